This design comes from an exercise in tuning for small area and a short achievable clock period on the open sky130 flow, not from production work. Only simulation tests tie the RTL to the original design; equivalence was not proved. The runs stand in the order in which they began. Some may have run side by side, so a run need not build on the results above it, and the first need not be the original design. Not every run is shown, and edits may drop behaviour that the tests do not exercise. Power and IR drop assume default switching activity.

[design/flow/design.v]
typedef enum bit [4:0] {
    ARITHMETIC,
    MEMORY,
    BRANCH,
    JUMP
} OP_TYPES;
typedef enum bit [5:0] {
    ADD,
    SUB,
    XOR,
    OR,
    AND,
    SLL,
    SRL,
    SRA,
    SLT,
    SLTU,
    EQ,
    LUI,
    AUIPC,
    MUL,
    MULH,
    MULSU,
    MULU,
    DIV,
    DIVU,
    REM,
    REMU
} ARITHMETIC_TYPES;
typedef enum bit [5:0] {
    LB,
    LH,
    LW,
    LBU,
    LHU,
    SB,
    SH,
    SW
} MEMORY_TYPES;
typedef enum bit [5:0] {
    BEQ,
    BNE,
    BLT,
    BGE,
    BLTU,
    BGEU
} BRANCH_TYPES;
typedef enum bit [5:0] {
    JAL,
    JALR
} JUMP_TYPES;
typedef struct packed {
    logic [31:0] instr_addr;  
    logic [4:0] op_type;  
    logic [6:0] op_spec;  
    logic [4:0] rd_ind;  
    logic [31:0] rs1_dat;  
    logic [31:0] rs2_dat;  
    logic [31:0] imm_val;  
} d_e_WI;
typedef struct packed {
    logic [4:0] op_type;   
    logic [6:0] op_spec;  
    logic [4:0] rd_ind;  
    logic [31:0] reg_dat;  
    logic [31:0] jmp_addr;  
    logic jmp_tk;  
} e_w_WI;
module d_ff #(
    parameter logic rst_val = 0
) (
    input logic clk,
    input logic rst_n,
    input logic en,
    input logic flush,
    input logic din,
    output logic dout
);
    logic din_t, dout_t;
    assign din_t = (~flush & din);
    assign dout = (~flush & dout_t);
    always_ff @(posedge clk) begin
        if (~rst_n) begin
            dout_t <= rst_val;
        end else if (en) begin
            dout_t <= din_t;
        end
    end
endmodule
module d_register #(  
    parameter integer _W = 32,
    parameter logic [_W - 1:0] rst_vect = '0
) (
    input logic clk,
    input logic rst_n,
    input logic en,
    input logic flush,
    input logic [_W - 1:0] din,
    output logic [_W - 1:0] dout
);
    logic [_W - 1:0] din_t, dout_t;
    assign din_t = flush ? '0 : din;
    assign dout = flush ? '0 : dout_t;
    always_ff @(posedge clk) begin
        if (~rst_n) begin
            dout_t <= rst_vect;
        end  else if (en) begin
            dout_t <= din_t;
        end
    end
endmodule
module _add_impl (  
    input logic [31:0] a,
    input logic [31:0] b,
    output logic [31:0] aer
);
    logic [31:0] G, P;
    logic [32:0] C;
    assign C[0] = 0;
    for (genvar i = 0; i < 32; ++i) begin : g_carry
        assign G[i] = a[i] & b[i];
        assign P[i] = a[i] | b[i];
        assign C[i + 1] = G[i] | (P[i] & C[i]);
    end
    for (genvar i = 0; i < 32; ++i) begin : g_sum
        assign aer[i] = a[i] ^ b[i] ^ C[i];
    end
endmodule
module _inv_impl (
    input logic [31:0] a,
    output logic [31:0] aer
);
    for (genvar i = 0; i < 32; ++i) begin : g_inv
        assign aer[i] = ~(a[i]);
    end
endmodule
module _sub_impl (
    input logic [31:0] a,
    input logic [31:0] b,
    output logic [31:0] aer
);
    logic [31:0] b_inv;
    _inv_impl inv(
        .a(b),
        .aer(b_inv)
    );
    logic [31:0] G, P;
    logic [32:0] C;
    assign C[0] = 1;
    for (genvar i = 0; i < 32; ++i) begin : g_carry
        assign G[i] = a[i] & b_inv[i];
        assign P[i] = a[i] | b_inv[i];
        assign C[i + 1] = G[i] | (P[i] & C[i]);
    end
    for (genvar i = 0; i < 32; ++i) begin : g_sum
        assign aer[i] = a[i] ^ b_inv[i] ^ C[i];
    end
endmodule
module _and_impl (
    input logic [31:0] a,
    input logic [31:0] b,
    output logic [31:0] aer
);
    for (genvar i = 0; i < 32; ++i) begin : g_and
        assign aer[i] = a[i] & b[i];
    end
endmodule
module _or_impl (
    input logic [31:0] a,
    input logic [31:0] b,
    output logic [31:0] aer
);
    for (genvar i = 0; i < 32; ++i) begin : g_or
        assign aer[i] = a[i] | b[i];
    end
endmodule
module _xor_impl (
    input logic [31:0] a,
    input logic [31:0] b,
    output logic [31:0] aer
);
    for (genvar i = 0; i < 32; ++i) begin : g_xor
        assign aer[i] = a[i] ^ b[i];
    end
endmodule
module _eq_impl(
    input logic [31:0] a,
    input logic [31:0] b,
    output logic [31:0] aer
);
    logic [31:0] k;
    assign k[0] = ~(a[0] ^ b[0]);
    for (genvar i = 1; i < 32; ++i) begin : g_eq
        assign k[i] = (~(a[i] ^ b[i])) & k[i - 1];
    end
    assign aer = {32{k[31]}};
endmodule
module _slt_impl (  
    input logic [31:0] a,
    input logic [31:0] b,
    output logic [31:0] aer
);
    logic [1:0] neg;  
    assign neg = {a[31], b[31]};
    logic [31:0] k1, k2;  
    assign k1[31] = 0;
    assign k2[31] = 0;
    for (genvar i = 30; i >= 0; --i) begin : g_cmp
        assign k1[i] = (~k2[i + 1]) & ((b[i] & ~a[i]) | k1[i + 1]);  
        assign k2[i] = (~k1[i + 1]) & ((a[i] & ~b[i]) | k2[i + 1]);
    end
    always_comb begin
        case(neg)
            2'b01: aer = {32{1'b0}};  
            2'b10: aer = {32{1'b1}};  
            default: aer = {32{k1[0]}};  
        endcase
    end
endmodule
module _sltu_impl (  
    input logic [31:0] a,
    input logic [31:0] b,
    output logic [31:0] aer
);
    logic [31:0] k1, k2;  
    assign k1[31] = b[31] & ~a[31];
    assign k2[31] = a[31] & ~b[31];
    for (genvar i = 30; i >= 0; --i) begin : g_cmp
        assign k1[i] = (~k2[i + 1]) & ((b[i] & ~a[i]) | k1[i + 1]);  
        assign k2[i] = (~k1[i + 1]) & ((a[i] & ~b[i]) | k2[i + 1]);
    end
    assign aer = {32{k1[0]}};
endmodule
module _sll_impl (
    input logic [31:0] a,
    input logic [31:0] b,
    output logic [31:0] aer
);
    assign aer = a << b[4:0];
endmodule
module _srl_impl (
    input logic [31:0] a,
    input logic [31:0] b,
    output logic [31:0] aer
);
    assign aer = a >> b[4:0];
endmodule
module _sra_impl (
    input logic [31:0] a,
    input logic [31:0] b,
    output logic [31:0] aer
);
    assign aer = $signed(a) >>> b[4:0];
endmodule
module _mul_impl (  
    input logic [31:0] a,
    input logic [31:0] b,
    output logic [31:0] aer
);
    assign aer = a * b;
endmodule
module _div_impl (  
    input logic [31:0] a,
    input logic [31:0] b,
    output logic [31:0] aer
);
    logic [31:0] a_m, b_m, q_m;
    logic neg;
    assign a_m = a[31] ? -a : a;
    assign b_m = b[31] ? -b : b;
    assign neg = a[31] ^ b[31];
    assign q_m = a_m / b_m;
    assign aer = (b == 32'b0) ? {32{1'b1}} : (neg ? -q_m : q_m);
endmodule
module _rem_impl (  
    input logic [31:0] a,
    input logic [31:0] b,
    output logic [31:0] aer
);
    logic [31:0] a_m, b_m, r_m;
    assign a_m = a[31] ? -a : a;
    assign b_m = b[31] ? -b : b;
    assign r_m = a_m % b_m;
    assign aer = (b == 32'b0) ? a : (a[31] ? -r_m : r_m);
endmodule
module _add(
    input logic [31:0] a,
    input logic [31:0] b,
    input logic en,
    output logic [31:0] aer
);
    logic [31:0] rslt;
    _add_impl impl(
        .a(a),
        .b(b),
        .aer(rslt)
    );
    assign aer = rslt & {32{en}};
endmodule
module _sub(
    input logic [31:0] a,
    input logic [31:0] b,
    input logic en,
    output logic [31:0] aer
);
    logic [31:0] rslt;
    _sub_impl impl(
        .a(a),
        .b(b),
        .aer(rslt)
    );
    assign aer = rslt & {32{en}};
endmodule
module _xor(
    input logic [31:0] a,
    input logic [31:0] b,
    input logic en,
    output logic [31:0] aer
);
    logic [31:0] rslt;
    _xor_impl impl(
        .a(a),
        .b(b),
        .aer(rslt)
    );
    assign aer = rslt & {32{en}};
endmodule
module _or(
    input logic [31:0] a,
    input logic [31:0] b,
    input logic en,
    output logic [31:0] aer
);
    logic [31:0] rslt;
    _or_impl impl(
        .a(a),
        .b(b),
        .aer(rslt)
    );
    assign aer = rslt & {32{en}};
endmodule
module _and(
    input logic [31:0] a,
    input logic [31:0] b,
    input logic en,
    output logic [31:0] aer
);
    logic [31:0] rslt;
    _and_impl impl(
        .a(a),
        .b(b),
        .aer(rslt)
    );
    assign aer = rslt & {32{en}};
endmodule
module _sll(
    input logic [31:0] a,
    input logic [31:0] b,
    input logic en,
    output logic [31:0] aer
);
    logic [31:0] rslt;
    _sll_impl impl(
        .a(a),
        .b(b),
        .aer(rslt)
    );
    assign aer = rslt & {32{en}};
endmodule
module _srl(
    input logic [31:0] a,
    input logic [31:0] b,
    input logic en,
    output logic [31:0] aer
);
    logic [31:0] rslt;
    _srl_impl impl(
        .a(a),
        .b(b),
        .aer(rslt)
    );
    assign aer = rslt & {32{en}};
endmodule
module _sra(
    input logic [31:0] a,
    input logic [31:0] b,
    input logic en,
    output logic [31:0] aer
);
    logic [31:0] rslt;
    _sra_impl impl(
        .a(a),
        .b(b),
        .aer(rslt)
    );
    assign aer = rslt & {32{en}};
endmodule
module _slt(
    input logic [31:0] a,
    input logic [31:0] b,
    input logic en,
    output logic [31:0] aer
);
    logic [31:0] rslt;
    _slt_impl impl(
        .a(a),
        .b(b),
        .aer(rslt)
    );
    assign aer = rslt & {32{en}};
endmodule
module _sltu(
    input logic [31:0] a,
    input logic [31:0] b,
    input logic en,
    output logic [31:0] aer
);
    logic [31:0] rslt;
    _sltu_impl impl(
        .a(a),
        .b(b),
        .aer(rslt)
    );
    assign aer = rslt & {32{en}};
endmodule
module _eq(
    input logic [31:0] a,
    input logic [31:0] b,
    input logic en,
    output logic [31:0] aer
);
    logic [31:0] rslt;
    _eq_impl impl(
        .a(a),
        .b(b),
        .aer(rslt)
    );
    assign aer = rslt & {32{en}};
endmodule
module _mul(
    input logic [31:0] a,
    input logic [31:0] b,
    input logic en,
    output logic [31:0] aer
);
    logic [31:0] rslt;
    _mul_impl impl(
        .a(a),
        .b(b),
        .aer(rslt)
    );
    assign aer = rslt & {32{en}};
endmodule
module _div(
    input logic [31:0] a,
    input logic [31:0] b,
    input logic en,
    output logic [31:0] aer
);
    logic [31:0] rslt;
    _div_impl impl(
        .a(a),
        .b(b),
        .aer(rslt)
    );
    assign aer = rslt & {32{en}};
endmodule
module _rem(
    input logic [31:0] a,
    input logic [31:0] b,
    input logic en,
    output logic [31:0] aer
);
    logic [31:0] rslt;
    _rem_impl impl(
        .a(a),
        .b(b),
        .aer(rslt)
    );
    assign aer = rslt & {32{en}};
endmodule
module execute (
    input logic clk,
    input logic rst_n,
    input logic [31:0] instr_addr,  
    input logic [4:0] op_type,  
    input logic [6:0] op_spec,  
    input logic [4:0] rd_ind,  
    input logic [31:0] rs1_dat,  
    input logic [31:0] rs2_dat,  
    input logic [31:0] imm_val,  
    output logic [4:0] e_op_type,
    output logic [6:0] e_op_spec,
    output logic [4:0] e_rd_ind,
    output logic [31:0] e_reg_dat,
    output logic [31:0] e_jmp_addr,
    output logic e_jmp_tk,
    input logic flush,
    output logic [31:0] mem_addr_out,  
    output logic [31:0] mem_dat_out,  
    output logic mem_read_en,  
    output logic mem_write_en,  
    input logic stall_in_bk,  
    input logic stall_in_ft,  
    output logic stall_out_ft  
);
    d_e_WI d_in;
    assign d_in.instr_addr = instr_addr;
    assign d_in.op_type = op_type;
    assign d_in.op_spec = op_spec;
    assign d_in.rd_ind = rd_ind;
    assign d_in.rs1_dat = rs1_dat;
    assign d_in.rs2_dat = rs2_dat;
    assign d_in.imm_val = imm_val;
    e_w_WI e_t, e_out;
    assign e_op_type = e_out.op_type;
    assign e_op_spec = e_out.op_spec;
    assign e_rd_ind = e_out.rd_ind;
    assign e_reg_dat = e_out.reg_dat;
    assign e_jmp_addr = e_out.jmp_addr;
    assign e_jmp_tk = e_out.jmp_tk;
    logic [63:0] op_en1;
    logic op_en2_add;
    logic [31:0] rslt1[64];  
    logic [31:0] rslt2_add;
    logic [31:0] src1[2], src2[2];
    _add add1(.a(src1[0]), .b(src2[0]), .en(op_en1[ADD]), .aer(rslt1[ADD]));
    _add add2(.a(src1[1]), .b(src2[1]), .en(op_en2_add), .aer(rslt2_add));
    _sub sub1(.a(src1[0]), .b(src2[0]), .en(op_en1[SUB]), .aer(rslt1[SUB]));
    _xor xor1(.a(src1[0]), .b(src2[0]), .en(op_en1[XOR]), .aer(rslt1[XOR]));
    _or or1(.a(src1[0]), .b(src2[0]), .en(op_en1[OR]), .aer(rslt1[OR]));
    _and and1(.a(src1[0]), .b(src2[0]), .en(op_en1[AND]), .aer(rslt1[AND]));
    _sll sll1(.a(src1[0]), .b(src2[0]), .en(op_en1[SLL]), .aer(rslt1[SLL]));
    _srl srl1(.a(src1[0]), .b(src2[0]), .en(op_en1[SRL]), .aer(rslt1[SRL]));
    _sra sra1(.a(src1[0]), .b(src2[0]), .en(op_en1[SRA]), .aer(rslt1[SRA]));
    _slt slt1(.a(src1[0]), .b(src2[0]), .en(op_en1[SLT]), .aer(rslt1[SLT]));
    _sltu sltu1(.a(src1[0]), .b(src2[0]), .en(op_en1[SLTU]), .aer(rslt1[SLTU]));
    _eq eq1(.a(src1[0]), .b(src2[0]), .en(op_en1[EQ]), .aer(rslt1[EQ]));
    _mul mul1(.a(src1[0]), .b(src2[0]), .en(op_en1[MUL]), .aer(rslt1[MUL]));
    _div div1(.a(src1[0]), .b(src2[0]), .en(op_en1[DIV]), .aer(rslt1[DIV]));
    _rem rem1(.a(src1[0]), .b(src2[0]), .en(op_en1[REM]), .aer(rslt1[REM]));
    logic r_tk;  
    assign r_tk = d_in.op_spec[6];
    always_comb begin
        for (int i = 0; i < 2; ++i) begin
            src1[i] = 0;
            src2[i] = 0;
        end
        op_en1 = '0;
        op_en2_add = 0;
        mem_addr_out = 0;
        mem_dat_out = 0;
        mem_read_en = 0;  
        mem_write_en = 0;
        e_t.op_type = d_in.op_type;
        e_t.op_spec = d_in.op_spec;
        e_t.rd_ind = d_in.rd_ind;
        e_t.reg_dat = 0;
        e_t.jmp_addr = 0;
        e_t.jmp_tk = 0;
        case (d_in.op_type)
            ARITHMETIC: begin  
                src1[0] = d_in.rs1_dat;
                src2[0] = (~r_tk) ? d_in.rs2_dat : d_in.imm_val;
                case (d_in.op_spec[5:0])
                    ADD: begin
                        op_en1[ADD] = 1;
                        e_t.reg_dat = rslt1[ADD];
                    end
                    SUB: begin
                        op_en1[SUB] = 1;
                        e_t.reg_dat = rslt1[SUB];
                    end
                    XOR: begin
                        op_en1[XOR] = 1;
                        e_t.reg_dat = rslt1[XOR];
                    end
                    OR: begin
                        op_en1[OR] = 1;
                        e_t.reg_dat = rslt1[OR];
                    end
                    AND: begin
                        op_en1[AND] = 1;
                        e_t.reg_dat = rslt1[AND];
                    end
                    SLL: begin
                        op_en1[SLL] = 1;
                        e_t.reg_dat = rslt1[SLL];
                    end
                    SRL: begin
                        op_en1[SRL] = 1;
                        e_t.reg_dat = rslt1[SRL];
                    end
                    SRA: begin
                        op_en1[SRA] = 1;
                        e_t.reg_dat = rslt1[SRA];
                    end
                    SLT: begin
                        op_en1[SLT] = 1;
                        e_t.reg_dat = {31'b0, rslt1[SLT][0]};
                    end
                    SLTU: begin
                        op_en1[SLTU] = 1;
                        e_t.reg_dat = {31'b0, rslt1[SLTU][0]};
                    end
                    MUL: begin
                        op_en1[MUL] = 1;
                        e_t.reg_dat = rslt1[MUL];
                    end
                    DIV: begin
                        op_en1[DIV] = 1;
                        e_t.reg_dat = rslt1[DIV];
                    end
                    REM: begin
                        op_en1[REM] = 1;
                        e_t.reg_dat = rslt1[REM];
                    end
                    LUI: begin  
                        e_t.reg_dat = d_in.imm_val;
                    end
                    AUIPC: begin  
                        src1[1] = d_in.instr_addr;
                        src2[1] = d_in.imm_val;
                        op_en2_add = 1;
                        e_t.reg_dat = rslt2_add;
                    end
                    default: begin
                    end
                endcase
            end
            MEMORY: begin  
                src1[0] = d_in.rs1_dat;
                src2[0] = d_in.imm_val;
                op_en1[ADD] = 1;
                mem_addr_out = rslt1[ADD];
                case (d_in.op_spec)
                    LB, LH, LW, LBU, LHU: begin  
                        mem_read_en = 1;
                        mem_write_en = 0;
                    end
                    SB: begin  
                        mem_read_en = 0;
                        mem_write_en = 1;
                        mem_dat_out = {{24{1'b0}}, d_in.rs2_dat[7:0]};
                    end
                    SH: begin  
                        mem_read_en = 0;
                        mem_write_en = 1;
                        mem_dat_out = {{16{1'b0}}, d_in.rs2_dat[15:0]};
                    end
                    SW: begin  
                        mem_read_en = 0;
                        mem_write_en = 1;
                        mem_dat_out = d_in.rs2_dat;
                    end
                    default: begin
                    end
                endcase
            end
            BRANCH: begin  
                src1[1] = d_in.instr_addr;
                src2[1] = d_in.imm_val;
                op_en2_add = 1;
                e_t.jmp_addr = rslt2_add;
                src1[0] = d_in.rs1_dat;
                src2[0] = d_in.rs2_dat;
                case (d_in.op_spec)
                    BEQ: begin
                        op_en1[EQ] = 1;
                        e_t.jmp_tk = (&rslt1[EQ]);
                    end
                    BNE: begin
                        op_en1[EQ] = 1;
                        e_t.jmp_tk = ~(&rslt1[EQ]);
                    end
                    BLT: begin
                        op_en1[SLT] = 1;
                        e_t.jmp_tk = (&rslt1[SLT]);
                    end
                    BGE: begin
                        op_en1[SLT] = 1;
                        e_t.jmp_tk = ~(&rslt1[SLT]);
                    end
                    BLTU: begin
                        op_en1[SLTU] = 1;
                        e_t.jmp_tk = (&rslt1[SLTU]);
                    end
                    BGEU: begin
                        op_en1[SLTU] = 1;
                        e_t.jmp_tk = ~(&rslt1[SLTU]);
                    end
                    default: begin
                    end
                endcase
            end
            JUMP: begin  
                src1[0] = 32'd4;
                src2[0] = d_in.instr_addr;
                op_en1[ADD] = 1;
                e_t.reg_dat = rslt1[ADD];
                e_t.jmp_tk = 1;
                case (d_in.op_spec)
                    JAL: begin
                        src1[1] = d_in.instr_addr;
                        src2[1] = d_in.imm_val;
                        op_en2_add = 1;
                        e_t.jmp_addr = rslt2_add;
                    end
                    JALR: begin
                        src1[1] = d_in.rs1_dat;
                        src2[1] = d_in.imm_val;
                        op_en2_add = 1;
                        e_t.jmp_addr = {rslt2_add[31:1], 1'b0};
                    end
                    default: begin
                    end
                endcase
            end
            default: begin
            end
        endcase
    end
    d_register #(
        ._W($bits(e_t))
    ) e_out_s (
        .clk(clk),
        .rst_n(rst_n),
        .flush(flush),
        .en(~stall_in_ft),
        .din(e_t),
        .dout(e_out)
    );
    d_ff stall_out_s(
        .clk(clk),
        .rst_n(rst_n),
        .flush(1'b0),
        .en(1'b1),
        .din(stall_in_bk | flush),
        .dout(stall_out_ft)
    );
endmodule
[design/flow/run.sh]
#!/bin/bash
# synth_recipe.tcl (not shown) runs the flow's synth.tcl, then flattens the netlist and writes it again
# the make line also repeats each setting of config.mk as NAME=value (left out here)
make -C /OpenROAD-flow-scripts/flow DESIGN_CONFIG=/design/flow/config.mk WORK_HOME=/design/flow/orfs CLKGATE_MAP_FILE= SYNTH_SCRIPT=/design/flow/synth_recipe.tcl finish
[design/flow/config.mk]
export PLATFORM = sky130hd
export DESIGN_NAME = execute
export DESIGN_NICKNAME = execute
export VERILOG_FILES = /design/flow/design.v
export SDC_FILE = /design/flow/constraint.sdc
export NUM_CORES = 4
export LEC_CHECK = 0
export CAP_MARGIN = 20
export CORE_MARGIN = 2
export CORE_UTILIZATION = 40
export SLEW_MARGIN = 20
[design/flow/constraint.sdc]
create_clock -name core_clock -period 110.0 [get_ports {clk}]
set_input_delay 22.0000 -clock core_clock [delete_from_list [all_inputs] [get_ports {clk}]]
set_output_delay 22.0000 -clock core_clock [all_outputs]
set_load 0.01 [all_outputs]
==> flow_summary.yaml, run 1 <==
drt:
  vias_per_cell: 6.60
  routed_wl_um: 406000
  dr_total_vias: 77834
  drc: 0
  wl_per_cell_um: 34.4
  drt-initial-drc-count: 10738
  drtAntennaViolNets: 0
  drt_pass1_iterations: 10
placement:
  place_ws_ns: -1.68
  routabilityCongestion: 1.12
  place.port_buffers: 298
  dp_hpwl_um: 325000
hold_path:
  hp-class: "register to register"
  worstHoldStart: "e_out_s.dout_t[54]"
sta:
  slew_headroom_pct: 10.6
  fin_ws_ns: 4.05
  skew_ns: 0
  worst_pin_slew_ns: 1.33
  min_period_ns: 105.95
  timing.final.hold_violations: 0
  timing.fmax_ghz: 0.00944
  setup_viol: 0
  timing.final.crit_share_pct: 96.3
  slew_violations: 0
clock_tree:
  cts.clk_slew.worst_paths_ns: 0.09
  cts_buffer_depth: 2
  clkLatencyLatePin_ns: 0.38
  cts_buffers: 9
  cts_sinks: 83
  cts_tree: "yes"
  htreeDepth: 3
  clock-root-buffer: "clkbuf_16"
  cts_hold_buf: 0
worst_setup_path:
  crit_top_cell: "o21a_1"
  crit_type: "primary input to register"
  crit_fanout: 44
  critPathMaxStageDelay_ns: 0.95
  startpoint: "op_type[3]"
  cpMaxStageDelayCell: "nand4_1"
  critical_path_arrival_ns: 106.23
  r2r_start: "e_out_s.dout_t[59]"
  start_kind: "primary input"
  worst_ep_required_time_ns: 110.29
  end_kind: "register"
grt:
  antenna_found_initial: 30
  grt_start_max_net_pins: 68
  overflow: 0
  grt_usage_pct: 47.4
  grt_pass1_wl_um: 559000
  grt_pass1_vias: 74171
floorplanning:
  die_h_um: 406
  rows: 147
  dieWidth_um: 406
  fp.dieArea_um2: 165000
  start_util_pct: 40.3
  ios: 299
  core-area_um2: 161000
logic_synthesis:
  ys_types: 124
  synthFlopType: "dfxtp_1"
  synth_cells: 9195
  yosysWarnings: 9
  syn_area_per_cell_um2: 7.04
  ys_ff_latch: 83
  synth.cell_area_um2: 64800
  synth-edff-count: 0
  ys_seq_area_share_pct: 2.57
  async_flop_share_pct: 0
final_layout:
  fillers: 16680
  synthToLayoutAreaGrowth_pct: 15.2
  layout.nets: 11048
  layout-drive-gt1-share_pct: 10.7
job:
  max_cap_viol_count: 0
status:
  run_status: "complete, no violations"
per-stage QoR:
step | area [um2] | hold slack (ns) | util, % | TNS, ns | std cells
after floorplan | 64800 | 0.417 | - | 0 | 9195
after global placement | 73000 | 0.437 | 45.4 | -48.82 | 11712
after detailed placement | 73000 | 0.447 | 45.4 | -24.06 | 11714
after CTS | 73400 | 0.467 | 45.7 | 0 | 11732
after global routing | 74600 | 0.493 | 46.4 | -4.15 | 11780
final | 74600 | 0.461 | 46.4 | 0 | 11796
critical path, delay by kind of cell:
family,cells,cell delay (ns)
buf+inv,38,7.46
fa+ha+maj,33,9.96
mux,3,0.66
compound gates,202,41.34
simple gates,110,24.16
xor+xnor,2,0.45
placed cells by master (no fill, tap or decap), types with 74 or more instances in the layout:
| master | Yosys | routed |
|---|---|---|
| nand2_1 | 1197 | 1188 |
| nor2_1 | 899 | 874 |
| ha_1 | 786 | 784 |
| inv_1 | 785 | 782 |
| a21oi_1 | 622 | 606 |
| buf_4 | 9 | 549 |
| fa_1 | 499 | 499 |
| o21ai_0 | 518 | 495 |
| xnor2_1 | 358 | 332 |
| clkdlybuf4s50_1 | 0 | 291 |
| nor3_1 | 264 | 253 |
| nor2b_1 | 191 | 190 |
| o21a_1 | 181 | 180 |
| nand3_1 | 181 | 179 |
| a21o_1 | 155 | 155 |
| xor2_1 | 155 | 155 |
| and2_1 | 111 | 110 |
| a31oi_1 | 117 | 106 |
| and3_1 | 103 | 102 |
| o211ai_1 | 101 | 101 |
| a22oi_1 | 84 | 83 |
| dfxtp_1 | 83 | 83 |
| a211oi_1 | 87 | 74 |
metal layers:
metal | vias up | wire, um | GRT usage [%]
met2 | 5423 | 165000 | 68.4
met1 | 37720 | 154000 | 59.3
li1 | 33174 | - | -
met5 | - | 268 | 0
met3 | 1488 | 51300 | 15.4
met4 | 29 | 35500 | 33.0
synthesized netlist by cell type (191+ instances only):
library cell     n  share of area (%)
nand2_1       1197                6.9
nor2_1         899                5.2
ha_1           786                 15
inv_1          785                4.5
a21oi_1        622                4.8
o21ai_0        518                4.0
fa_1           499                 15
xnor2_1        358                4.8
clkbuf_1       316                1.8
nor3_1         264                2.0
nor2b_1        191                1.8
what timing repair did:
action	in CTS	in global routing
gates cloned	0	2
resized for setup	20	195
setup buffers	2	42
pin swaps	1	36
endpoints found under the setup margin	26	32
path summary, 6_finish.rpt:
| kind | slack, ns | to | cells past startpoint |
|---|---|---|---|
| max reg2reg | 106.73 | e_out_s.dout_t[59] | 7 |
| max | 4.05 | e_out_s.dout_t[59] | 388 |
| min | 0.46 | e_out_s.dout_t[54] | 2 |
| min reg2reg | 0.46 | e_out_s.dout_t[54] | 2 |
cell type report:
class,count,area [um2],share of cell area [%]
clock inverters,7,76.3,0.102
inverters,816,3070,4.12
diodes,18,45.0,0.0603
repair buffers,866,7380,9.88
multi-input cells,7837,59500,79.7
flip-flops and latches,83,1660,2.23
clock buffers,9,225,0.302
well taps,2160,2700,3.62
state kept, by name, summed over array words and instances (netlist names):
| signal | cells |
|---|---|
| stall_out_s.dout_t | 1 |
| e_out_s.dout_t | 82 |
cell families (layout without fill, tap and decap cells):
group	after synthesis	count (layout)	share of synthesized area, %
compound gates	2551	2551	26.3
xor+xnor	515	515	6.99
fa+ha+maj	1285	1285	30.6
buf+inv	1276	1698	7.63
flops	83	83	2.57
mux	104	104	1.68
other cells	0	18	0
simple gates	3381	3382	24.3
Power of run 1 is left out: the tool's default activity adds up to more than one toggle a clock period on the data nets, which glitch-free logic cannot reach.
==> run 2: changes to the inputs <==
==> design/flow/design.v (replaced) <==
typedef enum bit [4:0] {
    ARITHMETIC,
    MEMORY,
    BRANCH,
    JUMP
} OP_TYPES;
typedef enum bit [5:0] {
    ADD,
    SUB,
    XOR,
    OR,
    AND,
    SLL,
    SRL,
    SRA,
    SLT,
    SLTU,
    EQ,
    LUI,
    AUIPC,
    MUL,
    MULH,
    MULSU,
    MULU,
    DIV,
    DIVU,
    REM,
    REMU
} ARITHMETIC_TYPES;
typedef enum bit [5:0] {
    LB,
    LH,
    LW,
    LBU,
    LHU,
    SB,
    SH,
    SW
} MEMORY_TYPES;
typedef enum bit [5:0] {
    BEQ,
    BNE,
    BLT,
    BGE,
    BLTU,
    BGEU
} BRANCH_TYPES;
typedef enum bit [5:0] {
    JAL,
    JALR
} JUMP_TYPES;
typedef struct packed {
    logic [31:0] instr_addr;  
    logic [4:0] op_type;  
    logic [6:0] op_spec;  
    logic [4:0] rd_ind;  
    logic [31:0] rs1_dat;  
    logic [31:0] rs2_dat;  
    logic [31:0] imm_val;  
} d_e_WI;
typedef struct packed {
    logic [4:0] op_type;   
    logic [6:0] op_spec;  
    logic [4:0] rd_ind;  
    logic [31:0] reg_dat;  
    logic [31:0] jmp_addr;  
    logic jmp_tk;  
} e_w_WI;
module md_array (
    input  logic        div,       
    input  logic [31:0] acc_in,    
    input  logic [31:0] y,         
    input  logic [31:0] mbits,     
    input  logic [31:0] hz,        
    output logic [31:0] q,         
    output logic [31:0] acc_out
);
    logic [31:0] acc [33];
    assign acc[32] = acc_in;
    for (genvar j = 31; j >= 0; --j) begin : g_row
        localparam int N = 32 - j;
        logic [N:0] s;
        logic sel;
        assign s = {1'b0, acc[j + 1][31:j]} + {1'b0, y[N - 1:0]} + {{N{1'b0}}, div};
        assign sel = div ? (s[N] & hz[j]) : mbits[j];
        assign q[j] = sel;
        if (j > 0) begin : g_lo
            assign acc[j] = {sel ? s[N - 1:0] : acc[j + 1][31:j], acc[j + 1][j - 1:0]};
        end else begin : g_lo0
            assign acc[j] = sel ? s[N - 1:0] : acc[j + 1];
        end
    end
    assign acc_out = acc[0];
endmodule
module execute (
    input logic clk,
    input logic rst_n,
    input logic [31:0] instr_addr,  
    input logic [4:0] op_type,  
    input logic [6:0] op_spec,  
    input logic [4:0] rd_ind,  
    input logic [31:0] rs1_dat,  
    input logic [31:0] rs2_dat,  
    input logic [31:0] imm_val,  
    output logic [4:0] e_op_type,
    output logic [6:0] e_op_spec,
    output logic [4:0] e_rd_ind,
    output logic [31:0] e_reg_dat,
    output logic [31:0] e_jmp_addr,
    output logic e_jmp_tk,
    input logic flush,
    output logic [31:0] mem_addr_out,  
    output logic [31:0] mem_dat_out,  
    output logic mem_read_en,  
    output logic mem_write_en,  
    input logic stall_in_bk,  
    input logic stall_in_ft,  
    output logic stall_out_ft  
);
    logic t_ar, t_mem, t_br, t_jmp;
    assign t_ar  = (op_type == 5'd0);
    assign t_mem = (op_type == 5'd1);
    assign t_br  = (op_type == 5'd2);
    assign t_jmp = (op_type == 5'd3);
    logic [5:0] sp;
    assign sp = op_spec[5:0];
    logic [31:0] a, b;
    assign a = rs1_dat;
    assign b = op_spec[6] ? imm_val : rs2_dat;
    logic do_sub;
    assign do_sub = t_br | (sp != 6'd0);
    logic [31:0] cb;
    assign cb = t_br ? rs2_dat : b;
    logic [32:0] as;
    assign as = {1'b0, a} + {1'b0, do_sub ? ~cb : cb} + {32'b0, do_sub};
    logic ltu, lt, eq;
    assign ltu = ~as[32];
    assign lt  = (a[31] ^ cb[31]) ? a[31] : ltu;
    assign eq  = (a == cb);
    logic [31:0] shl, shr;
    assign shl = a << b[4:0];
    assign shr = $signed({sp[0] & a[31], a}) >>> b[4:0];   
    logic md_div;
    assign md_div = sp[4];   
    logic na, nb;
    assign na = md_div & a[31];
    assign nb = md_div & b[31];
    logic [31:0] a_abs, b_abs;
    assign a_abs = (a ^ {32{na}}) + {31'b0, na};
    assign b_abs = (b ^ {32{nb}}) + {31'b0, nb};
    logic [31:0] hz;
    assign hz[0] = 1'b1;
    for (genvar j = 1; j < 32; ++j) begin : g_hz
        assign hz[j] = ~|b_abs[31:32 - j];
    end
    logic [31:0] md_q, md_r;
    md_array u_md (
        .div(md_div),
        .acc_in(md_div ? a_abs : 32'b0),
        .y(md_div ? ~b_abs : b),
        .mbits(a),
        .hz(hz),
        .q(md_q),
        .acc_out(md_r)
    );
    logic nq;
    assign nq = (a[31] ^ b[31]) & (b != 32'b0);
    logic [31:0] div_res, rem_res;
    assign div_res = (md_q ^ {32{nq}}) + {31'b0, nq};
    assign rem_res = (md_r ^ {32{a[31]}}) + {31'b0, a[31]};
    logic [31:0] pc_imm, rs1_imm, pc4;
    assign pc_imm  = instr_addr + imm_val;
    assign rs1_imm = rs1_dat + imm_val;
    assign pc4     = instr_addr + 32'd4;
    logic [31:0] reg_dat, jmp_addr;
    logic jmp_tk;
    always_comb begin
        reg_dat = 32'b0;
        if (t_ar) begin
            case (sp)
                6'd0, 6'd1: reg_dat = as[31:0];
                6'd2: reg_dat = a ^ b;
                6'd3: reg_dat = a | b;
                6'd4: reg_dat = a & b;
                6'd5: reg_dat = shl;
                6'd6, 6'd7: reg_dat = shr;
                6'd8: reg_dat = {31'b0, lt};
                6'd9: reg_dat = {31'b0, ltu};
                6'd11: reg_dat = imm_val;
                6'd12: reg_dat = pc_imm;
                6'd13: reg_dat = md_r;
                6'd17: reg_dat = div_res;
                6'd19: reg_dat = rem_res;
                default: reg_dat = 32'b0;
            endcase
        end else if (t_jmp) begin
            reg_dat = pc4;
        end
    end
    always_comb begin
        jmp_addr = 32'b0;
        if (t_br) jmp_addr = pc_imm;
        else if (t_jmp) begin
            if (op_spec == 7'd0) jmp_addr = pc_imm;
            else if (op_spec == 7'd1) jmp_addr = {rs1_imm[31:1], 1'b0};
        end
    end
    always_comb begin
        jmp_tk = 1'b0;
        if (t_jmp) jmp_tk = 1'b1;
        else if (t_br) begin
            case (op_spec)
                7'd0: jmp_tk = eq;
                7'd1: jmp_tk = ~eq;
                7'd2: jmp_tk = lt;
                7'd3: jmp_tk = ~lt;
                7'd4: jmp_tk = ltu;
                7'd5: jmp_tk = ~ltu;
                default: jmp_tk = 1'b0;
            endcase
        end
    end
    always_comb begin
        mem_addr_out = t_mem ? rs1_imm : 32'b0;
        mem_read_en  = t_mem & (op_spec <= 7'd4);
        mem_write_en = t_mem & (op_spec >= 7'd5) & (op_spec <= 7'd7);
        case (op_spec)
            7'd5: mem_dat_out = {24'b0, rs2_dat[7:0]};
            7'd6: mem_dat_out = {16'b0, rs2_dat[15:0]};
            7'd7: mem_dat_out = rs2_dat;
            default: mem_dat_out = 32'b0;
        endcase
        if (!t_mem) mem_dat_out = 32'b0;
    end
    logic [81:0] e_d, e_q;
    assign e_d = flush ? 82'b0 : {op_type, op_spec, rd_ind, reg_dat, jmp_addr, jmp_tk};
    always_ff @(posedge clk) begin
        if (~rst_n) e_q <= 82'b0;
        else if (~stall_in_ft) e_q <= e_d;
    end
    assign {e_op_type, e_op_spec, e_rd_ind, e_reg_dat, e_jmp_addr, e_jmp_tk} = flush ? 82'b0 : e_q;
    logic s_q;
    always_ff @(posedge clk) begin
        if (~rst_n) s_q <= 1'b0;
        else s_q <= stall_in_bk | flush;
    end
    assign stall_out_ft = s_q;
endmodule
--- a/design/flow/config.mk
+++ b/design/flow/config.mk
@@ -5,6 +5,7 @@
 export SDC_FILE = /design/flow/constraint.sdc
 export NUM_CORES = 4
 export LEC_CHECK = 0
+export ABC_AREA = 1
 export CAP_MARGIN = 20
 export CORE_MARGIN = 2
 export CORE_UTILIZATION = 40
==> run 2 against run 1 <==
Still clean; first-iteration DRC count shrank 44%; critical path depth grew 201; wire length shrank 32%; worst hold slack gained 0.0031 ns; area after synthesis shrank 21%; clock skew is the same; critical path type unchanged; critical endpoint is now e_q[63].
==> flow_summary.yaml, run 2 <==
grt:
  grt_pass1_wl_um: 393000
  overflow: 0
  grt_start_max_net_pins: 85
  grt_usage_pct: 40.3
  antenna_found_initial: 9
  grt_pass1_vias: 58796
logic_synthesis:
  synth.area.top_cells: "nand2_1 18%, ha_1 16%, inv_1 8.8%"
  synth_most_common_cell: "nand2_1"
  synth.cell_area_um2: 51300
  synth_cells: 9019
  synth_area_leader_cell: "nand2_1"
  synth.top_cell.area_share_pct: 17.8
  syn_area_per_cell_um2: 5.69
  ys_types: 79
  synthFlopType: "dfxtp_1"
  ys_seq_area_share_pct: 3.24
  yosysWarnings: 3
  ys_top_cells_by_count: "2440 x nand2_1, 1202 x inv_1, 776 x a21oi_1"
  ys_ff_latch: 83
  async_flop_share_pct: 0
  synth-edff-count: 0
sta:
  slew_headroom_pct: 14.4
  fin_ws_ns: 8.10
  min_period_ns: 101.90
  timing.final.hold_violations: 0
  skew_ns: 0
  setup_viol: 0
  slew_violations: 0
  worst_pin_slew_ns: 1.27
  timing.fmax_ghz: 0.00981
  timing.final.crit_share_pct: 92.6
floorplanning:
  core-area_um2: 127000
  ios: 299
  die_h_um: 362
  rows: 131
  fp.dieArea_um2: 131000
  start_util_pct: 40.3
  dieWidth_um: 362
status:
  run_status: "complete, no violations"
worst_setup_path:
  worst_ep_required_time_ns: 110.23
  reg2regPathDepth: 2
  worstSetupEndpoint: "e_q[63]"
  startpoint: "imm_val[6]"
  path_delay_family: "compound AO/OA/AOI/OAI gates"
  start_kind: "primary input"
  r2r_end: "e_q[64]"
  r2r_slack_ns: 109.29
  critPathMaxStageDelay_ns: 0.57
  crit_type: "primary input to register"
  cpMaxStageDelayCell: "clkdlybuf4s50_1"
  crit_top_cell: "nand2_1"
  r2r_start: "e_q[64]"
  end_kind: "register"
  crit_fanout: 39
  cp_num_cells: 589
  path_buf_inv: 65
  critical_path_arrival_ns: 102.13
hold_path:
  min_to: "e_q[11]"
  worstHoldStart: "e_q[11]"
  hold_depth: 2
  hp-class: "register to register"
drt:
  drtAntennaViolNets: 0
  vias_per_cell: 5.68
  routed_wl_um: 276000
  drt-initial-drc-count: 6047
  wl_per_cell_um: 25.0
  dr_total_vias: 62915
  drt_pass1_iterations: 9
  drc: 0
job:
  max_cap_viol_count: 0
clock_tree:
  cts_buffers: 9
  clock-root-buffer: "clkbuf_16"
  htreeDepth: 3
  clkLatencyLatePin_ns: 0.38
  cts_tree: "yes"
  cts.clk_slew.worst_paths_ns: 0.08
  cts_buffer_depth: 2
  cts_sinks: 83
final_layout:
  top_regs: "e_q (82), s_q (1)"
  fin_cells: 11073
  layout.nets: 10274
  final_common_cell: "nand2_1"
  final_cell_mix: "2423 x nand2_1, 1191 x inv_1, 761 x a21oi_1, 669 x nor2_1, 658 x ha_1"
  synthToLayoutAreaGrowth_pct: 14.9
  largest_reg_flops: 82
  fillers: 13946
  regMostFlops: "e_q"
  layout-drive-gt1-share_pct: 9.57
placement:
  place.port_buffers: 298
  place_ws_ns: -0.953
  dp_hpwl_um: 229000
  dp_cells: 10992
  routabilityCongestion: 1.14
-- run 2: changes by cell type after synthesis, moves of 183 or more --
cell and delta:
nor3_1 -183, xnor2_1 -203, fa_1 -434, nand2_1 +1243
nor2b_1 -191, nor2_1 -217, nand3_1 +450, inv_1 +417
xor2_1 +227
-- run 2: kinds of logic after synthesis --
family | Yosys count | share of synthesized area [%]
simple gates | 4268 | 35.7
compound gates | 1825 | 20.4
buf+inv | 1541 | 12.0
fa+ha+maj | 724 | 18.6
xor+xnor | 539 | 9.25
flops | 83 | 3.24
mux | 39 | 0.785
-- run 2: what timing repair did --
| item | CTS | global route |
|---|---|---|
| cloned | 0 | 13 |
| endpoints found under the setup margin | 14 | 32 |
| buffers inserted | 0 | 46 |
| hold buffers | 0 | 0 |
| pin swaps | 0 | 39 |
| resized for setup | 7 | 209 |
-- run 2: final cells by class --
| class | instances | area, um2 | area share, % |
|---|---|---|---|
| Timing Repair Buffer | 643 | 5700 | 9.66 |
| Clock buffer | 9 | 225 | 0.382 |
| Antenna cell | 6 | 15.0 | 0.0255 |
| Timing Repair inverter | 4 | 26.3 | 0.0446 |
| Clock inverter | 7 | 72.6 | 0.123 |
| Tap cell | 1662 | 2080 | 3.53 |
| Multi-Input combinational cell | 7403 | 44400 | 75.3 |
| Inverter | 1256 | 4770 | 8.09 |
| Sequential cell | 83 | 1660 | 2.82 |
-- run 2: metal layers --
metal	vias up	part of all wire, %	track usage [%]
met5	-	0.030	0
met1	29078	41	50.1
li1	30390	-	-
met3	654	8.1	6.38
met4	8	7.2	24.8
met2	2785	43	65.0
-- run 2: stage by stage --
stage,setup TNS (ns),hold WS [ns],cell area [um2],utilization [%]
after floorplan,0,0.436,51300,-
after global placement,0,0.447,57500,45.1
after detailed placement,-6.60,0.456,57500,45.1
after CTS,0,0.467,57800,45.4
after global routing,-1.95,0.477,59000,46.3
final,0,0.464,59000,46.3
-- run 2: worst max path at each step --
stage,from,endpoint,slack (ns)
2_1_floorplan,op_spec[4],e_q[61],12.49
3_3_place_gp,imm_val[31],e_q[58],0.99
Power of run 2 is not shown: the default activity estimate is doubtful for this run.
==> run 3: changes to the inputs <==
==> design/flow/design.v (replaced) <==
typedef enum bit [4:0] {
    ARITHMETIC,
    MEMORY,
    BRANCH,
    JUMP
} OP_TYPES;
typedef enum bit [5:0] {
    ADD,
    SUB,
    XOR,
    OR,
    AND,
    SLL,
    SRL,
    SRA,
    SLT,
    SLTU,
    EQ,
    LUI,
    AUIPC,
    MUL,
    MULH,
    MULSU,
    MULU,
    DIV,
    DIVU,
    REM,
    REMU
} ARITHMETIC_TYPES;
typedef enum bit [5:0] {
    LB,
    LH,
    LW,
    LBU,
    LHU,
    SB,
    SH,
    SW
} MEMORY_TYPES;
typedef enum bit [5:0] {
    BEQ,
    BNE,
    BLT,
    BGE,
    BLTU,
    BGEU
} BRANCH_TYPES;
typedef enum bit [5:0] {
    JAL,
    JALR
} JUMP_TYPES;
typedef struct packed {
    logic [31:0] instr_addr;  
    logic [4:0] op_type;  
    logic [6:0] op_spec;  
    logic [4:0] rd_ind;  
    logic [31:0] rs1_dat;  
    logic [31:0] rs2_dat;  
    logic [31:0] imm_val;  
} d_e_WI;
typedef struct packed {
    logic [4:0] op_type;   
    logic [6:0] op_spec;  
    logic [4:0] rd_ind;  
    logic [31:0] reg_dat;  
    logic [31:0] jmp_addr;  
    logic jmp_tk;  
} e_w_WI;
module pfx #(
    parameter int N = 8,
    parameter int STYLE = 0
) (
    input  logic [N-1:0] g,
    input  logic [N-1:0] p,
    output logic [N-1:0] c
);
    function automatic integer lg2(input integer n);
        begin
            lg2 = 0;
            while ((1 << lg2) < n) lg2 = lg2 + 1;
        end
    endfunction
    localparam int L = (N <= 1) ? 1 : lg2(N);
    localparam int M = 1 << L;
    if (STYLE == 1 || N == 1) begin : g_rip
        assign c[0] = g[0];
        for (genvar i = 1; i < N; ++i) begin : g_b
            assign c[i] = g[i] | (p[i] & c[i - 1]);
        end
    end else if (STYLE == 2) begin : g_blk
        localparam int NB = (N + 3) / 4;
        logic [4 * NB - 1:0] gg, pp, cc;
        assign gg = {{(4 * NB - N){1'b0}}, g};
        assign pp = {{(4 * NB - N){1'b0}}, p};
        logic [NB-1:0] bg, bp, bc;
        for (genvar k = 0; k < NB; ++k) begin : g_k
            logic [3:0] lg, lp;
            logic cin;
            assign lg = gg[4 * k + 3:4 * k];
            assign lp = pp[4 * k + 3:4 * k];
            assign bg[k] = lg[3] | (lp[3] & lg[2]) | (lp[3] & lp[2] & lg[1])
                         | (lp[3] & lp[2] & lp[1] & lg[0]);
            assign bp[k] = &lp;
            if (k == 0) begin : g_c0
                assign cin = 1'b0;
                assign bc[k] = bg[k];
            end else begin : g_cn
                assign cin = bc[k - 1];
                assign bc[k] = bg[k] | (bp[k] & bc[k - 1]);
            end
            assign cc[4 * k]     = lg[0] | (lp[0] & cin);
            assign cc[4 * k + 1] = lg[1] | (lp[1] & cc[4 * k]);
            assign cc[4 * k + 2] = lg[2] | (lp[2] & cc[4 * k + 1]);
            assign cc[4 * k + 3] = bc[k];
        end
        assign c = cc[N-1:0];
    end else if (STYLE == 3) begin : g_bk
        logic [M-1:0] G [2 * L];
        logic [M-1:0] P [2 * L];
        assign G[0] = {{(M - N){1'b0}}, g};
        assign P[0] = {{(M - N){1'b0}}, p};
        for (genvar l = 0; l < L; ++l) begin : g_up
            for (genvar i = 0; i < M; ++i) begin : g_b
                if (((i + 1) % (1 << (l + 1))) == 0) begin : g_m
                    assign G[l + 1][i] = G[l][i] | (P[l][i] & G[l][i - (1 << l)]);
                    assign P[l + 1][i] = P[l][i] & P[l][i - (1 << l)];
                end else begin : g_p
                    assign G[l + 1][i] = G[l][i];
                    assign P[l + 1][i] = P[l][i];
                end
            end
        end
        for (genvar d = 0; d < L - 1; ++d) begin : g_dn
            localparam int LL = L - 2 - d;
            for (genvar i = 0; i < M; ++i) begin : g_b
                if (((i + 1) % (1 << (LL + 1))) == (1 << LL) && i >= (1 << (LL + 1))) begin : g_m
                    assign G[L + d + 1][i] = G[L + d][i] | (P[L + d][i] & G[L + d][i - (1 << LL)]);
                    assign P[L + d + 1][i] = P[L + d][i] & P[L + d][i - (1 << LL)];
                end else begin : g_p
                    assign G[L + d + 1][i] = G[L + d][i];
                    assign P[L + d + 1][i] = P[L + d][i];
                end
            end
        end
        assign c = G[2 * L - 1][N-1:0];
    end else begin : g_skl
        logic [N-1:0] G [L + 1];
        logic [N-1:0] P [L + 1];
        assign G[0] = g;
        assign P[0] = p;
        for (genvar l = 0; l < L; ++l) begin : g_l
            for (genvar i = 0; i < N; ++i) begin : g_b
                if (((i >> l) & 1) == 1) begin : g_m
                    localparam int K = ((i >> l) << l) - 1;
                    assign G[l + 1][i] = G[l][i] | (P[l][i] & G[l][K]);
                    assign P[l + 1][i] = P[l][i] & P[l][K];
                end else begin : g_p
                    assign G[l + 1][i] = G[l][i];
                    assign P[l + 1][i] = P[l][i];
                end
            end
        end
        assign c = G[L];
    end
endmodule
module prow #(
    parameter int N = 8,
    parameter int STYLE = 0
) (
    input  logic [N-1:0] x,
    input  logic [N-1:0] y,
    input  logic         ci,
    input  logic         sel,
    output logic         co,
    output logic [N-1:0] acc_o
);
    logic [N-1:0] g, p, c, cin, yc;
    assign g = (x & y) | {{(N - 1){1'b0}}, ci & (x[0] | y[0])};
    assign p = x | y;
    pfx #(.N(N), .STYLE(STYLE)) u_c (.g(g), .p(p), .c(c));
    if (N > 1) begin : g_s
        assign cin = {c[N-2:0], ci};
    end else begin : g_s1
        assign cin = ci;
    end
    assign yc = y ^ cin;
    assign acc_o = x ^ ({N{sel}} & yc);
    assign co = c[N-1];
endmodule
module radd #(
    parameter int N = 32
) (
    input  logic [N-1:0] x,
    input  logic [N-1:0] y,
    input  logic         ci,
    output logic [N-1:0] s,
    output logic         co
);
    logic [N:0] c;
    assign c[0] = ci;
    for (genvar i = 0; i < N; ++i) begin : g_fa
        assign s[i] = x[i] ^ y[i] ^ c[i];
        assign c[i + 1] = (x[i] & y[i]) | (c[i] & (x[i] ^ y[i]));
    end
    assign co = c[N];
endmodule
module md_rows #(
    parameter int JH = 31,
    parameter int JL = 0,
    parameter int STYLE = 0
) (
    input  logic           div,
    input  logic [31:0]    acc_in,
    input  logic [31:0]    y,
    input  logic           ci,
    input  logic [JH:JL]   ssel,
    output logic [JH:JL]   q,
    output logic [31:0]    acc_out
);
    logic [31:0] acc [JL:JH + 1];
    assign acc[JH + 1] = acc_in;
    for (genvar j = JH; j >= JL; --j) begin : g_row
        localparam int N = 32 - j;
        logic [N-1:0] r;
        logic co, sel;
        prow #(.N(N), .STYLE(STYLE)) u_row (
            .x(acc[j + 1][31:j]), .y(y[N-1:0]), .ci(ci), .sel(sel), .co(co), .acc_o(r)
        );
        assign sel = div ? (co & ssel[j]) : ssel[j];
        assign q[j] = sel;
        if (j > 0) begin : g_lo
            assign acc[j] = {r, acc[j + 1][j-1:0]};
        end else begin : g_lo0
            assign acc[j] = r;
        end
    end
    assign acc_out = acc[JL];
endmodule
module fadd #(
    parameter int N = 32
) (
    input  logic [N-1:0] x,
    input  logic [N-1:0] y,
    input  logic         ci,
    output logic [N-1:0] s,
    output logic         co
);
    logic [N-1:0] g, p, c;
    assign g = (x & y) | {{(N - 1){1'b0}}, ci & (x[0] | y[0])};
    assign p = x | y;
    pfx #(.N(N), .STYLE(0)) u_c (.g(g), .p(p), .c(c));
    assign s = x ^ y ^ {c[N-2:0], ci};
    assign co = c[N-1];
endmodule
module execute (
    input logic clk,
    input logic rst_n,
    input logic [31:0] instr_addr,  
    input logic [4:0] op_type,  
    input logic [6:0] op_spec,  
    input logic [4:0] rd_ind,  
    input logic [31:0] rs1_dat,  
    input logic [31:0] rs2_dat,  
    input logic [31:0] imm_val,  
    output logic [4:0] e_op_type,
    output logic [6:0] e_op_spec,
    output logic [4:0] e_rd_ind,
    output logic [31:0] e_reg_dat,
    output logic [31:0] e_jmp_addr,
    output logic e_jmp_tk,
    input logic flush,
    output logic [31:0] mem_addr_out,  
    output logic [31:0] mem_dat_out,  
    output logic mem_read_en,  
    output logic mem_write_en,  
    input logic stall_in_bk,  
    input logic stall_in_ft,  
    output logic stall_out_ft  
);
    localparam int K = 14;
    logic t_ar, t_mem, t_br, t_jmp;
    assign t_ar  = (op_type == 5'd0);
    assign t_mem = (op_type == 5'd1);
    assign t_br  = (op_type == 5'd2);
    assign t_jmp = (op_type == 5'd3);
    logic [5:0] sp;
    assign sp = op_spec[5:0];
    logic [31:0] a, b;
    assign a = rs1_dat;
    assign b = op_spec[6] ? imm_val : rs2_dat;
    logic do_sub;
    assign do_sub = t_br | (t_ar & (sp != 6'd0));
    logic [31:0] cb;
    assign cb = t_ar ? b : (t_br ? rs2_dat : imm_val);
    logic [31:0] as;
    logic as_co;
    fadd #(.N(32)) u_as (.x(a), .y(cb ^ {32{do_sub}}), .ci(do_sub), .s(as), .co(as_co));
    logic ltu, lt, eq;
    assign ltu = ~as_co;
    assign lt  = (a[31] ^ cb[31]) ? a[31] : ltu;
    assign eq  = (as == 32'b0);
    logic [31:0] pc_imm, pc4;
    logic unused_co1, unused_co2;
    radd #(.N(32)) u_pci (.x(instr_addr), .y(imm_val), .ci(1'b0), .s(pc_imm), .co(unused_co1));
    radd #(.N(30)) u_pc4 (.x(instr_addr[31:2]), .y(30'b0), .ci(1'b1), .s(pc4[31:2]), .co(unused_co2));
    assign pc4[1:0] = instr_addr[1:0];
    logic md_op, md_div, md_shr, md_sra, md_sh;
    assign md_op  = t_ar & ((sp == 6'd5) | (sp == 6'd6) | (sp == 6'd7) | (sp == 6'd13)
                          | (sp == 6'd17) | (sp == 6'd19));
    assign md_div = sp[4];                    
    assign md_sh  = ~sp[3] & ~sp[4];          
    assign md_shr = sp[1];                    
    assign md_sra = sp[1] & sp[0] & a[31];    
    logic [31:0] a_rev;
    for (genvar i = 0; i < 32; ++i) begin : g_rev
        assign a_rev[i] = a[31 - i];
    end
    logic [31:0] shx;
    assign shx = (md_shr ? a_rev : a) ^ {32{md_sra}};
    logic [31:0] sdec;
    for (genvar i = 0; i < 32; ++i) begin : g_dec
        assign sdec[i] = (b[4:0] == i);
    end
    logic [31:0] hz;
    assign hz[0] = 1'b1;
    for (genvar j = 1; j < 32; ++j) begin : g_hz
        assign hz[j] = b[31] ? ((&b[31:32 - j]) & (|b[31 - j:0])) : ~|b[31:32 - j];
    end
    logic [31:0] md_y, md_ssel;
    logic md_ci;
    assign md_y    = md_div ? (b ^ {32{~b[31]}}) : (md_sh ? shx : b);
    assign md_ci   = md_div & ~b[31];
    assign md_ssel = md_div ? hz : (md_sh ? sdec : a);
    logic [31:K] q_hi;
    logic [31:0] acc_mid;
    md_rows #(.JH(31), .JL(K), .STYLE(3)) u_md_hi (
        .div(md_div),
        .acc_in(md_div ? (a ^ {32{a[31]}}) : 32'b0),
        .y(md_y),
        .ci(md_ci),
        .ssel(md_ssel[31:K]),
        .q(q_hi),
        .acc_out(acc_mid)
    );
    logic nq;
    assign nq = (a[31] ^ b[31]) & (b != 32'b0);
    logic [31:0] reg_dat, jmp_addr;
    logic jmp_tk;
    always_comb begin
        reg_dat = 32'b0;
        if (t_ar) begin
            case (sp)
                6'd0, 6'd1: reg_dat = as;
                6'd2: reg_dat = a ^ b;
                6'd3: reg_dat = a | b;
                6'd4: reg_dat = a & b;
                6'd8: reg_dat = {31'b0, lt};
                6'd9: reg_dat = {31'b0, ltu};
                6'd11: reg_dat = imm_val;
                6'd12: reg_dat = pc_imm;
                default: reg_dat = 32'b0;
            endcase
        end else if (t_jmp) begin
            reg_dat = pc4;
        end
    end
    always_comb begin
        jmp_addr = 32'b0;
        if (t_br) jmp_addr = pc_imm;
        else if (t_jmp) begin
            if (op_spec == 7'd0) jmp_addr = pc_imm;
            else if (op_spec == 7'd1) jmp_addr = {as[31:1], 1'b0};
        end
    end
    always_comb begin
        jmp_tk = 1'b0;
        if (t_jmp) jmp_tk = 1'b1;
        else if (t_br) begin
            case (op_spec)
                7'd0: jmp_tk = eq;
                7'd1: jmp_tk = ~eq;
                7'd2: jmp_tk = lt;
                7'd3: jmp_tk = ~lt;
                7'd4: jmp_tk = ltu;
                7'd5: jmp_tk = ~ltu;
                default: jmp_tk = 1'b0;
            endcase
        end
    end
    always_comb begin
        mem_addr_out = t_mem ? as : 32'b0;
        mem_read_en  = t_mem & (op_spec <= 7'd4);
        mem_write_en = t_mem & (op_spec >= 7'd5) & (op_spec <= 7'd7);
        case (op_spec)
            7'd5: mem_dat_out = {24'b0, rs2_dat[7:0]};
            7'd6: mem_dat_out = {16'b0, rs2_dat[15:0]};
            7'd7: mem_dat_out = rs2_dat;
            default: mem_dat_out = 32'b0;
        endcase
        if (!t_mem) mem_dat_out = 32'b0;
    end
    localparam int W = 17 + 32 + 32 + 1 + 1 + (32 - K) + K + 7;
    logic [W-1:0] e_d, e_q;
    assign e_d = flush ? '0 : {
        op_type, op_spec, rd_ind,
        md_op ? acc_mid : reg_dat,
        md_op ? md_y : jmp_addr,
        jmp_tk,
        md_op,
        q_hi,
        md_ssel[K-1:0],
        md_div, md_shr, md_sh, md_sra, a[31], nq, md_ci
    };
    always_ff @(posedge clk) begin
        if (~rst_n) e_q <= '0;
        else if (~stall_in_ft) e_q <= e_d;
    end
    logic [4:0] r_op_type, r_rd_ind;
    logic [6:0] r_op_spec;
    logic [31:0] r_f1, r_f2;
    logic r_jmp_tk, r_md;
    logic [31:K] r_q;
    logic [K-1:0] r_ss;
    logic r_div, r_shr, r_sh, r_sra, r_a31, r_nq, r_ci;
    assign {r_op_type, r_op_spec, r_rd_ind, r_f1, r_f2, r_jmp_tk, r_md, r_q, r_ss,
            r_div, r_shr, r_sh, r_sra, r_a31, r_nq, r_ci} = e_q;
    logic [K-1:0] q_lo;
    logic [31:0] md_r;
    md_rows #(.JH(K - 1), .JL(0), .STYLE(3)) u_md_lo (
        .div(r_div),
        .acc_in(r_f1),
        .y(r_f2),
        .ci(r_ci),
        .ssel(r_ss),
        .q(q_lo),
        .acc_out(md_r)
    );
    logic [31:0] md_q;
    assign md_q = {r_q, q_lo};
    logic [31:0] ex, ey, en;
    assign ex = ~md_r;
    assign ey = ~r_f2;
    assign en[0] = (ex[0] ^ ey[0]) ~^ ~r_ci;
    for (genvar i = 1; i < 32; ++i) begin : g_e
        assign en[i] = (ex[i] ^ ey[i]) ~^ (ex[i - 1] | ey[i - 1]);
    end
    logic e;
    assign e = r_a31 & (&en);
    logic [31:0] qx, qc, div_res, rem_res, md_rrev, md_res;
    logic qci;
    assign qx = md_q ^ {32{r_nq}};
    assign qci = r_nq ^ e;
    pfx #(.N(32), .STYLE(0)) u_qc (.g({31'b0, qx[0] & qci}), .p(qx), .c(qc));
    assign div_res = qx ^ {qc[30:0], qci};
    assign rem_res = r_a31 ? (e ? 32'b0 : ~md_r) : md_r;
    for (genvar i = 0; i < 32; ++i) begin : g_rrev
        assign md_rrev[i] = md_r[31 - i] ^ r_sra;
    end
    always_comb begin
        if (r_div) md_res = r_shr ? rem_res : div_res;
        else if (r_sh & r_shr) md_res = md_rrev;
        else md_res = md_r;
    end
    assign e_op_type  = flush ? 5'b0 : r_op_type;
    assign e_op_spec  = flush ? 7'b0 : r_op_spec;
    assign e_rd_ind   = flush ? 5'b0 : r_rd_ind;
    assign e_reg_dat  = flush ? 32'b0 : (r_md ? md_res : r_f1);
    assign e_jmp_addr = (flush | r_md) ? 32'b0 : r_f2;
    assign e_jmp_tk   = flush ? 1'b0 : r_jmp_tk;
    logic s_q;
    always_ff @(posedge clk) begin
        if (~rst_n) s_q <= 1'b0;
        else s_q <= stall_in_bk | flush;
    end
    assign stall_out_ft = s_q;
endmodule
==> run 3 against run 2 <==
Wire length rose by 1.7%; sequential cell count rose by 38; synthesized cell count rose by 12%; worst setup slack improved by 45 ns; cell area fell by 1.7%; global-route usage fell by 1.7 points; clock-buffer cell count rose by 9; register-to-register slack got worse by 0.91 ns; core utilization fell by 3.5 points.
==> flow_summary.yaml, run 3 <==
status:
  run_status: "complete, no violations"
power:
  p_int_uw: 163
  p_per_area_nw_per_um2: 6.71
  p_clk_share_pct: 16.9
  ir_drop_uv: 13.3
  swShare_pct: 57.9
  p_switching_uw: 225
  p_comb_share_pct: 71.5
  pwr-share-seq_pct: 11.6
  p_leak_uw: 0.0308
grt:
  overflow: 0
  antenna_found_initial: 10
  grt_pass1_vias: 59888
  grt_usage_pct: 38.5
  grt_pass1_wl_um: 404000
  grt_start_max_net_pins: 77
sta:
  slew_violations: 0
  timing.fmax_ghz: 0.0175
  fin_ws_ns: 52.73
  rsz0062_at_grt: "no"
  timing.final.hold_violations: 0
  setup_viol: 0
  slew_headroom_pct: 22.3
  final.setup.tns_ns: 0
  worst_pin_slew_ns: 1.16
  min_period_ns: 57.27
  skew_ns: 0
  timing.final.crit_share_pct: 52.1
worst_setup_path:
  worst_ep_required_time_ns: 88.00
  critical_path_arrival_ns: 35.27
  start_kind: "register"
  cpMaxStageDelayCell: "a21boi_4"
  critPathMaxStageDelay_ns: 0.76
  end_kind: "output pin"
  crit_type: "register to output pin"
  crit_top_cell: "nand2_2"
  crit_fanout: 46
logic_synthesis:
  ys_types: 92
  ys_ff_latch: 121
  ys_top_cells_by_count: "3271 x nand2_1, 1226 x inv_1, 987 x nand3_1"
  synth_area_leader_cell: "nand2_1"
  ys_seq_area_share_pct: 4.44
  syn_area_per_cell_um2: 5.38
  synth_cells: 10130
  synthFlopType: "dfxtp_1"
  yosysWarnings: 103
  synth.area.top_cells: "nand2_1 23%, nand3_1 9.1%, inv_1 8.4%"
  synth_most_common_cell: "nand2_1"
  async_flop_share_pct: 0
  synth-edff-count: 0
  synth.top_cell.area_share_pct: 22.5
  synth.cell_area_um2: 54500
final_layout:
  fillers: 15062
  layout-drive-gt1-share_pct: 9.62
  largest_reg_flops: 120
  synthToLayoutAreaGrowth_pct: 6.29
  top_regs: "e_q (120), s_q (1)"
  final_cell_mix: "3269 x nand2_1, 1221 x inv_1, 986 x nand3_1, 808 x nor2_1, 483 x o21ai_0"
  final_util_pct: 42.8
  layout.nets: 10508
  regMostFlops: "e_q"
  final_area_um2: 57900
  final_common_cell: "nand2_1"
drt:
  vias_per_cell: 5.75
  wl_per_cell_um: 23.6
  drt_pass1_iterations: 9
  drc: 0
  dr_total_vias: 68622
  drtAntennaViolNets: 0
  drt-initial-drc-count: 8983
  routed_wl_um: 281000
floorplanning:
  dieWidth_um: 373
  rows: 135
  die_h_um: 373
  core-area_um2: 135000
  start_util_pct: 40.3
  ios: 299
  fp.dieArea_um2: 139000
placement:
  place_area_um2: 57200
  dp_hpwl_um: 223000
  place_ws_ns: 53.98
  routabilityCongestion: 1.08
  place.port_buffers: 298
clock_tree:
  cts_hold_buf: 0
  clkLatencyLatePin_ns: 0.47
  cts_buffer_depth: 2
  cts_setup_buffers: 0
  cts_resized: 0
  clock-root-buffer: "clkbuf_16"
  cts.clk_slew.worst_paths_ns: 0.06
  cts_buffers: 17
  cts_tree: "yes"
  cts_sinks: 121
  htreeDepth: 4
job:
  max_cap_viol_count: 0
hold_path:
  hp-class: "register to register"
-- run 3: changes by cell type after synthesis, sizes merged, moves of 153 or more --
cell and change:
nor2 +154, a21oi -308, clkbuf +153, nand2 +1058, nand3 +403, nand4 +183
ha -466
-- run 3: power by group through the flow --
stage | sequential, uW | combinational, uW | clock, uW
detailed placement | 46.1 | 267 | 0
global route | 45.2 | 302 | 67.5
global placement | 46.1 | 264 | 0
finish | 45.2 | 278 | 65.8
CTS | 45.2 | 268 | 66.2
floorplan | 45.9 | 186 | 0
-- run 3: critical path, delay by kind of cell (launching register included) --
kind / cells / cell delay (ns)
AND/OR/NAND/NOR: 182 / 22.77
AO/OA/AOI/OAI: 13 / 4.39
buffers and inverters: 25 / 4.14
XOR/XNOR: 6 / 2.26
adder cells (fa/ha/maj): 3 / 0.71
flip-flops: 1 / 0.31
-- run 3: kinds of logic after synthesis --
family,synth area share [%]
xor+xnor,9.17
compound gates,14.3
flops,4.44
fa+ha+maj,5.73
buf+inv,16.4
simple gates,49.9
-- run 3: final cells by class --
class | count | area, um2 | share of cell area [%]
Antenna cell | 3 | 7.51 | 0.0130
Clock buffer | 18 | 429 | 0.741
Clock inverter | 14 | 219 | 0.378
Inverter | 1373 | 5180 | 8.94
Multi-Input combinational cell | 8146 | 43200 | 74.5
Sequential cell | 121 | 2420 | 4.19
Tap cell | 1781 | 2230 | 3.85
Timing Repair Buffer | 471 | 4260 | 7.35
-- run 3: metrics by stage --
| stage | power, uW | std cells | hold WS [ns] |
|---|---|---|---|
| 2_1_floorplan | 232 | 10130 | 0.445 |
| 3_3_place_gp | 310 | 11886 | 0.454 |
| 3_5_place_dp | 313 | 11887 | 0.455 |
| 4_1_cts | 380 | 11919 | 0.465 |
| 5_1_grt | 415 | 11924 | 0.482 |
| 6_report | 389 | 11927 | 0.462 |
-- run 3: metal layers --
layer	track usage (%)	share of wire, %	vias up
met2	58.3	41	3863
li1	-	-	32290
met4	21.9	6.9	12
met5	0	0.029	-
met1	51.3	41	31696
met3	6.91	11	761
-- run 3: path summary, 6_finish.rpt --
path	from	cells after the start	slack (ns)	endpoint
worst max-delay path	e_q[51]	229	52.73	e_reg_dat[30]
worst min-delay path	e_q[120]	2	0.46	e_q[120]
worst max register to register	e_q[44]	6	108.38	e_q[44]
worst min register to register	e_q[120]	2	0.46	e_q[120]
==> run 4: changes to the inputs <==
--- a/design/flow/design.v
+++ b/design/flow/design.v
@@ -66,13 +66,81 @@
     logic [31:0] jmp_addr;  
     logic jmp_tk;  
 } e_w_WI;
-module pfx #(
-    parameter int N = 8,
-    parameter int STYLE = 0
+module radd #(
+    parameter int N = 32
+) (
+    input  logic [N-1:0] x,
+    input  logic [N-1:0] y,
+    input  logic         ci,
+    output logic [N-1:0] s,
+    output logic         co
+);
+    logic [N:0] c;
+    assign c[0] = ci;
+    for (genvar i = 0; i < N; ++i) begin : g_fa
+        assign s[i] = x[i] ^ y[i] ^ c[i];
+        assign c[i + 1] = (x[i] & y[i]) | (c[i] & (x[i] ^ y[i]));
+    end
+    assign co = c[N];
+endmodule
+module fadd (
+    input  logic [31:0] x,
+    input  logic [31:0] y,
+    input  logic        ci,
+    output logic [31:0] s,
+    output logic        co
+);
+    logic [31:0] G [6];
+    logic [31:0] P [6];
+    assign G[0] = (x & y) | {31'b0, ci & (x[0] | y[0])};
+    assign P[0] = x | y;
+    for (genvar l = 0; l < 5; ++l) begin : g_l
+        for (genvar i = 0; i < 32; ++i) begin : g_b
+            if (((i >> l) & 1) == 1) begin : g_m
+                assign G[l + 1][i] = G[l][i] | (P[l][i] & G[l][((i >> l) << l) - 1]);
+                assign P[l + 1][i] = P[l][i] & P[l][((i >> l) << l) - 1];
+            end else begin : g_p
+                assign G[l + 1][i] = G[l][i];
+                assign P[l + 1][i] = P[l][i];
+            end
+        end
+    end
+    assign s = x ^ y ^ {G[5][30:0], ci};
+    assign co = G[5][31];
+endmodule
+module finc (
+    input  logic [31:0] x,
+    input  logic        ci,
+    output logic [31:0] s
+);
+    logic [31:0] G [6];
+    logic [31:0] P [6];
+    assign G[0] = {31'b0, ci & x[0]};
+    assign P[0] = x;
+    for (genvar l = 0; l < 5; ++l) begin : g_l
+        for (genvar i = 0; i < 32; ++i) begin : g_b
+            if (((i >> l) & 1) == 1) begin : g_m
+                assign G[l + 1][i] = G[l][i] | (P[l][i] & G[l][((i >> l) << l) - 1]);
+                assign P[l + 1][i] = P[l][i] & P[l][((i >> l) << l) - 1];
+            end else begin : g_p
+                assign G[l + 1][i] = G[l][i];
+                assign P[l + 1][i] = P[l][i];
+            end
+        end
+    end
+    assign s = x ^ {G[5][30:0], ci};
+endmodule
+module md_rows #(
+    parameter int JH = 31,
+    parameter int JL = 0
 ) (
-    input  logic [N-1:0] g,
-    input  logic [N-1:0] p,
-    output logic [N-1:0] c
+    input  logic           div,
+    input  logic [31:0]    acc_in,
+    input  logic [31:0]    y,
+    input  logic           ci,
+    input  logic [JH:JL]   ssel,
+    output logic [JH:JL]   q,
+    output logic [31:0]    acc_out
 );
     function automatic integer lg2(input integer n);
         begin
@@ -80,45 +148,20 @@
             while ((1 << lg2) < n) lg2 = lg2 + 1;
         end
     endfunction
-    localparam int L = (N <= 1) ? 1 : lg2(N);
-    localparam int M = 1 << L;
-    if (STYLE == 1 || N == 1) begin : g_rip
-        assign c[0] = g[0];
-        for (genvar i = 1; i < N; ++i) begin : g_b
-            assign c[i] = g[i] | (p[i] & c[i - 1]);
-        end
-    end else if (STYLE == 2) begin : g_blk
-        localparam int NB = (N + 3) / 4;
-        logic [4 * NB - 1:0] gg, pp, cc;
-        assign gg = {{(4 * NB - N){1'b0}}, g};
-        assign pp = {{(4 * NB - N){1'b0}}, p};
-        logic [NB-1:0] bg, bp, bc;
-        for (genvar k = 0; k < NB; ++k) begin : g_k
-            logic [3:0] lg, lp;
-            logic cin;
-            assign lg = gg[4 * k + 3:4 * k];
-            assign lp = pp[4 * k + 3:4 * k];
-            assign bg[k] = lg[3] | (lp[3] & lg[2]) | (lp[3] & lp[2] & lg[1])
-                         | (lp[3] & lp[2] & lp[1] & lg[0]);
-            assign bp[k] = &lp;
-            if (k == 0) begin : g_c0
-                assign cin = 1'b0;
-                assign bc[k] = bg[k];
-            end else begin : g_cn
-                assign cin = bc[k - 1];
-                assign bc[k] = bg[k] | (bp[k] & bc[k - 1]);
-            end
-            assign cc[4 * k]     = lg[0] | (lp[0] & cin);
-            assign cc[4 * k + 1] = lg[1] | (lp[1] & cc[4 * k]);
-            assign cc[4 * k + 2] = lg[2] | (lp[2] & cc[4 * k + 1]);
-            assign cc[4 * k + 3] = bc[k];
-        end
-        assign c = cc[N-1:0];
-    end else if (STYLE == 3) begin : g_bk
+    logic [31:0] acc [JL:JH + 1];
+    assign acc[JH + 1] = acc_in;
+    for (genvar j = JH; j >= JL; --j) begin : g_row
+        localparam int N = 32 - j;
+        localparam int L = (N <= 1) ? 1 : lg2(N);
+        localparam int M = 1 << L;
+        logic [N-1:0] x, yy, c, cin;
+        logic co, sel;
+        assign x = acc[j + 1][31:j];
+        assign yy = y[N-1:0];
         logic [M-1:0] G [2 * L];
         logic [M-1:0] P [2 * L];
-        assign G[0] = {{(M - N){1'b0}}, g};
-        assign P[0] = {{(M - N){1'b0}}, p};
+        assign G[0] = {{(M - N){1'b0}}, (x & yy) | {{(N - 1){1'b0}}, ci & (x[0] | yy[0])}};
+        assign P[0] = {{(M - N){1'b0}}, x | yy};
         for (genvar l = 0; l < L; ++l) begin : g_up
             for (genvar i = 0; i < M; ++i) begin : g_b
                 if (((i + 1) % (1 << (l + 1))) == 0) begin : g_m
@@ -142,116 +185,24 @@
                 end
             end
         end
-        assign c = G[2 * L - 1][N-1:0];
-    end else begin : g_skl
-        logic [N-1:0] G [L + 1];
-        logic [N-1:0] P [L + 1];
-        assign G[0] = g;
-        assign P[0] = p;
-        for (genvar l = 0; l < L; ++l) begin : g_l
-            for (genvar i = 0; i < N; ++i) begin : g_b
-                if (((i >> l) & 1) == 1) begin : g_m
-                    localparam int K = ((i >> l) << l) - 1;
-                    assign G[l + 1][i] = G[l][i] | (P[l][i] & G[l][K]);
-                    assign P[l + 1][i] = P[l][i] & P[l][K];
-                end else begin : g_p
-                    assign G[l + 1][i] = G[l][i];
-                    assign P[l + 1][i] = P[l][i];
-                end
-            end
+        if (N > 1) begin : g_n
+            assign c = G[2 * L - 1][N-1:0];
+            assign cin = {c[N-2:0], ci};
+        end else begin : g_1
+            assign c = G[0][0];
+            assign cin = ci;
         end
-        assign c = G[L];
-    end
-endmodule
-module prow #(
-    parameter int N = 8,
-    parameter int STYLE = 0
-) (
-    input  logic [N-1:0] x,
-    input  logic [N-1:0] y,
-    input  logic         ci,
-    input  logic         sel,
-    output logic         co,
-    output logic [N-1:0] acc_o
-);
-    logic [N-1:0] g, p, c, cin, yc;
-    assign g = (x & y) | {{(N - 1){1'b0}}, ci & (x[0] | y[0])};
-    assign p = x | y;
-    pfx #(.N(N), .STYLE(STYLE)) u_c (.g(g), .p(p), .c(c));
-    if (N > 1) begin : g_s
-        assign cin = {c[N-2:0], ci};
-    end else begin : g_s1
-        assign cin = ci;
-    end
-    assign yc = y ^ cin;
-    assign acc_o = x ^ ({N{sel}} & yc);
-    assign co = c[N-1];
-endmodule
-module radd #(
-    parameter int N = 32
-) (
-    input  logic [N-1:0] x,
-    input  logic [N-1:0] y,
-    input  logic         ci,
-    output logic [N-1:0] s,
-    output logic         co
-);
-    logic [N:0] c;
-    assign c[0] = ci;
-    for (genvar i = 0; i < N; ++i) begin : g_fa
-        assign s[i] = x[i] ^ y[i] ^ c[i];
-        assign c[i + 1] = (x[i] & y[i]) | (c[i] & (x[i] ^ y[i]));
-    end
-    assign co = c[N];
-endmodule
-module md_rows #(
-    parameter int JH = 31,
-    parameter int JL = 0,
-    parameter int STYLE = 0
-) (
-    input  logic           div,
-    input  logic [31:0]    acc_in,
-    input  logic [31:0]    y,
-    input  logic           ci,
-    input  logic [JH:JL]   ssel,
-    output logic [JH:JL]   q,
-    output logic [31:0]    acc_out
-);
-    logic [31:0] acc [JL:JH + 1];
-    assign acc[JH + 1] = acc_in;
-    for (genvar j = JH; j >= JL; --j) begin : g_row
-        localparam int N = 32 - j;
-        logic [N-1:0] r;
-        logic co, sel;
-        prow #(.N(N), .STYLE(STYLE)) u_row (
-            .x(acc[j + 1][31:j]), .y(y[N-1:0]), .ci(ci), .sel(sel), .co(co), .acc_o(r)
-        );
+        assign co = c[N-1];
         assign sel = div ? (co & ssel[j]) : ssel[j];
         assign q[j] = sel;
         if (j > 0) begin : g_lo
-            assign acc[j] = {r, acc[j + 1][j-1:0]};
+            assign acc[j] = {x ^ ({N{sel}} & (yy ^ cin)), acc[j + 1][j-1:0]};
         end else begin : g_lo0
-            assign acc[j] = r;
+            assign acc[j] = x ^ ({N{sel}} & (yy ^ cin));
         end
     end
     assign acc_out = acc[JL];
 endmodule
-module fadd #(
-    parameter int N = 32
-) (
-    input  logic [N-1:0] x,
-    input  logic [N-1:0] y,
-    input  logic         ci,
-    output logic [N-1:0] s,
-    output logic         co
-);
-    logic [N-1:0] g, p, c;
-    assign g = (x & y) | {{(N - 1){1'b0}}, ci & (x[0] | y[0])};
-    assign p = x | y;
-    pfx #(.N(N), .STYLE(0)) u_c (.g(g), .p(p), .c(c));
-    assign s = x ^ y ^ {c[N-2:0], ci};
-    assign co = c[N-1];
-endmodule
 module execute (
     input logic clk,
     input logic rst_n,
@@ -294,7 +245,7 @@
     assign cb = t_ar ? b : (t_br ? rs2_dat : imm_val);
     logic [31:0] as;
     logic as_co;
-    fadd #(.N(32)) u_as (.x(a), .y(cb ^ {32{do_sub}}), .ci(do_sub), .s(as), .co(as_co));
+    fadd u_as (.x(a), .y(cb ^ {32{do_sub}}), .ci(do_sub), .s(as), .co(as_co));
     logic ltu, lt, eq;
     assign ltu = ~as_co;
     assign lt  = (a[31] ^ cb[31]) ? a[31] : ltu;
@@ -333,7 +284,7 @@
     assign md_ssel = md_div ? hz : (md_sh ? sdec : a);
     logic [31:K] q_hi;
     logic [31:0] acc_mid;
-    md_rows #(.JH(31), .JL(K), .STYLE(3)) u_md_hi (
+    md_rows #(.JH(31), .JL(K)) u_md_hi (
         .div(md_div),
         .acc_in(md_div ? (a ^ {32{a[31]}}) : 32'b0),
         .y(md_y),
@@ -426,7 +377,7 @@
             r_div, r_shr, r_sh, r_sra, r_a31, r_nq, r_ci} = e_q;
     logic [K-1:0] q_lo;
     logic [31:0] md_r;
-    md_rows #(.JH(K - 1), .JL(0), .STYLE(3)) u_md_lo (
+    md_rows #(.JH(K - 1), .JL(0)) u_md_lo (
         .div(r_div),
         .acc_in(r_f1),
         .y(r_f2),
@@ -446,12 +397,11 @@
     end
     logic e;
     assign e = r_a31 & (&en);
-    logic [31:0] qx, qc, div_res, rem_res, md_rrev, md_res;
+    logic [31:0] qx, div_res, rem_res, md_rrev, md_res;
     logic qci;
     assign qx = md_q ^ {32{r_nq}};
     assign qci = r_nq ^ e;
-    pfx #(.N(32), .STYLE(0)) u_qc (.g({31'b0, qx[0] & qci}), .p(qx), .c(qc));
-    assign div_res = qx ^ {qc[30:0], qci};
+    finc u_qc (.x(qx), .ci(qci), .s(div_res));
     assign rem_res = r_a31 ? (e ? 32'b0 : ~md_r) : md_r;
     for (genvar i = 0; i < 32; ++i) begin : g_rrev
         assign md_rrev[i] = md_r[31 - i] ^ r_sra;
==> design/flow/flow/run.sh (new file) <==
#!/bin/bash
# The standard layout, except that synthesis maps the multiply/divide array rows
# (the md_rows modules, kept as separate modules by SYNTH_HIERARCHICAL) with their
# own ABC script and delay target; everything else uses the standard ABC script.
set -euo pipefail
W=$(pwd)
F=$W/flow
{
  cat <<EOT
proc abc {args} {
  set i [lsearch -exact \$args -script]
  set rargs [lreplace \$args [expr {\$i + 1}] [expr {\$i + 1}] $F/abc_rows.script]
  yosys abc {*}\$rargs *md_rows*
  yosys abc {*}\$args * *md_rows* %d
}
EOT
  cat "$W/synth_recipe.tcl"
} > "$W/synth_rows.tcl"
bash "$W/standard.sh" SYNTH_SCRIPT="$W/synth_rows.tcl" finish > "$W/flow_make.log" 2>&1
==> design/flow/flow/abc_rows.script (new file) <==
strash
dch
map -D 20000
topo
stime -c
buffer -c
upsize -c -D 20000
dnsize -c -D 20000
==> design/flow/standard.sh (new file) <==
#!/bin/bash
# synth_recipe.tcl (not shown) runs the flow's synth.tcl, then flattens the netlist and writes it again
# the make line also repeats each setting of config.mk as NAME=value (left out here)
make -C /OpenROAD-flow-scripts/flow DESIGN_CONFIG=/design/flow/config.mk WORK_HOME=/design/flow/orfs CLKGATE_MAP_FILE= SYNTH_SCRIPT=/design/flow/synth_recipe.tcl "${@:-finish}"
--- a/design/flow/config.mk
+++ b/design/flow/config.mk
@@ -10,3 +10,5 @@
 export CORE_MARGIN = 2
 export CORE_UTILIZATION = 40
 export SLEW_MARGIN = 20
+export SYNTH_HIERARCHICAL = 1
+export SYNTH_MINIMUM_KEEP_SIZE = 0
removed: design/flow/run.sh
==> run 4 against run 3 <==
Still clean on timing, DRC and antenna; register-to-register slack lost 0.04 ns; first-iteration DRC count shrank 22%; wire length shrank 7.0%; fmax shrank 7.2%; core utilization shrank 0.082 points; critical path type unchanged; critical endpoint is now e_reg_dat[21]; largest power group unchanged.
==> flow_summary.yaml, run 4 <==
status:
  run_status: "complete, no violations"
clock_tree:
  cts_hold_buf: 0
  cts_tree: "yes"
  cts.clk_slew.worst_paths_ns: 0.06
  cts_buffers: 17
  htreeDepth: 4
  cts_setup_buffers: 0
  cts_resized: 0
  cts_sinks: 121
  clkLatencyLatePin_ns: 0.47
  cts_buffer_depth: 2
  clock-root-buffer: "clkbuf_16"
worst_setup_path:
  start_kind: "register"
  crit_top_cell: "nand2_1"
  cpMaxStageDelayCell: "and2_1"
  worst_ep_required_time_ns: 88.00
  critPathMaxStageDelay_ns: 0.93
  critical_path_arrival_ns: 39.69
  crit_fanout: 61
  path_delay_family: "compound AO/OA/AOI/OAI gates"
  path_buf_inv: 17
  end_kind: "output pin"
  crit_type: "register to output pin"
drt:
  vias_per_cell: 5.77
  drc: 0
  routed_wl_um: 261000
  dr_total_vias: 62761
  drt_pass1_iterations: 9
  drtAntennaViolNets: 0
  wl_per_cell_um: 24.0
  drt-initial-drc-count: 7007
power:
  ir_drop_uv: 20.0
  p_leak_uw: 0.0256
  p_per_area_nw_per_um2: 12.8
logic_synthesis:
  syn_area_per_cell_um2: 5.74
  synth_cells: 9130
  yosysWarnings: 81
  synth.cell_area_um2: 52400
hold_path:
  hp-class: "register to register"
sta:
  timing.final.crit_share_pct: 56.1
  slew_headroom_pct: 23.1
  final.setup.tns_ns: 0
  worst_pin_slew_ns: 1.15
  skew_ns: 0
  min_period_ns: 61.69
  slew_violations: 0
  setup_viol: 0
  timing.final.hold_violations: 0
  rsz0062_at_grt: "no"
  timing.fmax_ghz: 0.0162
grt:
  grt_pass1_vias: 57532
  overflow: 0
  grt_pass1_wl_um: 377000
  antenna_found_initial: 8
  grt_start_max_net_pins: 90
  grt_usage_pct: 37.1
placement:
  place.port_buffers: 298
  place_area_um2: 54800
  routabilityCongestion: 1.04
  dp_hpwl_um: 206000
final_layout:
  synthToLayoutAreaGrowth_pct: 5.84
  final_cell_mix: "2385 x nand2_1, 1006 x nor2_1, 946 x inv_1, 632 x a21oi_1, 596 x nand3_1"
  largest_reg_flops: 120
  final_common_cell: "nand2_1"
  layout.nets: 9492
  top_regs: "e_q (120), s_q (1)"
  final_area_um2: 55500
  final_util_pct: 42.7
  layout-drive-gt1-share_pct: 9.02
  fillers: 14499
  regMostFlops: "e_q"
floorplanning:
  die_h_um: 366
  fp.dieArea_um2: 134000
  start_util_pct: 40.4
  ios: 299
  rows: 132
  core-area_um2: 130000
  dieWidth_um: 366
job:
  max_cap_viol_count: 0
## run 4: power breakdown
group          internal (uW)  switching [uW]
Clock                   43.8            24.1
Sequential              44.8            1.05
Combinational            181             413
## run 4: area by class of cell
cell class / instances / area (um2) / share of cell area, %
diodes: 2 / 5.00 / 0.00902
clock buffers: 19 / 453 / 0.816
clock inverters: 13 / 238 / 0.428
inverters: 1032 / 3890 / 7.01
multi-input cells: 7500 / 42200 / 76.1
flip-flops and latches: 121 / 2430 / 4.39
well taps: 1742 / 2180 / 3.93
repair buffers: 442 / 4060 / 7.31
## run 4: worst min-delay path, delay by kind of cell, from the launching register on
kind	cells	cell delay [ns]
AOI/OAI and AO/OA	1	0.05
and+or+nand+nor	1	0.06
DFF	1	0.31
## run 4: final timing paths
| kind | end | from | cells past startpoint | slack, ns |
|---|---|---|---|---|
| max | e_reg_dat[21] | e_q[46] | 196 | 48.31 |
| min | e_q[120] | e_q[120] | 2 | 0.46 |
| max reg2reg | e_q[63] | e_q[63] | 5 | 108.34 |
| min reg2reg | e_q[120] | e_q[120] | 2 | 0.46 |
## run 4: metrics by stage
step	instances	setup slack, ns	power (uW)	hold slack, ns
floorplan	9162	62.33	486	0.445
global placement	10835	50.21	619	0.454
detailed placement	10836	49.52	629	0.456
CTS	10868	48.89	699	0.465
global route	10869	44.96	773	0.480
finish	10871	48.31	708	0.460
## run 4: routing by layer
metal / global-route usage, % / up-vias / share of wire (%)
li1: - / 29717 / -
met1: 46.0 / 29219 / 40
met2: 58.8 / 3100 / 43
met3: 6.11 / 717 / 8.3
met4: 25.5 / 8 / 8.0
met5: 0 / - / 0.020
==> run 5: changes to the inputs <==
--- a/design/flow/config.mk
+++ b/design/flow/config.mk
@@ -8,7 +8,8 @@
 export ABC_AREA = 1
 export CAP_MARGIN = 20
 export CORE_MARGIN = 2
-export CORE_UTILIZATION = 40
+export CORE_UTILIZATION = 60
+export PLACE_DENSITY = 0.75
 export SLEW_MARGIN = 20
 export SYNTH_HIERARCHICAL = 1
 export SYNTH_MINIMUM_KEEP_SIZE = 0
==> run 5 against run 4 <==
Wire length is 4.3% lower; cell area is 1.5% lower; still clean; first-iteration DRC count is 45% higher; global-route usage is 16 points higher; worst setup slack better by 0.94 ns; critical path type unchanged; cell count is 5.4% lower; clock skew stayed put; die area is 33% lower; non-clock buffer count is 6 lower; fmax is 1.6% higher.
==> flow_summary.yaml, run 5 <==
drt:
  drt-initial-drc-count: 10148
  drc: 0
  wl_per_cell_um: 24.3
  dr_total_vias: 65911
  drtAntennaViolNets: 0
  drt_pass1_iterations: 13
  vias_per_cell: 6.41
  routed_wl_um: 250000
logic_synthesis:
  synth.cell_area_um2: 52400
  yosysWarnings: 81
  synth_cells: 9130
  syn_area_per_cell_um2: 5.74
sta:
  worst_pin_slew_ns: 1.18
  min_period_ns: 60.74
  timing.final.hold_violations: 0
  slew_violations: 0
  timing.fmax_ghz: 0.0165
  setup_viol: 0
  final.setup.tns_ns: 0
  skew_ns: 0
  timing.final.crit_share_pct: 55.2
  rsz0062_at_grt: "no"
  slew_headroom_pct: 20.5
floorplanning:
  dieWidth_um: 300
  core-area_um2: 86600
  fp.dieArea_um2: 89700
  start_util_pct: 60.5
  ios: 299
  rows: 108
  die_h_um: 300
final_layout:
  final_area_um2: 54700
  regMostFlops: "e_q"
  synthToLayoutAreaGrowth_pct: 4.27
  fillers: 8219
  final_cell_mix: "2385 x nand2_1, 1006 x nor2_1, 947 x inv_1, 631 x a21oi_1, 596 x nand3_1"
  fin_cells: 10284
  largest_reg_flops: 120
  top_regs: "e_q (120), s_q (1)"
  layout.nets: 9486
  layout-drive-gt1-share_pct: 8.97
  final_common_cell: "nand2_1"
placement:
  dp_cells: 10241
  dp_hpwl_um: 191000
  place_area_um2: 54000
  place.port_buffers: 298
  routabilityCongestion: 1.09
power:
  p_per_area_nw_per_um2: 12.9
  total_power_uw: 706
  ir_drop_uv: 30.8
  p_leak_uw: 0.0255
worst_setup_path:
  critical_path_arrival_ns: 38.74
  end_kind: "output pin"
  r2r_slack_ns: 108.44
  cpMaxStageDelayCell: "and2_1"
  r2r_start: "e_q[52]"
  r2r_end: "e_q[52]"
  worstSetupEndpoint: "e_reg_dat[19]"
  critPathMaxStageDelay_ns: 0.93
  reg2regPathDepth: 5
  startpoint: "e_q[44]"
  crit_top_cell: "nand2_1"
  worst_ep_required_time_ns: 88.00
  crit_type: "register to output pin"
  start_kind: "register"
  crit_fanout: 50
grt:
  grt_pass1_vias: 59715
  antenna_found_initial: 16
  grt_usage_pct: 53.2
  grt_start_max_net_pins: 83
  overflow: 0
  grt_pass1_wl_um: 364000
job:
  max_cap_viol_count: 0
clock_tree:
  htreeDepth: 4
  cts_resized: 0
  clock-root-buffer: "clkbuf_16"
  cts_sinks: 121
  cts_tree: "yes"
  cts_hold_buf: 0
  cts.clk_slew.worst_paths_ns: 0.06
  cts_buffers: 17
  cts_setup_buffers: 0
  clkLatencyLatePin_ns: 0.45
  cts_buffer_depth: 2
hold_path:
  hp-class: "register to register"
status:
  run_status: "complete, no violations"
run 5: layer usage:
layer | GRT usage [%] | part of all wire, % | up-vias
li1 | - | - | 29712
met1 | 61.4 | 34 | 29623
met2 | 80.2 | 40 | 5077
met3 | 14.6 | 14 | 1481
met4 | 48.4 | 11 | 18
met5 | 0.847 | 0.073 | -
run 5: worst min path at each step:
stage | startpoint | endpoint | slack, ns | depth (start not counted)
global route | e_q[8] | e_q[8] | 0.48 | 2
global placement | e_q[8] | e_q[8] | 0.45 | 2
detailed placement | e_q[120] | e_q[120] | 0.46 | 2
finish | e_q[120] | e_q[120] | 0.47 | 2
floorplan | e_q[105] | e_q[105] | 0.45 | 2
CTS | e_q[120] | e_q[120] | 0.47 | 2
run 5: cell type report:
class,count,area (um2),share of cell area [%]
inverters,1032,3890,7.12
flip-flops and latches,121,2430,4.45
diodes,8,20.0,0.0366
multi-input cells,7500,42200,77.3
well taps,1155,1450,2.64
clock inverters,15,168,0.307
repair buffers,436,4040,7.39
clock buffers,17,425,0.778
run 5: metrics by stage:
stage          util [%]  hold slack [ns]  worst slack [ns]
3_5_place_dp       62.3            0.458             50.61
2_1_floorplan         -            0.445             62.33
6_report           63.1            0.466             49.26
3_3_place_gp       62.3            0.453             51.79
4_1_cts            63.0            0.466             50.02
5_1_grt            63.1            0.482             46.28
run 5: worst max-delay path: cells and delay by family, from the launching register on:
| family | cells | cell delay (ns) |
|---|---|---|
| flip-flops | 1 | 0.29 |
| buffers and inverters | 18 | 3.81 |
| XOR/XNOR | 10 | 2.05 |
| adder cells (fa/ha/maj) | 3 | 0.72 |
| AO/OA/AOI/OAI | 73 | 17.40 |
| AND/OR/NAND/NOR | 93 | 13.78 |
run 5: where the power goes:
group	leakage (uW)	total (uW)	switching (uW)	internal, uW
clock	0.000284	57.7	24.0	33.7
sequential	0.000983	46.1	1.29	44.8
combinational	0.0243	603	422	181
total	0.0255	706	447	259
==> run 6: changes to the inputs <==
--- a/design/flow/design.v
+++ b/design/flow/design.v
@@ -130,7 +130,80 @@
     end
     assign s = x ^ {G[5][30:0], ci};
 endmodule
-module md_rows #(
+module md_rows_hi #(
+    parameter int JH = 31,
+    parameter int JL = 0
+) (
+    input  logic           div,
+    input  logic [31:0]    acc_in,
+    input  logic [31:0]    y,
+    input  logic           ci,
+    input  logic [JH:JL]   ssel,
+    output logic [JH:JL]   q,
+    output logic [31:0]    acc_out
+);
+    function automatic integer lg2(input integer n);
+        begin
+            lg2 = 0;
+            while ((1 << lg2) < n) lg2 = lg2 + 1;
+        end
+    endfunction
+    logic [31:0] acc [JL:JH + 1];
+    assign acc[JH + 1] = acc_in;
+    for (genvar j = JH; j >= JL; --j) begin : g_row
+        localparam int N = 32 - j;
+        localparam int L = (N <= 1) ? 1 : lg2(N);
+        localparam int M = 1 << L;
+        logic [N-1:0] x, yy, c, cin;
+        logic co, sel;
+        assign x = acc[j + 1][31:j];
+        assign yy = y[N-1:0];
+        logic [M-1:0] G [2 * L];
+        logic [M-1:0] P [2 * L];
+        assign G[0] = {{(M - N){1'b0}}, (x & yy) | {{(N - 1){1'b0}}, ci & (x[0] | yy[0])}};
+        assign P[0] = {{(M - N){1'b0}}, x | yy};
+        for (genvar l = 0; l < L; ++l) begin : g_up
+            for (genvar i = 0; i < M; ++i) begin : g_b
+                if (((i + 1) % (1 << (l + 1))) == 0) begin : g_m
+                    assign G[l + 1][i] = G[l][i] | (P[l][i] & G[l][i - (1 << l)]);
+                    assign P[l + 1][i] = P[l][i] & P[l][i - (1 << l)];
+                end else begin : g_p
+                    assign G[l + 1][i] = G[l][i];
+                    assign P[l + 1][i] = P[l][i];
+                end
+            end
+        end
+        for (genvar d = 0; d < L - 1; ++d) begin : g_dn
+            localparam int LL = L - 2 - d;
+            for (genvar i = 0; i < M; ++i) begin : g_b
+                if (((i + 1) % (1 << (LL + 1))) == (1 << LL) && i >= (1 << (LL + 1))) begin : g_m
+                    assign G[L + d + 1][i] = G[L + d][i] | (P[L + d][i] & G[L + d][i - (1 << LL)]);
+                    assign P[L + d + 1][i] = P[L + d][i] & P[L + d][i - (1 << LL)];
+                end else begin : g_p
+                    assign G[L + d + 1][i] = G[L + d][i];
+                    assign P[L + d + 1][i] = P[L + d][i];
+                end
+            end
+        end
+        if (N > 1) begin : g_n
+            assign c = G[2 * L - 1][N-1:0];
+            assign cin = {c[N-2:0], ci};
+        end else begin : g_1
+            assign c = G[0][0];
+            assign cin = ci;
+        end
+        assign co = c[N-1];
+        assign sel = div ? (co & ssel[j]) : ssel[j];
+        assign q[j] = sel;
+        if (j > 0) begin : g_lo
+            assign acc[j] = {x ^ ({N{sel}} & (yy ^ cin)), acc[j + 1][j-1:0]};
+        end else begin : g_lo0
+            assign acc[j] = x ^ ({N{sel}} & (yy ^ cin));
+        end
+    end
+    assign acc_out = acc[JL];
+endmodule
+module md_rows_lo #(
     parameter int JH = 31,
     parameter int JL = 0
 ) (
@@ -228,7 +301,7 @@
     input logic stall_in_ft,  
     output logic stall_out_ft  
 );
-    localparam int K = 14;
+    localparam int K = 13;
     logic t_ar, t_mem, t_br, t_jmp;
     assign t_ar  = (op_type == 5'd0);
     assign t_mem = (op_type == 5'd1);
@@ -272,19 +345,39 @@
     for (genvar i = 0; i < 32; ++i) begin : g_dec
         assign sdec[i] = (b[4:0] == i);
     end
+    logic [31:0] yd, ryd;
+    assign yd = b ^ {32{~b[31]}};
+    for (genvar i = 0; i < 32; ++i) begin : g_ryd
+        assign ryd[i] = yd[31 - i];
+    end
+    logic [31:0] PA [6];
+    logic [31:0] PO [6];
+    assign PA[0] = ryd;
+    assign PO[0] = b;
+    for (genvar l = 0; l < 5; ++l) begin : g_pl
+        for (genvar i = 0; i < 32; ++i) begin : g_pb
+            if (((i >> l) & 1) == 1) begin : g_m
+                assign PA[l + 1][i] = PA[l][i] & PA[l][((i >> l) << l) - 1];
+                assign PO[l + 1][i] = PO[l][i] | PO[l][((i >> l) << l) - 1];
+            end else begin : g_p
+                assign PA[l + 1][i] = PA[l][i];
+                assign PO[l + 1][i] = PO[l][i];
+            end
+        end
+    end
     logic [31:0] hz;
     assign hz[0] = 1'b1;
     for (genvar j = 1; j < 32; ++j) begin : g_hz
-        assign hz[j] = b[31] ? ((&b[31:32 - j]) & (|b[31 - j:0])) : ~|b[31:32 - j];
+        assign hz[j] = PA[5][j - 1] & (~b[31] | PO[5][31 - j]);
     end
     logic [31:0] md_y, md_ssel;
     logic md_ci;
-    assign md_y    = md_div ? (b ^ {32{~b[31]}}) : (md_sh ? shx : b);
+    assign md_y    = md_div ? yd : (md_sh ? shx : b);
     assign md_ci   = md_div & ~b[31];
     assign md_ssel = md_div ? hz : (md_sh ? sdec : a);
     logic [31:K] q_hi;
     logic [31:0] acc_mid;
-    md_rows #(.JH(31), .JL(K)) u_md_hi (
+    md_rows_hi #(.JH(31), .JL(K)) u_md_hi (
         .div(md_div),
         .acc_in(md_div ? (a ^ {32{a[31]}}) : 32'b0),
         .y(md_y),
@@ -294,7 +387,7 @@
         .acc_out(acc_mid)
     );
     logic nq;
-    assign nq = (a[31] ^ b[31]) & (b != 32'b0);
+    assign nq = (a[31] ^ b[31]) & PO[5][31];
     logic [31:0] reg_dat, jmp_addr;
     logic jmp_tk;
     always_comb begin
@@ -352,7 +445,7 @@
     end
     localparam int W = 17 + 32 + 32 + 1 + 1 + (32 - K) + K + 7;
     logic [W-1:0] e_d, e_q;
-    assign e_d = flush ? '0 : {
+    assign e_d = {
         op_type, op_spec, rd_ind,
         md_op ? acc_mid : reg_dat,
         md_op ? md_y : jmp_addr,
@@ -363,7 +456,7 @@
         md_div, md_shr, md_sh, md_sra, a[31], nq, md_ci
     };
     always_ff @(posedge clk) begin
-        if (~rst_n) e_q <= '0;
+        if (~rst_n | (flush & ~stall_in_ft)) e_q <= '0;
         else if (~stall_in_ft) e_q <= e_d;
     end
     logic [4:0] r_op_type, r_rd_ind;
@@ -377,7 +470,7 @@
             r_div, r_shr, r_sh, r_sra, r_a31, r_nq, r_ci} = e_q;
     logic [K-1:0] q_lo;
     logic [31:0] md_r;
-    md_rows #(.JH(K - 1), .JL(0)) u_md_lo (
+    md_rows_lo #(.JH(K - 1), .JL(0)) u_md_lo (
         .div(r_div),
         .acc_in(r_f1),
         .y(r_f2),
@@ -401,7 +494,9 @@
     logic qci;
     assign qx = md_q ^ {32{r_nq}};
     assign qci = r_nq ^ e;
-    finc u_qc (.x(qx), .ci(qci), .s(div_res));
+    logic [31:0] qx1;
+    finc u_qc (.x(qx), .ci(1'b1), .s(qx1));
+    assign div_res = qci ? qx1 : qx;
     assign rem_res = r_a31 ? (e ? 32'b0 : ~md_r) : md_r;
     for (genvar i = 0; i < 32; ++i) begin : g_rrev
         assign md_rrev[i] = md_r[31 - i] ^ r_sra;
==> design/flow/flow/run.sh (replaced) <==
#!/bin/bash
# The standard layout, except that synthesis maps some modules (kept separate by
# SYNTH_HIERARCHICAL) with their own ABC scripts and delay targets:
#   md_rows_hi / md_rows_lo (the multiply/divide array rows before / after the
#   result register): flow/abc_hi.script / flow/abc_lo.script
#   execute (the top module's own logic): flow/abc_top.script
# Every other module (the fast adders) uses the standard ABC script.
set -euo pipefail
W=$(pwd)
F=$W/flow
{
  cat <<EOT
proc abc {args} {
  set i [lsearch -exact \$args -script]
  foreach {sel scr} {*md_rows_hi* abc_hi *md_rows_lo* abc_lo execute abc_top} {
    yosys abc {*}[lreplace \$args [expr {\$i + 1}] [expr {\$i + 1}] $F/\$scr.script] \$sel
  }
  yosys abc {*}\$args * *md_rows_hi* %d *md_rows_lo* %d execute %d
}
EOT
  cat "$W/synth_recipe.tcl"
} > "$W/synth_split.tcl"
bash "$W/standard.sh" SYNTH_SCRIPT="$W/synth_split.tcl" finish > "$W/flow_make.log" 2>&1
==> design/flow/flow/abc_hi.script (new file) <==
strash
dch
map -D 20000
topo
stime -c
buffer -c
upsize -c -D 20000
dnsize -c -D 20000
==> design/flow/flow/abc_lo.script (new file) <==
strash
dch
map -D 20000
topo
stime -c
buffer -c
upsize -c -D 20000
dnsize -c -D 20000
==> design/flow/flow/abc_top.script (new file) <==
strash
dch
map -D 2500
topo
stime -c
buffer -c
upsize -c -D 2500
dnsize -c -D 2500
removed: design/flow/flow/abc_rows.script
==> run 6 against run 5 <==
The run now fails in global routing; synthesized cell count down 7.0%; area after synthesis is 5.1% lower.
==> flow_summary.yaml, run 6 <==
grt:
  grt_start_max_net_pins: 118
  overflow: 2
  grt_pass1_vias: 55399
  grt_pass1_wl_um: 332000
  grt_usage_pct: 50.4
clock_tree:
  cts_buffer_depth: 2
  cts_resized: 0
  cts_buffers: 17
  clock-root-buffer: "clkbuf_16"
  cts_setup_buffers: 0
  cts_sinks: 121
  cts_hold_buf: 0
  htreeDepth: 4
floorplanning:
  dieWidth_um: 292
  rows: 105
  die_h_um: 292
  start_util_pct: 60.6
  ios: 299
status:
  failing_step: "global routing"
  error: "[ERROR GRT-0116] Global routing finished with congestion. Check the congestion regions in the DRC Viewer."
  run_status: "did not finish"
logic_synthesis:
  synth_cells: 8489
  yosysWarnings: 83
  synth.cell_area_um2: 49800
  syn_area_per_cell_um2: 5.86
placement:
  dp_hpwl_um: 170000
  dp_cells: 9520
  routabilityCongestion: 1.15
  place.port_buffers: 298
==> run 6: how the worst max path moves through the flow <==
stage,from,to,slack [ns]
after floorplan,op_spec[4],mem_addr_out[17],62.54
after global placement,e_q[42],e_reg_dat[31],52.45
after detailed placement,e_q[42],e_reg_dat[31],51.43
after CTS,e_q[42],e_reg_dat[31],50.88
==> run 6: metrics by stage <==
step,cell area [um2],setup slack (ns)
3_3_place_gp,51500,52.45
3_5_place_dp,51500,51.43
4_1_cts,52100,50.88
2_1_floorplan,49900,62.54
==> run 6: metal layers <==
layer	GRT usage, %	GRT overflow
met1	59.2	0
met2	75.0	0
met3	14.4	0
met4	44.0	2
met5	0	0
==> run 7: changes to the inputs <==
==> design/flow/flow/abc_hi.script (replaced) <==
strash
dch
map -D 14000
topo
stime -c
buffer -c
upsize -c -D 14000
dnsize -c -D 14000
==> design/flow/flow/abc_lo.script (replaced) <==
strash
dch
map -D 14000
topo
stime -c
buffer -c
upsize -c -D 14000
dnsize -c -D 14000
==> run 7 against run 6 <==
Area after synthesis up 17%; the run now finishes clean; synthesized cell count up 21%.
==> flow_summary.yaml, run 7 <==
status:
  run_status: "complete, no violations"
worst_setup_path:
  crit_top_cell: "nand3_1"
  r2r_start: "e_q[58]"
  r2r_end: "e_q[58]"
  start_kind: "register"
  critPathMaxStageDelay_ns: 0.93
  end_kind: "output pin"
  critical_path_arrival_ns: 36.55
  worstSetupEndpoint: "e_reg_dat[25]"
  worst_ep_required_time_ns: 88.00
  startpoint: "e_q[50]"
  cpMaxStageDelayCell: "and2_1"
  crit_type: "register to output pin"
  crit_fanout: 65
  r2r_slack_ns: 108.16
  reg2regPathDepth: 3
grt:
  busiest_layer: "met2"
  antenna_found_initial: 12
  overflow: 0
  grt_start_max_net_pins: 102
  grt_pass1_wl_um: 400000
  grt_usage_pct: 51.6
  grt_pass1_vias: 69795
  met3_usage_pct: 16.1
  use_met1_pct: 58.9
  use_met2_pct: 77.6
logic_synthesis:
  synth_cells: 10235
  syn_area_per_cell_um2: 5.67
  yosysWarnings: 83
  synth.cell_area_um2: 58000
sta:
  timing.final.hold_violations: 0
  worst_pin_slew_ns: 1.28
  slew_headroom_pct: 13.6
  timing.final.crit_share_pct: 53.2
  skew_ns: 0
  final.setup.tns_ns: 0
  hold_ws_ns: 0.469
  fin_ws_ns: 51.45
  slew_violations: 0
  min_period_ns: 58.55
  setup_viol: 0
  rsz0062_at_grt: "no"
  timing.fmax_ghz: 0.0171
drt:
  drc: 0
  drt-initial-drc-count: 11508
  dr_total_vias: 76608
  drtAntennaViolNets: 0
  drt_pass1_iterations: 9
  vias_per_cell: 6.71
  routed_wl_um: 268000
  wl_per_cell_um: 23.5
clock_tree:
  cts_sinks: 121
  cts_resized: 0
  clock-root-buffer: "clkbuf_16"
  cts_tree: "yes"
  cts.clk_slew.worst_paths_ns: 0.07
  cts_setup_buffers: 0
  cts_buffers: 17
  cts_buffer_depth: 2
  clkLatencyLatePin_ns: 0.43
  cts_hold_buf: 0
  htreeDepth: 4
hold_path:
  hp-class: "register to register"
  worstHoldStart: "e_q[106]"
power:
  ir_drop_uv: 15.1
  p_per_area_nw_per_um2: 10.8
  p_leak_uw: 0.0292
floorplanning:
  ios: 299
  fp.dieArea_um2: 99200
  rows: 114
  core-area_um2: 96300
  die_h_um: 315
  dieWidth_um: 315
  start_util_pct: 60.3
final_layout:
  final_area_um2: 60800
  layout-drive-gt1-share_pct: 7.95
  synthToLayoutAreaGrowth_pct: 4.74
  top_regs: "e_q (120), s_q (1)"
  regMostFlops: "e_q"
  layout.nets: 10508
  final_cell_mix: "2525 x nand2_1, 1353 x nand3_1, 1140 x inv_1, 709 x a21oi_1, 587 x nor2_1"
  largest_reg_flops: 120
  final_common_cell: "nand2_1"
job:
  max_cap_viol_count: 0
placement:
  routabilityCongestion: 1.14
  dp_hpwl_um: 202000
  place.port_buffers: 298
  place_area_um2: 60100
  place_ws_ns: 53.41
run 7: worst min-delay path by stage:
stage          endpoint  slack, ns  depth (start not counted)
2_1_floorplan  e_q[105]       0.45                          2
3_3_place_gp   e_q[106]       0.45                          2
3_5_place_dp   e_q[110]       0.46                          2
4_1_cts        e_q[110]       0.47                          2
5_1_grt        e_q[110]       0.48                          2
6_report       e_q[106]       0.47                          2
run 7: through the flow:
stage | instances | total power, uW | util [%]
after CTS | 11417 | 634 | 63.1
after floorplan | 10268 | 453 | -
after global routing | 11419 | 703 | 63.1
after global placement | 11384 | 557 | 62.4
final | 11424 | 658 | 63.1
after detailed placement | 11385 | 573 | 62.4
run 7: area by class of cell:
cell class	instances	area, um2
clock inverter	15	178
multi-input combinational	8343	47500
timing repair buffer	457	4200
tap	1276	1600
fill	9476	35500
antenna	5	12.5
inverter	1190	4500
clock buffer	17	425
sequential	121	2430
run 7: report_power, final:
| part | leakage [uW] | switching [uW] | internal (uW) |
|---|---|---|---|
| combinational | 0.0279 | 390 | 159 |
| sequential | 0.000992 | 3.40 | 45.8 |
| clock | 0.000294 | 26.0 | 34.3 |
run 7: critical path, delay by kind of cell (launching register included):
kind / cells / cell delay [ns]
buf+inv: 9 / 4.03
simple gates: 65 / 12.60
compound gates: 62 / 18.02
flops: 1 / 0.56
xor+xnor: 1 / 0.23
fa+ha+maj: 1 / 0.35
run 7: layer usage:
layer / vias to the layer above / part of all wire [%]
met5: - / 0.021
li1: 34751 / -
met2: 5641 / 41
met1: 34553 / 35
met4: 10 / 11
met3: 1653 / 14
==> run 8: changes to the inputs <==
==> design/flow/flow/run.sh (replaced) <==
#!/bin/bash
# The standard layout, except that synthesis maps some modules (kept separate by
# SYNTH_HIERARCHICAL) with their own ABC scripts and delay targets:
#   md_rows_hi / md_rows_lo (the multiply/divide array rows before / after the
#   result register): flow/abc_hi.script / flow/abc_lo.script
#   execute (the top module's own logic): flow/abc_top.script
#   fadd (the ALU / address adder): flow/abc_fadd.script
# Every other module uses the standard ABC script.
set -euo pipefail
W=$(pwd)
F=$W/flow
{
  cat <<EOT
proc abc {args} {
  set i [lsearch -exact \$args -script]
  foreach {sel scr} {*md_rows_hi* abc_hi *md_rows_lo* abc_lo execute abc_top fadd abc_fadd} {
    yosys abc {*}[lreplace \$args [expr {\$i + 1}] [expr {\$i + 1}] $F/\$scr.script] \$sel
  }
  yosys abc {*}\$args * *md_rows_hi* %d *md_rows_lo* %d execute %d fadd %d
}
EOT
  cat "$W/synth_recipe.tcl"
} > "$W/synth_split.tcl"
bash "$W/standard.sh" SYNTH_SCRIPT="$W/synth_split.tcl" finish > "$W/flow_make.log" 2>&1
==> design/flow/flow/abc_fadd.script (new file) <==
strash
dch
map -D 3500
topo
stime -c
buffer -c
upsize -c -D 3500
dnsize -c -D 3500
==> design/flow/flow/abc_hi.script (replaced) <==
strash
dch
map -D 20000
topo
stime -c
buffer -c
upsize -c -D 20000
dnsize -c -D 20000
==> design/flow/flow/abc_lo.script (replaced) <==
strash
dch
map -D 20000
topo
stime -c
buffer -c
upsize -c -D 20000
dnsize -c -D 20000
==> design/flow/flow/abc_top.script (replaced) <==
strash
dch
map -D 2000
topo
stime -c
buffer -c
upsize -c -D 2000
dnsize -c -D 2000
--- a/design/flow/config.mk
+++ b/design/flow/config.mk
@@ -8,8 +8,8 @@
 export ABC_AREA = 1
 export CAP_MARGIN = 20
 export CORE_MARGIN = 2
-export CORE_UTILIZATION = 60
-export PLACE_DENSITY = 0.75
+export CORE_UTILIZATION = 50
+export PLACE_DENSITY = 0.65
 export SLEW_MARGIN = 20
 export SYNTH_HIERARCHICAL = 1
 export SYNTH_MINIMUM_KEEP_SIZE = 0
==> run 8 against run 7 <==
Cell count fell by 15%; clock power barely moved; sequential share of layout area rose by 0.65 points; sequential cell count did not move; critical path depth rose by 48; fmax fell by 2.7%; area after synthesis fell by 15%; die area rose by 2.1%; first-iteration DRC count fell by 40%; sequential power barely moved; clock-buffer cell count did not move; critical endpoint is now e_reg_dat[0].
==> flow_summary.yaml, run 8 <==
clock_tree:
  cts_resized: 0
  cts.clk_slew.worst_paths_ns: 0.07
  cts_buffer_depth: 2
  clkLatencyLatePin_ns: 0.49
  clock-root-buffer: "clkbuf_16"
  cts_hold_buf: 0
  htreeDepth: 4
  cts_sinks: 121
  cts_buffers: 17
  cts_tree: "yes"
  cts_setup_buffers: 0
sta:
  timing.final.crit_share_pct: 54.7
  final.setup.tns_ns: 0
  slew_headroom_pct: 17.4
  slew_violations: 0
  min_period_ns: 60.16
  skew_ns: 0
  timing.fmax_ghz: 0.0166
  rsz0062_at_grt: "no"
  worst_pin_slew_ns: 1.23
  hold_ws_ns: 0.468
  setup_viol: 0
  timing.final.hold_violations: 0
final_layout:
  layout.nets: 8750
  final_util_pct: 53.2
  final_common_cell: "nand2_1"
  synthToLayoutAreaGrowth_pct: 5.59
  fin_cells: 9674
  regMostFlops: "e_q"
  top_regs: "e_q (120), s_q (1)"
  final_cell_mix: "1711 x nand2_1, 939 x inv_1, 919 x nor2_1, 717 x a21oi_1, 634 x xor2_1"
  largest_reg_flops: 120
  layout-drive-gt1-share_pct: 7.84
status:
  run_status: "complete, no violations"
floorplanning:
  die_h_um: 318
  rows: 115
  start_util_pct: 50.4
  core-area_um2: 98100
  dieWidth_um: 318
  fp.dieArea_um2: 101000
  ios: 299
placement:
  routabilityCongestion: 1.07
  dp_hpwl_um: 182000
  place.port_buffers: 298
  dp_cells: 9639
grt:
  grt_start_max_net_pins: 106
  overflow: 0
  antenna_found_initial: 7
  grt_pass1_wl_um: 338000
  grt_pass1_vias: 52504
  grt_usage_pct: 43.9
power:
  p_per_area_nw_per_um2: 13.3
  p_switching_uw: 446
  pwr-share-seq_pct: 7.1
  p_comb_share_pct: 84.2
  swShare_pct: 64.1
  p_int_uw: 249
  p_clk_share_pct: 8.7
  ir_drop_uv: 19.5
  total_power_uw: 695
  p_leak_uw: 0.0235
worst_setup_path:
  critical_path_arrival_ns: 38.16
  crit_top_cell: "nand2_1"
  cpMaxStageDelayCell: "xnor2_1"
  critPathMaxStageDelay_ns: 0.97
  worst_ep_required_time_ns: 88.00
  crit_fanout: 45
  path_buf_inv: 13
  end_kind: "output pin"
  crit_type: "register to output pin"
  start_kind: "register"
  startpoint: "e_q[41]"
  r2r_start: "e_q[60]"
  path_delay_family: "compound AO/OA/AOI/OAI gates"
drt:
  drt-initial-drc-count: 6874
  vias_per_cell: 6.06
  drtAntennaViolNets: 0
  dr_total_vias: 58644
  drc: 0
  drt_pass1_iterations: 6
  routed_wl_um: 233000
  wl_per_cell_um: 24.1
hold_path:
  worstHoldStart: "e_q[105]"
  hp-class: "register to register"
job:
  max_cap_viol_count: 0
logic_synthesis:
  yosysWarnings: 83
  synth_cells: 8375
  syn_area_per_cell_um2: 5.90
  synth.cell_area_um2: 49400
## run 8: worst paths after layout
path | to | slack, ns | cells after the start
worst max-delay path | e_reg_dat[0] | 49.84 | 186
worst min register to register | e_q[105] | 0.47 | 2
worst max register to register | e_q[60] | 108.23 | 3
worst min-delay path | e_q[105] | 0.47 | 2
## run 8: through the flow
stage	worst slack [ns]	instance area, um2
2_1_floorplan	62.26	49500
3_3_place_gp	51.56	51600
3_5_place_dp	50.83	51600
4_1_cts	50.20	52100
5_1_grt	46.52	52200
6_report	49.84	52200
## run 8: worst register-to-register path: cells and delay by family (launching register included)
kind,cells,cell delay [ns]
buffers and inverters,1,0.52
DFF,1,0.88
AOI/OAI and AO/OA,2,0.30
## run 8: cell type report
| type | count | area, um2 |
|---|---|---|
| timing repair buffer | 443 | 4070 |
| fill | 10486 | 46000 |
| clock buffer | 17 | 425 |
| clock inverter | 15 | 154 |
| multi-input combinational | 6783 | 39700 |
| sequential | 121 | 2420 |
| inverter | 1006 | 3790 |
| antenna | 2 | 5.00 |
| tap | 1287 | 1610 |
## run 8: per-layer routing
metal / track usage [%] / wire length (um)
met5: 0.473 / 64
met3: 10.8 / 25900
met4: 34.8 / 21800
met2: 67.4 / 98500
met1: 52.3 / 86700
## run 8: power groups by stage
stage	registers [uW]	clock network, uW	logic [uW]
CTS	49.0	60.5	566
floorplan	48.4	0	426
detailed placement	50.0	0	563
global placement	49.9	0	555
finish	49.2	60.3	585
global route	49.3	62.0	638
==> run 9: changes to the inputs <==
--- a/design/flow/design.v
+++ b/design/flow/design.v
@@ -66,81 +66,13 @@
     logic [31:0] jmp_addr;  
     logic jmp_tk;  
 } e_w_WI;
-module radd #(
-    parameter int N = 32
+module pfx #(
+    parameter int N = 8,
+    parameter int STYLE = 0
 ) (
-    input  logic [N-1:0] x,
-    input  logic [N-1:0] y,
-    input  logic         ci,
-    output logic [N-1:0] s,
-    output logic         co
-);
-    logic [N:0] c;
-    assign c[0] = ci;
-    for (genvar i = 0; i < N; ++i) begin : g_fa
-        assign s[i] = x[i] ^ y[i] ^ c[i];
-        assign c[i + 1] = (x[i] & y[i]) | (c[i] & (x[i] ^ y[i]));
-    end
-    assign co = c[N];
-endmodule
-module fadd (
-    input  logic [31:0] x,
-    input  logic [31:0] y,
-    input  logic        ci,
-    output logic [31:0] s,
-    output logic        co
-);
-    logic [31:0] G [6];
-    logic [31:0] P [6];
-    assign G[0] = (x & y) | {31'b0, ci & (x[0] | y[0])};
-    assign P[0] = x | y;
-    for (genvar l = 0; l < 5; ++l) begin : g_l
-        for (genvar i = 0; i < 32; ++i) begin : g_b
-            if (((i >> l) & 1) == 1) begin : g_m
-                assign G[l + 1][i] = G[l][i] | (P[l][i] & G[l][((i >> l) << l) - 1]);
-                assign P[l + 1][i] = P[l][i] & P[l][((i >> l) << l) - 1];
-            end else begin : g_p
-                assign G[l + 1][i] = G[l][i];
-                assign P[l + 1][i] = P[l][i];
-            end
-        end
-    end
-    assign s = x ^ y ^ {G[5][30:0], ci};
-    assign co = G[5][31];
-endmodule
-module finc (
-    input  logic [31:0] x,
-    input  logic        ci,
-    output logic [31:0] s
-);
-    logic [31:0] G [6];
-    logic [31:0] P [6];
-    assign G[0] = {31'b0, ci & x[0]};
-    assign P[0] = x;
-    for (genvar l = 0; l < 5; ++l) begin : g_l
-        for (genvar i = 0; i < 32; ++i) begin : g_b
-            if (((i >> l) & 1) == 1) begin : g_m
-                assign G[l + 1][i] = G[l][i] | (P[l][i] & G[l][((i >> l) << l) - 1]);
-                assign P[l + 1][i] = P[l][i] & P[l][((i >> l) << l) - 1];
-            end else begin : g_p
-                assign G[l + 1][i] = G[l][i];
-                assign P[l + 1][i] = P[l][i];
-            end
-        end
-    end
-    assign s = x ^ {G[5][30:0], ci};
-endmodule
-module md_rows_hi #(
-    parameter int JH = 31,
-    parameter int JL = 0
-) (
-    input  logic           div,
-    input  logic [31:0]    acc_in,
-    input  logic [31:0]    y,
-    input  logic           ci,
-    input  logic [JH:JL]   ssel,
-    output logic [JH:JL]   q,
-    output logic [31:0]    acc_out
+    input  logic [N-1:0] g,
+    input  logic [N-1:0] p,
+    output logic [N-1:0] c
 );
     function automatic integer lg2(input integer n);
         begin
@@ -148,20 +80,45 @@
             while ((1 << lg2) < n) lg2 = lg2 + 1;
         end
     endfunction
-    logic [31:0] acc [JL:JH + 1];
-    assign acc[JH + 1] = acc_in;
-    for (genvar j = JH; j >= JL; --j) begin : g_row
-        localparam int N = 32 - j;
-        localparam int L = (N <= 1) ? 1 : lg2(N);
-        localparam int M = 1 << L;
-        logic [N-1:0] x, yy, c, cin;
-        logic co, sel;
-        assign x = acc[j + 1][31:j];
-        assign yy = y[N-1:0];
+    localparam int L = (N <= 1) ? 1 : lg2(N);
+    localparam int M = 1 << L;
+    if (STYLE == 1 || N == 1) begin : g_rip
+        assign c[0] = g[0];
+        for (genvar i = 1; i < N; ++i) begin : g_b
+            assign c[i] = g[i] | (p[i] & c[i - 1]);
+        end
+    end else if (STYLE == 2) begin : g_blk
+        localparam int NB = (N + 3) / 4;
+        logic [4 * NB - 1:0] gg, pp, cc;
+        assign gg = {{(4 * NB - N){1'b0}}, g};
+        assign pp = {{(4 * NB - N){1'b0}}, p};
+        logic [NB-1:0] bg, bp, bc;
+        for (genvar k = 0; k < NB; ++k) begin : g_k
+            logic [3:0] lg, lp;
+            logic cin;
+            assign lg = gg[4 * k + 3:4 * k];
+            assign lp = pp[4 * k + 3:4 * k];
+            assign bg[k] = lg[3] | (lp[3] & lg[2]) | (lp[3] & lp[2] & lg[1])
+                         | (lp[3] & lp[2] & lp[1] & lg[0]);
+            assign bp[k] = &lp;
+            if (k == 0) begin : g_c0
+                assign cin = 1'b0;
+                assign bc[k] = bg[k];
+            end else begin : g_cn
+                assign cin = bc[k - 1];
+                assign bc[k] = bg[k] | (bp[k] & bc[k - 1]);
+            end
+            assign cc[4 * k]     = lg[0] | (lp[0] & cin);
+            assign cc[4 * k + 1] = lg[1] | (lp[1] & cc[4 * k]);
+            assign cc[4 * k + 2] = lg[2] | (lp[2] & cc[4 * k + 1]);
+            assign cc[4 * k + 3] = bc[k];
+        end
+        assign c = cc[N-1:0];
+    end else if (STYLE == 3) begin : g_bk
         logic [M-1:0] G [2 * L];
         logic [M-1:0] P [2 * L];
-        assign G[0] = {{(M - N){1'b0}}, (x & yy) | {{(N - 1){1'b0}}, ci & (x[0] | yy[0])}};
-        assign P[0] = {{(M - N){1'b0}}, x | yy};
+        assign G[0] = {{(M - N){1'b0}}, g};
+        assign P[0] = {{(M - N){1'b0}}, p};
         for (genvar l = 0; l < L; ++l) begin : g_up
             for (genvar i = 0; i < M; ++i) begin : g_b
                 if (((i + 1) % (1 << (l + 1))) == 0) begin : g_m
@@ -185,27 +142,72 @@
                 end
             end
         end
-        if (N > 1) begin : g_n
-            assign c = G[2 * L - 1][N-1:0];
-            assign cin = {c[N-2:0], ci};
-        end else begin : g_1
-            assign c = G[0][0];
-            assign cin = ci;
-        end
-        assign co = c[N-1];
-        assign sel = div ? (co & ssel[j]) : ssel[j];
-        assign q[j] = sel;
-        if (j > 0) begin : g_lo
-            assign acc[j] = {x ^ ({N{sel}} & (yy ^ cin)), acc[j + 1][j-1:0]};
-        end else begin : g_lo0
-            assign acc[j] = x ^ ({N{sel}} & (yy ^ cin));
+        assign c = G[2 * L - 1][N-1:0];
+    end else begin : g_skl
+        logic [N-1:0] G [L + 1];
+        logic [N-1:0] P [L + 1];
+        assign G[0] = g;
+        assign P[0] = p;
+        for (genvar l = 0; l < L; ++l) begin : g_l
+            for (genvar i = 0; i < N; ++i) begin : g_b
+                if (((i >> l) & 1) == 1) begin : g_m
+                    localparam int K = ((i >> l) << l) - 1;
+                    assign G[l + 1][i] = G[l][i] | (P[l][i] & G[l][K]);
+                    assign P[l + 1][i] = P[l][i] & P[l][K];
+                end else begin : g_p
+                    assign G[l + 1][i] = G[l][i];
+                    assign P[l + 1][i] = P[l][i];
+                end
+            end
         end
+        assign c = G[L];
     end
-    assign acc_out = acc[JL];
 endmodule
-module md_rows_lo #(
+module prow #(
+    parameter int N = 8,
+    parameter int STYLE = 0
+) (
+    input  logic [N-1:0] x,
+    input  logic [N-1:0] y,
+    input  logic         ci,
+    input  logic         sel,
+    output logic         co,
+    output logic [N-1:0] acc_o
+);
+    logic [N-1:0] g, p, c, cin, yc;
+    assign g = (x & y) | {{(N - 1){1'b0}}, ci & (x[0] | y[0])};
+    assign p = x | y;
+    pfx #(.N(N), .STYLE(STYLE)) u_c (.g(g), .p(p), .c(c));
+    if (N > 1) begin : g_s
+        assign cin = {c[N-2:0], ci};
+    end else begin : g_s1
+        assign cin = ci;
+    end
+    assign yc = y ^ cin;
+    assign acc_o = x ^ ({N{sel}} & yc);
+    assign co = c[N-1];
+endmodule
+module radd #(
+    parameter int N = 32
+) (
+    input  logic [N-1:0] x,
+    input  logic [N-1:0] y,
+    input  logic         ci,
+    output logic [N-1:0] s,
+    output logic         co
+);
+    logic [N:0] c;
+    assign c[0] = ci;
+    for (genvar i = 0; i < N; ++i) begin : g_fa
+        assign s[i] = x[i] ^ y[i] ^ c[i];
+        assign c[i + 1] = (x[i] & y[i]) | (c[i] & (x[i] ^ y[i]));
+    end
+    assign co = c[N];
+endmodule
+module md_rows #(
     parameter int JH = 31,
-    parameter int JL = 0
+    parameter int JL = 0,
+    parameter int STYLE = 0
 ) (
     input  logic           div,
     input  logic [31:0]    acc_in,
@@ -215,67 +217,41 @@
     output logic [JH:JL]   q,
     output logic [31:0]    acc_out
 );
-    function automatic integer lg2(input integer n);
-        begin
-            lg2 = 0;
-            while ((1 << lg2) < n) lg2 = lg2 + 1;
-        end
-    endfunction
     logic [31:0] acc [JL:JH + 1];
     assign acc[JH + 1] = acc_in;
     for (genvar j = JH; j >= JL; --j) begin : g_row
         localparam int N = 32 - j;
-        localparam int L = (N <= 1) ? 1 : lg2(N);
-        localparam int M = 1 << L;
-        logic [N-1:0] x, yy, c, cin;
+        logic [N-1:0] r;
         logic co, sel;
-        assign x = acc[j + 1][31:j];
-        assign yy = y[N-1:0];
-        logic [M-1:0] G [2 * L];
-        logic [M-1:0] P [2 * L];
-        assign G[0] = {{(M - N){1'b0}}, (x & yy) | {{(N - 1){1'b0}}, ci & (x[0] | yy[0])}};
-        assign P[0] = {{(M - N){1'b0}}, x | yy};
-        for (genvar l = 0; l < L; ++l) begin : g_up
-            for (genvar i = 0; i < M; ++i) begin : g_b
-                if (((i + 1) % (1 << (l + 1))) == 0) begin : g_m
-                    assign G[l + 1][i] = G[l][i] | (P[l][i] & G[l][i - (1 << l)]);
-                    assign P[l + 1][i] = P[l][i] & P[l][i - (1 << l)];
-                end else begin : g_p
-                    assign G[l + 1][i] = G[l][i];
-                    assign P[l + 1][i] = P[l][i];
-                end
-            end
-        end
-        for (genvar d = 0; d < L - 1; ++d) begin : g_dn
-            localparam int LL = L - 2 - d;
-            for (genvar i = 0; i < M; ++i) begin : g_b
-                if (((i + 1) % (1 << (LL + 1))) == (1 << LL) && i >= (1 << (LL + 1))) begin : g_m
-                    assign G[L + d + 1][i] = G[L + d][i] | (P[L + d][i] & G[L + d][i - (1 << LL)]);
-                    assign P[L + d + 1][i] = P[L + d][i] & P[L + d][i - (1 << LL)];
-                end else begin : g_p
-                    assign G[L + d + 1][i] = G[L + d][i];
-                    assign P[L + d + 1][i] = P[L + d][i];
-                end
-            end
-        end
-        if (N > 1) begin : g_n
-            assign c = G[2 * L - 1][N-1:0];
-            assign cin = {c[N-2:0], ci};
-        end else begin : g_1
-            assign c = G[0][0];
-            assign cin = ci;
-        end
-        assign co = c[N-1];
+        prow #(.N(N), .STYLE(STYLE)) u_row (
+            .x(acc[j + 1][31:j]), .y(y[N-1:0]), .ci(ci), .sel(sel), .co(co), .acc_o(r)
+        );
         assign sel = div ? (co & ssel[j]) : ssel[j];
         assign q[j] = sel;
         if (j > 0) begin : g_lo
-            assign acc[j] = {x ^ ({N{sel}} & (yy ^ cin)), acc[j + 1][j-1:0]};
+            assign acc[j] = {r, acc[j + 1][j-1:0]};
         end else begin : g_lo0
-            assign acc[j] = x ^ ({N{sel}} & (yy ^ cin));
+            assign acc[j] = r;
         end
     end
     assign acc_out = acc[JL];
 endmodule
+module fadd #(
+    parameter int N = 32
+) (
+    input  logic [N-1:0] x,
+    input  logic [N-1:0] y,
+    input  logic         ci,
+    output logic [N-1:0] s,
+    output logic         co
+);
+    logic [N-1:0] g, p, c;
+    assign g = (x & y) | {{(N - 1){1'b0}}, ci & (x[0] | y[0])};
+    assign p = x | y;
+    pfx #(.N(N), .STYLE(0)) u_c (.g(g), .p(p), .c(c));
+    assign s = x ^ y ^ {c[N-2:0], ci};
+    assign co = c[N-1];
+endmodule
 module execute (
     input logic clk,
     input logic rst_n,
@@ -318,7 +294,7 @@
     assign cb = t_ar ? b : (t_br ? rs2_dat : imm_val);
     logic [31:0] as;
     logic as_co;
-    fadd u_as (.x(a), .y(cb ^ {32{do_sub}}), .ci(do_sub), .s(as), .co(as_co));
+    fadd #(.N(32)) u_as (.x(a), .y(cb ^ {32{do_sub}}), .ci(do_sub), .s(as), .co(as_co));
     logic ltu, lt, eq;
     assign ltu = ~as_co;
     assign lt  = (a[31] ^ cb[31]) ? a[31] : ltu;
@@ -377,7 +353,7 @@
     assign md_ssel = md_div ? hz : (md_sh ? sdec : a);
     logic [31:K] q_hi;
     logic [31:0] acc_mid;
-    md_rows_hi #(.JH(31), .JL(K)) u_md_hi (
+    md_rows #(.JH(31), .JL(K), .STYLE(3)) u_md_hi (
         .div(md_div),
         .acc_in(md_div ? (a ^ {32{a[31]}}) : 32'b0),
         .y(md_y),
@@ -470,7 +446,7 @@
             r_div, r_shr, r_sh, r_sra, r_a31, r_nq, r_ci} = e_q;
     logic [K-1:0] q_lo;
     logic [31:0] md_r;
-    md_rows_lo #(.JH(K - 1), .JL(0)) u_md_lo (
+    md_rows #(.JH(K - 1), .JL(0), .STYLE(3)) u_md_lo (
         .div(r_div),
         .acc_in(r_f1),
         .y(r_f2),
@@ -490,12 +466,13 @@
     end
     logic e;
     assign e = r_a31 & (&en);
-    logic [31:0] qx, div_res, rem_res, md_rrev, md_res;
+    logic [31:0] qx, qc, div_res, rem_res, md_rrev, md_res;
     logic qci;
     assign qx = md_q ^ {32{r_nq}};
     assign qci = r_nq ^ e;
     logic [31:0] qx1;
-    finc u_qc (.x(qx), .ci(1'b1), .s(qx1));
+    pfx #(.N(32), .STYLE(0)) u_qc (.g({31'b0, qx[0]}), .p(qx), .c(qc));
+    assign qx1 = qx ^ {qc[30:0], 1'b1};
     assign div_res = qci ? qx1 : qx;
     assign rem_res = r_a31 ? (e ? 32'b0 : ~md_r) : md_r;
     for (genvar i = 0; i < 32; ++i) begin : g_rrev
==> design/flow/run.sh (new file) <==
#!/bin/bash
# synth_recipe.tcl (not shown) runs the flow's synth.tcl, then flattens the netlist and writes it again
# the make line also repeats each setting of config.mk as NAME=value (left out here)
make -C /OpenROAD-flow-scripts/flow DESIGN_CONFIG=/design/flow/config.mk WORK_HOME=/design/flow/orfs CLKGATE_MAP_FILE= SYNTH_SCRIPT=/design/flow/synth_recipe.tcl finish
--- a/design/flow/config.mk
+++ b/design/flow/config.mk
@@ -8,8 +8,5 @@
 export ABC_AREA = 1
 export CAP_MARGIN = 20
 export CORE_MARGIN = 2
-export CORE_UTILIZATION = 50
-export PLACE_DENSITY = 0.65
+export CORE_UTILIZATION = 40
 export SLEW_MARGIN = 20
-export SYNTH_HIERARCHICAL = 1
-export SYNTH_MINIMUM_KEEP_SIZE = 0
removed: design/flow/flow/run.sh
removed: design/flow/flow/abc_fadd.script
removed: design/flow/flow/abc_hi.script
removed: design/flow/flow/abc_lo.script
removed: design/flow/flow/abc_top.script
removed: design/flow/standard.sh
==> run 9 against run 8 <==
Clock-buffer cell count rose by 2; wire length rose by 18%; critical path depth rose by 6; critical path type unchanged; critical endpoint is now e_reg_dat[4].
==> flow_summary.yaml, run 9 <==
logic_synthesis:
  synth.top_cell.area_share_pct: 22.4
  synth_area_leader_cell: "nand2_1"
  ys_ff_latch: 121
  ys_top_cells_by_count: "3281 x nand2_1, 1268 x inv_1, 1065 x nand3_1"
  syn_area_per_cell_um2: 5.41
  synth_cells: 10183
  synth_most_common_cell: "nand2_1"
  synthFlopType: "dfxtp_1"
  ys_types: 99
  ys_seq_area_share_pct: 4.40
  synth-edff-count: 0
  synth.area.top_cells: "nand2_1 22%, nand3_1 9.7%, inv_1 8.6%"
  yosysWarnings: 105
  async_flop_share_pct: 0
  synth.cell_area_um2: 55100
final_layout:
  synthToLayoutAreaGrowth_pct: 5.14
  fin_cells: 11998
  top_regs: "e_q (120), s_q (1)"
  regMostFlops: "e_q"
  fillers: 15377
  layout.nets: 10559
  largest_reg_flops: 120
  layout-drive-gt1-share_pct: 9.30
  final_cell_mix: "3280 x nand2_1, 1263 x inv_1, 1064 x nand3_1, 841 x nor2_1, 473 x o21ai_0"
  final_common_cell: "nand2_1"
worst_setup_path:
  r2r_end: "e_q[57]"
  crit_top_cell: "nand2_2"
  reg2regPathDepth: 6
  critPathMaxStageDelay_ns: 1.05
  cp_num_cells: 192
  worstSetupEndpoint: "e_reg_dat[4]"
  path_delay_family: "simple AND/OR/NAND/NOR gates"
  critical_path_arrival_ns: 32.67
  worst_ep_required_time_ns: 88.00
  end_kind: "output pin"
  crit_fanout: 31
  start_kind: "register"
  crit_type: "register to output pin"
  path_buf_inv: 19
  r2r_slack_ns: 107.61
  r2r_start: "e_q[57]"
  startpoint: "e_q[43]"
  cpMaxStageDelayCell: "dfxtp_1"
grt:
  grt_pass1_wl_um: 398000
  antenna_found_initial: 23
  busiest_layer: "met2"
  use_met2_pct: 61.3
  met3_usage_pct: 6.29
  overflow: 0
  grt_pass1_vias: 61008
  grt_start_max_net_pins: 73
  grt_usage_pct: 37.7
  use_met1_pct: 45.3
clock_tree:
  cts_buffer_depth: 2
  clkLatencyLatePin_ns: 0.48
  cts_tree: "yes"
  cts_resized: 0
  cts_buffers: 17
  cts_setup_buffers: 0
  htreeDepth: 4
  cts.clk_slew.worst_paths_ns: 0.07
  cts_hold_buf: 0
  clock-root-buffer: "clkbuf_16"
  cts_sinks: 121
drt:
  drt-initial-drc-count: 6621
  drc: 0
  drtAntennaViolNets: 0
  vias_per_cell: 5.63
  drt_pass1_iterations: 7
  dr_total_vias: 67489
  wl_per_cell_um: 22.9
  routed_wl_um: 274000
status:
  run_status: "complete, no violations"
sta:
  hold_ws_ns: 0.467
  slew_violations: 0
  skew_ns: 0
  timing.final.hold_violations: 0
  final.setup.tns_ns: 0
  timing.final.crit_share_pct: 49.7
  worst_pin_slew_ns: 1.22
  fin_ws_ns: 55.33
  min_period_ns: 54.67
  timing.fmax_ghz: 0.0183
  rsz0062_at_grt: "no"
  setup_viol: 0
  slew_headroom_pct: 18.3
hold_path:
  hp-class: "register to register"
placement:
  place_ws_ns: 56.59
  routabilityCongestion: 1.09
  dp_cells: 11953
  dp_hpwl_um: 216000
  place.port_buffers: 298
power:
  p_clk_share_pct: 11.9
  pwr-share-seq_pct: 10.1
  p_leak_uw: 0.0313
  ir_drop_uv: 11.2
  p_per_area_nw_per_um2: 8.49
  p_int_uw: 188
  swShare_pct: 61.7
  p_comb_share_pct: 78.1
  p_switching_uw: 303
floorplanning:
  fp.dieArea_um2: 141000
  ios: 299
  rows: 136
  core-area_um2: 137000
  dieWidth_um: 375
  start_util_pct: 40.2
  die_h_um: 375
job:
  max_cap_viol_count: 0
## run 9: worst min path at each step
stage	start	end	slack, ns	depth (start not counted)
CTS	e_q[107]	e_q[107]	0.47	2
floorplan	e_q[105]	e_q[105]	0.45	2
global route	e_q[107]	e_q[107]	0.48	2
finish	e_q[105]	e_q[105]	0.47	2
detailed placement	e_q[107]	e_q[107]	0.46	2
global placement	e_q[109]	e_q[109]	0.45	2
## run 9: tightest hold or removal path: cells and delay by family, from the launching register on
family          cells  cell delay, ns
flops               1            0.31
compound gates      1            0.05
simple gates        1            0.06
## run 9: cell type report
class / count / area, um2 / area share, %
Inverter: 1379 / 5210 / 8.99
Antenna cell: 9 / 22.5 / 0.0389
Sequential cell: 121 / 2420 / 4.19
Tap cell: 1794 / 2240 / 3.88
Clock buffer: 19 / 443 / 0.765
Timing Repair Buffer: 465 / 4250 / 7.34
Clock inverter: 13 / 108 / 0.186
Multi-Input combinational cell: 8198 / 43200 / 74.6
## run 9: cell families (layout without fill, tap and decap cells)
family,Yosys count,count (layout),share of synthesized area [%]
AO/OA/AOI/OAI,1317,1317,14.0
buffers and inverters,1864,1876,17.4
flip-flops,121,121,4.40
other,0,9,0
adder cells (fa/ha/maj),228,228,5.65
AND/OR/NAND/NOR,6115,6115,49.7
XOR/XNOR,538,538,8.84
## run 9: through the flow
stage / instance area (um2) / total power [uW] / utilization (%)
final: 57900 / 491 / 42.2
after global routing: 57900 / 535 / 42.2
after CTS: 57800 / 484 / 42.2
after detailed placement: 57300 / 424 / 41.7
after global placement: 57200 / 420 / 41.7
after floorplan: 55100 / 323 / -
## run 9: power by group through the flow
stage | Combinational [uW] | Sequential (uW) | Clock (uW)
final | 384 | 49.5 | 58.3
after detailed placement | 374 | 50.3 | 0
after global placement | 369 | 50.2 | 0
after floorplan | 275 | 48.3 | 0
after global routing | 426 | 49.5 | 59.9
after CTS | 376 | 49.3 | 58.6
## run 9: per-layer routing
metal,share of wire [%],routed length (um),up-vias
met5,0.046,125,-
met4,7.8,21500,18
met3,8.3,22900,831
met2,45,122000,3015
met1,39,108000,31121
li1,-,-,32504
==> run 10: changes to the inputs <==
--- a/design/flow/design.v
+++ b/design/flow/design.v
@@ -66,127 +66,6 @@
     logic [31:0] jmp_addr;  
     logic jmp_tk;  
 } e_w_WI;
-module pfx #(
-    parameter int N = 8,
-    parameter int STYLE = 0
-) (
-    input  logic [N-1:0] g,
-    input  logic [N-1:0] p,
-    output logic [N-1:0] c
-);
-    function automatic integer lg2(input integer n);
-        begin
-            lg2 = 0;
-            while ((1 << lg2) < n) lg2 = lg2 + 1;
-        end
-    endfunction
-    localparam int L = (N <= 1) ? 1 : lg2(N);
-    localparam int M = 1 << L;
-    if (STYLE == 1 || N == 1) begin : g_rip
-        assign c[0] = g[0];
-        for (genvar i = 1; i < N; ++i) begin : g_b
-            assign c[i] = g[i] | (p[i] & c[i - 1]);
-        end
-    end else if (STYLE == 2) begin : g_blk
-        localparam int NB = (N + 3) / 4;
-        logic [4 * NB - 1:0] gg, pp, cc;
-        assign gg = {{(4 * NB - N){1'b0}}, g};
-        assign pp = {{(4 * NB - N){1'b0}}, p};
-        logic [NB-1:0] bg, bp, bc;
-        for (genvar k = 0; k < NB; ++k) begin : g_k
-            logic [3:0] lg, lp;
-            logic cin;
-            assign lg = gg[4 * k + 3:4 * k];
-            assign lp = pp[4 * k + 3:4 * k];
-            assign bg[k] = lg[3] | (lp[3] & lg[2]) | (lp[3] & lp[2] & lg[1])
-                         | (lp[3] & lp[2] & lp[1] & lg[0]);
-            assign bp[k] = &lp;
-            if (k == 0) begin : g_c0
-                assign cin = 1'b0;
-                assign bc[k] = bg[k];
-            end else begin : g_cn
-                assign cin = bc[k - 1];
-                assign bc[k] = bg[k] | (bp[k] & bc[k - 1]);
-            end
-            assign cc[4 * k]     = lg[0] | (lp[0] & cin);
-            assign cc[4 * k + 1] = lg[1] | (lp[1] & cc[4 * k]);
-            assign cc[4 * k + 2] = lg[2] | (lp[2] & cc[4 * k + 1]);
-            assign cc[4 * k + 3] = bc[k];
-        end
-        assign c = cc[N-1:0];
-    end else if (STYLE == 3) begin : g_bk
-        logic [M-1:0] G [2 * L];
-        logic [M-1:0] P [2 * L];
-        assign G[0] = {{(M - N){1'b0}}, g};
-        assign P[0] = {{(M - N){1'b0}}, p};
-        for (genvar l = 0; l < L; ++l) begin : g_up
-            for (genvar i = 0; i < M; ++i) begin : g_b
-                if (((i + 1) % (1 << (l + 1))) == 0) begin : g_m
-                    assign G[l + 1][i] = G[l][i] | (P[l][i] & G[l][i - (1 << l)]);
-                    assign P[l + 1][i] = P[l][i] & P[l][i - (1 << l)];
-                end else begin : g_p
-                    assign G[l + 1][i] = G[l][i];
-                    assign P[l + 1][i] = P[l][i];
-                end
-            end
-        end
-        for (genvar d = 0; d < L - 1; ++d) begin : g_dn
-            localparam int LL = L - 2 - d;
-            for (genvar i = 0; i < M; ++i) begin : g_b
-                if (((i + 1) % (1 << (LL + 1))) == (1 << LL) && i >= (1 << (LL + 1))) begin : g_m
-                    assign G[L + d + 1][i] = G[L + d][i] | (P[L + d][i] & G[L + d][i - (1 << LL)]);
-                    assign P[L + d + 1][i] = P[L + d][i] & P[L + d][i - (1 << LL)];
-                end else begin : g_p
-                    assign G[L + d + 1][i] = G[L + d][i];
-                    assign P[L + d + 1][i] = P[L + d][i];
-                end
-            end
-        end
-        assign c = G[2 * L - 1][N-1:0];
-    end else begin : g_skl
-        logic [N-1:0] G [L + 1];
-        logic [N-1:0] P [L + 1];
-        assign G[0] = g;
-        assign P[0] = p;
-        for (genvar l = 0; l < L; ++l) begin : g_l
-            for (genvar i = 0; i < N; ++i) begin : g_b
-                if (((i >> l) & 1) == 1) begin : g_m
-                    localparam int K = ((i >> l) << l) - 1;
-                    assign G[l + 1][i] = G[l][i] | (P[l][i] & G[l][K]);
-                    assign P[l + 1][i] = P[l][i] & P[l][K];
-                end else begin : g_p
-                    assign G[l + 1][i] = G[l][i];
-                    assign P[l + 1][i] = P[l][i];
-                end
-            end
-        end
-        assign c = G[L];
-    end
-endmodule
-module prow #(
-    parameter int N = 8,
-    parameter int STYLE = 0
-) (
-    input  logic [N-1:0] x,
-    input  logic [N-1:0] y,
-    input  logic         ci,
-    input  logic         sel,
-    output logic         co,
-    output logic [N-1:0] acc_o
-);
-    logic [N-1:0] g, p, c, cin, yc;
-    assign g = (x & y) | {{(N - 1){1'b0}}, ci & (x[0] | y[0])};
-    assign p = x | y;
-    pfx #(.N(N), .STYLE(STYLE)) u_c (.g(g), .p(p), .c(c));
-    if (N > 1) begin : g_s
-        assign cin = {c[N-2:0], ci};
-    end else begin : g_s1
-        assign cin = ci;
-    end
-    assign yc = y ^ cin;
-    assign acc_o = x ^ ({N{sel}} & yc);
-    assign co = c[N-1];
-endmodule
 module radd #(
     parameter int N = 32
 ) (
@@ -204,10 +83,56 @@
     end
     assign co = c[N];
 endmodule
-module md_rows #(
-    parameter int JH = 31,
-    parameter int JL = 0,
-    parameter int STYLE = 0
+module fadd (
+    input  logic [31:0] x,
+    input  logic [31:0] y,
+    input  logic        ci,
+    output logic [31:0] s,
+    output logic        co
+);
+    logic [31:0] G [6];
+    logic [31:0] P [6];
+    assign G[0] = (x & y) | {31'b0, ci & (x[0] | y[0])};
+    assign P[0] = x | y;
+    for (genvar l = 0; l < 5; ++l) begin : g_l
+        for (genvar i = 0; i < 32; ++i) begin : g_b
+            if (((i >> l) & 1) == 1) begin : g_m
+                assign G[l + 1][i] = G[l][i] | (P[l][i] & G[l][((i >> l) << l) - 1]);
+                assign P[l + 1][i] = P[l][i] & P[l][((i >> l) << l) - 1];
+            end else begin : g_p
+                assign G[l + 1][i] = G[l][i];
+                assign P[l + 1][i] = P[l][i];
+            end
+        end
+    end
+    assign s = x ^ y ^ {G[5][30:0], ci};
+    assign co = G[5][31];
+endmodule
+module finc (
+    input  logic [31:0] x,
+    input  logic        ci,
+    output logic [31:0] s
+);
+    logic [31:0] G [6];
+    logic [31:0] P [6];
+    assign G[0] = {31'b0, ci & x[0]};
+    assign P[0] = x;
+    for (genvar l = 0; l < 5; ++l) begin : g_l
+        for (genvar i = 0; i < 32; ++i) begin : g_b
+            if (((i >> l) & 1) == 1) begin : g_m
+                assign G[l + 1][i] = G[l][i] | (P[l][i] & G[l][((i >> l) << l) - 1]);
+                assign P[l + 1][i] = P[l][i] & P[l][((i >> l) << l) - 1];
+            end else begin : g_p
+                assign G[l + 1][i] = G[l][i];
+                assign P[l + 1][i] = P[l][i];
+            end
+        end
+    end
+    assign s = x ^ {G[5][30:0], ci};
+endmodule
+module md_rows_hi #(
+    parameter int JH = 0,
+    parameter int JL = 0
 ) (
     input  logic           div,
     input  logic [31:0]    acc_in,
@@ -217,40 +142,117 @@
     output logic [JH:JL]   q,
     output logic [31:0]    acc_out
 );
+    function automatic [31:0] bk32(input [31:0] g, input [31:0] p);
+        reg [31:0] G, P;
+        integer l, i;
+        begin
+            G = g;
+            P = p;
+            for (l = 0; l < 5; l = l + 1)
+                for (i = 0; i < 32; i = i + 1)
+                    if (((i + 1) % (1 << (l + 1))) == 0) begin
+                        G[i] = G[i] | (P[i] & G[i - (1 << l)]);
+                        P[i] = P[i] & P[i - (1 << l)];
+                    end
+            for (l = 3; l >= 0; l = l - 1)
+                for (i = 0; i < 32; i = i + 1)
+                    if (((i + 1) % (1 << (l + 1))) == (1 << l) && i >= (1 << (l + 1))) begin
+                        G[i] = G[i] | (P[i] & G[i - (1 << l)]);
+                        P[i] = P[i] & P[i - (1 << l)];
+                    end
+            bk32 = G;
+        end
+    endfunction
     logic [31:0] acc [JL:JH + 1];
     assign acc[JH + 1] = acc_in;
     for (genvar j = JH; j >= JL; --j) begin : g_row
         localparam int N = 32 - j;
-        logic [N-1:0] r;
+        logic [N-1:0] x, yy, c, cin;
         logic co, sel;
-        prow #(.N(N), .STYLE(STYLE)) u_row (
-            .x(acc[j + 1][31:j]), .y(y[N-1:0]), .ci(ci), .sel(sel), .co(co), .acc_o(r)
-        );
+        logic [31:0] gg, pp, cc;
+        assign x = acc[j + 1][31:j];
+        assign yy = y[N-1:0];
+        assign gg = (x & yy) | {{(N - 1){1'b0}}, ci & (x[0] | yy[0])};
+        assign pp = x | yy;
+        assign cc = bk32(gg, pp);
+        assign c = cc[N-1:0];
+        if (N > 1) begin : g_n
+            assign cin = {c[N-2:0], ci};
+        end else begin : g_1
+            assign cin = ci;
+        end
+        assign co = c[N-1];
         assign sel = div ? (co & ssel[j]) : ssel[j];
         assign q[j] = sel;
         if (j > 0) begin : g_lo
-            assign acc[j] = {r, acc[j + 1][j-1:0]};
+            assign acc[j] = {x ^ ({N{sel}} & (yy ^ cin)), acc[j + 1][j-1:0]};
         end else begin : g_lo0
-            assign acc[j] = r;
+            assign acc[j] = x ^ ({N{sel}} & (yy ^ cin));
         end
     end
     assign acc_out = acc[JL];
 endmodule
-module fadd #(
-    parameter int N = 32
+module md_rows_lo #(
+    parameter int JH = 0,
+    parameter int JL = 0
 ) (
-    input  logic [N-1:0] x,
-    input  logic [N-1:0] y,
-    input  logic         ci,
-    output logic [N-1:0] s,
-    output logic         co
+    input  logic           div,
+    input  logic [31:0]    acc_in,
+    input  logic [31:0]    y,
+    input  logic           ci,
+    input  logic [JH:JL]   ssel,
+    output logic [JH:JL]   q,
+    output logic [31:0]    acc_out
 );
-    logic [N-1:0] g, p, c;
-    assign g = (x & y) | {{(N - 1){1'b0}}, ci & (x[0] | y[0])};
-    assign p = x | y;
-    pfx #(.N(N), .STYLE(0)) u_c (.g(g), .p(p), .c(c));
-    assign s = x ^ y ^ {c[N-2:0], ci};
-    assign co = c[N-1];
+    function automatic [31:0] bk32(input [31:0] g, input [31:0] p);
+        reg [31:0] G, P;
+        integer l, i;
+        begin
+            G = g;
+            P = p;
+            for (l = 0; l < 5; l = l + 1)
+                for (i = 0; i < 32; i = i + 1)
+                    if (((i + 1) % (1 << (l + 1))) == 0) begin
+                        G[i] = G[i] | (P[i] & G[i - (1 << l)]);
+                        P[i] = P[i] & P[i - (1 << l)];
+                    end
+            for (l = 3; l >= 0; l = l - 1)
+                for (i = 0; i < 32; i = i + 1)
+                    if (((i + 1) % (1 << (l + 1))) == (1 << l) && i >= (1 << (l + 1))) begin
+                        G[i] = G[i] | (P[i] & G[i - (1 << l)]);
+                        P[i] = P[i] & P[i - (1 << l)];
+                    end
+            bk32 = G;
+        end
+    endfunction
+    logic [31:0] acc [JL:JH + 1];
+    assign acc[JH + 1] = acc_in;
+    for (genvar j = JH; j >= JL; --j) begin : g_row
+        localparam int N = 32 - j;
+        logic [N-1:0] x, yy, c, cin;
+        logic co, sel;
+        logic [31:0] gg, pp, cc;
+        assign x = acc[j + 1][31:j];
+        assign yy = y[N-1:0];
+        assign gg = (x & yy) | {{(N - 1){1'b0}}, ci & (x[0] | yy[0])};
+        assign pp = x | yy;
+        assign cc = bk32(gg, pp);
+        assign c = cc[N-1:0];
+        if (N > 1) begin : g_n
+            assign cin = {c[N-2:0], ci};
+        end else begin : g_1
+            assign cin = ci;
+        end
+        assign co = c[N-1];
+        assign sel = div ? (co & ssel[j]) : ssel[j];
+        assign q[j] = sel;
+        if (j > 0) begin : g_lo
+            assign acc[j] = {x ^ ({N{sel}} & (yy ^ cin)), acc[j + 1][j-1:0]};
+        end else begin : g_lo0
+            assign acc[j] = x ^ ({N{sel}} & (yy ^ cin));
+        end
+    end
+    assign acc_out = acc[JL];
 endmodule
 module execute (
     input logic clk,
@@ -277,7 +279,7 @@
     input logic stall_in_ft,  
     output logic stall_out_ft  
 );
-    localparam int K = 13;
+    localparam int K = 12;
     logic t_ar, t_mem, t_br, t_jmp;
     assign t_ar  = (op_type == 5'd0);
     assign t_mem = (op_type == 5'd1);
@@ -294,7 +296,7 @@
     assign cb = t_ar ? b : (t_br ? rs2_dat : imm_val);
     logic [31:0] as;
     logic as_co;
-    fadd #(.N(32)) u_as (.x(a), .y(cb ^ {32{do_sub}}), .ci(do_sub), .s(as), .co(as_co));
+    fadd u_as (.x(a), .y(cb ^ {32{do_sub}}), .ci(do_sub), .s(as), .co(as_co));
     logic ltu, lt, eq;
     assign ltu = ~as_co;
     assign lt  = (a[31] ^ cb[31]) ? a[31] : ltu;
@@ -353,7 +355,7 @@
     assign md_ssel = md_div ? hz : (md_sh ? sdec : a);
     logic [31:K] q_hi;
     logic [31:0] acc_mid;
-    md_rows #(.JH(31), .JL(K), .STYLE(3)) u_md_hi (
+    md_rows_hi #(.JH(31), .JL(K)) u_md_hi (
         .div(md_div),
         .acc_in(md_div ? (a ^ {32{a[31]}}) : 32'b0),
         .y(md_y),
@@ -446,7 +448,7 @@
             r_div, r_shr, r_sh, r_sra, r_a31, r_nq, r_ci} = e_q;
     logic [K-1:0] q_lo;
     logic [31:0] md_r;
-    md_rows #(.JH(K - 1), .JL(0), .STYLE(3)) u_md_lo (
+    md_rows_lo #(.JH(K - 1), .JL(0)) u_md_lo (
         .div(r_div),
         .acc_in(r_f1),
         .y(r_f2),
@@ -466,13 +468,12 @@
     end
     logic e;
     assign e = r_a31 & (&en);
-    logic [31:0] qx, qc, div_res, rem_res, md_rrev, md_res;
+    logic [31:0] qx, div_res, rem_res, md_rrev, md_res;
     logic qci;
     assign qx = md_q ^ {32{r_nq}};
     assign qci = r_nq ^ e;
     logic [31:0] qx1;
-    pfx #(.N(32), .STYLE(0)) u_qc (.g({31'b0, qx[0]}), .p(qx), .c(qc));
-    assign qx1 = qx ^ {qc[30:0], 1'b1};
+    finc u_qc (.x(qx), .ci(1'b1), .s(qx1));
     assign div_res = qci ? qx1 : qx;
     assign rem_res = r_a31 ? (e ? 32'b0 : ~md_r) : md_r;
     for (genvar i = 0; i < 32; ++i) begin : g_rrev
==> design/flow/flow/run.sh (new file) <==
#!/bin/bash
# The standard layout, except that synthesis maps some modules (kept separate by
# SYNTH_HIERARCHICAL) with their own ABC scripts and delay targets:
#   md_rows_hi / md_rows_lo (the multiply/divide array rows before / after the
#   result register): flow/abc_hi.script / flow/abc_lo.script
#   execute (the top module's own logic): flow/abc_top.script
#   fadd (the ALU / address adder): flow/abc_fadd.script
# Every other module uses the standard ABC script.
set -euo pipefail
W=$(pwd)
F=$W/flow
{
  cat <<EOT
proc abc {args} {
  set i [lsearch -exact \$args -script]
  foreach {sel scr} {*md_rows_hi* abc_hi *md_rows_lo* abc_lo execute abc_top fadd abc_fadd} {
    yosys abc {*}[lreplace \$args [expr {\$i + 1}] [expr {\$i + 1}] $F/\$scr.script] \$sel
  }
  yosys abc {*}\$args * *md_rows_hi* %d *md_rows_lo* %d execute %d fadd %d
}
EOT
  cat "$W/synth_recipe.tcl"
} > "$W/synth_split.tcl"
bash "$W/standard.sh" SYNTH_SCRIPT="$W/synth_split.tcl" finish > "$W/flow_make.log" 2>&1
==> design/flow/flow/abc_fadd.script (new file) <==
strash
dch
map -D 3500
topo
stime -c
buffer -c
upsize -c -D 3500
dnsize -c -D 3500
==> design/flow/flow/abc_hi.script (new file) <==
strash
dch
map -D 26000
topo
stime -c
buffer -c
upsize -c -D 26000
dnsize -c -D 26000
==> design/flow/flow/abc_lo.script (new file) <==
strash
dch
map -D 26000
topo
stime -c
buffer -c
upsize -c -D 26000
dnsize -c -D 26000
==> design/flow/flow/abc_top.script (new file) <==
strash
dch
map -D 2000
topo
stime -c
buffer -c
upsize -c -D 2000
dnsize -c -D 2000
==> design/flow/standard.sh (new file) <==
#!/bin/bash
# synth_recipe.tcl (not shown) runs the flow's synth.tcl, then flattens the netlist and writes it again
# the make line also repeats each setting of config.mk as NAME=value (left out here)
make -C /OpenROAD-flow-scripts/flow DESIGN_CONFIG=/design/flow/config.mk WORK_HOME=/design/flow/orfs CLKGATE_MAP_FILE= SYNTH_SCRIPT=/design/flow/synth_recipe.tcl "${@:-finish}"
--- a/design/flow/config.mk
+++ b/design/flow/config.mk
@@ -8,5 +8,8 @@
 export ABC_AREA = 1
 export CAP_MARGIN = 20
 export CORE_MARGIN = 2
-export CORE_UTILIZATION = 40
+export CORE_UTILIZATION = 50
+export PLACE_DENSITY = 0.65
 export SLEW_MARGIN = 20
+export SYNTH_HIERARCHICAL = 1
+export SYNTH_MINIMUM_KEEP_SIZE = 0
removed: design/flow/run.sh
==> run 10 against run 9 <==
Clock-buffer cell count decreased by 1; register-to-register slack improved by 0.38 ns; fmax decreased by 15%; die area decreased by 34%; clock power increased by 7.7%; clock skew unchanged; core utilization increased by 12 points.
==> flow_summary.yaml, run 10 <==
final_layout:
  final_common_cell: "nand2_1"
  layout.nets: 8246
  layout-drive-gt1-share_pct: 6.02
  largest_reg_flops: 120
  regArea_um2: 2420
  fillers: 9448
  top_regs: "e_q (120), s_q (1)"
  final_cell_mix: "1302 x nand2_1, 1236 x nor2_1, 970 x inv_1, 799 x xor2_1, 749 x a21oi_1"
  synthToLayoutAreaGrowth_pct: 7.65
  multi_input_area_um2: 36500
  regMostFlops: "e_q"
  final_area_um2: 49000
drt:
  wl_per_cell_um: 24.3
  drtAntennaViolNets: 0
  dr_total_vias: 54347
  drt-initial-drc-count: 6801
  wl_met1_um: 84600
  dr_wl_met3_um: 23200
  drt_pass1_iterations: 9
  routed.top_layer: "met5"
  drc: 0
  dr_wl_met2_um: 92300
  vias_per_cell: 6.00
  routed_wl_um: 220000
clock_tree:
  cts_sinks: 121
  cts_buffers: 17
  clkLatencyLatePin_ns: 0.48
  clock-root-buffer: "clkbuf_16"
  cts_hold_buf: 0
  cts_buffer_depth: 2
  cts_tree: "yes"
  cts_setup_buffers: 0
  htreeDepth: 4
  cts_resized: 0
  cts.clk_slew.worst_paths_ns: 0.06
power:
  p_clk_share_pct: 8.2
  total_power_uw: 765
  ir_drop_uv: 17.8
  swShare_pct: 61.5
  p_comb_share_pct: 85.3
  p_switching_uw: 470
  p_per_area_nw_per_um2: 15.6
  p_int_uw: 294
  pwr-share-seq_pct: 6.5
  p_leak_uw: 0.0215
worst_setup_path:
  worstSetupEndpoint: "e_reg_dat[0]"
  critPathMaxStageDelay_ns: 0.90
  critical_path_arrival_ns: 42.27
  start_kind: "register"
  crit_type: "register to output pin"
  cp_num_cells: 247
  path_buf_inv: 58
  r2r_slack_ns: 107.99
  path_delay_family: "simple AND/OR/NAND/NOR gates"
  cpMaxStageDelayCell: "dfxtp_1"
  end_kind: "output pin"
  r2r_start: "e_q[58]"
  crit_fanout: 32
  r2r_end: "e_q[58]"
  worst_ep_required_time_ns: 88.00
  reg2regPathDepth: 3
  startpoint: "e_q[42]"
sta:
  slew_headroom_pct: 20.0
  slew_violations: 0
  setup_viol: 0
  min_period_ns: 64.27
  timing.final.crit_share_pct: 58.4
  timing.final.hold_violations: 0
  rsz0062_at_grt: "no"
  worst_pin_slew_ns: 1.20
  timing.fmax_ghz: 0.0156
  skew_ns: 0
  final.setup.tns_ns: 0
job:
  max_cap_viol_count: 0
hold_path:
  worstHoldStart: "e_q[106]"
  hp-class: "register to register"
placement:
  dp_hpwl_um: 171000
  place.port_buffers: 298
  place_area_um2: 48300
  routabilityCongestion: 1.08
grt:
  grt_usage_pct: 45.5
  overflow: 0
  grt_start_max_net_pins: 93
  grt_pass1_vias: 49204
  grt_pass1_wl_um: 321000
  antenna_found_initial: 13
logic_synthesis:
  synth.cell_area_um2: 45500
  syn_area_per_cell_um2: 5.80
  yosysWarnings: 19
  synth_cells: 7840
floorplanning:
  die_h_um: 306
  core-area_um2: 90100
  ios: 299
  rows: 110
  fp.dieArea_um2: 93400
  dieWidth_um: 306
  start_util_pct: 50.5
status:
  run_status: "complete, no violations"
[run 10: cell types whose count changed in the layout (fill, tap and decap cells not counted), moves of 45 or more]
cell | previous run | this run
inv_1 | 1263 | 970
o21ai_0 | 473 | 526
xor2_1 | 411 | 799
a22oi_1 | 4 | 58
nor2_1 | 841 | 1236
nand3_1 | 1064 | 242
nand2_2 | 290 | 39
nand2_1 | 3280 | 1302
a21oi_1 | 371 | 749
o21ai_1 | 100 | 55
xnor2_1 | 108 | 183
nand4_1 | 187 | 32
a221oi_1 | 22 | 88
nand3_2 | 82 | 9
[run 10: metal layers]
layer,vias to the layer above,GRT usage (%)
li1,25333,-
met1,24937,56.4
met2,3316,69.2
met3,753,8.86
met4,8,35.5
met5,-,0
[run 10: stage by stage]
step | utilization, % | worst slack, ns | cells | hold slack [ns]
after floorplan | - | 58.24 | 7874 | 0.445
after CTS | 54.3 | 46.46 | 9054 | 0.465
after global placement | 53.6 | 47.77 | 9023 | 0.453
final | 54.3 | 45.73 | 9063 | 0.464
after global routing | 54.3 | 42.45 | 9056 | 0.484
after detailed placement | 53.6 | 47.08 | 9023 | 0.455
[run 10: power by group through the flow]
| stage | sequential [uW] | combinational [uW] | clock, uW |
|---|---|---|---|
| floorplan | 48.3 | 494 | 0 |
| global placement | 50.0 | 627 | 0 |
| detailed placement | 50.1 | 636 | 0 |
| CTS | 49.1 | 639 | 62.8 |
| global route | 49.4 | 717 | 64.3 |
| finish | 49.3 | 652 | 62.8 |
[run 10: final cells by class]
| type | count | area share (%) |
|---|---|---|
| diodes | 7 | 0.0358 |
| clock buffers | 18 | 0.896 |
| inverters | 1057 | 8.12 |
| repair buffers | 434 | 8.14 |
| multi-input cells | 6237 | 74.5 |
| well taps | 1176 | 3.00 |
| flip-flops and latches | 121 | 4.95 |
| clock inverters | 13 | 0.342 |
[run 10: worst min path at each step]
stage	end	cells after the start
floorplan	e_q[105]	2
global placement	e_q[107]	2
detailed placement	e_q[118]	2
CTS	e_q[118]	2
global route	e_q[121]	2
finish	e_q[106]	2
[run 10: worst register-to-register path, stage by stage (launching register included)]
cell and delay [ns]:
dfxtp_1 0.95, buf_4 0.44, inv_1 0.17, a221oi_1 0.35
==> run 11: changes to the inputs <==
--- a/design/flow/design.v
+++ b/design/flow/design.v
@@ -66,6 +66,127 @@
     logic [31:0] jmp_addr;  
     logic jmp_tk;  
 } e_w_WI;
+module pfx #(
+    parameter int N = 8,
+    parameter int STYLE = 0
+) (
+    input  logic [N-1:0] g,
+    input  logic [N-1:0] p,
+    output logic [N-1:0] c
+);
+    function automatic integer lg2(input integer n);
+        begin
+            lg2 = 0;
+            while ((1 << lg2) < n) lg2 = lg2 + 1;
+        end
+    endfunction
+    localparam int L = (N <= 1) ? 1 : lg2(N);
+    localparam int M = 1 << L;
+    if (STYLE == 1 || N == 1) begin : g_rip
+        assign c[0] = g[0];
+        for (genvar i = 1; i < N; ++i) begin : g_b
+            assign c[i] = g[i] | (p[i] & c[i - 1]);
+        end
+    end else if (STYLE == 2) begin : g_blk
+        localparam int NB = (N + 3) / 4;
+        logic [4 * NB - 1:0] gg, pp, cc;
+        assign gg = {{(4 * NB - N){1'b0}}, g};
+        assign pp = {{(4 * NB - N){1'b0}}, p};
+        logic [NB-1:0] bg, bp, bc;
+        for (genvar k = 0; k < NB; ++k) begin : g_k
+            logic [3:0] lg, lp;
+            logic cin;
+            assign lg = gg[4 * k + 3:4 * k];
+            assign lp = pp[4 * k + 3:4 * k];
+            assign bg[k] = lg[3] | (lp[3] & lg[2]) | (lp[3] & lp[2] & lg[1])
+                         | (lp[3] & lp[2] & lp[1] & lg[0]);
+            assign bp[k] = &lp;
+            if (k == 0) begin : g_c0
+                assign cin = 1'b0;
+                assign bc[k] = bg[k];
+            end else begin : g_cn
+                assign cin = bc[k - 1];
+                assign bc[k] = bg[k] | (bp[k] & bc[k - 1]);
+            end
+            assign cc[4 * k]     = lg[0] | (lp[0] & cin);
+            assign cc[4 * k + 1] = lg[1] | (lp[1] & cc[4 * k]);
+            assign cc[4 * k + 2] = lg[2] | (lp[2] & cc[4 * k + 1]);
+            assign cc[4 * k + 3] = bc[k];
+        end
+        assign c = cc[N-1:0];
+    end else if (STYLE == 3) begin : g_bk
+        logic [M-1:0] G [2 * L];
+        logic [M-1:0] P [2 * L];
+        assign G[0] = {{(M - N){1'b0}}, g};
+        assign P[0] = {{(M - N){1'b0}}, p};
+        for (genvar l = 0; l < L; ++l) begin : g_up
+            for (genvar i = 0; i < M; ++i) begin : g_b
+                if (((i + 1) % (1 << (l + 1))) == 0) begin : g_m
+                    assign G[l + 1][i] = G[l][i] | (P[l][i] & G[l][i - (1 << l)]);
+                    assign P[l + 1][i] = P[l][i] & P[l][i - (1 << l)];
+                end else begin : g_p
+                    assign G[l + 1][i] = G[l][i];
+                    assign P[l + 1][i] = P[l][i];
+                end
+            end
+        end
+        for (genvar d = 0; d < L - 1; ++d) begin : g_dn
+            localparam int LL = L - 2 - d;
+            for (genvar i = 0; i < M; ++i) begin : g_b
+                if (((i + 1) % (1 << (LL + 1))) == (1 << LL) && i >= (1 << (LL + 1))) begin : g_m
+                    assign G[L + d + 1][i] = G[L + d][i] | (P[L + d][i] & G[L + d][i - (1 << LL)]);
+                    assign P[L + d + 1][i] = P[L + d][i] & P[L + d][i - (1 << LL)];
+                end else begin : g_p
+                    assign G[L + d + 1][i] = G[L + d][i];
+                    assign P[L + d + 1][i] = P[L + d][i];
+                end
+            end
+        end
+        assign c = G[2 * L - 1][N-1:0];
+    end else begin : g_skl
+        logic [N-1:0] G [L + 1];
+        logic [N-1:0] P [L + 1];
+        assign G[0] = g;
+        assign P[0] = p;
+        for (genvar l = 0; l < L; ++l) begin : g_l
+            for (genvar i = 0; i < N; ++i) begin : g_b
+                if (((i >> l) & 1) == 1) begin : g_m
+                    localparam int K = ((i >> l) << l) - 1;
+                    assign G[l + 1][i] = G[l][i] | (P[l][i] & G[l][K]);
+                    assign P[l + 1][i] = P[l][i] & P[l][K];
+                end else begin : g_p
+                    assign G[l + 1][i] = G[l][i];
+                    assign P[l + 1][i] = P[l][i];
+                end
+            end
+        end
+        assign c = G[L];
+    end
+endmodule
+module prow #(
+    parameter int N = 8,
+    parameter int STYLE = 0
+) (
+    input  logic [N-1:0] x,
+    input  logic [N-1:0] y,
+    input  logic         ci,
+    input  logic         sel,
+    output logic         co,
+    output logic [N-1:0] acc_o
+);
+    logic [N-1:0] g, p, c, cin, yc;
+    assign g = (x & y) | {{(N - 1){1'b0}}, ci & (x[0] | y[0])};
+    assign p = x | y;
+    pfx #(.N(N), .STYLE(STYLE)) u_c (.g(g), .p(p), .c(c));
+    if (N > 1) begin : g_s
+        assign cin = {c[N-2:0], ci};
+    end else begin : g_s1
+        assign cin = ci;
+    end
+    assign yc = y ^ cin;
+    assign acc_o = x ^ ({N{sel}} & yc);
+    assign co = c[N-1];
+endmodule
 module radd #(
     parameter int N = 32
 ) (
@@ -83,56 +204,10 @@
     end
     assign co = c[N];
 endmodule
-module fadd (
-    input  logic [31:0] x,
-    input  logic [31:0] y,
-    input  logic        ci,
-    output logic [31:0] s,
-    output logic        co
-);
-    logic [31:0] G [6];
-    logic [31:0] P [6];
-    assign G[0] = (x & y) | {31'b0, ci & (x[0] | y[0])};
-    assign P[0] = x | y;
-    for (genvar l = 0; l < 5; ++l) begin : g_l
-        for (genvar i = 0; i < 32; ++i) begin : g_b
-            if (((i >> l) & 1) == 1) begin : g_m
-                assign G[l + 1][i] = G[l][i] | (P[l][i] & G[l][((i >> l) << l) - 1]);
-                assign P[l + 1][i] = P[l][i] & P[l][((i >> l) << l) - 1];
-            end else begin : g_p
-                assign G[l + 1][i] = G[l][i];
-                assign P[l + 1][i] = P[l][i];
-            end
-        end
-    end
-    assign s = x ^ y ^ {G[5][30:0], ci};
-    assign co = G[5][31];
-endmodule
-module finc (
-    input  logic [31:0] x,
-    input  logic        ci,
-    output logic [31:0] s
-);
-    logic [31:0] G [6];
-    logic [31:0] P [6];
-    assign G[0] = {31'b0, ci & x[0]};
-    assign P[0] = x;
-    for (genvar l = 0; l < 5; ++l) begin : g_l
-        for (genvar i = 0; i < 32; ++i) begin : g_b
-            if (((i >> l) & 1) == 1) begin : g_m
-                assign G[l + 1][i] = G[l][i] | (P[l][i] & G[l][((i >> l) << l) - 1]);
-                assign P[l + 1][i] = P[l][i] & P[l][((i >> l) << l) - 1];
-            end else begin : g_p
-                assign G[l + 1][i] = G[l][i];
-                assign P[l + 1][i] = P[l][i];
-            end
-        end
-    end
-    assign s = x ^ {G[5][30:0], ci};
-endmodule
-module md_rows_hi #(
-    parameter int JH = 0,
-    parameter int JL = 0
+module md_rows #(
+    parameter int JH = 31,
+    parameter int JL = 0,
+    parameter int STYLE = 0
 ) (
     input  logic           div,
     input  logic [31:0]    acc_in,
@@ -142,117 +217,40 @@
     output logic [JH:JL]   q,
     output logic [31:0]    acc_out
 );
-    function automatic [31:0] bk32(input [31:0] g, input [31:0] p);
-        reg [31:0] G, P;
-        integer l, i;
-        begin
-            G = g;
-            P = p;
-            for (l = 0; l < 5; l = l + 1)
-                for (i = 0; i < 32; i = i + 1)
-                    if (((i + 1) % (1 << (l + 1))) == 0) begin
-                        G[i] = G[i] | (P[i] & G[i - (1 << l)]);
-                        P[i] = P[i] & P[i - (1 << l)];
-                    end
-            for (l = 3; l >= 0; l = l - 1)
-                for (i = 0; i < 32; i = i + 1)
-                    if (((i + 1) % (1 << (l + 1))) == (1 << l) && i >= (1 << (l + 1))) begin
-                        G[i] = G[i] | (P[i] & G[i - (1 << l)]);
-                        P[i] = P[i] & P[i - (1 << l)];
-                    end
-            bk32 = G;
-        end
-    endfunction
     logic [31:0] acc [JL:JH + 1];
     assign acc[JH + 1] = acc_in;
     for (genvar j = JH; j >= JL; --j) begin : g_row
         localparam int N = 32 - j;
-        logic [N-1:0] x, yy, c, cin;
+        logic [N-1:0] r;
         logic co, sel;
-        logic [31:0] gg, pp, cc;
-        assign x = acc[j + 1][31:j];
-        assign yy = y[N-1:0];
-        assign gg = (x & yy) | {{(N - 1){1'b0}}, ci & (x[0] | yy[0])};
-        assign pp = x | yy;
-        assign cc = bk32(gg, pp);
-        assign c = cc[N-1:0];
-        if (N > 1) begin : g_n
-            assign cin = {c[N-2:0], ci};
-        end else begin : g_1
-            assign cin = ci;
-        end
-        assign co = c[N-1];
+        prow #(.N(N), .STYLE(STYLE)) u_row (
+            .x(acc[j + 1][31:j]), .y(y[N-1:0]), .ci(ci), .sel(sel), .co(co), .acc_o(r)
+        );
         assign sel = div ? (co & ssel[j]) : ssel[j];
         assign q[j] = sel;
         if (j > 0) begin : g_lo
-            assign acc[j] = {x ^ ({N{sel}} & (yy ^ cin)), acc[j + 1][j-1:0]};
+            assign acc[j] = {r, acc[j + 1][j-1:0]};
         end else begin : g_lo0
-            assign acc[j] = x ^ ({N{sel}} & (yy ^ cin));
+            assign acc[j] = r;
         end
     end
     assign acc_out = acc[JL];
 endmodule
-module md_rows_lo #(
-    parameter int JH = 0,
-    parameter int JL = 0
+module fadd #(
+    parameter int N = 32
 ) (
-    input  logic           div,
-    input  logic [31:0]    acc_in,
-    input  logic [31:0]    y,
-    input  logic           ci,
-    input  logic [JH:JL]   ssel,
-    output logic [JH:JL]   q,
-    output logic [31:0]    acc_out
+    input  logic [N-1:0] x,
+    input  logic [N-1:0] y,
+    input  logic         ci,
+    output logic [N-1:0] s,
+    output logic         co
 );
-    function automatic [31:0] bk32(input [31:0] g, input [31:0] p);
-        reg [31:0] G, P;
-        integer l, i;
-        begin
-            G = g;
-            P = p;
-            for (l = 0; l < 5; l = l + 1)
-                for (i = 0; i < 32; i = i + 1)
-                    if (((i + 1) % (1 << (l + 1))) == 0) begin
-                        G[i] = G[i] | (P[i] & G[i - (1 << l)]);
-                        P[i] = P[i] & P[i - (1 << l)];
-                    end
-            for (l = 3; l >= 0; l = l - 1)
-                for (i = 0; i < 32; i = i + 1)
-                    if (((i + 1) % (1 << (l + 1))) == (1 << l) && i >= (1 << (l + 1))) begin
-                        G[i] = G[i] | (P[i] & G[i - (1 << l)]);
-                        P[i] = P[i] & P[i - (1 << l)];
-                    end
-            bk32 = G;
-        end
-    endfunction
-    logic [31:0] acc [JL:JH + 1];
-    assign acc[JH + 1] = acc_in;
-    for (genvar j = JH; j >= JL; --j) begin : g_row
-        localparam int N = 32 - j;
-        logic [N-1:0] x, yy, c, cin;
-        logic co, sel;
-        logic [31:0] gg, pp, cc;
-        assign x = acc[j + 1][31:j];
-        assign yy = y[N-1:0];
-        assign gg = (x & yy) | {{(N - 1){1'b0}}, ci & (x[0] | yy[0])};
-        assign pp = x | yy;
-        assign cc = bk32(gg, pp);
-        assign c = cc[N-1:0];
-        if (N > 1) begin : g_n
-            assign cin = {c[N-2:0], ci};
-        end else begin : g_1
-            assign cin = ci;
-        end
-        assign co = c[N-1];
-        assign sel = div ? (co & ssel[j]) : ssel[j];
-        assign q[j] = sel;
-        if (j > 0) begin : g_lo
-            assign acc[j] = {x ^ ({N{sel}} & (yy ^ cin)), acc[j + 1][j-1:0]};
-        end else begin : g_lo0
-            assign acc[j] = x ^ ({N{sel}} & (yy ^ cin));
-        end
-    end
-    assign acc_out = acc[JL];
+    logic [N-1:0] g, p, c;
+    assign g = (x & y) | {{(N - 1){1'b0}}, ci & (x[0] | y[0])};
+    assign p = x | y;
+    pfx #(.N(N), .STYLE(0)) u_c (.g(g), .p(p), .c(c));
+    assign s = x ^ y ^ {c[N-2:0], ci};
+    assign co = c[N-1];
 endmodule
 module execute (
     input logic clk,
@@ -296,7 +294,7 @@
     assign cb = t_ar ? b : (t_br ? rs2_dat : imm_val);
     logic [31:0] as;
     logic as_co;
-    fadd u_as (.x(a), .y(cb ^ {32{do_sub}}), .ci(do_sub), .s(as), .co(as_co));
+    fadd #(.N(32)) u_as (.x(a), .y(cb ^ {32{do_sub}}), .ci(do_sub), .s(as), .co(as_co));
     logic ltu, lt, eq;
     assign ltu = ~as_co;
     assign lt  = (a[31] ^ cb[31]) ? a[31] : ltu;
@@ -355,7 +353,7 @@
     assign md_ssel = md_div ? hz : (md_sh ? sdec : a);
     logic [31:K] q_hi;
     logic [31:0] acc_mid;
-    md_rows_hi #(.JH(31), .JL(K)) u_md_hi (
+    md_rows #(.JH(31), .JL(K), .STYLE(3)) u_md_hi (
         .div(md_div),
         .acc_in(md_div ? (a ^ {32{a[31]}}) : 32'b0),
         .y(md_y),
@@ -448,7 +446,7 @@
             r_div, r_shr, r_sh, r_sra, r_a31, r_nq, r_ci} = e_q;
     logic [K-1:0] q_lo;
     logic [31:0] md_r;
-    md_rows_lo #(.JH(K - 1), .JL(0)) u_md_lo (
+    md_rows #(.JH(K - 1), .JL(0), .STYLE(3)) u_md_lo (
         .div(r_div),
         .acc_in(r_f1),
         .y(r_f2),
@@ -468,12 +466,13 @@
     end
     logic e;
     assign e = r_a31 & (&en);
-    logic [31:0] qx, div_res, rem_res, md_rrev, md_res;
+    logic [31:0] qx, qc, div_res, rem_res, md_rrev, md_res;
     logic qci;
     assign qx = md_q ^ {32{r_nq}};
     assign qci = r_nq ^ e;
     logic [31:0] qx1;
-    finc u_qc (.x(qx), .ci(1'b1), .s(qx1));
+    pfx #(.N(32), .STYLE(0)) u_qc (.g({31'b0, qx[0]}), .p(qx), .c(qc));
+    assign qx1 = qx ^ {qc[30:0], 1'b1};
     assign div_res = qci ? qx1 : qx;
     assign rem_res = r_a31 ? (e ? 32'b0 : ~md_r) : md_r;
     for (genvar i = 0; i < 32; ++i) begin : g_rrev
==> design/flow/run.sh (new file) <==
#!/bin/bash
# synth_recipe.tcl (not shown) runs the flow's synth.tcl, then flattens the netlist and writes it again
# the make line also repeats each setting of config.mk as NAME=value (left out here)
make -C /OpenROAD-flow-scripts/flow DESIGN_CONFIG=/design/flow/config.mk WORK_HOME=/design/flow/orfs CLKGATE_MAP_FILE= SYNTH_SCRIPT=/design/flow/synth_recipe.tcl finish
--- a/design/flow/config.mk
+++ b/design/flow/config.mk
@@ -11,5 +11,3 @@
 export CORE_UTILIZATION = 50
 export PLACE_DENSITY = 0.65
 export SLEW_MARGIN = 20
-export SYNTH_HIERARCHICAL = 1
-export SYNTH_MINIMUM_KEEP_SIZE = 0
removed: design/flow/flow/run.sh
removed: design/flow/flow/abc_fadd.script
removed: design/flow/flow/abc_hi.script
removed: design/flow/flow/abc_lo.script
removed: design/flow/flow/abc_top.script
removed: design/flow/standard.sh
==> run 11 against run 10 <==
Still clean on timing, DRC and antenna; worst setup slack improved by 8.5 ns; cell area rose by 17%; clock power barely moved; largest cell class unchanged; highest routed layer unchanged.
==> flow_summary.yaml, run 11 <==
floorplanning:
  ios: 299
  start_util_pct: 50.4
  rows: 121
  die_h_um: 335
  dieWidth_um: 335
  fp.dieArea_um2: 112000
  core-area_um2: 109000
clock_tree:
  cts_setup_buffers: 0
  cts.clk_slew.worst_paths_ns: 0.07
  cts_resized: 0
  cts_hold_buf: 0
  clock-root-buffer: "clkbuf_16"
  cts_buffers: 17
  cts_tree: "yes"
  htreeDepth: 4
  cts_buffer_depth: 2
  cts_sinks: 121
  clkLatencyLatePin_ns: 0.51
final_layout:
  synthToLayoutAreaGrowth_pct: 5.01
  final_util_pct: 52.9
  final_common_cell: "nand2_1"
  layout.nets: 10466
  final_area_um2: 57500
  layout-drive-gt1-share_pct: 10.5
  largest_reg_flops: 120
  top_regs: "e_q (120), s_q (1)"
  regMostFlops: "e_q"
  final_cell_mix: "3114 x nand2_1, 1175 x inv_1, 1136 x nand3_1, 784 x nor2_1, 488 x o21ai_0"
logic_synthesis:
  synthFlopType: "dfxtp_1"
  async_flop_share_pct: 0
  synth.area.top_cells: "nand2_1 21%, nand3_1 10%, inv_1 8.1%"
  ys_types: 97
  synth_most_common_cell: "nand2_1"
  synth-edff-count: 0
  syn_area_per_cell_um2: 5.41
  synth_area_leader_cell: "nand2_1"
  ys_seq_area_share_pct: 4.42
  ys_ff_latch: 121
  synth.cell_area_um2: 54800
  ys_top_cells_by_count: "3116 x nand2_1, 1179 x inv_1, 1138 x nand3_1"
  synth_cells: 10113
  synth.top_cell.area_share_pct: 21.4
  yosysWarnings: 105
placement:
  place_area_um2: 56800
  place_ws_ns: 55.33
  routabilityCongestion: 1.14
  dp_hpwl_um: 198000
  place.port_buffers: 298
hold_path:
  hold_depth: 2
  hp-class: "register to register"
grt:
  grt_start_max_net_pins: 67
  grt_pass1_vias: 62186
  antenna_found_initial: 13
  grt_usage_pct: 45.1
  overflow: 0
  grt_pass1_wl_um: 382000
worst_setup_path:
  critical_path_arrival_ns: 33.81
  critPathMaxStageDelay_ns: 0.85
  end_kind: "output pin"
  start_kind: "register"
  crit_top_cell: "nand2_1"
  worst_ep_required_time_ns: 88.00
  reg2regPathDepth: 3
  crit_type: "register to output pin"
  crit_fanout: 39
  cpMaxStageDelayCell: "a31oi_4"
drt:
  vias_per_cell: 5.97
  drt_pass1_iterations: 13
  routed_wl_um: 261000
  drc: 0
  dr_total_vias: 68810
  drtAntennaViolNets: 0
  drt-initial-drc-count: 8008
  wl_per_cell_um: 22.6
sta:
  setup_viol: 0
  worst_pin_slew_ns: 1.37
  fin_ws_ns: 54.19
  min_period_ns: 55.81
  timing.fmax_ghz: 0.0179
  slew_violations: 0
  timing.final.crit_share_pct: 50.7
  skew_ns: 0
  slew_headroom_pct: 8.01
  final.setup.tns_ns: 0
  timing.final.hold_violations: 0
  rsz0062_at_grt: "no"
power:
  p_per_area_nw_per_um2: 9.55
  ir_drop_uv: 13.2
  p_leak_uw: 0.0311
  total_power_uw: 549
status:
  run_status: "complete, no violations"
job:
  max_cap_viol_count: 0
==> run 11: critical path: cells and delay by family, from the launching register on <==
kind / cells / cell delay [ns]
buffers and inverters: 11 / 2.41
xor gates and xnor gates: 6 / 2.25
DFF: 1 / 0.47
adders and majority gates: 2 / 0.57
and+or+nand+nor: 153 / 21.04
AOI/OAI and AO/OA: 24 / 6.39
==> run 11: logic make-up after synthesis <==
group	count (synthesis)	synth area share (%)
simple gates	6091	50.9
compound gates	1295	13.7
flops	121	4.42
xor+xnor	539	8.72
fa+ha+maj	229	5.70
buf+inv	1838	16.6
==> run 11: metal layers <==
| metal | routed length (um) | part of all wire (%) | vias to the layer above | track usage [%] |
|---|---|---|---|---|
| met2 | 111000 | 42 | 4064 | 70.5 |
| met3 | 30200 | 12 | 1273 | 13.9 |
| met4 | 27500 | 11 | 18 | 39.4 |
| li1 | - | - | 32364 | - |
| met5 | 122 | 0.047 | - | 0 |
| met1 | 92300 | 35 | 31091 | 49.4 |
==> run 11: layout make-up <==
type	count	area (um2)
inverter	1344	5130
sequential	121	2420
fill	11716	51200
antenna	9	22.5
clock buffer	17	425
tap	1414	1770
timing repair buffer	451	4120
multi-input combinational	8154	43400
clock inverter	15	179
==> run 11: worst paths after layout <==
check | startpoint | to | slack, ns
setup / recovery | e_q[41] | e_reg_dat[16] | 54.19
hold / removal | e_q[105] | e_q[105] | 0.47
setup reg to reg | e_q[67] | e_q[67] | 107.86
hold reg to reg | e_q[105] | e_q[105] | 0.47
==> run 11: where the power goes <==
part	internal, uW	total, uW	leakage, uW	switching (uW)
Combinational	130	436	0.0298	307
Clock	30.6	62.6	0.000295	32.0
Sequential	45.8	49.9	0.000992	4.14
==> run 11: per-stage QoR <==
step                hold slack [ns]  cells
finish                        0.467  11525
detailed placement            0.457  11480
floorplan                     0.445  10113
global placement              0.452  11480
global route                  0.479  11518
CTS                           0.467  11512
==> run 12: changes to the inputs <==
--- a/design/flow/design.v
+++ b/design/flow/design.v
@@ -215,6 +215,7 @@
     input  logic           ci,
     input  logic [JH:JL]   ssel,
     output logic [JH:JL]   q,
+    output logic [31:0]    acc_last,    
     output logic [31:0]    acc_out
 );
     logic [31:0] acc [JL:JH + 1];
@@ -234,6 +235,7 @@
             assign acc[j] = r;
         end
     end
+    assign acc_last = acc[JL + 1];
     assign acc_out = acc[JL];
 endmodule
 module fadd #(
@@ -360,6 +362,7 @@
         .ci(md_ci),
         .ssel(md_ssel[31:K]),
         .q(q_hi),
+        .acc_last(),
         .acc_out(acc_mid)
     );
     logic nq;
@@ -445,6 +448,7 @@
     assign {r_op_type, r_op_spec, r_rd_ind, r_f1, r_f2, r_jmp_tk, r_md, r_q, r_ss,
             r_div, r_shr, r_sh, r_sra, r_a31, r_nq, r_ci} = e_q;
     logic [K-1:0] q_lo;
+    logic [31:0] md_x0;
     logic [31:0] md_r;
     md_rows #(.JH(K - 1), .JL(0), .STYLE(3)) u_md_lo (
         .div(r_div),
@@ -453,26 +457,41 @@
         .ci(r_ci),
         .ssel(r_ss),
         .q(q_lo),
+        .acc_last(md_x0),
         .acc_out(md_r)
     );
     logic [31:0] md_q;
     assign md_q = {r_q, q_lo};
-    logic [31:0] ex, ey, en;
-    assign ex = ~md_r;
-    assign ey = ~r_f2;
-    assign en[0] = (ex[0] ^ ey[0]) ~^ ~r_ci;
+    logic [31:0] eb1, eb2, et1, et2;
+    assign eb1 = r_f2;
+    assign eb2 = {r_f2[30:0], r_ci};
+    assign et1[0] = md_x0[0] ^ eb1[0] ^ r_ci;
+    assign et2[0] = md_x0[0] ^ eb2[0] ^ r_ci;
     for (genvar i = 1; i < 32; ++i) begin : g_e
-        assign en[i] = (ex[i] ^ ey[i]) ~^ (ex[i - 1] | ey[i - 1]);
+        assign et1[i] = md_x0[i] ^ eb1[i] ^ (md_x0[i - 1] & eb1[i - 1]);
+        assign et2[i] = md_x0[i] ^ eb2[i] ^ (md_x0[i - 1] & eb2[i - 1]);
     end
     logic e;
-    assign e = r_a31 & (&en);
-    logic [31:0] qx, qc, div_res, rem_res, md_rrev, md_res;
+    assign e = r_a31 & (q_lo[0] ? (&et2) : (&et1));
+    logic [31:0] qx, qx1, div_res, rem_res, md_rrev, md_res;
     logic qci;
     assign qx = md_q ^ {32{r_nq}};
     assign qci = r_nq ^ e;
-    logic [31:0] qx1;
-    pfx #(.N(32), .STYLE(0)) u_qc (.g({31'b0, qx[0]}), .p(qx), .c(qc));
-    assign qx1 = qx ^ {qc[30:0], 1'b1};
+    logic [31:0] QA [6];
+    assign QA[0] = {qx[30:1], 2'b11};    
+    for (genvar l = 0; l < 5; ++l) begin : g_ql
+        for (genvar i = 0; i < 32; ++i) begin : g_qb
+            if (((i >> l) & 1) == 1 && i > 0) begin : g_m
+                assign QA[l + 1][i] = QA[l][i] & QA[l][((i >> l) << l) - 1];
+            end else begin : g_p
+                assign QA[l + 1][i] = QA[l][i];
+            end
+        end
+    end
+    assign qx1[0] = ~qx[0];
+    for (genvar i = 1; i < 32; ++i) begin : g_qi
+        assign qx1[i] = qx[i] ^ (qx[0] & QA[5][i]);
+    end
     assign div_res = qci ? qx1 : qx;
     assign rem_res = r_a31 ? (e ? 32'b0 : ~md_r) : md_r;
     for (genvar i = 0; i < 32; ++i) begin : g_rrev
==> run 12 against run 11 <==
Combinational power increased by 3%; first-iteration DRC count decreased by 3.0%; sequential power about the same; critical path type unchanged.
==> flow_summary.yaml, run 12 <==
drt:
  drt-initial-drc-count: 7766
  dr_total_vias: 67649
  vias_per_cell: 5.83
  wl_per_cell_um: 22.9
  drt_pass1_iterations: 10
  routed_wl_um: 266000
  drtAntennaViolNets: 0
  drc: 0
worst_setup_path:
  r2r_start: "e_q[51]"
  crit_fanout: 32
  r2r_slack_ns: 107.26
  worst_ep_required_time_ns: 88.00
  critPathMaxStageDelay_ns: 1.08
  reg2regPathDepth: 4
  crit_type: "register to output pin"
  startpoint: "e_q[46]"
  critical_path_arrival_ns: 36.85
  end_kind: "output pin"
  cpMaxStageDelayCell: "dfxtp_1"
  start_kind: "register"
  crit_top_cell: "nand2_1"
  r2r_end: "e_q[51]"
clock_tree:
  clock-root-buffer: "clkbuf_16"
  cts_resized: 0
  cts_tree: "yes"
  cts_hold_buf: 0
  clkLatencyLatePin_ns: 0.48
  htreeDepth: 4
  cts.clk_slew.worst_paths_ns: 0.07
  cts_buffer_depth: 2
  cts_buffers: 17
  cts_sinks: 121
  cts_setup_buffers: 0
sta:
  fin_ws_ns: 51.15
  hold_ws_ns: 0.465
  timing.fmax_ghz: 0.0170
  min_period_ns: 58.85
  skew_ns: 0
  slew_violations: 0
  worst_pin_slew_ns: 1.47
  timing.final.hold_violations: 0
  final.setup.tns_ns: 0
  slew_headroom_pct: 2.09
  timing.final.crit_share_pct: 53.5
  rsz0062_at_grt: "no"
  setup_viol: 0
logic_synthesis:
  syn_area_per_cell_um2: 5.58
  synthFlopType: "dfxtp_1"
  synth.cell_area_um2: 56300
  synth.area.top_cells: "nand2_1 21%, nand3_1 9.2%, inv_1 8.1%"
  synth_cells: 10088
  synth-edff-count: 0
  ys_ff_latch: 121
  async_flop_share_pct: 0
  ys_top_cells_by_count: "3097 x nand2_1, 1220 x inv_1, 1030 x nand3_1"
  ys_types: 93
  synth_most_common_cell: "nand2_1"
  synth.top_cell.area_share_pct: 20.6
  synth_area_leader_cell: "nand2_1"
  ys_seq_area_share_pct: 4.30
  yosysWarnings: 106
floorplanning:
  ios: 299
  start_util_pct: 50.2
  fp.dieArea_um2: 115000
  dieWidth_um: 340
  core-area_um2: 112000
  rows: 123
  die_h_um: 340
placement:
  place_ws_ns: 52.70
  place.port_buffers: 298
  routabilityCongestion: 1.07
  dp_hpwl_um: 208000
grt:
  antenna_found_initial: 20
  overflow: 0
  grt_start_max_net_pins: 64
  grt_usage_pct: 44.3
  grt_pass1_wl_um: 389000
  grt_pass1_vias: 61344
final_layout:
  final_util_pct: 52.3
  final_common_cell: "nand2_1"
  final_cell_mix: "3094 x nand2_1, 1219 x inv_1, 1030 x nand3_1, 738 x nor2_1, 467 x o21ai_0"
  top_regs: "e_q (120), s_q (1)"
  layout.nets: 10538
  layout-drive-gt1-share_pct: 11.6
  regMostFlops: "e_q"
  synthToLayoutAreaGrowth_pct: 4.12
  fillers: 12048
  largest_reg_flops: 120
hold_path:
  hp-class: "register to register"
  hold_depth: 2
  min_to: "e_q[107]"
  worstHoldStart: "e_q[107]"
power:
  ir_drop_uv: 15.5
  p_per_area_nw_per_um2: 9.57
  total_power_uw: 562
  p_leak_uw: 0.0316
status:
  run_status: "complete, no violations"
job:
  max_cap_viol_count: 0
-- run 12: cell count changes in the layout (fill, tap and decap cells not counted), sizes merged, moves of 9 or more --
cell / delta
fa: +16
nand2: +10
inv: +42
xor2: +36
a31oi: -23
a21oi: -9
nand3b: -18
nand4: +11
nand3: -89
nor2: -31
o21ai: -38
xnor2: +12
ha: +58
-- run 12: kinds of logic after synthesis --
logic type               synth area share [%]
AND/OR/NAND/NOR                          48.6
buffers and inverters                    17.5
AO/OA/AOI/OAI                            12.8
XOR/XNOR                                 9.35
adder cells (fa/ha/maj)                  7.41
flip-flops                               4.30
-- run 12: critical path: cells and delay by family, from the launching register on --
family	cells	cell delay, ns
AO/OA/AOI/OAI	42	10.37
XOR/XNOR	7	2.60
adder cells (fa/ha/maj)	2	0.54
buffers and inverters	21	4.18
flip-flops	1	1.08
AND/OR/NAND/NOR	141	17.47
-- run 12: routing by layer --
layer	routed length, um	vias up	part of all wire (%)	GRT usage (%)
met5	123	-	0.046	0
met1	99000	30904	37	52.6
met3	27200	989	10	8.70
met2	115000	3649	43	70.5
met4	24200	18	9.1	34.0
li1	-	32089	-	-
-- run 12: where the power goes --
part	total [uW]	leakage [uW]	switching (uW)	internal (uW)
clock network	63.1	0.000300	26.6	36.5
logic	449	0.0303	315	134
registers	49.6	0.000991	3.80	45.8
total	562	0.0316	345	216
-- run 12: worst max path at each step --
| stage | to | cells after the start | slack, ns |
|---|---|---|---|
| 6_report | e_reg_dat[11] | 213 | 51.15 |
| 5_1_grt | e_reg_dat[22] | 214 | 47.37 |
| 3_5_place_dp | e_reg_dat[11] | 213 | 52.70 |
| 3_3_place_gp | e_reg_dat[11] | 213 | 53.43 |
| 4_1_cts | e_reg_dat[11] | 213 | 51.99 |
| 2_1_floorplan | mem_addr_out[31] | 56 | 58.76 |
-- run 12: area by class of cell --
class | instances | area [um2] | share of cell area, %
Antenna cell | 6 | 15.0 | 0.0256
Multi-Input combinational cell | 8095 | 44200 | 75.3
Inverter | 1398 | 5420 | 9.25
Clock buffer | 20 | 447 | 0.762
Clock inverter | 12 | 165 | 0.282
Tap cell | 1500 | 1880 | 3.20
Sequential cell | 121 | 2420 | 4.13
Timing Repair Buffer | 454 | 4130 | 7.05
-- run 12: through the flow --
stage,instances,area [um2]
detailed placement,11568,58000
floorplan,10088,56300
global placement,11568,58000
global route,11600,58600
finish,11606,58600
CTS,11600,58600
==> run 13: changes to the inputs <==
--- a/design/flow/design.v
+++ b/design/flow/design.v
@@ -66,127 +66,6 @@
     logic [31:0] jmp_addr;  
     logic jmp_tk;  
 } e_w_WI;
-module pfx #(
-    parameter int N = 8,
-    parameter int STYLE = 0
-) (
-    input  logic [N-1:0] g,
-    input  logic [N-1:0] p,
-    output logic [N-1:0] c
-);
-    function automatic integer lg2(input integer n);
-        begin
-            lg2 = 0;
-            while ((1 << lg2) < n) lg2 = lg2 + 1;
-        end
-    endfunction
-    localparam int L = (N <= 1) ? 1 : lg2(N);
-    localparam int M = 1 << L;
-    if (STYLE == 1 || N == 1) begin : g_rip
-        assign c[0] = g[0];
-        for (genvar i = 1; i < N; ++i) begin : g_b
-            assign c[i] = g[i] | (p[i] & c[i - 1]);
-        end
-    end else if (STYLE == 2) begin : g_blk
-        localparam int NB = (N + 3) / 4;
-        logic [4 * NB - 1:0] gg, pp, cc;
-        assign gg = {{(4 * NB - N){1'b0}}, g};
-        assign pp = {{(4 * NB - N){1'b0}}, p};
-        logic [NB-1:0] bg, bp, bc;
-        for (genvar k = 0; k < NB; ++k) begin : g_k
-            logic [3:0] lg, lp;
-            logic cin;
-            assign lg = gg[4 * k + 3:4 * k];
-            assign lp = pp[4 * k + 3:4 * k];
-            assign bg[k] = lg[3] | (lp[3] & lg[2]) | (lp[3] & lp[2] & lg[1])
-                         | (lp[3] & lp[2] & lp[1] & lg[0]);
-            assign bp[k] = &lp;
-            if (k == 0) begin : g_c0
-                assign cin = 1'b0;
-                assign bc[k] = bg[k];
-            end else begin : g_cn
-                assign cin = bc[k - 1];
-                assign bc[k] = bg[k] | (bp[k] & bc[k - 1]);
-            end
-            assign cc[4 * k]     = lg[0] | (lp[0] & cin);
-            assign cc[4 * k + 1] = lg[1] | (lp[1] & cc[4 * k]);
-            assign cc[4 * k + 2] = lg[2] | (lp[2] & cc[4 * k + 1]);
-            assign cc[4 * k + 3] = bc[k];
-        end
-        assign c = cc[N-1:0];
-    end else if (STYLE == 3) begin : g_bk
-        logic [M-1:0] G [2 * L];
-        logic [M-1:0] P [2 * L];
-        assign G[0] = {{(M - N){1'b0}}, g};
-        assign P[0] = {{(M - N){1'b0}}, p};
-        for (genvar l = 0; l < L; ++l) begin : g_up
-            for (genvar i = 0; i < M; ++i) begin : g_b
-                if (((i + 1) % (1 << (l + 1))) == 0) begin : g_m
-                    assign G[l + 1][i] = G[l][i] | (P[l][i] & G[l][i - (1 << l)]);
-                    assign P[l + 1][i] = P[l][i] & P[l][i - (1 << l)];
-                end else begin : g_p
-                    assign G[l + 1][i] = G[l][i];
-                    assign P[l + 1][i] = P[l][i];
-                end
-            end
-        end
-        for (genvar d = 0; d < L - 1; ++d) begin : g_dn
-            localparam int LL = L - 2 - d;
-            for (genvar i = 0; i < M; ++i) begin : g_b
-                if (((i + 1) % (1 << (LL + 1))) == (1 << LL) && i >= (1 << (LL + 1))) begin : g_m
-                    assign G[L + d + 1][i] = G[L + d][i] | (P[L + d][i] & G[L + d][i - (1 << LL)]);
-                    assign P[L + d + 1][i] = P[L + d][i] & P[L + d][i - (1 << LL)];
-                end else begin : g_p
-                    assign G[L + d + 1][i] = G[L + d][i];
-                    assign P[L + d + 1][i] = P[L + d][i];
-                end
-            end
-        end
-        assign c = G[2 * L - 1][N-1:0];
-    end else begin : g_skl
-        logic [N-1:0] G [L + 1];
-        logic [N-1:0] P [L + 1];
-        assign G[0] = g;
-        assign P[0] = p;
-        for (genvar l = 0; l < L; ++l) begin : g_l
-            for (genvar i = 0; i < N; ++i) begin : g_b
-                if (((i >> l) & 1) == 1) begin : g_m
-                    localparam int K = ((i >> l) << l) - 1;
-                    assign G[l + 1][i] = G[l][i] | (P[l][i] & G[l][K]);
-                    assign P[l + 1][i] = P[l][i] & P[l][K];
-                end else begin : g_p
-                    assign G[l + 1][i] = G[l][i];
-                    assign P[l + 1][i] = P[l][i];
-                end
-            end
-        end
-        assign c = G[L];
-    end
-endmodule
-module prow #(
-    parameter int N = 8,
-    parameter int STYLE = 0
-) (
-    input  logic [N-1:0] x,
-    input  logic [N-1:0] y,
-    input  logic         ci,
-    input  logic         sel,
-    output logic         co,
-    output logic [N-1:0] acc_o
-);
-    logic [N-1:0] g, p, c, cin, yc;
-    assign g = (x & y) | {{(N - 1){1'b0}}, ci & (x[0] | y[0])};
-    assign p = x | y;
-    pfx #(.N(N), .STYLE(STYLE)) u_c (.g(g), .p(p), .c(c));
-    if (N > 1) begin : g_s
-        assign cin = {c[N-2:0], ci};
-    end else begin : g_s1
-        assign cin = ci;
-    end
-    assign yc = y ^ cin;
-    assign acc_o = x ^ ({N{sel}} & yc);
-    assign co = c[N-1];
-endmodule
 module radd #(
     parameter int N = 32
 ) (
@@ -204,10 +83,56 @@
     end
     assign co = c[N];
 endmodule
-module md_rows #(
-    parameter int JH = 31,
-    parameter int JL = 0,
-    parameter int STYLE = 0
+module fadd (
+    input  logic [31:0] x,
+    input  logic [31:0] y,
+    input  logic        ci,
+    output logic [31:0] s,
+    output logic        co
+);
+    logic [31:0] G [6];
+    logic [31:0] P [6];
+    assign G[0] = (x & y) | {31'b0, ci & (x[0] | y[0])};
+    assign P[0] = x | y;
+    for (genvar l = 0; l < 5; ++l) begin : g_l
+        for (genvar i = 0; i < 32; ++i) begin : g_b
+            if (((i >> l) & 1) == 1) begin : g_m
+                assign G[l + 1][i] = G[l][i] | (P[l][i] & G[l][((i >> l) << l) - 1]);
+                assign P[l + 1][i] = P[l][i] & P[l][((i >> l) << l) - 1];
+            end else begin : g_p
+                assign G[l + 1][i] = G[l][i];
+                assign P[l + 1][i] = P[l][i];
+            end
+        end
+    end
+    assign s = x ^ y ^ {G[5][30:0], ci};
+    assign co = G[5][31];
+endmodule
+module finc (
+    input  logic [31:0] x,
+    input  logic        ci,
+    output logic [31:0] s
+);
+    logic [31:0] G [6];
+    logic [31:0] P [6];
+    assign G[0] = {31'b0, ci & x[0]};
+    assign P[0] = x;
+    for (genvar l = 0; l < 5; ++l) begin : g_l
+        for (genvar i = 0; i < 32; ++i) begin : g_b
+            if (((i >> l) & 1) == 1) begin : g_m
+                assign G[l + 1][i] = G[l][i] | (P[l][i] & G[l][((i >> l) << l) - 1]);
+                assign P[l + 1][i] = P[l][i] & P[l][((i >> l) << l) - 1];
+            end else begin : g_p
+                assign G[l + 1][i] = G[l][i];
+                assign P[l + 1][i] = P[l][i];
+            end
+        end
+    end
+    assign s = x ^ {G[5][30:0], ci};
+endmodule
+module md_rows_hi #(
+    parameter int JH = 0,
+    parameter int JL = 0
 ) (
     input  logic           div,
     input  logic [31:0]    acc_in,
@@ -215,44 +140,121 @@
     input  logic           ci,
     input  logic [JH:JL]   ssel,
     output logic [JH:JL]   q,
-    output logic [31:0]    acc_last,    
     output logic [31:0]    acc_out
 );
+    function automatic [31:0] bk32(input [31:0] g, input [31:0] p);
+        reg [31:0] G, P;
+        integer l, i;
+        begin
+            G = g;
+            P = p;
+            for (l = 0; l < 5; l = l + 1)
+                for (i = 0; i < 32; i = i + 1)
+                    if (((i + 1) % (1 << (l + 1))) == 0) begin
+                        G[i] = G[i] | (P[i] & G[i - (1 << l)]);
+                        P[i] = P[i] & P[i - (1 << l)];
+                    end
+            for (l = 3; l >= 0; l = l - 1)
+                for (i = 0; i < 32; i = i + 1)
+                    if (((i + 1) % (1 << (l + 1))) == (1 << l) && i >= (1 << (l + 1))) begin
+                        G[i] = G[i] | (P[i] & G[i - (1 << l)]);
+                        P[i] = P[i] & P[i - (1 << l)];
+                    end
+            bk32 = G;
+        end
+    endfunction
     logic [31:0] acc [JL:JH + 1];
     assign acc[JH + 1] = acc_in;
     for (genvar j = JH; j >= JL; --j) begin : g_row
         localparam int N = 32 - j;
-        logic [N-1:0] r;
+        logic [N-1:0] x, yy, c, cin;
         logic co, sel;
-        prow #(.N(N), .STYLE(STYLE)) u_row (
-            .x(acc[j + 1][31:j]), .y(y[N-1:0]), .ci(ci), .sel(sel), .co(co), .acc_o(r)
-        );
+        logic [31:0] gg, pp, cc;
+        assign x = acc[j + 1][31:j];
+        assign yy = y[N-1:0];
+        assign gg = (x & yy) | {{(N - 1){1'b0}}, ci & (x[0] | yy[0])};
+        assign pp = x | yy;
+        assign cc = bk32(gg, pp);
+        assign c = cc[N-1:0];
+        if (N > 1) begin : g_n
+            assign cin = {c[N-2:0], ci};
+        end else begin : g_1
+            assign cin = ci;
+        end
+        assign co = c[N-1];
         assign sel = div ? (co & ssel[j]) : ssel[j];
         assign q[j] = sel;
         if (j > 0) begin : g_lo
-            assign acc[j] = {r, acc[j + 1][j-1:0]};
+            assign acc[j] = {x ^ ({N{sel}} & (yy ^ cin)), acc[j + 1][j-1:0]};
         end else begin : g_lo0
-            assign acc[j] = r;
+            assign acc[j] = x ^ ({N{sel}} & (yy ^ cin));
         end
     end
-    assign acc_last = acc[JL + 1];
     assign acc_out = acc[JL];
 endmodule
-module fadd #(
-    parameter int N = 32
+module md_rows_lo #(
+    parameter int JH = 0,
+    parameter int JL = 0
 ) (
-    input  logic [N-1:0] x,
-    input  logic [N-1:0] y,
-    input  logic         ci,
-    output logic [N-1:0] s,
-    output logic         co
+    input  logic           div,
+    input  logic [31:0]    acc_in,
+    input  logic [31:0]    y,
+    input  logic           ci,
+    input  logic [JH:JL]   ssel,
+    output logic [JH:JL]   q,
+    output logic [31:0]    acc_last,    
+    output logic [31:0]    acc_out
 );
-    logic [N-1:0] g, p, c;
-    assign g = (x & y) | {{(N - 1){1'b0}}, ci & (x[0] | y[0])};
-    assign p = x | y;
-    pfx #(.N(N), .STYLE(0)) u_c (.g(g), .p(p), .c(c));
-    assign s = x ^ y ^ {c[N-2:0], ci};
-    assign co = c[N-1];
+    function automatic [31:0] bk32(input [31:0] g, input [31:0] p);
+        reg [31:0] G, P;
+        integer l, i;
+        begin
+            G = g;
+            P = p;
+            for (l = 0; l < 5; l = l + 1)
+                for (i = 0; i < 32; i = i + 1)
+                    if (((i + 1) % (1 << (l + 1))) == 0) begin
+                        G[i] = G[i] | (P[i] & G[i - (1 << l)]);
+                        P[i] = P[i] & P[i - (1 << l)];
+                    end
+            for (l = 3; l >= 0; l = l - 1)
+                for (i = 0; i < 32; i = i + 1)
+                    if (((i + 1) % (1 << (l + 1))) == (1 << l) && i >= (1 << (l + 1))) begin
+                        G[i] = G[i] | (P[i] & G[i - (1 << l)]);
+                        P[i] = P[i] & P[i - (1 << l)];
+                    end
+            bk32 = G;
+        end
+    endfunction
+    logic [31:0] acc [JL:JH + 1];
+    assign acc[JH + 1] = acc_in;
+    for (genvar j = JH; j >= JL; --j) begin : g_row
+        localparam int N = 32 - j;
+        logic [N-1:0] x, yy, c, cin;
+        logic co, sel;
+        logic [31:0] gg, pp, cc;
+        assign x = acc[j + 1][31:j];
+        assign yy = y[N-1:0];
+        assign gg = (x & yy) | {{(N - 1){1'b0}}, ci & (x[0] | yy[0])};
+        assign pp = x | yy;
+        assign cc = bk32(gg, pp);
+        assign c = cc[N-1:0];
+        if (N > 1) begin : g_n
+            assign cin = {c[N-2:0], ci};
+        end else begin : g_1
+            assign cin = ci;
+        end
+        assign co = c[N-1];
+        assign sel = div ? (co & ssel[j]) : ssel[j];
+        assign q[j] = sel;
+        if (j > 0) begin : g_lo
+            assign acc[j] = {x ^ ({N{sel}} & (yy ^ cin)), acc[j + 1][j-1:0]};
+        end else begin : g_lo0
+            assign acc[j] = x ^ ({N{sel}} & (yy ^ cin));
+        end
+    end
+    assign acc_last = acc[JL + 1];
+    assign acc_out = acc[JL];
 endmodule
 module execute (
     input logic clk,
@@ -296,7 +298,7 @@
     assign cb = t_ar ? b : (t_br ? rs2_dat : imm_val);
     logic [31:0] as;
     logic as_co;
-    fadd #(.N(32)) u_as (.x(a), .y(cb ^ {32{do_sub}}), .ci(do_sub), .s(as), .co(as_co));
+    fadd u_as (.x(a), .y(cb ^ {32{do_sub}}), .ci(do_sub), .s(as), .co(as_co));
     logic ltu, lt, eq;
     assign ltu = ~as_co;
     assign lt  = (a[31] ^ cb[31]) ? a[31] : ltu;
@@ -355,14 +357,13 @@
     assign md_ssel = md_div ? hz : (md_sh ? sdec : a);
     logic [31:K] q_hi;
     logic [31:0] acc_mid;
-    md_rows #(.JH(31), .JL(K), .STYLE(3)) u_md_hi (
+    md_rows_hi #(.JH(31), .JL(K)) u_md_hi (
         .div(md_div),
         .acc_in(md_div ? (a ^ {32{a[31]}}) : 32'b0),
         .y(md_y),
         .ci(md_ci),
         .ssel(md_ssel[31:K]),
         .q(q_hi),
-        .acc_last(),
         .acc_out(acc_mid)
     );
     logic nq;
@@ -450,7 +451,7 @@
     logic [K-1:0] q_lo;
     logic [31:0] md_x0;
     logic [31:0] md_r;
-    md_rows #(.JH(K - 1), .JL(0), .STYLE(3)) u_md_lo (
+    md_rows_lo #(.JH(K - 1), .JL(0)) u_md_lo (
         .div(r_div),
         .acc_in(r_f1),
         .y(r_f2),
==> design/flow/flow/run.sh (new file) <==
#!/bin/bash
# The standard layout, except that synthesis maps some modules (kept separate by
# SYNTH_HIERARCHICAL) with their own ABC scripts and delay targets:
#   md_rows_hi / md_rows_lo (the multiply/divide array rows before / after the
#   result register): flow/abc_hi.script / flow/abc_lo.script
#   execute (the top module's own logic): flow/abc_top.script
#   fadd (the ALU / address adder): flow/abc_fadd.script
# Every other module uses the standard ABC script.
set -euo pipefail
W=$(pwd)
F=$W/flow
{
  cat <<EOT
proc abc {args} {
  set i [lsearch -exact \$args -script]
  foreach {sel scr} {*md_rows_hi* abc_hi *md_rows_lo* abc_lo execute abc_top fadd abc_fadd} {
    yosys abc {*}[lreplace \$args [expr {\$i + 1}] [expr {\$i + 1}] $F/\$scr.script] \$sel
  }
  yosys abc {*}\$args * *md_rows_hi* %d *md_rows_lo* %d execute %d fadd %d
}
EOT
  cat "$W/synth_recipe.tcl"
} > "$W/synth_split.tcl"
bash "$W/standard.sh" SYNTH_SCRIPT="$W/synth_split.tcl" finish > "$W/flow_make.log" 2>&1
==> design/flow/flow/abc_fadd.script (new file) <==
strash
dch
map -D 3500
topo
stime -c
buffer -c
upsize -c -D 3500
dnsize -c -D 3500
==> design/flow/flow/abc_hi.script (new file) <==
strash
dch
map -D 26000
topo
stime -c
buffer -c
upsize -c -D 26000
dnsize -c -D 26000
==> design/flow/flow/abc_lo.script (new file) <==
strash
dch
map -D 26000
topo
stime -c
buffer -c
upsize -c -D 26000
dnsize -c -D 26000
==> design/flow/flow/abc_top.script (new file) <==
strash
dch
map -D 2000
topo
stime -c
buffer -c
upsize -c -D 2000
dnsize -c -D 2000
==> design/flow/standard.sh (new file) <==
#!/bin/bash
# synth_recipe.tcl (not shown) runs the flow's synth.tcl, then flattens the netlist and writes it again
# the make line also repeats each setting of config.mk as NAME=value (left out here)
make -C /OpenROAD-flow-scripts/flow DESIGN_CONFIG=/design/flow/config.mk WORK_HOME=/design/flow/orfs CLKGATE_MAP_FILE= SYNTH_SCRIPT=/design/flow/synth_recipe.tcl "${@:-finish}"
--- a/design/flow/config.mk
+++ b/design/flow/config.mk
@@ -11,3 +11,5 @@
 export CORE_UTILIZATION = 50
 export PLACE_DENSITY = 0.65
 export SLEW_MARGIN = 20
+export SYNTH_HIERARCHICAL = 1
+export SYNTH_MINIMUM_KEEP_SIZE = 0
removed: design/flow/run.sh
==> run 13 against run 12 <==
Area after synthesis down 19%; largest power group unchanged; sequential cell count is the same; fmax fell by 7.5%; still clean; clock skew is the same; via count fell by 20%; non-clock buffer count down 20; sequential power barely moved; worst setup slack worse by 4.7 ns; die area down 19%.
==> flow_summary.yaml, run 13 <==
status:
  run_status: "complete, no violations"
clock_tree:
  cts_setup_buffers: 0
  cts_buffer_depth: 2
  cts.clk_slew.worst_paths_ns: 0.07
  cts_buffers: 17
  cts_sinks: 121
  clkLatencyLatePin_ns: 0.46
  cts_hold_buf: 0
  htreeDepth: 4
  cts_tree: "yes"
  clock-root-buffer: "clkbuf_16"
  cts_resized: 0
sta:
  slew_violations: 0
  fin_ws_ns: 46.40
  setup_viol: 0
  timing.final.hold_violations: 0
  slew_headroom_pct: 12.9
  final.setup.tns_ns: 0
  min_period_ns: 63.60
  worst_pin_slew_ns: 1.29
  timing.final.crit_share_pct: 57.8
  skew_ns: 0
  timing.fmax_ghz: 0.0157
  hold_ws_ns: 0.465
  rsz0062_at_grt: "no"
worst_setup_path:
  worst_ep_required_time_ns: 88.00
  critical_path_arrival_ns: 41.60
  crit_type: "register to output pin"
  crit_fanout: 31
  end_kind: "output pin"
  start_kind: "register"
  critPathMaxStageDelay_ns: 0.80
  crit_top_cell: "nand2_1"
  cpMaxStageDelayCell: "o21a_1"
logic_synthesis:
  synth.cell_area_um2: 45500
  synth_cells: 7805
  syn_area_per_cell_um2: 5.83
  yosysWarnings: 17
drt:
  dr_total_vias: 54058
  drt_pass1_iterations: 9
  drc: 0
  drtAntennaViolNets: 0
  wl_per_cell_um: 23.2
  drt-initial-drc-count: 6375
  routed_wl_um: 210000
  vias_per_cell: 5.98
grt:
  grt_start_max_net_pins: 82
  grt_pass1_wl_um: 311000
  grt_usage_pct: 43.5
  grt_pass1_vias: 49218
  overflow: 0
  antenna_found_initial: 6
floorplanning:
  fp.dieArea_um2: 93500
  dieWidth_um: 306
  ios: 299
  start_util_pct: 50.5
  die_h_um: 306
  core-area_um2: 90100
  rows: 110
power:
  p_leak_uw: 0.0219
  p_per_area_nw_per_um2: 12.7
  total_power_uw: 627
  ir_drop_uv: 19.5
placement:
  routabilityCongestion: 1.06
  dp_hpwl_um: 164000
  place.port_buffers: 298
  place_ws_ns: 47.66
  dp_cells: 9004
final_layout:
  top_regs: "e_q (120), s_q (1)"
  fillers: 9641
  final_common_cell: "nand2_1"
  layout-drive-gt1-share_pct: 5.70
  fin_cells: 9041
  multi_input_area_um2: 36900
  final_cell_mix: "1266 x nand2_1, 1186 x nor2_1, 996 x inv_1, 794 x xor2_1, 693 x a21oi_1"
  regMostFlops: "e_q"
  layout.nets: 8255
  synthToLayoutAreaGrowth_pct: 8.45
  regArea_um2: 2420
  largest_reg_flops: 120
hold_path:
  hp-class: "register to register"
job:
  max_cap_viol_count: 0
## run 13: where the power goes
part | internal [uW] | switching [uW] | total [uW]
registers | 45.9 | 3.72 | 49.6
clock network | 29.9 | 26.6 | 56.6
logic | 169 | 352 | 521
## run 13: worst paths after layout
path / slack [ns] / cells past startpoint / endpoint / start
setup / recovery: 46.40 / 219 / e_reg_dat[27] / e_q[0]
hold / removal: 0.46 / 2 / e_q[108] / e_q[108]
setup reg to reg: 108.20 / 3 / e_q[48] / e_q[48]
hold reg to reg: 0.46 / 2 / e_q[108] / e_q[108]
## run 13: metrics by stage
step	utilization [%]	area (um2)
after floorplan	-	45700
after global placement	54.1	48800
after detailed placement	54.1	48800
after CTS	54.8	49400
after global routing	54.8	49400
final	54.8	49400
## run 13: final cells by class
class | instances | area share, %
timing repair buffer | 434 | 8.07
inverter | 1067 | 8.12
antenna | 4 | 0.0203
clock inverter | 15 | 0.304
sequential | 121 | 4.91
clock buffer | 17 | 0.861
tap | 1176 | 2.98
multi-input combinational | 6207 | 74.7
## run 13: worst max-delay path, delay by kind of cell, from the launching register on
kind | cells | cell delay (ns)
buffers and inverters | 42 | 8.01
adders and majority gates | 2 | 0.72
DFF | 1 | 0.39
AOI/OAI and AO/OA | 63 | 13.40
xor gates and xnor gates | 11 | 3.12
and+or+nand+nor | 101 | 15.27
## run 13: layer usage
layer	up-vias	part of all wire, %	global-route usage (%)
li1	25411	-	-
met1	24877	39	53.9
met2	3060	43	68.2
met3	706	10	8.15
met4	4	8.1	30.0
met5	-	0.011	0
==> run 14: changes to the inputs <==
--- a/design/flow/flow/run.sh
+++ b/design/flow/flow/run.sh
@@ -6,6 +6,7 @@
 #   execute (the top module's own logic): flow/abc_top.script
 #   fadd (the ALU / address adder): flow/abc_fadd.script
 # Every other module uses the standard ABC script.
+# Port buffers (one per input and output port, as standard) use buf_1 cells.
 set -euo pipefail
 W=$(pwd)
 F=$W/flow
@@ -21,4 +22,4 @@
 EOT
   cat "$W/synth_recipe.tcl"
 } > "$W/synth_split.tcl"
-bash "$W/standard.sh" SYNTH_SCRIPT="$W/synth_split.tcl" finish > "$W/flow_make.log" 2>&1
+bash "$W/standard.sh" SYNTH_SCRIPT="$W/synth_split.tcl" "BUFFER_PORTS_ARGS=-buffer_cell sky130_fd_sc_hd__buf_1" finish > "$W/flow_make.log" 2>&1
==> run 14 against run 13 <==
Still clean on timing, DRC and antenna; die area stayed put; total power fell by 0.92%; register-to-register slack improved by 0.02 ns; worst hold slack is essentially flat; sequential power about the same; non-clock buffer count decreased by 3; via count shrank 0.98%; area after synthesis stayed put; clock-buffer cell count unchanged; clock power increased by 3%; sequential cell count is the same; synthesized cell count is the same; critical path type unchanged.
==> flow_summary.yaml, run 14 <==
sta:
  timing.final.crit_share_pct: 57.5
  slew_headroom_pct: 17.8
  timing.fmax_ghz: 0.0158
  min_period_ns: 63.24
  worst_pin_slew_ns: 1.23
  slew_violations: 0
  skew_ns: 0
  timing.final.hold_violations: 0
  final.setup.tns_ns: 0
  setup_viol: 0
  rsz0062_at_grt: "no"
clock_tree:
  cts_buffers: 17
  clkLatencyLatePin_ns: 0.46
  htreeDepth: 4
  cts_sinks: 121
  cts_buffer_depth: 2
  cts_hold_buf: 0
  cts_resized: 0
  cts_setup_buffers: 0
  cts.clk_slew.worst_paths_ns: 0.07
  cts_tree: "yes"
  clock-root-buffer: "clkbuf_16"
drt:
  wl_per_cell_um: 23.2
  routed_wl_um: 210000
  drt_pass1_iterations: 6
  drtAntennaViolNets: 0
  drc: 0
  drt-initial-drc-count: 5866
  dr_total_vias: 53528
  vias_per_cell: 5.92
status:
  run_status: "complete, no violations"
grt:
  grt_usage_pct: 43.4
  grt_pass1_vias: 48772
  antenna_found_initial: 13
  overflow: 0
  grt_start_max_net_pins: 82
  grt_pass1_wl_um: 309000
placement:
  place_area_um2: 46900
  routabilityCongestion: 1.06
  dp_hpwl_um: 164000
  place.port_buffers: 298
  dp_cells: 9001
final_layout:
  final_common_cell: "nand2_1"
  regMostFlops: "e_q"
  fin_cells: 9041
  top_regs: "e_q (120), s_q (1)"
  final_area_um2: 47500
  final_cell_mix: "1266 x nand2_1, 1186 x nor2_1, 996 x inv_1, 794 x xor2_1, 693 x a21oi_1"
  synthToLayoutAreaGrowth_pct: 4.42
  layout.nets: 8252
  largest_reg_flops: 120
  layout-drive-gt1-share_pct: 5.65
logic_synthesis:
  synth.cell_area_um2: 45500
  synth_cells: 7805
  syn_area_per_cell_um2: 5.83
  yosysWarnings: 17
worst_setup_path:
  critical_path_arrival_ns: 41.24
  start_kind: "register"
  crit_type: "register to output pin"
  cpMaxStageDelayCell: "inv_1"
  crit_fanout: 31
  end_kind: "output pin"
  crit_top_cell: "nand2_1"
  worst_ep_required_time_ns: 88.00
  critPathMaxStageDelay_ns: 0.79
floorplanning:
  fp.dieArea_um2: 93500
  core-area_um2: 90100
  rows: 110
  ios: 299
  start_util_pct: 50.5
  die_h_um: 306
  dieWidth_um: 306
power:
  ir_drop_uv: 16.1
  p_leak_uw: 0.0212
  p_per_area_nw_per_um2: 13.1
  total_power_uw: 622
job:
  max_cap_viol_count: 0
hold_path:
  hp-class: "register to register"
run 14: area by class of cell:
class / instances / area (um2)
fillers: 9673 / 42600
multi-input cells: 6207 / 36900
clock buffers: 17 / 425
repair buffers: 431 / 2140
well taps: 1176 / 1470
inverters: 1067 / 4010
flip-flops and latches: 121 / 2420
clock inverters: 15 / 154
diodes: 7 / 17.5
run 14: worst max-delay path: cells and delay by family, from the launching register on:
kind / cells / cell delay [ns]
xor+xnor: 11 / 2.88
fa+ha+maj: 2 / 0.72
flops: 1 / 0.30
simple gates: 104 / 15.42
compound gates: 63 / 12.89
buf+inv: 41 / 8.28
run 14: path summary, 6_finish.rpt:
| path | from | to | slack [ns] | cells after the start |
|---|---|---|---|---|
| worst min-delay path | e_q[116] | e_q[116] | 0.46 | 2 |
| worst max register to register | e_q[58] | e_q[58] | 108.22 | 3 |
| worst max-delay path | e_q[44] | e_reg_dat[10] | 46.76 | 221 |
| worst min register to register | e_q[116] | e_q[116] | 0.46 | 2 |
run 14: per-stage QoR:
| stage | hold WS, ns | util (%) | worst slack (ns) |
|---|---|---|---|
| 2_1_floorplan | 0.445 | - | 58.65 |
| 3_3_place_gp | 0.452 | 52.1 | 47.74 |
| 3_5_place_dp | 0.457 | 52.1 | 47.47 |
| 4_1_cts | 0.467 | 52.7 | 46.84 |
| 5_1_grt | 0.485 | 52.7 | 42.55 |
| 6_report | 0.465 | 52.7 | 46.76 |
run 14: layer usage:
| metal | share of wire, % | vias up | track usage, % |
|---|---|---|---|
| met2 | 43 | 2765 | 68.3 |
| li1 | - | 25436 | - |
| met3 | 9.7 | 672 | 8.72 |
| met4 | 8.6 | 14 | 31.4 |
| met1 | 39 | 24641 | 52.8 |
| met5 | 0.056 | - | 0 |
run 14: power breakdown:
part,internal (uW),switching (uW)
sequential,45.9,3.75
combinational,164,350
clock,30.1,28.1
==> run 15: changes to the inputs <==
==> design/flow/flow/abc_lo.script (replaced) <==
strash
dch
map -D 19000
topo
stime -c
buffer -c
upsize -c -D 19000
dnsize -c -D 19000
==> run 15 against run 14 <==
Via count increased by 3.0%; global-route usage decreased by 3.4 points; clock power increased by 3%; worst setup slack improved by 2.7 ns; synthesized cell count increased by 2.4%; register-to-register slack got worse by 0.04 ns; critical path depth increased by 14; total power increased by 1.0%; non-clock buffer count decreased by 3; sequential cell count unchanged; clock skew unchanged; critical path type is now primary input to register; critical endpoint is now e_q[101]; largest power group unchanged.
==> flow_summary.yaml, run 15 <==
drt:
  drt-initial-drc-count: 6065
  routed_wl_um: 207000
  drc: 0
  drt_pass1_iterations: 8
  drtAntennaViolNets: 0
  wl_per_cell_um: 22.3
  dr_total_vias: 55128
  vias_per_cell: 5.93
power:
  ir_drop_uv: 11.5
  pwr-share-seq_pct: 7.9
  p_int_uw: 249
  p_leak_uw: 0.0224
  p_per_area_nw_per_um2: 12.6
  swShare_pct: 60.4
  p_clk_share_pct: 9.5
  p_comb_share_pct: 82.6
  p_switching_uw: 379
sta:
  min_period_ns: 60.55
  timing.final.hold_violations: 0
  slew_violations: 0
  slew_headroom_pct: 11.2
  rsz0062_at_grt: "no"
  setup_viol: 0
  skew_ns: 0
  hold_ws_ns: 0.464
  final.setup.tns_ns: 0
  worst_pin_slew_ns: 1.32
  timing.fmax_ghz: 0.0165
  timing.final.crit_share_pct: 55.0
  fin_ws_ns: 49.45
final_layout:
  fin_cells: 9304
  final_common_cell: "nand2_1"
  fillers: 10293
  largest_reg_flops: 120
  final_cell_mix: "1464 x nand2_1, 988 x nor2_1, 917 x inv_1, 700 x xor2_1, 670 x a21oi_1"
  layout.nets: 8420
  synthToLayoutAreaGrowth_pct: 1.99
  final_area_um2: 49700
  layout-drive-gt1-share_pct: 8.78
  top_regs: "e_q (120), s_q (1)"
  regMostFlops: "e_q"
grt:
  grt_start_max_net_pins: 82
  grt_pass1_vias: 50426
  grt_usage_pct: 40.0
  overflow: 0
  grt_pass1_wl_um: 308000
  antenna_found_initial: 5
clock_tree:
  cts_buffers: 17
  clkLatencyLatePin_ns: 0.43
  cts_resized: 0
  cts_setup_buffers: 0
  cts_sinks: 121
  cts.clk_slew.worst_paths_ns: 0.06
  cts_hold_buf: 0
  cts_buffer_depth: 2
  htreeDepth: 4
  cts_tree: "yes"
  clock-root-buffer: "clkbuf_16"
floorplanning:
  ios: 299
  dieWidth_um: 316
  core-area_um2: 96600
  die_h_um: 316
  rows: 114
  start_util_pct: 50.4
  fp.dieArea_um2: 99900
worst_setup_path:
  crit_top_cell: "nand2_1"
  crit_type: "primary input to register"
  critical_path_arrival_ns: 60.85
  cpMaxStageDelayCell: "a21boi_2"
  r2r_slack_ns: 108.18
  worst_ep_required_time_ns: 110.31
  crit_fanout: 60
  end_kind: "register"
  reg2regPathDepth: 3
  critPathMaxStageDelay_ns: 0.71
  r2r_end: "e_q[45]"
  start_kind: "primary input"
  r2r_start: "e_q[45]"
status:
  run_status: "complete, no violations"
job:
  max_cap_viol_count: 0
logic_synthesis:
  synth_cells: 7992
  yosysWarnings: 17
  syn_area_per_cell_um2: 6.09
  synth.cell_area_um2: 48700
hold_path:
  hold_depth: 2
  min_to: "e_q[109]"
  worstHoldStart: "e_q[109]"
  hp-class: "register to register"
placement:
  place_area_um2: 49000
  dp_cells: 9270
  routabilityCongestion: 1.09
  place_ws_ns: 49.36
  place.port_buffers: 298
  dp_hpwl_um: 164000
==> run 15: changes by cell type in the layout (fill, tap and decap cells not counted), sizes merged, moves of 7 or more <==
cell and change:
inv -76, nor4 -14, a21boi +8, nor2 -182, nor3 -18, nand4 +42
nand3b +9, xor2 -64, o21a +7, o21bai +9, o21ai +20, nand2 +275
nand3 +124, and2 +12
==> run 15: layout make-up <==
class                   instances  area, um2  area share (%)
repair buffers                428       2100            4.23
flip-flops and latches        121       2420            4.88
well taps                    1276       1600            3.22
inverters                     998       3750            7.56
diodes                          2       5.00          0.0101
clock buffers                  22        474           0.955
multi-input cells            6447      39200            78.9
clock inverters                10        140           0.282
==> run 15: per-stage QoR <==
step	total power (uW)	util, %
finish	628	51.4
global route	682	51.4
CTS	619	51.4
detailed placement	557	50.8
global placement	552	50.8
floorplan	448	-
==> run 15: power by group through the flow <==
stage | Sequential, uW | Combinational (uW) | Clock [uW]
final | 49.3 | 519 | 59.7
after global routing | 49.4 | 572 | 61.5
after CTS | 49.2 | 510 | 59.8
after detailed placement | 50.1 | 507 | 0
after global placement | 50.1 | 502 | 0
after floorplan | 48.6 | 400 | 0
==> run 15: per-layer routing <==
| metal | vias to the layer above | share of wire, % | track usage (%) |
|---|---|---|---|
| met5 | - | 0.021 | 0 |
| met4 | 6 | 7.4 | 25.8 |
| met3 | 588 | 9.8 | 7.44 |
| met2 | 2747 | 43 | 63.2 |
| met1 | 25582 | 39 | 49.9 |
| li1 | 26205 | - | - |
==> run 15: critical path: cells and delay by family <==
kind                     cells  cell delay, ns
AO/OA/AOI/OAI               97           19.07
buffers and inverters       34            4.35
XOR/XNOR                    20            4.16
AND/OR/NAND/NOR             82           10.63
adder cells (fa/ha/maj)      2            0.51
==> run 15: worst max-delay path by stage <==
stage	startpoint	endpoint	slack, ns
4_1_cts	op_spec[6]	e_q[101]	49.66
6_report	op_spec[6]	e_q[101]	49.45
5_1_grt	op_spec[6]	e_q[101]	45.50
2_1_floorplan	op_spec[6]	e_q[95]	58.65
3_3_place_gp	op_spec[6]	e_q[101]	49.64
3_5_place_dp	op_spec[6]	e_q[101]	49.36
==> run 16: changes to the inputs <==
==> design/flow/design.v: back to that of run 9 <==
==> design/flow/flow/run.sh (replaced) <==
#!/bin/bash
# The standard layout, except that the port buffers (one per input and output
# port, as standard) use buf_1 cells.
set -euo pipefail
W=$(pwd)
bash "$W/standard.sh" "BUFFER_PORTS_ARGS=-buffer_cell sky130_fd_sc_hd__buf_1" finish > "$W/flow_make.log" 2>&1
--- a/design/flow/config.mk
+++ b/design/flow/config.mk
@@ -8,8 +8,5 @@
 export ABC_AREA = 1
 export CAP_MARGIN = 20
 export CORE_MARGIN = 2
-export CORE_UTILIZATION = 50
-export PLACE_DENSITY = 0.65
+export CORE_UTILIZATION = 40
 export SLEW_MARGIN = 20
-export SYNTH_HIERARCHICAL = 1
-export SYNTH_MINIMUM_KEEP_SIZE = 0
removed: design/flow/flow/abc_fadd.script
removed: design/flow/flow/abc_hi.script
removed: design/flow/flow/abc_lo.script
removed: design/flow/flow/abc_top.script
==> run 16 against run 15 <==
Still clean on timing, DRC and antenna; first-iteration DRC count rose by 19%; area after synthesis rose by 13%; core utilization fell by 11 points; global-route usage down 3.3 points.
==> flow_summary.yaml, run 16 <==
placement:
  place_area_um2: 55400
  place.port_buffers: 298
  dp_hpwl_um: 210000
  routabilityCongestion: 1.05
final_layout:
  largest_reg_flops: 120
  layout.nets: 10559
  synthToLayoutAreaGrowth_pct: 1.75
  final_area_um2: 56000
  regMostFlops: "e_q"
  final_cell_mix: "3280 x nand2_1, 1264 x inv_1, 1064 x nand3_1, 841 x nor2_1, 473 x o21ai_0"
  fillers: 15465
  layout-drive-gt1-share_pct: 9.29
  final_common_cell: "nand2_1"
  top_regs: "e_q (120), s_q (1)"
logic_synthesis:
  syn_area_per_cell_um2: 5.41
  synth_most_common_cell: "nand2_1"
  synth_cells: 10183
  synth.cell_area_um2: 55100
  ys_seq_area_share_pct: 4.40
  ys_ff_latch: 121
  synth.top_cell.area_share_pct: 22.4
  synth_area_leader_cell: "nand2_1"
  ys_types: 99
  synthFlopType: "dfxtp_1"
  yosysWarnings: 105
  synth-edff-count: 0
  ys_top_cells_by_count: "3281 x nand2_1, 1268 x inv_1, 1065 x nand3_1"
  async_flop_share_pct: 0
  synth.area.top_cells: "nand2_1 22%, nand3_1 9.7%, inv_1 8.6%"
drt:
  routed_wl_um: 267000
  drt-initial-drc-count: 7214
  vias_per_cell: 5.61
  dr_total_vias: 67322
  drc: 0
  drt_pass1_iterations: 10
  drtAntennaViolNets: 0
  wl_per_cell_um: 22.2
power:
  p_clk_share_pct: 12.7
  p_int_uw: 183
  p_per_area_nw_per_um2: 8.69
  p_switching_uw: 304
  pwr-share-seq_pct: 9.9
  p_comb_share_pct: 77.3
  p_leak_uw: 0.0305
  swShare_pct: 62.5
  ir_drop_uv: 12.9
worst_setup_path:
  crit_type: "register to output pin"
  r2r_start: "e_q[58]"
  r2r_end: "e_q[58]"
  worst_ep_required_time_ns: 88.00
  r2r_slack_ns: 107.57
  start_kind: "register"
  critical_path_arrival_ns: 32.28
  reg2regPathDepth: 6
  end_kind: "output pin"
  crit_fanout: 31
  critPathMaxStageDelay_ns: 0.95
  cpMaxStageDelayCell: "nand2_2"
  crit_top_cell: "nand2_2"
sta:
  skew_ns: 0
  timing.final.hold_violations: 0
  timing.final.crit_share_pct: 49.3
  timing.fmax_ghz: 0.0184
  worst_pin_slew_ns: 1.26
  final.setup.tns_ns: 0
  rsz0062_at_grt: "no"
  setup_viol: 0
  min_period_ns: 54.28
  slew_violations: 0
  slew_headroom_pct: 16.1
status:
  run_status: "complete, no violations"
floorplanning:
  die_h_um: 375
  core-area_um2: 137000
  rows: 136
  fp.dieArea_um2: 141000
  ios: 299
  dieWidth_um: 375
  start_util_pct: 40.2
clock_tree:
  clkLatencyLatePin_ns: 0.50
  cts.clk_slew.worst_paths_ns: 0.09
  cts_sinks: 121
  cts_hold_buf: 0
  cts_buffer_depth: 2
  htreeDepth: 4
  cts_setup_buffers: 0
  clock-root-buffer: "clkbuf_16"
  cts_tree: "yes"
  cts_buffers: 17
  cts_resized: 0
hold_path:
  worstHoldStart: "e_q[120]"
  hp-class: "register to register"
  min_to: "e_q[120]"
  hold_depth: 2
grt:
  grt_start_max_net_pins: 86
  grt_pass1_vias: 60641
  grt_usage_pct: 36.7
  grt_pass1_wl_um: 388000
  overflow: 0
  antenna_found_initial: 33
job:
  max_cap_viol_count: 0
==> run 16: changes by cell type in the layout (fill, tap and decap cells not counted), moves of 199 or more <==
cell / before / now
nand2_1: 1464 / 3280
nand3_1: 300 / 1064
inv_1: 917 / 1264
a21oi_1: 670 / 371
xor2_1: 700 / 411
nand2_2: 91 / 290
==> run 16: worst max-delay path by stage <==
stage,startpoint,endpoint,slack [ns]
final,e_q[42],e_reg_dat[4],55.72
after global routing,e_q[42],e_reg_dat[4],52.73
after CTS,e_q[42],e_reg_dat[4],56.02
after detailed placement,e_q[42],e_reg_dat[4],56.65
after global placement,e_q[42],e_reg_dat[4],57.33
after floorplan,op_spec[1],mem_addr_out[31],59.04
==> run 16: power by group through the flow <==
| stage | clock [uW] | combinational (uW) | sequential, uW |
|---|---|---|---|
| CTS | 62.2 | 368 | 48.3 |
| floorplan | 0 | 275 | 48.3 |
| global route | 63.6 | 418 | 48.5 |
| detailed placement | 0 | 367 | 49.3 |
| global placement | 0 | 361 | 49.2 |
| finish | 62.1 | 376 | 48.4 |
==> run 16: final cells by class <==
cell class                      instances  area [um2]  area share (%)
Clock inverter                         15         153           0.272
Sequential cell                       121        2420            4.32
Multi-Input combinational cell       8198       43200            77.1
Timing Repair Buffer                  465        2380            4.25
Tap cell                             1794        2240            4.01
Antenna cell                            8        20.0          0.0357
Inverter                             1379        5210            9.29
Clock buffer                           17         425           0.759
==> run 16: cells by family (layout without fill, tap and decap cells) <==
| logic type | Yosys count | after routing | synth area share (%) |
|---|---|---|---|
| AO/OA/AOI/OAI | 1317 | 1317 | 14.0 |
| buffers and inverters | 1864 | 1876 | 17.4 |
| flip-flops | 121 | 121 | 4.40 |
| XOR/XNOR | 538 | 538 | 8.84 |
| adder cells (fa/ha/maj) | 228 | 228 | 5.65 |
| AND/OR/NAND/NOR | 6115 | 6115 | 49.7 |
| other | 0 | 8 | 0 |
==> run 16: stage by stage <==
step / setup WS (ns) / hold slack [ns] / total power, uW / cells / util, %
final: 55.72 / 0.472 / 487 / 11997 / 40.9
after global placement: 57.33 / 0.452 / 410 / 11957 / 40.4
after detailed placement: 56.65 / 0.461 / 416 / 11957 / 40.4
after global routing: 52.73 / 0.495 / 530 / 11990 / 40.8
after floorplan: 59.04 / 0.445 / 323 / 10183 / -
after CTS: 56.02 / 0.471 / 479 / 11989 / 40.8
==> run 16: critical path, delay by kind of cell, from the launching register on <==
kind	cells	cell delay [ns]
buffers and inverters	17	3.43
AO/OA/AOI/OAI	12	4.11
adder cells (fa/ha/maj)	1	0.32
XOR/XNOR	4	1.40
flip-flops	1	0.93
AND/OR/NAND/NOR	164	21.27
==> run 16: layer usage <==
layer  track usage [%]  wire length, um
met1              43.8           103000
met4              25.8            22000
met2              59.4           118000
met3              6.48            23700
met5                 0              153
==> run 17: changes to the inputs <==
--- a/design/flow/design.v
+++ b/design/flow/design.v
@@ -66,127 +66,6 @@
     logic [31:0] jmp_addr;  
     logic jmp_tk;  
 } e_w_WI;
-module pfx #(
-    parameter int N = 8,
-    parameter int STYLE = 0
-) (
-    input  logic [N-1:0] g,
-    input  logic [N-1:0] p,
-    output logic [N-1:0] c
-);
-    function automatic integer lg2(input integer n);
-        begin
-            lg2 = 0;
-            while ((1 << lg2) < n) lg2 = lg2 + 1;
-        end
-    endfunction
-    localparam int L = (N <= 1) ? 1 : lg2(N);
-    localparam int M = 1 << L;
-    if (STYLE == 1 || N == 1) begin : g_rip
-        assign c[0] = g[0];
-        for (genvar i = 1; i < N; ++i) begin : g_b
-            assign c[i] = g[i] | (p[i] & c[i - 1]);
-        end
-    end else if (STYLE == 2) begin : g_blk
-        localparam int NB = (N + 3) / 4;
-        logic [4 * NB - 1:0] gg, pp, cc;
-        assign gg = {{(4 * NB - N){1'b0}}, g};
-        assign pp = {{(4 * NB - N){1'b0}}, p};
-        logic [NB-1:0] bg, bp, bc;
-        for (genvar k = 0; k < NB; ++k) begin : g_k
-            logic [3:0] lg, lp;
-            logic cin;
-            assign lg = gg[4 * k + 3:4 * k];
-            assign lp = pp[4 * k + 3:4 * k];
-            assign bg[k] = lg[3] | (lp[3] & lg[2]) | (lp[3] & lp[2] & lg[1])
-                         | (lp[3] & lp[2] & lp[1] & lg[0]);
-            assign bp[k] = &lp;
-            if (k == 0) begin : g_c0
-                assign cin = 1'b0;
-                assign bc[k] = bg[k];
-            end else begin : g_cn
-                assign cin = bc[k - 1];
-                assign bc[k] = bg[k] | (bp[k] & bc[k - 1]);
-            end
-            assign cc[4 * k]     = lg[0] | (lp[0] & cin);
-            assign cc[4 * k + 1] = lg[1] | (lp[1] & cc[4 * k]);
-            assign cc[4 * k + 2] = lg[2] | (lp[2] & cc[4 * k + 1]);
-            assign cc[4 * k + 3] = bc[k];
-        end
-        assign c = cc[N-1:0];
-    end else if (STYLE == 3) begin : g_bk
-        logic [M-1:0] G [2 * L];
-        logic [M-1:0] P [2 * L];
-        assign G[0] = {{(M - N){1'b0}}, g};
-        assign P[0] = {{(M - N){1'b0}}, p};
-        for (genvar l = 0; l < L; ++l) begin : g_up
-            for (genvar i = 0; i < M; ++i) begin : g_b
-                if (((i + 1) % (1 << (l + 1))) == 0) begin : g_m
-                    assign G[l + 1][i] = G[l][i] | (P[l][i] & G[l][i - (1 << l)]);
-                    assign P[l + 1][i] = P[l][i] & P[l][i - (1 << l)];
-                end else begin : g_p
-                    assign G[l + 1][i] = G[l][i];
-                    assign P[l + 1][i] = P[l][i];
-                end
-            end
-        end
-        for (genvar d = 0; d < L - 1; ++d) begin : g_dn
-            localparam int LL = L - 2 - d;
-            for (genvar i = 0; i < M; ++i) begin : g_b
-                if (((i + 1) % (1 << (LL + 1))) == (1 << LL) && i >= (1 << (LL + 1))) begin : g_m
-                    assign G[L + d + 1][i] = G[L + d][i] | (P[L + d][i] & G[L + d][i - (1 << LL)]);
-                    assign P[L + d + 1][i] = P[L + d][i] & P[L + d][i - (1 << LL)];
-                end else begin : g_p
-                    assign G[L + d + 1][i] = G[L + d][i];
-                    assign P[L + d + 1][i] = P[L + d][i];
-                end
-            end
-        end
-        assign c = G[2 * L - 1][N-1:0];
-    end else begin : g_skl
-        logic [N-1:0] G [L + 1];
-        logic [N-1:0] P [L + 1];
-        assign G[0] = g;
-        assign P[0] = p;
-        for (genvar l = 0; l < L; ++l) begin : g_l
-            for (genvar i = 0; i < N; ++i) begin : g_b
-                if (((i >> l) & 1) == 1) begin : g_m
-                    localparam int K = ((i >> l) << l) - 1;
-                    assign G[l + 1][i] = G[l][i] | (P[l][i] & G[l][K]);
-                    assign P[l + 1][i] = P[l][i] & P[l][K];
-                end else begin : g_p
-                    assign G[l + 1][i] = G[l][i];
-                    assign P[l + 1][i] = P[l][i];
-                end
-            end
-        end
-        assign c = G[L];
-    end
-endmodule
-module prow #(
-    parameter int N = 8,
-    parameter int STYLE = 0
-) (
-    input  logic [N-1:0] x,
-    input  logic [N-1:0] y,
-    input  logic         ci,
-    input  logic         sel,
-    output logic         co,
-    output logic [N-1:0] acc_o
-);
-    logic [N-1:0] g, p, c, cin, yc;
-    assign g = (x & y) | {{(N - 1){1'b0}}, ci & (x[0] | y[0])};
-    assign p = x | y;
-    pfx #(.N(N), .STYLE(STYLE)) u_c (.g(g), .p(p), .c(c));
-    if (N > 1) begin : g_s
-        assign cin = {c[N-2:0], ci};
-    end else begin : g_s1
-        assign cin = ci;
-    end
-    assign yc = y ^ cin;
-    assign acc_o = x ^ ({N{sel}} & yc);
-    assign co = c[N-1];
-endmodule
 module radd #(
     parameter int N = 32
 ) (
@@ -204,10 +83,56 @@
     end
     assign co = c[N];
 endmodule
-module md_rows #(
-    parameter int JH = 31,
-    parameter int JL = 0,
-    parameter int STYLE = 0
+module fadd (
+    input  logic [31:0] x,
+    input  logic [31:0] y,
+    input  logic        ci,
+    output logic [31:0] s,
+    output logic        co
+);
+    logic [31:0] G [6];
+    logic [31:0] P [6];
+    assign G[0] = (x & y) | {31'b0, ci & (x[0] | y[0])};
+    assign P[0] = x | y;
+    for (genvar l = 0; l < 5; ++l) begin : g_l
+        for (genvar i = 0; i < 32; ++i) begin : g_b
+            if (((i >> l) & 1) == 1) begin : g_m
+                assign G[l + 1][i] = G[l][i] | (P[l][i] & G[l][((i >> l) << l) - 1]);
+                assign P[l + 1][i] = P[l][i] & P[l][((i >> l) << l) - 1];
+            end else begin : g_p
+                assign G[l + 1][i] = G[l][i];
+                assign P[l + 1][i] = P[l][i];
+            end
+        end
+    end
+    assign s = x ^ y ^ {G[5][30:0], ci};
+    assign co = G[5][31];
+endmodule
+module finc (
+    input  logic [31:0] x,
+    input  logic        ci,
+    output logic [31:0] s
+);
+    logic [31:0] G [6];
+    logic [31:0] P [6];
+    assign G[0] = {31'b0, ci & x[0]};
+    assign P[0] = x;
+    for (genvar l = 0; l < 5; ++l) begin : g_l
+        for (genvar i = 0; i < 32; ++i) begin : g_b
+            if (((i >> l) & 1) == 1) begin : g_m
+                assign G[l + 1][i] = G[l][i] | (P[l][i] & G[l][((i >> l) << l) - 1]);
+                assign P[l + 1][i] = P[l][i] & P[l][((i >> l) << l) - 1];
+            end else begin : g_p
+                assign G[l + 1][i] = G[l][i];
+                assign P[l + 1][i] = P[l][i];
+            end
+        end
+    end
+    assign s = x ^ {G[5][30:0], ci};
+endmodule
+module md_rows_hi #(
+    parameter int JH = 0,
+    parameter int JL = 0
 ) (
     input  logic           div,
     input  logic [31:0]    acc_in,
@@ -217,40 +142,119 @@
     output logic [JH:JL]   q,
     output logic [31:0]    acc_out
 );
+    function automatic [31:0] bk32(input [31:0] g, input [31:0] p);
+        reg [31:0] G, P;
+        integer l, i;
+        begin
+            G = g;
+            P = p;
+            for (l = 0; l < 5; l = l + 1)
+                for (i = 0; i < 32; i = i + 1)
+                    if (((i + 1) % (1 << (l + 1))) == 0) begin
+                        G[i] = G[i] | (P[i] & G[i - (1 << l)]);
+                        P[i] = P[i] & P[i - (1 << l)];
+                    end
+            for (l = 3; l >= 0; l = l - 1)
+                for (i = 0; i < 32; i = i + 1)
+                    if (((i + 1) % (1 << (l + 1))) == (1 << l) && i >= (1 << (l + 1))) begin
+                        G[i] = G[i] | (P[i] & G[i - (1 << l)]);
+                        P[i] = P[i] & P[i - (1 << l)];
+                    end
+            bk32 = G;
+        end
+    endfunction
     logic [31:0] acc [JL:JH + 1];
     assign acc[JH + 1] = acc_in;
     for (genvar j = JH; j >= JL; --j) begin : g_row
         localparam int N = 32 - j;
-        logic [N-1:0] r;
+        logic [N-1:0] x, yy, c, cin;
         logic co, sel;
-        prow #(.N(N), .STYLE(STYLE)) u_row (
-            .x(acc[j + 1][31:j]), .y(y[N-1:0]), .ci(ci), .sel(sel), .co(co), .acc_o(r)
-        );
+        logic [31:0] gg, pp, cc;
+        assign x = acc[j + 1][31:j];
+        assign yy = y[N-1:0];
+        assign gg = (x & yy) | {{(N - 1){1'b0}}, ci & (x[0] | yy[0])};
+        assign pp = x | yy;
+        assign cc = bk32(gg, pp);
+        assign c = cc[N-1:0];
+        if (N > 1) begin : g_n
+            assign cin = {c[N-2:0], ci};
+        end else begin : g_1
+            assign cin = ci;
+        end
+        assign co = c[N-1];
         assign sel = div ? (co & ssel[j]) : ssel[j];
         assign q[j] = sel;
         if (j > 0) begin : g_lo
-            assign acc[j] = {r, acc[j + 1][j-1:0]};
+            assign acc[j] = {x ^ ({N{sel}} & (yy ^ cin)), acc[j + 1][j-1:0]};
         end else begin : g_lo0
-            assign acc[j] = r;
+            assign acc[j] = x ^ ({N{sel}} & (yy ^ cin));
         end
     end
     assign acc_out = acc[JL];
 endmodule
-module fadd #(
-    parameter int N = 32
+module md_rows_lo #(
+    parameter int JH = 0,
+    parameter int JL = 0
 ) (
-    input  logic [N-1:0] x,
-    input  logic [N-1:0] y,
-    input  logic         ci,
-    output logic [N-1:0] s,
-    output logic         co
+    input  logic           div,
+    input  logic [31:0]    acc_in,
+    input  logic [31:0]    y,
+    input  logic           ci,
+    input  logic [JH:JL]   ssel,
+    output logic [JH:JL]   q,
+    output logic [31:0]    acc_last,    
+    output logic [31:0]    acc_out
 );
-    logic [N-1:0] g, p, c;
-    assign g = (x & y) | {{(N - 1){1'b0}}, ci & (x[0] | y[0])};
-    assign p = x | y;
-    pfx #(.N(N), .STYLE(0)) u_c (.g(g), .p(p), .c(c));
-    assign s = x ^ y ^ {c[N-2:0], ci};
-    assign co = c[N-1];
+    function automatic [31:0] bk32(input [31:0] g, input [31:0] p);
+        reg [31:0] G, P;
+        integer l, i;
+        begin
+            G = g;
+            P = p;
+            for (l = 0; l < 5; l = l + 1)
+                for (i = 0; i < 32; i = i + 1)
+                    if (((i + 1) % (1 << (l + 1))) == 0) begin
+                        G[i] = G[i] | (P[i] & G[i - (1 << l)]);
+                        P[i] = P[i] & P[i - (1 << l)];
+                    end
+            for (l = 3; l >= 0; l = l - 1)
+                for (i = 0; i < 32; i = i + 1)
+                    if (((i + 1) % (1 << (l + 1))) == (1 << l) && i >= (1 << (l + 1))) begin
+                        G[i] = G[i] | (P[i] & G[i - (1 << l)]);
+                        P[i] = P[i] & P[i - (1 << l)];
+                    end
+            bk32 = G;
+        end
+    endfunction
+    logic [31:0] acc [JL:JH + 1];
+    assign acc[JH + 1] = acc_in;
+    for (genvar j = JH; j >= JL; --j) begin : g_row
+        localparam int N = 32 - j;
+        logic [N-1:0] x, yy, c, cin;
+        logic co, sel;
+        logic [31:0] gg, pp, cc;
+        assign x = acc[j + 1][31:j];
+        assign yy = y[N-1:0];
+        assign gg = (x & yy) | {{(N - 1){1'b0}}, ci & (x[0] | yy[0])};
+        assign pp = x | yy;
+        assign cc = bk32(gg, pp);
+        assign c = cc[N-1:0];
+        if (N > 1) begin : g_n
+            assign cin = {c[N-2:0], ci};
+        end else begin : g_1
+            assign cin = ci;
+        end
+        assign co = c[N-1];
+        assign sel = div ? (co & ssel[j]) : ssel[j];
+        assign q[j] = sel;
+        if (j > 0) begin : g_lo
+            assign acc[j] = {x ^ ({N{sel}} & (yy ^ cin)), acc[j + 1][j-1:0]};
+        end else begin : g_lo0
+            assign acc[j] = x ^ ({N{sel}} & (yy ^ cin));
+        end
+    end
+    assign acc_last = acc[JL + 1];
+    assign acc_out = acc[JL];
 endmodule
 module execute (
     input logic clk,
@@ -277,7 +281,7 @@
     input logic stall_in_ft,  
     output logic stall_out_ft  
 );
-    localparam int K = 13;
+    localparam int K = 11;
     logic t_ar, t_mem, t_br, t_jmp;
     assign t_ar  = (op_type == 5'd0);
     assign t_mem = (op_type == 5'd1);
@@ -294,7 +298,7 @@
     assign cb = t_ar ? b : (t_br ? rs2_dat : imm_val);
     logic [31:0] as;
     logic as_co;
-    fadd #(.N(32)) u_as (.x(a), .y(cb ^ {32{do_sub}}), .ci(do_sub), .s(as), .co(as_co));
+    fadd u_as (.x(a), .y(cb ^ {32{do_sub}}), .ci(do_sub), .s(as), .co(as_co));
     logic ltu, lt, eq;
     assign ltu = ~as_co;
     assign lt  = (a[31] ^ cb[31]) ? a[31] : ltu;
@@ -353,7 +357,7 @@
     assign md_ssel = md_div ? hz : (md_sh ? sdec : a);
     logic [31:K] q_hi;
     logic [31:0] acc_mid;
-    md_rows #(.JH(31), .JL(K), .STYLE(3)) u_md_hi (
+    md_rows_hi #(.JH(31), .JL(K)) u_md_hi (
         .div(md_div),
         .acc_in(md_div ? (a ^ {32{a[31]}}) : 32'b0),
         .y(md_y),
@@ -445,34 +449,50 @@
     assign {r_op_type, r_op_spec, r_rd_ind, r_f1, r_f2, r_jmp_tk, r_md, r_q, r_ss,
             r_div, r_shr, r_sh, r_sra, r_a31, r_nq, r_ci} = e_q;
     logic [K-1:0] q_lo;
+    logic [31:0] md_x0;
     logic [31:0] md_r;
-    md_rows #(.JH(K - 1), .JL(0), .STYLE(3)) u_md_lo (
+    md_rows_lo #(.JH(K - 1), .JL(0)) u_md_lo (
         .div(r_div),
         .acc_in(r_f1),
         .y(r_f2),
         .ci(r_ci),
         .ssel(r_ss),
         .q(q_lo),
+        .acc_last(md_x0),
         .acc_out(md_r)
     );
     logic [31:0] md_q;
     assign md_q = {r_q, q_lo};
-    logic [31:0] ex, ey, en;
-    assign ex = ~md_r;
-    assign ey = ~r_f2;
-    assign en[0] = (ex[0] ^ ey[0]) ~^ ~r_ci;
+    logic [31:0] eb1, eb2, et1, et2;
+    assign eb1 = r_f2;
+    assign eb2 = {r_f2[30:0], r_ci};
+    assign et1[0] = md_x0[0] ^ eb1[0] ^ r_ci;
+    assign et2[0] = md_x0[0] ^ eb2[0] ^ r_ci;
     for (genvar i = 1; i < 32; ++i) begin : g_e
-        assign en[i] = (ex[i] ^ ey[i]) ~^ (ex[i - 1] | ey[i - 1]);
+        assign et1[i] = md_x0[i] ^ eb1[i] ^ (md_x0[i - 1] & eb1[i - 1]);
+        assign et2[i] = md_x0[i] ^ eb2[i] ^ (md_x0[i - 1] & eb2[i - 1]);
     end
     logic e;
-    assign e = r_a31 & (&en);
-    logic [31:0] qx, qc, div_res, rem_res, md_rrev, md_res;
+    assign e = r_a31 & (q_lo[0] ? (&et2) : (&et1));
+    logic [31:0] qx, qx1, div_res, rem_res, md_rrev, md_res;
     logic qci;
     assign qx = md_q ^ {32{r_nq}};
     assign qci = r_nq ^ e;
-    logic [31:0] qx1;
-    pfx #(.N(32), .STYLE(0)) u_qc (.g({31'b0, qx[0]}), .p(qx), .c(qc));
-    assign qx1 = qx ^ {qc[30:0], 1'b1};
+    logic [31:0] QA [6];
+    assign QA[0] = {qx[30:1], 2'b11};    
+    for (genvar l = 0; l < 5; ++l) begin : g_ql
+        for (genvar i = 0; i < 32; ++i) begin : g_qb
+            if (((i >> l) & 1) == 1 && i > 0) begin : g_m
+                assign QA[l + 1][i] = QA[l][i] & QA[l][((i >> l) << l) - 1];
+            end else begin : g_p
+                assign QA[l + 1][i] = QA[l][i];
+            end
+        end
+    end
+    assign qx1[0] = ~qx[0];
+    for (genvar i = 1; i < 32; ++i) begin : g_qi
+        assign qx1[i] = qx[i] ^ (qx[0] & QA[5][i]);
+    end
     assign div_res = qci ? qx1 : qx;
     assign rem_res = r_a31 ? (e ? 32'b0 : ~md_r) : md_r;
     for (genvar i = 0; i < 32; ++i) begin : g_rrev
==> design/flow/flow/run.sh (replaced) <==
#!/bin/bash
# The standard layout, except that synthesis maps some modules (kept separate by
# SYNTH_HIERARCHICAL) with their own ABC scripts and delay targets:
#   md_rows_hi / md_rows_lo (the multiply/divide array rows before / after the
#   result register): flow/abc_hi.script / flow/abc_lo.script
#   execute (the top module's own logic): flow/abc_top.script
#   fadd (the ALU / address adder): flow/abc_fadd.script
# Every other module uses the standard ABC script.
# Port buffers (one per input and output port, as standard) use buf_1 cells.
set -euo pipefail
W=$(pwd)
F=$W/flow
{
  cat <<EOT
proc abc {args} {
  set i [lsearch -exact \$args -script]
  foreach {sel scr} {*md_rows_hi* abc_hi *md_rows_lo* abc_lo execute abc_top fadd abc_fadd} {
    yosys abc {*}[lreplace \$args [expr {\$i + 1}] [expr {\$i + 1}] $F/\$scr.script] \$sel
  }
  yosys abc {*}\$args * *md_rows_hi* %d *md_rows_lo* %d execute %d fadd %d
}
EOT
  cat "$W/synth_recipe.tcl"
} > "$W/synth_split.tcl"
bash "$W/standard.sh" SYNTH_SCRIPT="$W/synth_split.tcl" "BUFFER_PORTS_ARGS=-buffer_cell sky130_fd_sc_hd__buf_1" finish > "$W/flow_make.log" 2>&1
==> design/flow/flow/abc_fadd.script (new file) <==
strash
dch
map -D 3500
topo
stime -c
buffer -c
upsize -c -D 3500
dnsize -c -D 3500
==> design/flow/flow/abc_hi.script (new file) <==
strash
dch
map -D 26000
topo
stime -c
buffer -c
upsize -c -D 26000
dnsize -c -D 26000
==> design/flow/flow/abc_lo.script (new file) <==
strash
dch
map -D 26000
topo
stime -c
buffer -c
upsize -c -D 26000
dnsize -c -D 26000
==> design/flow/flow/abc_top.script (new file) <==
strash
dch
map -D 2000
topo
stime -c
buffer -c
upsize -c -D 2000
dnsize -c -D 2000
--- a/design/flow/config.mk
+++ b/design/flow/config.mk
@@ -8,5 +8,8 @@
 export ABC_AREA = 1
 export CAP_MARGIN = 20
 export CORE_MARGIN = 2
-export CORE_UTILIZATION = 40
+export CORE_UTILIZATION = 50
+export PLACE_DENSITY = 0.65
 export SLEW_MARGIN = 20
+export SYNTH_HIERARCHICAL = 1
+export SYNTH_MINIMUM_KEEP_SIZE = 0
==> run 17 against run 16 <==
Via count is 20% lower; core utilization is 12 points higher; clock power shrank 4.0%; sequential power rose by 2%; sequential share of layout area increased by 0.75 points; non-clock buffer count decreased by 23; sequential cell count did not move; cell count decreased by 25%; critical path depth increased by 13; clock skew did not move; wire length down 22%; highest routed layer unchanged; global-route usage up 6.3 points.
==> flow_summary.yaml, run 17 <==
grt:
  grt_pass1_vias: 48648
  overflow: 0
  grt_pass1_wl_um: 308000
  grt_start_max_net_pins: 92
  antenna_found_initial: 9
  grt_usage_pct: 43.0
logic_synthesis:
  syn_area_per_cell_um2: 5.86
  yosysWarnings: 17
  synth_cells: 7796
  synth.cell_area_um2: 45700
job:
  max_cap_viol_count: 0
sta:
  slew_headroom_pct: 15.5
  worst_pin_slew_ns: 1.27
  timing.final.hold_violations: 0
  timing.fmax_ghz: 0.0164
  rsz0062_at_grt: "no"
  skew_ns: 0
  min_period_ns: 60.93
  setup_viol: 0
  final.setup.tns_ns: 0
  slew_violations: 0
  timing.final.crit_share_pct: 55.4
floorplanning:
  start_util_pct: 50.6
  dieWidth_um: 306
  core-area_um2: 90300
  fp.dieArea_um2: 93800
  rows: 110
  ios: 299
  die_h_um: 306
drt:
  wl_per_cell_um: 23.0
  routed_wl_um: 208000
  vias_per_cell: 5.95
  drc: 0
  dr_total_vias: 53756
  drt-initial-drc-count: 6328
  drt_pass1_iterations: 7
  drtAntennaViolNets: 0
final_layout:
  synthToLayoutAreaGrowth_pct: 4.52
  final_common_cell: "nand2_1"
  final_cell_mix: "1300 x nand2_1, 1224 x nor2_1, 968 x inv_1, 799 x xor2_1, 573 x a21oi_1"
  regMostFlops: "e_q"
  fillers: 9530
  top_regs: "e_q (120), s_q (1)"
  layout.nets: 8255
  largest_reg_flops: 120
  layout-drive-gt1-share_pct: 6.12
placement:
  routabilityCongestion: 1.07
  place.port_buffers: 298
  dp_hpwl_um: 165000
worst_setup_path:
  path_delay_family: "simple AND/OR/NAND/NOR gates"
  critical_path_arrival_ns: 38.93
  crit_fanout: 32
  worst_ep_required_time_ns: 88.00
  path_buf_inv: 47
  start_kind: "register"
  critPathMaxStageDelay_ns: 0.73
  r2r_slack_ns: 108.58
  cpMaxStageDelayCell: "clkinv_1"
  crit_top_cell: "nand2_1"
  end_kind: "output pin"
  crit_type: "register to output pin"
clock_tree:
  clock-root-buffer: "clkbuf_16"
  cts_tree: "yes"
  clkLatencyLatePin_ns: 0.47
  cts_buffer_depth: 2
  cts_hold_buf: 0
  cts_resized: 0
  cts_buffers: 17
  cts_sinks: 121
  htreeDepth: 4
  cts.clk_slew.worst_paths_ns: 0.06
  cts_setup_buffers: 0
power:
  p_leak_uw: 0.0209
  p_per_area_nw_per_um2: 13.9
  total_power_uw: 662
  ir_drop_uv: 21.2
hold_path:
  hp-class: "register to register"
status:
  run_status: "complete, no violations"
[run 17: tightest hold or removal path: cells and delay by family (launching register included)]
kind	cells	cell delay (ns)
compound gates	1	0.05
flops	1	0.31
simple gates	1	0.06
[run 17: worst paths after layout]
path,start,to,cells past startpoint
worst max-delay path,e_q[45],e_reg_dat[9],211
worst min-delay path,e_q[118],e_q[118],2
worst max register to register,e_q[53],e_q[53],3
worst min register to register,e_q[118],e_q[118],2
[run 17: final cells by class]
cell class | instances | area (um2) | share of cell area (%)
timing repair buffer | 442 | 2210 | 4.62
inverter | 1017 | 3830 | 8.03
tap | 1176 | 1470 | 3.08
multi-input combinational | 6249 | 37200 | 77.9
antenna | 4 | 10.0 | 0.0210
clock inverter | 13 | 133 | 0.278
clock buffer | 19 | 453 | 0.949
sequential | 121 | 2420 | 5.08
[run 17: stage by stage]
step / util, % / instances / cell area, um2 / hold slack, ns / setup WS (ns)
5_1_grt: 52.9 / 9039 / 47700 / 0.485 / 45.77
6_report: 52.9 / 9041 / 47700 / 0.467 / 49.07
2_1_floorplan: - / 7829 / 45800 / 0.445 / 57.25
3_3_place_gp: 52.2 / 9004 / 47100 / 0.453 / 49.51
3_5_place_dp: 52.2 / 9005 / 47100 / 0.460 / 49.22
4_1_cts: 52.8 / 9037 / 47700 / 0.470 / 49.60
[run 17: per-layer routing]
layer | GRT usage (%) | vias up | share of wire [%]
met5 | 0 | - | 0.032
met4 | 30.3 | 10 | 8.4
met3 | 7.01 | 626 | 9.3
met2 | 67.3 | 2949 | 43
met1 | 53.7 | 24747 | 39
li1 | - | 25424 | -
[run 17: power breakdown]
group	total, uW	switching (uW)	internal [uW]	leakage (uW)
clock network	59.6	26.7	32.9	0.000281
logic	553	374	179	0.0197
registers	49.6	3.69	45.9	0.000990
==> run 18: changes to the inputs <==
--- a/design/flow/design.v
+++ b/design/flow/design.v
@@ -281,7 +281,7 @@
     input logic stall_in_ft,  
     output logic stall_out_ft  
 );
-    localparam int K = 11;
+    localparam int K = 12;
     logic t_ar, t_mem, t_br, t_jmp;
     assign t_ar  = (op_type == 5'd0);
     assign t_mem = (op_type == 5'd1);
==> design/flow/flow/abc_hi.script (replaced) <==
strash
dch
map -D 21000
topo
stime -c
buffer -c
upsize -c -D 21000
dnsize -c -D 21000
==> design/flow/flow/abc_lo.script (replaced) <==
strash
dch
map -D 19000
topo
stime -c
buffer -c
upsize -c -D 19000
dnsize -c -D 19000
==> run 18 against run 17 <==
Worst setup slack improved by 2.1 ns; cell count is 8.8% higher; total power increased by 5.3%; die area rose by 13%; critical endpoint is now e_reg_dat[3]; clock-buffer cell count grew 2; core utilization is 1.6 points lower; combinational power up 6.5%; non-clock buffer count fell by 3; fmax increased by 3.6%; worst hold slack worse by 0.0042 ns; wire length increased by 5.3%.
==> flow_summary.yaml, run 18 <==
final_layout:
  top_regs: "e_q (120), s_q (1)"
  fillers: 11039
  layout-drive-gt1-share_pct: 9.87
  final_area_um2: 52300
  regMostFlops: "e_q"
  final_common_cell: "nand2_1"
  largest_reg_flops: 120
  synthToLayoutAreaGrowth_pct: 1.43
  layout.nets: 8866
  final_util_pct: 51.3
  final_cell_mix: "1663 x nand2_1, 941 x inv_1, 928 x nor2_1, 633 x a21oi_1, 616 x xor2_1"
sta:
  min_period_ns: 58.81
  skew_ns: 0
  hold_ws_ns: 0.463
  timing.final.crit_share_pct: 53.5
  timing.final.hold_violations: 0
  setup_viol: 0
  timing.fmax_ghz: 0.0170
  slew_headroom_pct: 20.8
  final.setup.tns_ns: 0
  rsz0062_at_grt: "no"
  slew_violations: 0
  worst_pin_slew_ns: 1.18
floorplanning:
  start_util_pct: 50.6
  die_h_um: 325
  ios: 299
  fp.dieArea_um2: 106000
  core-area_um2: 102000
  dieWidth_um: 325
  rows: 117
clock_tree:
  cts_buffers: 17
  cts.clk_slew.worst_paths_ns: 0.06
  cts_hold_buf: 0
  htreeDepth: 4
  cts_setup_buffers: 0
  clock-root-buffer: "clkbuf_16"
  cts_buffer_depth: 2
  cts_tree: "yes"
  cts_sinks: 121
  cts_resized: 0
  clkLatencyLatePin_ns: 0.44
placement:
  place_area_um2: 51700
  place.port_buffers: 298
  dp_hpwl_um: 174000
  routabilityCongestion: 1.05
power:
  p_leak_uw: 0.0239
  total_power_uw: 697
  ir_drop_uv: 11.4
  p_per_area_nw_per_um2: 13.3
worst_setup_path:
  worst_ep_required_time_ns: 88.00
  crit_fanout: 67
  crit_type: "register to output pin"
  crit_top_cell: "nand2_1"
  start_kind: "register"
  end_kind: "output pin"
  cpMaxStageDelayCell: "a211oi_2"
  path_buf_inv: 26
  critPathMaxStageDelay_ns: 0.86
  path_delay_family: "compound AO/OA/AOI/OAI gates"
  critical_path_arrival_ns: 36.81
logic_synthesis:
  synth_cells: 8457
  yosysWarnings: 17
  synth.cell_area_um2: 51600
  syn_area_per_cell_um2: 6.10
grt:
  grt_pass1_vias: 53693
  grt_pass1_wl_um: 325000
  antenna_found_initial: 6
  grt_start_max_net_pins: 82
  overflow: 0
  grt_usage_pct: 39.5
status:
  run_status: "complete, no violations"
drt:
  drtAntennaViolNets: 0
  drc: 0
  vias_per_cell: 5.96
  wl_per_cell_um: 22.3
  drt-initial-drc-count: 5747
  drt_pass1_iterations: 6
  routed_wl_um: 219000
  dr_total_vias: 58664
hold_path:
  hp-class: "register to register"
job:
  max_cap_viol_count: 0
run 18: path summary, 6_finish.rpt:
path	from	end	slack [ns]	depth (start not counted)
worst max-delay path	e_q[44]	e_reg_dat[3]	51.19	185
worst min-delay path	e_q[109]	e_q[109]	0.46	2
worst max register to register	e_q[58]	e_q[58]	108.43	3
worst min register to register	e_q[109]	e_q[109]	0.46	2
run 18: area by class of cell:
| cell class | count | area [um2] | share of cell area (%) |
|---|---|---|---|
| multi-input combinational | 6853 | 41500 | 79.3 |
| inverter | 1027 | 3880 | 7.42 |
| sequential | 121 | 2420 | 4.63 |
| timing repair buffer | 439 | 2220 | 4.25 |
| tap | 1368 | 1710 | 3.27 |
| clock buffer | 21 | 460 | 0.880 |
| clock inverter | 11 | 144 | 0.275 |
| antenna | 1 | 2.50 | 0.00478 |
run 18: tightest hold or removal path, delay by kind of cell (launching register included):
family          cells  cell delay (ns)
simple gates        1             0.06
compound gates      1             0.05
flops               1             0.30
run 18: routing by layer:
metal  global-route usage [%]  routed length, um  vias to the layer above
met5                        0                 45                        -
li1                         -                  -                    27965
met4                     23.3              15100                        6
met2                     64.8              98500                     2734
met3                     5.75              18500                      593
met1                     48.9              87000                    27366
run 18: metrics by stage:
stage,instances,setup WS [ns]
finish,9841,51.19
global route,9840,49.05
CTS,9838,51.86
detailed placement,9806,52.33
global placement,9806,52.71
floorplan,8489,61.73
run 18: power by group:
part	total [uW]	switching (uW)	internal [uW]
Clock	59.0	22.2	36.8
Combinational	589	412	178
Sequential	49.1	3.19	45.9
==> run 19: changes to the inputs <==
==> design/flow/design.v: back to that of run 11 <==
==> design/flow/flow/run.sh (replaced) <==
#!/bin/bash
# The standard layout, except that the port buffers (one per input and output
# port, as standard) use buf_1 cells.
set -euo pipefail
W=$(pwd)
bash "$W/standard.sh" "BUFFER_PORTS_ARGS=-buffer_cell sky130_fd_sc_hd__buf_1" finish > "$W/flow_make.log" 2>&1
--- a/design/flow/config.mk
+++ b/design/flow/config.mk
@@ -8,8 +8,5 @@
 export ABC_AREA = 1
 export CAP_MARGIN = 20
 export CORE_MARGIN = 2
-export CORE_UTILIZATION = 50
-export PLACE_DENSITY = 0.65
+export CORE_UTILIZATION = 40
 export SLEW_MARGIN = 20
-export SYNTH_HIERARCHICAL = 1
-export SYNTH_MINIMUM_KEEP_SIZE = 0
removed: design/flow/flow/abc_fadd.script
removed: design/flow/flow/abc_hi.script
removed: design/flow/flow/abc_lo.script
removed: design/flow/flow/abc_top.script
==> run 19 against run 18 <==
Cell count grew 21%; worst hold slack gained 0.0060 ns; highest routed layer unchanged; die area grew 32%; non-clock buffer count grew 28.
==> flow_summary.yaml, run 19 <==
worst_setup_path:
  end_kind: "output pin"
  startpoint: "e_q[42]"
  cpMaxStageDelayCell: "dfxtp_1"
  worst_ep_required_time_ns: 88.00
  crit_type: "register to output pin"
  critPathMaxStageDelay_ns: 1.01
  crit_top_cell: "nand2_1"
  crit_fanout: 33
  r2r_start: "e_q[57]"
  path_delay_family: "simple AND/OR/NAND/NOR gates"
  start_kind: "register"
  critical_path_arrival_ns: 33.58
  path_buf_inv: 18
hold_path:
  worstHoldStart: "e_q[117]"
  hp-class: "register to register"
power:
  p_comb_share_pct: 79.5
  ir_drop_uv: 14.0
  p_per_area_nw_per_um2: 9.69
  p_leak_uw: 0.0304
  p_clk_share_pct: 11.5
  swShare_pct: 63.0
  p_int_uw: 202
  pwr-share-seq_pct: 9.0
  p_switching_uw: 343
logic_synthesis:
  synth.top_cell.area_share_pct: 21.4
  synthFlopType: "dfxtp_1"
  synth.cell_area_um2: 54800
  syn_area_per_cell_um2: 5.41
  synth_most_common_cell: "nand2_1"
  synth_cells: 10113
  ys_types: 97
  synth_area_leader_cell: "nand2_1"
  yosysWarnings: 105
  async_flop_share_pct: 0
  ys_top_cells_by_count: "3116 x nand2_1, 1179 x inv_1, 1138 x nand3_1"
  synth.area.top_cells: "nand2_1 21%, nand3_1 10%, inv_1 8.1%"
  synth-edff-count: 0
  ys_seq_area_share_pct: 4.42
  ys_ff_latch: 121
floorplanning:
  start_util_pct: 40.4
  core-area_um2: 136000
  die_h_um: 374
  fp.dieArea_um2: 140000
  ios: 299
  rows: 135
  dieWidth_um: 374
sta:
  slew_headroom_pct: 22.3
  setup_viol: 0
  final.setup.tns_ns: 0
  timing.final.crit_share_pct: 50.5
  rsz0062_at_grt: "no"
  skew_ns: 0
  timing.fmax_ghz: 0.0180
  slew_violations: 0
  min_period_ns: 55.58
  timing.final.hold_violations: 0
  worst_pin_slew_ns: 1.14
clock_tree:
  cts_buffers: 17
  cts_buffer_depth: 2
  cts_hold_buf: 0
  clkLatencyLatePin_ns: 0.51
  cts_resized: 0
  htreeDepth: 4
  cts_setup_buffers: 0
  cts_sinks: 121
  clock-root-buffer: "clkbuf_16"
  cts_tree: "yes"
  cts.clk_slew.worst_paths_ns: 0.08
drt:
  drt_pass1_iterations: 6
  dr_total_vias: 67731
  drc: 0
  vias_per_cell: 5.69
  drt-initial-drc-count: 7020
  wl_per_cell_um: 22.8
  drtAntennaViolNets: 0
  routed_wl_um: 271000
grt:
  grt_usage_pct: 37.3
  overflow: 0
  grt_pass1_wl_um: 394000
  grt_pass1_vias: 61687
  grt_start_max_net_pins: 63
  antenna_found_initial: 15
final_layout:
  synthToLayoutAreaGrowth_pct: 2.69
  final_area_um2: 56200
  final_util_pct: 41.5
  layout-drive-gt1-share_pct: 10.6
  largest_reg_flops: 120
  layout.nets: 10482
  final_common_cell: "nand2_1"
  regMostFlops: "e_q"
  final_cell_mix: "3114 x nand2_1, 1173 x inv_1, 1137 x nand3_1, 783 x nor2_1, 491 x o21ai_0"
  fillers: 15310
  top_regs: "e_q (120), s_q (1)"
placement:
  dp_hpwl_um: 211000
  place_area_um2: 55600
  place.port_buffers: 298
  routabilityCongestion: 1.07
status:
  run_status: "complete, no violations"
job:
  max_cap_viol_count: 0
-- run 19: power by group through the flow --
stage                     clock (uW)  combinational [uW]  sequential, uW
after floorplan                    0                 323            48.1
after global placement             0                 415            49.7
after detailed placement           0                 422            49.7
after CTS                       63.2                 424            48.7
after global routing            63.8                 478            48.9
final                           62.8                 433            48.9
-- run 19: cell families after synthesis --
group	count (synthesis)	synth area share, %
buffers and inverters	1838	16.6
AOI/OAI and AO/OA	1295	13.7
adders and majority gates	229	5.70
and+or+nand+nor	6091	50.9
DFF	121	4.42
xor gates and xnor gates	539	8.72
-- run 19: path summary, 6_finish.rpt --
check | cells after the start | endpoint | slack, ns
hold reg to reg | 2 | e_q[117] | 0.47
setup reg to reg | 5 | e_q[57] | 108.10
hold / removal | 2 | e_q[117] | 0.47
setup / recovery | 208 | e_reg_dat[27] | 54.42
-- run 19: stage by stage --
| stage | hold WS, ns | power (uW) | setup WS (ns) | std cells |
|---|---|---|---|---|
| 6_report | 0.469 | 545 | 54.42 | 11910 |
| 5_1_grt | 0.485 | 590 | 50.76 | 11904 |
| 2_1_floorplan | 0.445 | 371 | 58.76 | 10113 |
| 3_3_place_gp | 0.455 | 465 | 54.99 | 11865 |
| 4_1_cts | 0.471 | 536 | 54.37 | 11897 |
| 3_5_place_dp | 0.460 | 472 | 54.99 | 11865 |
-- run 19: metal layers --
layer	wire length [um]	global-route usage (%)
met1	105000	44.6
met2	117000	59.3
met3	24700	6.87
met5	61	0
met4	23600	28.0
-- run 19: layout make-up --
class | count | area [um2] | area share [%]
multi-input cells | 8154 | 43400 | 77.2
repair buffers | 467 | 2420 | 4.30
flip-flops and latches | 121 | 2430 | 4.31
clock buffers | 17 | 425 | 0.757
diodes | 11 | 27.5 | 0.0490
clock inverters | 15 | 161 | 0.287
well taps | 1781 | 2230 | 3.96
inverters | 1344 | 5130 | 9.12
-- run 19: tightest hold or removal path: stages, from the launching register on --
cell	delay (ns)
dfxtp_1	0.31
nand2_1	0.06
a21oi_1	0.05

==> what the ideal ports hide <==
No port has a modelled driver above. Below, the same layouts with a new extraction and two added sets of constraints. Step 1 (the two cells are an assumption about what drives the block):
set clk [get_ports {clk}]
set_driving_cell -lib_cell sky130_fd_sc_hd__clkbuf_16 $clk
set_driving_cell -lib_cell sky130_fd_sc_hd__buf_2 [delete_from_list [all_inputs] $clk]
Step 2 times the ports against the registers' clock, not the clock port: input delays grow and output delays shrink by t, the midpoint of the rising clock arrivals with the driver on. a / b / c = no drivers / after step 1 / after step 2; a / b = the first two.
run	t, ns	slack for setup (ns)	worst data-port slew with drivers (ns)
run 1	0.438	4.054 / 3.939 / 3.502	0.17
run 2	0.427	8.101 / 8.128 / 7.701	0.13
run 3	0.530	52.729 / 52.673 / 53.203	0.14
run 4	0.530	48.314 / 48.257 / 48.787	0.13
run 5	0.510	49.256 / 49.203 / 49.713	0.12
run 7	0.495	51.447 / 51.392 / 51.888	0.09
run 8	0.564	49.839 / 49.768 / 50.331	0.07
run 9	0.556	55.332 / 55.265 / 55.822	0.12
run 10	0.557	45.727 / 45.659 / 46.216	0.06
run 11	0.568	54.192 / 54.133 / 54.701	0.11
run 12	0.555	51.145 / 51.081 / 51.636	0.14
run 13	0.522	46.404 / 46.345 / 46.867	0.11
run 14	0.531	46.756 / 46.703 / 47.234	0.06
run 15	0.492	49.452 / 49.484 / 48.992	0.07
run 16	0.567	55.720 / 55.657 / 56.223	0.22
run 17	0.529	49.069 / 49.007 / 48.806	0.11
run 18	0.500	51.190 / 51.122 / 51.623	0.05
run 19	0.567	54.423 / 54.361 / 54.928	0.14
After both steps every run listed still meets setup and hold. For run 1, which loses most, drivers alone change the setup slack by -0.115 ns; drivers and shift together by -0.552 ns.
